Background: an optimization exercise with open tools, aiming at small area. Do not read the settings as production practice.
RTL that was checked went through simulation tests only; none was proved equivalent to the original.
Runs are listed by start time; runs that overlapped did not see each other's results, and the first one shown may already differ from the original design.
The series may have gaps, and a smaller design here may also do less where the tests do not look.
The RTL of run 1 was laid out without a check of its function.

<file path="design/flow/config.mk">
export PLATFORM = sky130hd
export DESIGN_NAME = mf_alu
export DESIGN_NICKNAME = mf_alu
export VERILOG_FILES = /design/flow/design.v
export SDC_FILE = /design/flow/constraint.sdc
export NUM_CORES = 4
export LEC_CHECK = 0
export CAP_MARGIN = 20
export CORE_MARGIN = 2
export CORE_UTILIZATION = 45
export SLEW_MARGIN = 20
</file>
<file path="design/flow/constraint.sdc">
create_clock -name core_clock -period 70.0 [get_ports {clk}]
set_input_delay 14.0000 -clock core_clock [delete_from_list [all_inputs] [get_ports {clk}]]
set_output_delay 14.0000 -clock core_clock [all_outputs]
set_load 0.01 [all_outputs]
</file>
<file path="design/flow/design.v">
`timescale 1ns/1ps
module mf_alu #(parameter WIDTH = 16) (
    input clk,     
    input rst_n,   
    input signed [WIDTH-1:0] a1, a2, b1, b2,
    input op, is_complex, use_cop,
    output logic signed [WIDTH-1:0] out1, out2
);
    wire signed [WIDTH-1:0] res1_add, res2_add;  
    wire signed [WIDTH-1:0] res1_cop, res2_cop;  
    arithm #(WIDTH) ar1(clk, rst_n, a1, a2, b1, b2, op, res1_add, res2_add);
    coproc #(WIDTH) cop(clk, rst_n, a1, a2, b1, b2, op, is_complex, res1_cop, res2_cop);
    assign out1 = use_cop ? res1_cop : res1_add;
    assign out2 = use_cop ? res2_cop : res2_add;
endmodule
module arithm #(parameter WIDTH = 16) (
    input clk,     
    input rst_n,   
    input signed [WIDTH-1:0] a1, a2, b1, b2,
    input addsub,
    output logic signed [WIDTH-1:0] out1, out2
);
    reg signed [WIDTH-1:0] res1, res2; 
    assign res1 = addsub ? (a1-a2) : (a1+a2);
    assign res2 = addsub ? (b1-b2) : (b1+b2);
    always_ff @(posedge clk or negedge rst_n) begin
        if(~rst_n) begin
            {out2, out1} <= '0;
        end else begin
            out1 <= res1;
            out2 <= res2;
        end
    end
endmodule
module coproc #(parameter WIDTH = 16) (
    input clk,     
    input rst_n,   
    input signed [WIDTH-1:0] a1, a2, b1, b2,
    input muldiv, is_complex,
    output logic signed [WIDTH-1:0] out1, out2
);
    reg signed [WIDTH-1:0] res1, res2; 
    function automatic signed [WIDTH-1:0] sdiv(input signed [WIDTH-1:0] n, input signed [WIDTH-1:0] d);
        if (d == 0)
            sdiv = -1;
        else if (d == -1)
            sdiv = -n;
        else
            sdiv = n / d;
    endfunction
    always_comb begin 
        case (is_complex)
            0:  case (muldiv)
                    0:  begin   
                            res1 = a1*a2;
                            res2 = b1*b2;
                        end
                    1:  begin
                            res1 = sdiv(a1, a2);
                            res2 = sdiv(b1, b2);
                        end
                endcase
            1:  case (muldiv)
                    0:  begin
                            res1 = (a1*a2) - (b1*b2);  
                            res2 = (a1*b2) + (b1*a2);
                        end
                    1:  begin
                            res1 = sdiv((a1*a2) + (b1*b2), (a2*a2)+(b2*b2));
                            res2 = sdiv((a2*b1) - (b2*a1), (a2*a2)+(b2*b2));
                        end
                endcase
        endcase
    end
    always_ff @(posedge clk or negedge rst_n) begin
        if(~rst_n) begin
            {out2, out1} <= '0;
        end else begin
            out1 <= res1;
            out2 <= res2;
        end
    end
endmodule
</file>
<file path="design/flow/run.sh">
#!/bin/bash
# synth_recipe.tcl (not shown) runs the flow's synth.tcl, then flattens the netlist and writes it again
# the make line also repeats each setting of config.mk as NAME=value (left out here)
make -C /OpenROAD-flow-scripts/flow DESIGN_CONFIG=/design/flow/config.mk WORK_HOME=/design/flow/orfs CLKGATE_MAP_FILE= SYNTH_SCRIPT=/design/flow/synth_recipe.tcl finish
</file>
==> results of run 1 <==
-- stage by stage --
step,setup slack [ns],instances,instance area (sq um),hold slack [ns],util [%]
after floorplan,13.27,7904,60000,13.70,-
after global placement,6.75,9601,63200,14.17,47.9
after detailed placement,6.54,9601,63200,14.17,47.9
after CTS,6.67,9617,63500,13.78,48.1
after global routing,2.63,9617,63500,13.83,48.1
final,6.06,9618,63500,13.75,48.1
-- routing by layer --
metal / routed length, um / vias to the layer above / global-route usage [%]
li1: - / 26800 / -
met3: 14100 / 308 / 2.77
met1: 92400 / 27400 / 41.3
met2: 93200 / 1968 / 49.5
met5: 7 / - / 0
met4: 6100 / 2 / 7.80
-- placed cells by master (no fill, tap or decap), drive strengths merged, types with 105 or more instances in the layout --
master  instances
inv          1008
ha           1004
nand2         660
nor2          601
fa            482
xnor2         455
a21oi         376
and2          357
o21ai         351
nor3          318
o21a          273
mux2          173
buf           171
xor2          155
a21o          133
nand3         105
-- sequential cells by signal (all words and copies together) (netlist names) --
signal    flops
ar1.out1     16
ar1.out2     16
cop.out1     16
cop.out2     16
-- critical path, delay by kind of cell --
kind / cells / cell delay (ns)
multiplexers: 3 / 1.21
AO/OA/AOI/OAI: 117 / 26.78
buffers and inverters: 14 / 3.46
AND/OR/NAND/NOR: 31 / 8.03
XOR/XNOR: 7 / 1.80
adder cells (fa/ha/maj): 24 / 8.77
-- cells by family after synthesis --
family,after synthesis,share of synthesized area [%]
multiplexers,212,3.91
AO/OA/AOI/OAI,1667,18.3
buffers and inverters,1335,8.41
XOR/XNOR,615,9.09
adder cells (fa/ha/maj),1488,37.1
flip-flops,64,2.67
AND/OR/NAND/NOR,2523,20.5
-- worst min path at each step --
stage,from,cells after the start,end
after detailed placement,rst_n,1,ar1.out1[8]$_DFF_PN0_
after floorplan,rst_n,0,ar1.out1[0]$_DFF_PN0_
after global placement,rst_n,1,cop.out1[8]$_DFF_PN0_
final,rst_n,1,ar1.out1[8]$_DFF_PN0_
after CTS,rst_n,1,cop.out1[6]$_DFF_PN0_
after global routing,rst_n,1,cop.out1[9]$_DFF_PN0_
-- cell type report --
| class | count | area, sq um |
|---|---|---|
| tap | 1755 | 2200 |
| timing repair buffer | 254 | 2070 |
| clock inverter | 5 | 31.3 |
| fill | 13200 | 68500 |
| clock buffer | 11 | 253 |
| multi-input combinational | 6505 | 53500 |
| sequential | 64 | 1600 |
| inverter | 1023 | 3840 |
| antenna | 1 | 2.50 |
==> results_dict.tcl, run 1 <==
set metrics [dict create \
    nets 9412 \
    holdBufCountCts 0 \
    drive_gt1_share_pct 6.17 \
    antenna_found_initial 9 \
    slew_violations 0 \
    yosys-top-cells-area "ha_1 21%, fa_1 16%, xnor2_1 6.6%" \
    post_cts_buffers 0 \
    critPathLaunchType "primary input" \
    hp-class "primary input to asynchronous set/reset pin" \
    rsz0062_at_grt "no" \
    yosysSeqAreaShare_pct 2.67 \
    cts_buffers 9 \
    slew_headroom_pct 27.3 \
    root_buffer "clkbuf_16" \
    dieArea_sq_um 136000 \
    wl_um 206000 \
    cpMaxStageDelayCell "clkdlybuf4s50_1" \
    initialDrtViolationCount 4659 \
    antenna_left 0 \
    cpPeakStageDelay_ns 1.17 \
    syn_nets 9459 \
    drc 0 \
    clock_sink_count 64 \
    dp_hpwl_um 164000 \
    cp-endpoint "cop.out1[4]$_DFF_PN0_" \
    fp-row-count 133 \
    maxCapViolCount 0 \
    crit_top_cell "o21a_1" \
    synth_area_leader_cell "ha_1" \
    tritoncts "built" \
    first_global_vias 55300 \
    vias 56500 \
    boundaryPins 101 \
    drt_pass1_iterations 9 \
    die_w_um 369 \
    netlist-cell-type-count 106 \
    critical_path.max_fanout 23 \
    startpoint "b2[12]" \
    areaGrowthSynthToFinish_pct 5.88 \
    setup_viol 0 \
    grt_max_degree 65 \
    setup_tns_ns 0 \
    synth.most_common_cell "inv_1" \
    syn_avg_cell_area_sq_um 7.59 \
    netlist_instances 7904 \
    synth-seq-cells 64 \
    synth_edf_count 0 \
    finalHoldViolCount 0 \
    ctsResizeCount 0 \
    fin_crit_sh_pct 91.3 \
    cp.required_ns 70.22 \
    endpoint_kind "register" \
    synthArstFlopShare_pct 100 \
    clock.fmax_mhz 15.6 \
    initial_utilization_pct 45.5 \
    cts_max_path_buffers 2 \
    grt_use_total_pct 29.8 \
    wl_per_cell_um 21.4 \
    grt_pass1_wl_um 320000 \
    gp_congestion 0.944 \
    clkSlewWorstSetupHoldPaths_ns 0.06 \
    core_sq_um 132000 \
    yosysWarnings 4 \
    grt.overflow.total 0 \
    worstPathArrival_ns 64.16 \
    die_y_um 369 \
    finalCriticalPeriod_ns 63.94 \
    vias_per_cell 5.87 \
    synthTopCellsByCount "1007 x inv_1, 1004 x ha_1, 660 x nand2_1" \
    syn-cell-area_sq_um 60000 \
    cts_max_level 3 \
    outcome "no timing/DRC/antenna violations" \
    synth_top_area_share_pct 20.9 \
    worst_pin_slew_ns 1.08 \
    ys.flop_type "dfrtp_1" \
    port_buffers 100 \
    path_class "primary input to register" \
]
Power of run 1 is not shown: default switching activity piles up to over one toggle a cycle in this logic, so the estimate is an artifact.
==> run 2: too many edits to list; what changed since run 1 <==
design/flow/design.v: 83 -> 2591 lines; modules unchanged: 0
  mf_alu: edited, 14 -> 2590 lines, shown in part
  removed: arithm, coproc
==> module mf_alu, changes in run 2, first 47 of 2591 lines <==
@@ -7,8 +7,2584 @@
 );
-    wire signed [WIDTH-1:0] res1_add, res2_add;  
-    wire signed [WIDTH-1:0] res1_cop, res2_cop;  
-    arithm #(WIDTH) ar1(clk, rst_n, a1, a2, b1, b2, op, res1_add, res2_add);
-    coproc #(WIDTH) cop(clk, rst_n, a1, a2, b1, b2, op, is_complex, res1_cop, res2_cop);
-    assign out1 = use_cop ? res1_cop : res1_add;
-    assign out2 = use_cop ? res2_cop : res2_add;
+  wire cx = is_complex;
+  wire rd = op & ~is_complex;
+  wire n1 = a2[0] ^ op;
+  wire n2 = a2[1] ^ op;
+  wire n3 = a2[2] ^ op;
+  wire n4 = a2[3] ^ op;
+  wire n5 = a2[4] ^ op;
+  wire n6 = a2[5] ^ op;
+  wire n7 = a2[6] ^ op;
+  wire n8 = a2[7] ^ op;
+  wire n9 = a2[8] ^ op;
+  wire n10 = a2[9] ^ op;
+  wire n11 = a2[10] ^ op;
+  wire n12 = a2[11] ^ op;
+  wire n13 = a2[12] ^ op;
+  wire n14 = a2[13] ^ op;
+  wire n15 = a2[14] ^ op;
+  wire n16 = a2[15] ^ op;
+  wire s17 = a1[0] ^ n1 ^ op;
+  wire c18 = (a1[0] & n1) | (a1[0] & op) | (n1 & op);
+  wire s19 = a1[1] ^ n2 ^ c18;
+  wire c20 = (a1[1] & n2) | (a1[1] & c18) | (n2 & c18);
+  wire s21 = a1[2] ^ n3 ^ c20;
+  wire c22 = (a1[2] & n3) | (a1[2] & c20) | (n3 & c20);
+  wire s23 = a1[3] ^ n4 ^ c22;
+  wire c24 = (a1[3] & n4) | (a1[3] & c22) | (n4 & c22);
+  wire s25 = a1[4] ^ n5 ^ c24;
+  wire c26 = (a1[4] & n5) | (a1[4] & c24) | (n5 & c24);
+  wire s27 = a1[5] ^ n6 ^ c26;
+  wire c28 = (a1[5] & n6) | (a1[5] & c26) | (n6 & c26);
+  wire s29 = a1[6] ^ n7 ^ c28;
+  wire c30 = (a1[6] & n7) | (a1[6] & c28) | (n7 & c28);
+  wire s31 = a1[7] ^ n8 ^ c30;
+  wire c32 = (a1[7] & n8) | (a1[7] & c30) | (n8 & c30);
+  wire s33 = a1[8] ^ n9 ^ c32;
+  wire c34 = (a1[8] & n9) | (a1[8] & c32) | (n9 & c32);
+  wire s35 = a1[9] ^ n10 ^ c34;
+  wire c36 = (a1[9] & n10) | (a1[9] & c34) | (n10 & c34);
+  wire s37 = a1[10] ^ n11 ^ c36;
--- a/design/flow/config.mk
+++ b/design/flow/config.mk
@@ -7,2 +7,3 @@
 export LEC_CHECK = 0
+export ABC_AREA = 1
 export CAP_MARGIN = 20
==> results_dict.tcl, run 2 <==
set metrics [dict create \
    outcome "no timing/DRC/antenna violations" \
    synth_top_area_share_pct 26.3 \
    post_cts_buffers 0 \
    areaGrowthSynthToFinish_pct 5.42 \
    syn_avg_cell_area_sq_um 7.31 \
    grt_use_total_pct 27.5 \
    synthArstFlopShare_pct 100 \
    wl_um 105000 \
    path_buf_inv 34 \
    synth_edf_count 0 \
    hold_slack_ns 13.84 \
    antenna_left 0 \
    setup_tns_ns 0 \
    grt_pass1_wl_um 167000 \
    grt_max_degree 70 \
    synth_top_family_by_area "adder cells" \
    synth-simple-area-share_pct 29.1 \
    synth_compound_area_share_pct 3.54 \
    drc 0 \
    grt.overflow.total 0 \
    ctsResizeCount 0 \
    vias 29300 \
    ys.flop_type "dfrtp_1" \
    yosysWarnings 1 \
    gp_congestion 0.917 \
    dp_hpwl_um 86400 \
    synth_mux_area_share_pct 1.08 \
    synth-seq-cells 64 \
    maxCapViolCount 0 \
    final_cell_count_no_fill 5695 \
    synth_xor_area_share_pct 11.0 \
    dieArea_sq_um 78300 \
    initial_utilization_pct 45.3 \
    clock.fmax_mhz 17.5 \
    die_w_um 280 \
    nets 5506 \
    wl_per_cell_um 18.5 \
    layout_setup_ws_ns 12.75 \
    clock_sink_count 64 \
    cts_max_level 3 \
    first_global_vias 29200 \
    core_sq_um 75600 \
    boundaryPins 101 \
    antenna_found_initial 2 \
    holdBufCountCts 0 \
    drt_pass1_iterations 6 \
    placed_cells 5677 \
    synth_fa_ha_area_share_pct 36.5 \
    drive_gt1_share_pct 12.6 \
    slew_headroom_pct 36.8 \
    critical_path.max_fanout 25 \
    cts_max_path_buffers 2 \
    finalCriticalPeriod_ns 57.25 \
    fp-row-count 101 \
    netlist_instances 4681 \
    endpoint_kind "register" \
    synth_area_leader_cell "fa_1" \
    worstPathArrival_ns 57.49 \
    path_class "primary input to register" \
    clkSlewWorstSetupHoldPaths_ns 0.06 \
    syn_nets 5477 \
    final_common_cell "inv_1" \
    die_y_um 280 \
    syn-cell-area_sq_um 34200 \
    tritoncts "built" \
    worst_pin_slew_ns 0.948 \
    crit_top_cell "nand2_2" \
    setup_viol 0 \
    synthTopCellsByCount "929 x inv_1, 732 x nand2_1, 450 x fa_1" \
    cp.required_ns 70.24 \
    startpoint "b2[0]" \
    rsz0062_at_grt "no" \
    cpMaxStageDelayCell "fa_1" \
    cpPeakStageDelay_ns 0.56 \
    yosysSeqAreaShare_pct 4.68 \
    port_buffers 100 \
    slew_violations 0 \
    yosys-top-cells-area "fa_1 26%, inv_1 10%, ha_1 10%" \
    vias_per_cell 5.15 \
    layout_common_cells "929 x inv_1, 732 x nand2_1, 450 x fa_1, 448 x nor2_1, 403 x nand3_1" \
    critPathLaunchType "primary input" \
    cp_num_cells 306 \
    pre_cts_slack_ns 12.41 \
    fillers 7680 \
    hp-class "primary input to asynchronous set/reset pin" \
    cp-endpoint "res2_cop[14]$_DFF_PN0_" \
    netlist-cell-type-count 61 \
    initialDrtViolationCount 2147 \
    fin_crit_sh_pct 81.8 \
    root_buffer "clkbuf_16" \
    finalHoldViolCount 0 \
    cts_buffers 9 \
    synth.most_common_cell "inv_1" \
    critPathTopFamily "simple AND/OR/NAND/NOR gates" \
]
[run 2: changes by cell type after synthesis, sizes merged, moves of 262 or more]
cell	change
o21ai	-270
nand2	+426
nor3	-284
o21a	-262
and2	-357
ha	-727
nand3	+325
a21oi	-300
[run 2: kinds of logic after synthesis]
| kind of cell | count (synthesis) |
|---|---|
| AOI/OAI and AO/OA | 207 |
| xor gates and xnor gates | 427 |
| adders and majority gates | 727 |
| buffers and inverters | 1121 |
| DFF | 64 |
| muxes | 33 |
| and+or+nand+nor | 2102 |
[run 2: how the worst min path moves through the flow]
stage               start                endpoint  slack [ns]  cells past startpoint
CTS                 rst_n  res2_cop[10]$_DFF_PN0_       13.88                      2
floorplan           rst_n   res1_add[0]$_DFF_PN0_       13.70                      0
detailed placement  rst_n  res2_cop[10]$_DFF_PN0_       14.25                      2
global placement    rst_n  res2_cop[10]$_DFF_PN0_       14.25                      2
finish              rst_n  res2_cop[10]$_DFF_PN0_       13.84                      2
global route        rst_n  res2_add[10]$_DFF_PN0_       13.91                      2
[run 2: routing by layer]
layer	vias up	GRT usage (%)	routed length, um	part of all wire, %
li1	14100	-	-	-
met1	14000	37.1	45100	43
met2	1009	46.4	49400	47
met3	176	3.01	7350	7.0
met4	0	7.93	3370	3.2
met5	-	0	0	0
[run 2: cell type report]
cell class / instances / area, sq um / share of cell area [%]
inverter: 974 / 3680 / 10.2
sequential: 64 / 1600 / 4.44
antenna: 2 / 5.00 / 0.0139
clock buffer: 9 / 225 / 0.624
multi-input combinational: 3496 / 27800 / 77.1
tap: 978 / 1220 / 3.39
timing repair buffer: 165 / 1470 / 4.08
clock inverter: 7 / 71.3 / 0.198
[run 2: through the flow]
stage	util, %	cell area [sq um]
floorplan	-	34200
global placement	47.3	35800
detailed placement	47.3	35800
CTS	47.7	36100
global route	47.7	36100
finish	47.7	36100
Power of run 2 is left out for the same reason.
==> run 3: changes to the inputs <==
==> design/flow/flow/run.sh (new file) <==
#!/bin/bash
# Standard synthesis, then a netlist clean-up, then the standard layout.
#  1. the standard synthesis (standard.sh) up to 1_2_yosys.v
#  2. fa_flip.py: complement full-adder cells where that removes inverters
#  3. reabc.ys: re-map the logic between adders and flip-flops for area with ABC
#     (adders, flip-flops and tie cells are kept as they are)
#  4. the rest of the standard layout from the new netlist
set -euo pipefail
here=$(pwd)
res=$here/orfs/results/$FLOW_PLATFORM/mf_alu/base
lib=$FLOW_HOME/platforms/$FLOW_PLATFORM/lib/sky130_fd_sc_hd__tt_025C_1v80.lib

bash standard.sh $res/1_2_yosys.v > synth_standard.log 2>&1
cp $res/1_2_yosys.v $here/netlist_standard.v

python3 flow/fa_flip.py $here/netlist_standard.v $here/netlist_flip.v > fa_flip.log 2>&1

sed -e "s#@LIB@#$lib#g" -e "s#@IN@#$here/netlist_flip.v#g" -e "s#@OUT@#$here/netlist_reabc.v#g" \
    -e "s#@ABC@#$here/flow/area.abc#g" flow/reabc.ys > reabc_run.ys
yosys -s reabc_run.ys > yosys_reabc.log 2>&1
python3 flow/check_netlist.py $here/netlist_standard.v $here/netlist_reabc.v > check_netlist.log 2>&1

cp $here/netlist_reabc.v $res/1_2_yosys.v
touch $res/1_2_yosys.v
bash standard.sh finish > layout_standard.log 2>&1
==> design/flow/flow/area.abc (new file) <==
strash; dch; map -a; strash; dch; map -a; topo; stime -c
==> design/flow/flow/check_netlist.py (new file) <==
#!/usr/bin/env python3
"""Check the re-mapped netlist: same flip-flops (names, cell types), only platform cells,
no don't-use cells, no assign statements."""
import re
import sys

def cells(f):
    t = open(f).read()
    assert not re.search(r"^\s*assign\b", t, re.M), "assign in " + f
    return re.findall(r"^\s*(sky130_fd_sc_hd__\w+)\s+(\S+)\s*\(", t, re.M)

a = cells(sys.argv[1])
b = cells(sys.argv[2])
fa = sorted((n, c) for c, n in a if "__df" in c)
fb = sorted((n, c) for c, n in b if "__df" in c)
assert fa == fb, "flip-flops differ"
for c, n in b:
    assert "lpflow" not in c and "probe" not in c, c
print("ok: %d cells before, %d after, %d flip-flops" % (len(a), len(b), len(fb)))
==> design/flow/flow/fa_flip.py (new file) <==
#!/usr/bin/env python3
"""Remove inverters around full-adder cells in a mapped Yosys netlist.

A full adder is self-dual: FA(~a, ~b, ~c) = (~cout, ~sum). Yosys's extract_fa
often leaves a cell with inverted inputs and outputs. This pass collapses all
inverters, chooses for each fa cell whether to complement it, and re-inserts
one inverter per net that still needs the complement.

usage: fa_flip.py in.v out.v
"""
import re
import sys

INV = re.compile(r"sky130_fd_sc_hd__(inv|clkinv)_\d+$")
FA = re.compile(r"sky130_fd_sc_hd__fa_\d+$")
OUTPINS = {"X", "Y", "SUM", "COUT", "Q", "Q_N", "HI", "LO"}

src = open(sys.argv[1]).read()
m = re.search(r"^module\s+(\w+)\s*\((.*?)\);(.*?)^endmodule", src, re.S | re.M)
head_end = m.start(3)
body = m.group(3)

cell_re = re.compile(r"^\s*(sky130_fd_sc_hd__\w+)\s+(\S+)\s*\((.*?)\);\s*$", re.S | re.M)
cells = []
decls = []
pos = 0
for cm in cell_re.finditer(body):
    decls.append(body[pos:cm.start()])
    pos = cm.end()
    pins = [(p, n.strip()) for p, n in re.findall(r"\.(\w+)\(([^()]*)\)", cm.group(3))]
    cells.append([cm.group(1), cm.group(2), pins])
tail = body[pos:]
decl_text = "".join(decls)
assert "assign" not in decl_text and "assign" not in tail, "assign statements not supported"

ports = set()
for d in re.findall(r"^\s*(?:input|output)\s+(?:\[(\d+):(\d+)\]\s+)?(\w+);", decl_text, re.M):
    if d[0]:
        for i in range(int(d[1]), int(d[0]) + 1):
            ports.add(f"{d[2]}[{i}]")
    else:
        ports.add(d[2])
outports = set()
for d in re.findall(r"^\s*output\s+(?:\[(\d+):(\d+)\]\s+)?(\w+);", decl_text, re.M):
    if d[0]:
        for i in range(int(d[1]), int(d[0]) + 1):
            outports.add(f"{d[2]}[{i}]")
    else:
        outports.add(d[2])

# inverters that can be collapsed: output not a port
invmap = {}  # out net -> in net
for typ, name, pins in cells:
    if INV.match(typ):
        pd = dict(pins)
        if pd["Y"] not in outports:
            invmap[pd["Y"]] = pd["A"]


def root(n):
    p = 0
    while n in invmap:
        n = invmap[n]
        p ^= 1
    return n, p


driver = {}
for ci, (typ, name, pins) in enumerate(cells):
    for p, n in pins:
        if p in OUTPINS:
            driver[n] = ci

keep = [ci for ci, (typ, name, pins) in enumerate(cells)
        if not (INV.match(typ) and dict(pins)["Y"] in invmap)]
isfa = {ci: bool(FA.match(cells[ci][0])) for ci in keep}
flip = {ci: 0 for ci in keep}

# load list: (cell, pinidx, root, pol)
loads = {}
cellins = {ci: [] for ci in keep}
for ci in keep:
    typ, name, pins = cells[ci]
    for k, (p, n) in enumerate(pins):
        if p in OUTPINS:
            continue
        r, pol = root(n)
        loads.setdefault(r, []).append((ci, k, pol))
        cellins[ci].append(r)
# output ports driven through collapsed inverters are kept (not in invmap)


def drvflip(r):
    ci = driver.get(r)
    if ci is None or ci not in flip:
        return 0
    return flip[ci]


def cost(r):
    fd = drvflip(r)
    for ci, k, pol in loads.get(r, []):
        if pol ^ flip[ci] ^ fd:
            return 1
    return 0


def touched(ci):
    rs = set(cellins[ci])
    for p, n in cells[ci][2]:
        if p in OUTPINS:
            rs.add(n)
    return rs


base = sum(cost(r) for r in loads)
changed = True
it = 0
while changed and it < 50:
    changed = False
    it += 1
    for ci in keep:
        if not isfa[ci]:
            continue
        rs = touched(ci)
        before = sum(cost(r) for r in rs)
        flip[ci] ^= 1
        after = sum(cost(r) for r in rs)
        if after < before:
            changed = True
        else:
            flip[ci] ^= 1
final = sum(cost(r) for r in loads)
ninv = sum(1 for typ, name, pins in cells if INV.match(typ))
print(f"fa_flip: inverters before {ninv}, collapsed-net need {base}, after flipping {final}, "
      f"flipped {sum(flip.values())} fa cells", file=sys.stderr)

# rewrite
def esc(n):
    return n + " " if n.startswith("\\") else n


newnets = []
out = []
negname = {}
for r in loads:
    if cost(r):
        nn = "_faflip_n%d_" % len(negname)
        negname[r] = nn
        newnets.append(nn)
for ci in keep:
    typ, name, pins = cells[ci]
    newpins = []
    for p, n in pins:
        if p in OUTPINS:
            newpins.append((p, n))
        else:
            r, pol = root(n)
            need = pol ^ flip[ci] ^ drvflip(r)
            newpins.append((p, negname[r] if need else r))
    out.append(f"  {typ} {name} (\n" + ",\n".join(f"    .{p}({esc(n)})" for p, n in newpins) + "\n  );\n")
for i, (r, nn) in enumerate(negname.items()):
    out.append(f"  sky130_fd_sc_hd__inv_1 _faflip_inv{i}_ (\n    .A({esc(r)}),\n    .Y({nn})\n  );\n")
newdecl = "".join(f"  wire {n};\n" for n in newnets)
res = src[:head_end] + decl_text + newdecl + "".join(out) + tail + src[m.end(3):]
open(sys.argv[2], "w").write(res)
==> design/flow/flow/reabc.ys (new file) <==
read_liberty -ignore_miss_func @LIB@
read_verilog @IN@
hierarchy -top mf_alu
# keep multi-output, sequential and tie cells as they are
blackbox =sky130_fd_sc_hd__fa_* =sky130_fd_sc_hd__ha_* =sky130_fd_sc_hd__df* =sky130_fd_sc_hd__conb_*
flatten -wb
opt_clean
delete t:$scopeinfo
techmap
opt -purge
abc -liberty @LIB@ -script @ABC@ -dont_use sky130_fd_sc_hd__probe_p_8 -dont_use sky130_fd_sc_hd__probec_p_8 -dont_use sky130_fd_sc_hd__lpflow_*
opt_clean -purge
hilomap -singleton -hicell sky130_fd_sc_hd__conb_1 HI -locell sky130_fd_sc_hd__conb_1 LO
insbuf -buf sky130_fd_sc_hd__buf_4 A X
splitnets
opt_clean -purge
stat -liberty @LIB@
read_liberty -lib -overwrite -ignore_miss_func @LIB@
check -assert
write_verilog -noattr -noexpr -nohex -nodec @OUT@
==> design/flow/standard.sh (new file) <==
#!/bin/bash
# synth_recipe.tcl (not shown) runs the flow's synth.tcl, then flattens the netlist and writes it again
# the make line also repeats each setting of config.mk as NAME=value (left out here)
make -C /OpenROAD-flow-scripts/flow DESIGN_CONFIG=/design/flow/config.mk WORK_HOME=/design/flow/orfs CLKGATE_MAP_FILE= SYNTH_SCRIPT=/design/flow/synth_recipe.tcl "${@:-finish}"
removed: design/flow/run.sh
==> results_dict.tcl, run 3 <==
set metrics [dict create \
    outcome "no timing/DRC/antenna violations" \
    die_w_um 258 \
    grt_use_total_pct 29.2 \
    grt_max_degree 65 \
    fp-row-count 93 \
    hp-class "primary input to asynchronous set/reset pin" \
    syn-cell-area_sq_um 29100 \
    nets 4761 \
    worst_pin_slew_ns 0.994 \
    cts_max_level 3 \
    worstPathArrival_ns 64.46 \
    critPathLaunchType "primary input" \
    netlist_instances 3777 \
    finalHoldViolCount 0 \
    cp.required_ns 70.22 \
    die_y_um 258 \
    drive_gt1_share_pct 5.79 \
    drc 0 \
    wl_um 95400 \
    vias_per_cell 5.33 \
    holdBufCountCts 0 \
    finalCriticalPeriod_ns 64.23 \
    clkSlewWorstSetupHoldPaths_ns 0.06 \
    root_buffer "clkbuf_16" \
    first_global_vias 25200 \
    fillers 6422 \
    slew_violations 0 \
    layout_common_cells "607 x nor2_1, 576 x clkinv_1, 570 x nand2_1, 449 x fa_1, 277 x ha_1" \
    vias 25700 \
    syn_avg_cell_area_sq_um 7.70 \
    antenna_found_initial 0 \
    initial_utilization_pct 45.3 \
    fin_crit_sh_pct 91.8 \
    areaGrowthSynthToFinish_pct 11.4 \
    top_layer "met4" \
    maxCapViolCount 0 \
    syn_nets 4573 \
    cts_max_path_buffers 2 \
    antennaDiodeCount 0 \
    antenna_left 0 \
    cpPeakStageDelay_ns 0.57 \
    path_class "primary input to register" \
    grt_pass1_wl_um 150000 \
    setup_viol 0 \
    core_sq_um 64200 \
    tritoncts "built" \
    met1_length_um 42100 \
    initialDrtViolationCount 1931 \
    met3WireLength_um 6380 \
    final_common_cell "nor2_1" \
    endpoint_kind "register" \
    cts_buffers 9 \
    critical_path.max_fanout 20 \
    placed_cells 4784 \
    yosysWarnings 1 \
    dp_hpwl_um 78000 \
    grt.overflow.total 0 \
    cpMaxStageDelayCell "fa_1" \
    port_buffers 100 \
    wl_per_cell_um 19.8 \
    boundaryPins 101 \
    slew_headroom_pct 33.7 \
    pre_cts_slack_ns 1.95 \
    wl_met2_um 43200 \
    placed_cell_area_sq_um 31600 \
    layout_setup_ws_ns 5.77 \
    clock_sink_count 64 \
    dieArea_sq_um 66700 \
    gp_congestion 0.993 \
    clock.fmax_mhz 15.6 \
    hold_slack_ns 13.74 \
    crit_top_cell "clkinv_1" \
    final_cell_count_no_fill 4825 \
    drt_pass1_iterations 5 \
    finish.instance_area_sq_um 32400 \
]
==> run 3: cell types whose count changed in the layout (fill, tap and decap cells not counted), moves of 21 or more <==
| cell | delta |
|---|---|
| nor2_1 | +159 |
| nand2_1 | -162 |
| o21ai_0 | +101 |
| inv_1 | -929 |
| nand2_2 | -341 |
| a21oi_2 | +21 |
| nand3_2 | -27 |
| nand3_1 | -300 |
| a21oi_1 | +177 |
| xnor2_1 | +49 |
| nand4_1 | -27 |
| clkinv_1 | +551 |
==> run 3: critical path, delay by kind of cell <==
kind | cells | cell delay, ns
AND/OR/NAND/NOR | 55 | 6.73
XOR/XNOR | 17 | 3.16
buffers and inverters | 80 | 9.75
AO/OA/AOI/OAI | 100 | 17.38
adder cells (fa/ha/maj) | 35 | 13.36
==> run 3: path summary, 6_finish.rpt <==
kind                       startpoint                      to  slack [ns]  depth (start not counted)
min                             rst_n   res2_add[8]$_DFF_PN0_       13.74                          1
min in group core_clock         a1[0]   res1_add[0]$_DFF_PN0_       14.13                          3
max                             b2[0]  res2_cop[15]$_DFF_PN0_        5.77                        287
max in group asynchronous       rst_n   res1_cop[0]$_DFF_PN0_       55.64                          1
==> run 3: per-stage QoR <==
stage	util [%]	setup TNS [ns]
final	50.5	0
after CTS	49.7	0
after floorplan	-	0
after global placement	49.2	0
after global routing	50.5	-0.00776
after detailed placement	49.2	0
==> run 3: routing by layer <==
metal / vias up / track usage [%]
li1: 12300 / -
met1: 12400 / 41.0
met2: 894 / 47.0
met3: 155 / 3.72
met4: 0 / 9.62
met5: - / 0
==> run 3: repair_timing <==
item                                    in CTS  in global routing
gates resized for setup                      0                 77
endpoints found under the setup margin       0                 32
setup buffers                                0                 24
==> run 3: layout make-up <==
class / instances / area [sq um] / share of cell area (%)
clock buffers: 9 / 225 / 0.695
clock inverters: 7 / 125 / 0.386
inverters: 589 / 2240 / 6.90
multi-input cells: 3124 / 25600 / 78.9
flip-flops and latches: 64 / 1600 / 4.94
well taps: 855 / 1070 / 3.30
repair buffers: 176 / 1570 / 4.84
repair inverters: 1 / 5.00 / 0.0154
Power of run 3 is left out for the same reason.
==> run 4: changes to the inputs <==
--- a/design/flow/design.v
+++ b/design/flow/design.v
@@ -1892,3 +1892,3 @@
   wire b1866 = ~d1_nm[14] & d1_dm[0];
-  wire b1867 = (~r1865 & d1_dm[1]) | (~(r1865 ^ d1_dm[1]) & b1866);
+  wire b1867 = (r1865 ^ d1_dm[1]) ? d1_dm[1] : b1866;
   wire q1868 = ~b1867 & z1860;
@@ -1897,4 +1897,4 @@
   wire b1871 = ~d1_nm[13] & d1_dm[0];
-  wire b1872 = (~r1869 & d1_dm[1]) | (~(r1869 ^ d1_dm[1]) & b1871);
-  wire b1873 = (~r1870 & d1_dm[2]) | (~(r1870 ^ d1_dm[2]) & b1872);
+  wire b1872 = (r1869 ^ d1_dm[1]) ? d1_dm[1] : b1871;
+  wire b1873 = (r1870 ^ d1_dm[2]) ? d1_dm[2] : b1872;
   wire q1874 = ~b1873 & z1859;
@@ -1904,5 +1904,5 @@
   wire b1878 = ~d1_nm[12] & d1_dm[0];
-  wire b1879 = (~r1875 & d1_dm[1]) | (~(r1875 ^ d1_dm[1]) & b1878);
-  wire b1880 = (~r1876 & d1_dm[2]) | (~(r1876 ^ d1_dm[2]) & b1879);
-  wire b1881 = (~r1877 & d1_dm[3]) | (~(r1877 ^ d1_dm[3]) & b1880);
+  wire b1879 = (r1875 ^ d1_dm[1]) ? d1_dm[1] : b1878;
+  wire b1880 = (r1876 ^ d1_dm[2]) ? d1_dm[2] : b1879;
+  wire b1881 = (r1877 ^ d1_dm[3]) ? d1_dm[3] : b1880;
   wire q1882 = ~b1881 & z1858;
@@ -1913,6 +1913,6 @@
   wire b1887 = ~d1_nm[11] & d1_dm[0];
-  wire b1888 = (~r1883 & d1_dm[1]) | (~(r1883 ^ d1_dm[1]) & b1887);
-  wire b1889 = (~r1884 & d1_dm[2]) | (~(r1884 ^ d1_dm[2]) & b1888);
-  wire b1890 = (~r1885 & d1_dm[3]) | (~(r1885 ^ d1_dm[3]) & b1889);
-  wire b1891 = (~r1886 & d1_dm[4]) | (~(r1886 ^ d1_dm[4]) & b1890);
+  wire b1888 = (r1883 ^ d1_dm[1]) ? d1_dm[1] : b1887;
+  wire b1889 = (r1884 ^ d1_dm[2]) ? d1_dm[2] : b1888;
+  wire b1890 = (r1885 ^ d1_dm[3]) ? d1_dm[3] : b1889;
+  wire b1891 = (r1886 ^ d1_dm[4]) ? d1_dm[4] : b1890;
   wire q1892 = ~b1891 & z1857;
@@ -1924,7 +1924,7 @@
   wire b1898 = ~d1_nm[10] & d1_dm[0];
-  wire b1899 = (~r1893 & d1_dm[1]) | (~(r1893 ^ d1_dm[1]) & b1898);
-  wire b1900 = (~r1894 & d1_dm[2]) | (~(r1894 ^ d1_dm[2]) & b1899);
-  wire b1901 = (~r1895 & d1_dm[3]) | (~(r1895 ^ d1_dm[3]) & b1900);
-  wire b1902 = (~r1896 & d1_dm[4]) | (~(r1896 ^ d1_dm[4]) & b1901);
-  wire b1903 = (~r1897 & d1_dm[5]) | (~(r1897 ^ d1_dm[5]) & b1902);
+  wire b1899 = (r1893 ^ d1_dm[1]) ? d1_dm[1] : b1898;
+  wire b1900 = (r1894 ^ d1_dm[2]) ? d1_dm[2] : b1899;
+  wire b1901 = (r1895 ^ d1_dm[3]) ? d1_dm[3] : b1900;
+  wire b1902 = (r1896 ^ d1_dm[4]) ? d1_dm[4] : b1901;
+  wire b1903 = (r1897 ^ d1_dm[5]) ? d1_dm[5] : b1902;
   wire q1904 = ~b1903 & z1856;
@@ -1937,8 +1937,8 @@
   wire b1911 = ~d1_nm[9] & d1_dm[0];
-  wire b1912 = (~r1905 & d1_dm[1]) | (~(r1905 ^ d1_dm[1]) & b1911);
-  wire b1913 = (~r1906 & d1_dm[2]) | (~(r1906 ^ d1_dm[2]) & b1912);
-  wire b1914 = (~r1907 & d1_dm[3]) | (~(r1907 ^ d1_dm[3]) & b1913);
-  wire b1915 = (~r1908 & d1_dm[4]) | (~(r1908 ^ d1_dm[4]) & b1914);
-  wire b1916 = (~r1909 & d1_dm[5]) | (~(r1909 ^ d1_dm[5]) & b1915);
-  wire b1917 = (~r1910 & d1_dm[6]) | (~(r1910 ^ d1_dm[6]) & b1916);
+  wire b1912 = (r1905 ^ d1_dm[1]) ? d1_dm[1] : b1911;
+  wire b1913 = (r1906 ^ d1_dm[2]) ? d1_dm[2] : b1912;
+  wire b1914 = (r1907 ^ d1_dm[3]) ? d1_dm[3] : b1913;
+  wire b1915 = (r1908 ^ d1_dm[4]) ? d1_dm[4] : b1914;
+  wire b1916 = (r1909 ^ d1_dm[5]) ? d1_dm[5] : b1915;
+  wire b1917 = (r1910 ^ d1_dm[6]) ? d1_dm[6] : b1916;
   wire q1918 = ~b1917 & z1855;
@@ -1952,9 +1952,9 @@
   wire b1926 = ~d1_nm[8] & d1_dm[0];
-  wire b1927 = (~r1919 & d1_dm[1]) | (~(r1919 ^ d1_dm[1]) & b1926);
-  wire b1928 = (~r1920 & d1_dm[2]) | (~(r1920 ^ d1_dm[2]) & b1927);
-  wire b1929 = (~r1921 & d1_dm[3]) | (~(r1921 ^ d1_dm[3]) & b1928);
-  wire b1930 = (~r1922 & d1_dm[4]) | (~(r1922 ^ d1_dm[4]) & b1929);
-  wire b1931 = (~r1923 & d1_dm[5]) | (~(r1923 ^ d1_dm[5]) & b1930);
-  wire b1932 = (~r1924 & d1_dm[6]) | (~(r1924 ^ d1_dm[6]) & b1931);
-  wire b1933 = (~r1925 & d1_dm[7]) | (~(r1925 ^ d1_dm[7]) & b1932);
+  wire b1927 = (r1919 ^ d1_dm[1]) ? d1_dm[1] : b1926;
+  wire b1928 = (r1920 ^ d1_dm[2]) ? d1_dm[2] : b1927;
+  wire b1929 = (r1921 ^ d1_dm[3]) ? d1_dm[3] : b1928;
+  wire b1930 = (r1922 ^ d1_dm[4]) ? d1_dm[4] : b1929;
+  wire b1931 = (r1923 ^ d1_dm[5]) ? d1_dm[5] : b1930;
+  wire b1932 = (r1924 ^ d1_dm[6]) ? d1_dm[6] : b1931;
+  wire b1933 = (r1925 ^ d1_dm[7]) ? d1_dm[7] : b1932;
   wire q1934 = ~b1933 & z1854;
@@ -1969,10 +1969,10 @@
   wire b1943 = ~d1_nm[7] & d1_dm[0];
-  wire b1944 = (~r1935 & d1_dm[1]) | (~(r1935 ^ d1_dm[1]) & b1943);
-  wire b1945 = (~r1936 & d1_dm[2]) | (~(r1936 ^ d1_dm[2]) & b1944);
-  wire b1946 = (~r1937 & d1_dm[3]) | (~(r1937 ^ d1_dm[3]) & b1945);
-  wire b1947 = (~r1938 & d1_dm[4]) | (~(r1938 ^ d1_dm[4]) & b1946);
-  wire b1948 = (~r1939 & d1_dm[5]) | (~(r1939 ^ d1_dm[5]) & b1947);
-  wire b1949 = (~r1940 & d1_dm[6]) | (~(r1940 ^ d1_dm[6]) & b1948);
-  wire b1950 = (~r1941 & d1_dm[7]) | (~(r1941 ^ d1_dm[7]) & b1949);
-  wire b1951 = (~r1942 & d1_dm[8]) | (~(r1942 ^ d1_dm[8]) & b1950);
+  wire b1944 = (r1935 ^ d1_dm[1]) ? d1_dm[1] : b1943;
+  wire b1945 = (r1936 ^ d1_dm[2]) ? d1_dm[2] : b1944;
+  wire b1946 = (r1937 ^ d1_dm[3]) ? d1_dm[3] : b1945;
+  wire b1947 = (r1938 ^ d1_dm[4]) ? d1_dm[4] : b1946;
+  wire b1948 = (r1939 ^ d1_dm[5]) ? d1_dm[5] : b1947;
+  wire b1949 = (r1940 ^ d1_dm[6]) ? d1_dm[6] : b1948;
+  wire b1950 = (r1941 ^ d1_dm[7]) ? d1_dm[7] : b1949;
+  wire b1951 = (r1942 ^ d1_dm[8]) ? d1_dm[8] : b1950;
   wire q1952 = ~b1951 & z1853;
@@ -1988,11 +1988,11 @@
   wire b1962 = ~d1_nm[6] & d1_dm[0];
-  wire b1963 = (~r1953 & d1_dm[1]) | (~(r1953 ^ d1_dm[1]) & b1962);
-  wire b1964 = (~r1954 & d1_dm[2]) | (~(r1954 ^ d1_dm[2]) & b1963);
-  wire b1965 = (~r1955 & d1_dm[3]) | (~(r1955 ^ d1_dm[3]) & b1964);
-  wire b1966 = (~r1956 & d1_dm[4]) | (~(r1956 ^ d1_dm[4]) & b1965);
-  wire b1967 = (~r1957 & d1_dm[5]) | (~(r1957 ^ d1_dm[5]) & b1966);
-  wire b1968 = (~r1958 & d1_dm[6]) | (~(r1958 ^ d1_dm[6]) & b1967);
-  wire b1969 = (~r1959 & d1_dm[7]) | (~(r1959 ^ d1_dm[7]) & b1968);
-  wire b1970 = (~r1960 & d1_dm[8]) | (~(r1960 ^ d1_dm[8]) & b1969);
-  wire b1971 = (~r1961 & d1_dm[9]) | (~(r1961 ^ d1_dm[9]) & b1970);
+  wire b1963 = (r1953 ^ d1_dm[1]) ? d1_dm[1] : b1962;
+  wire b1964 = (r1954 ^ d1_dm[2]) ? d1_dm[2] : b1963;
+  wire b1965 = (r1955 ^ d1_dm[3]) ? d1_dm[3] : b1964;
+  wire b1966 = (r1956 ^ d1_dm[4]) ? d1_dm[4] : b1965;
+  wire b1967 = (r1957 ^ d1_dm[5]) ? d1_dm[5] : b1966;
+  wire b1968 = (r1958 ^ d1_dm[6]) ? d1_dm[6] : b1967;
+  wire b1969 = (r1959 ^ d1_dm[7]) ? d1_dm[7] : b1968;
+  wire b1970 = (r1960 ^ d1_dm[8]) ? d1_dm[8] : b1969;
+  wire b1971 = (r1961 ^ d1_dm[9]) ? d1_dm[9] : b1970;
   wire q1972 = ~b1971 & z1852;
@@ -2009,12 +2009,12 @@
   wire b1983 = ~d1_nm[5] & d1_dm[0];
-  wire b1984 = (~r1973 & d1_dm[1]) | (~(r1973 ^ d1_dm[1]) & b1983);
-  wire b1985 = (~r1974 & d1_dm[2]) | (~(r1974 ^ d1_dm[2]) & b1984);
-  wire b1986 = (~r1975 & d1_dm[3]) | (~(r1975 ^ d1_dm[3]) & b1985);
-  wire b1987 = (~r1976 & d1_dm[4]) | (~(r1976 ^ d1_dm[4]) & b1986);
-  wire b1988 = (~r1977 & d1_dm[5]) | (~(r1977 ^ d1_dm[5]) & b1987);
-  wire b1989 = (~r1978 & d1_dm[6]) | (~(r1978 ^ d1_dm[6]) & b1988);
-  wire b1990 = (~r1979 & d1_dm[7]) | (~(r1979 ^ d1_dm[7]) & b1989);
-  wire b1991 = (~r1980 & d1_dm[8]) | (~(r1980 ^ d1_dm[8]) & b1990);
-  wire b1992 = (~r1981 & d1_dm[9]) | (~(r1981 ^ d1_dm[9]) & b1991);
-  wire b1993 = (~r1982 & d1_dm[10]) | (~(r1982 ^ d1_dm[10]) & b1992);
+  wire b1984 = (r1973 ^ d1_dm[1]) ? d1_dm[1] : b1983;
+  wire b1985 = (r1974 ^ d1_dm[2]) ? d1_dm[2] : b1984;
+  wire b1986 = (r1975 ^ d1_dm[3]) ? d1_dm[3] : b1985;
+  wire b1987 = (r1976 ^ d1_dm[4]) ? d1_dm[4] : b1986;
+  wire b1988 = (r1977 ^ d1_dm[5]) ? d1_dm[5] : b1987;
+  wire b1989 = (r1978 ^ d1_dm[6]) ? d1_dm[6] : b1988;
+  wire b1990 = (r1979 ^ d1_dm[7]) ? d1_dm[7] : b1989;
+  wire b1991 = (r1980 ^ d1_dm[8]) ? d1_dm[8] : b1990;
+  wire b1992 = (r1981 ^ d1_dm[9]) ? d1_dm[9] : b1991;
+  wire b1993 = (r1982 ^ d1_dm[10]) ? d1_dm[10] : b1992;
   wire q1994 = ~b1993 & z1851;
@@ -2032,13 +2032,13 @@
   wire b2006 = ~d1_nm[4] & d1_dm[0];
-  wire b2007 = (~r1995 & d1_dm[1]) | (~(r1995 ^ d1_dm[1]) & b2006);
-  wire b2008 = (~r1996 & d1_dm[2]) | (~(r1996 ^ d1_dm[2]) & b2007);
-  wire b2009 = (~r1997 & d1_dm[3]) | (~(r1997 ^ d1_dm[3]) & b2008);
-  wire b2010 = (~r1998 & d1_dm[4]) | (~(r1998 ^ d1_dm[4]) & b2009);
-  wire b2011 = (~r1999 & d1_dm[5]) | (~(r1999 ^ d1_dm[5]) & b2010);
-  wire b2012 = (~r2000 & d1_dm[6]) | (~(r2000 ^ d1_dm[6]) & b2011);
-  wire b2013 = (~r2001 & d1_dm[7]) | (~(r2001 ^ d1_dm[7]) & b2012);
-  wire b2014 = (~r2002 & d1_dm[8]) | (~(r2002 ^ d1_dm[8]) & b2013);
-  wire b2015 = (~r2003 & d1_dm[9]) | (~(r2003 ^ d1_dm[9]) & b2014);
-  wire b2016 = (~r2004 & d1_dm[10]) | (~(r2004 ^ d1_dm[10]) & b2015);
-  wire b2017 = (~r2005 & d1_dm[11]) | (~(r2005 ^ d1_dm[11]) & b2016);
+  wire b2007 = (r1995 ^ d1_dm[1]) ? d1_dm[1] : b2006;
+  wire b2008 = (r1996 ^ d1_dm[2]) ? d1_dm[2] : b2007;
+  wire b2009 = (r1997 ^ d1_dm[3]) ? d1_dm[3] : b2008;
+  wire b2010 = (r1998 ^ d1_dm[4]) ? d1_dm[4] : b2009;
+  wire b2011 = (r1999 ^ d1_dm[5]) ? d1_dm[5] : b2010;
+  wire b2012 = (r2000 ^ d1_dm[6]) ? d1_dm[6] : b2011;
+  wire b2013 = (r2001 ^ d1_dm[7]) ? d1_dm[7] : b2012;
+  wire b2014 = (r2002 ^ d1_dm[8]) ? d1_dm[8] : b2013;
+  wire b2015 = (r2003 ^ d1_dm[9]) ? d1_dm[9] : b2014;
+  wire b2016 = (r2004 ^ d1_dm[10]) ? d1_dm[10] : b2015;
+  wire b2017 = (r2005 ^ d1_dm[11]) ? d1_dm[11] : b2016;
   wire q2018 = ~b2017 & z1850;
@@ -2057,14 +2057,14 @@
   wire b2031 = ~d1_nm[3] & d1_dm[0];
-  wire b2032 = (~r2019 & d1_dm[1]) | (~(r2019 ^ d1_dm[1]) & b2031);
-  wire b2033 = (~r2020 & d1_dm[2]) | (~(r2020 ^ d1_dm[2]) & b2032);
-  wire b2034 = (~r2021 & d1_dm[3]) | (~(r2021 ^ d1_dm[3]) & b2033);
-  wire b2035 = (~r2022 & d1_dm[4]) | (~(r2022 ^ d1_dm[4]) & b2034);
-  wire b2036 = (~r2023 & d1_dm[5]) | (~(r2023 ^ d1_dm[5]) & b2035);
-  wire b2037 = (~r2024 & d1_dm[6]) | (~(r2024 ^ d1_dm[6]) & b2036);
-  wire b2038 = (~r2025 & d1_dm[7]) | (~(r2025 ^ d1_dm[7]) & b2037);
-  wire b2039 = (~r2026 & d1_dm[8]) | (~(r2026 ^ d1_dm[8]) & b2038);
-  wire b2040 = (~r2027 & d1_dm[9]) | (~(r2027 ^ d1_dm[9]) & b2039);
-  wire b2041 = (~r2028 & d1_dm[10]) | (~(r2028 ^ d1_dm[10]) & b2040);
-  wire b2042 = (~r2029 & d1_dm[11]) | (~(r2029 ^ d1_dm[11]) & b2041);
-  wire b2043 = (~r2030 & d1_dm[12]) | (~(r2030 ^ d1_dm[12]) & b2042);
+  wire b2032 = (r2019 ^ d1_dm[1]) ? d1_dm[1] : b2031;
+  wire b2033 = (r2020 ^ d1_dm[2]) ? d1_dm[2] : b2032;
+  wire b2034 = (r2021 ^ d1_dm[3]) ? d1_dm[3] : b2033;
+  wire b2035 = (r2022 ^ d1_dm[4]) ? d1_dm[4] : b2034;
+  wire b2036 = (r2023 ^ d1_dm[5]) ? d1_dm[5] : b2035;
+  wire b2037 = (r2024 ^ d1_dm[6]) ? d1_dm[6] : b2036;
+  wire b2038 = (r2025 ^ d1_dm[7]) ? d1_dm[7] : b2037;
+  wire b2039 = (r2026 ^ d1_dm[8]) ? d1_dm[8] : b2038;
+  wire b2040 = (r2027 ^ d1_dm[9]) ? d1_dm[9] : b2039;
+  wire b2041 = (r2028 ^ d1_dm[10]) ? d1_dm[10] : b2040;
+  wire b2042 = (r2029 ^ d1_dm[11]) ? d1_dm[11] : b2041;
+  wire b2043 = (r2030 ^ d1_dm[12]) ? d1_dm[12] : b2042;
   wire q2044 = ~b2043 & z1849;
@@ -2084,15 +2084,15 @@
   wire b2058 = ~d1_nm[2] & d1_dm[0];
-  wire b2059 = (~r2045 & d1_dm[1]) | (~(r2045 ^ d1_dm[1]) & b2058);
-  wire b2060 = (~r2046 & d1_dm[2]) | (~(r2046 ^ d1_dm[2]) & b2059);
-  wire b2061 = (~r2047 & d1_dm[3]) | (~(r2047 ^ d1_dm[3]) & b2060);
-  wire b2062 = (~r2048 & d1_dm[4]) | (~(r2048 ^ d1_dm[4]) & b2061);
-  wire b2063 = (~r2049 & d1_dm[5]) | (~(r2049 ^ d1_dm[5]) & b2062);
-  wire b2064 = (~r2050 & d1_dm[6]) | (~(r2050 ^ d1_dm[6]) & b2063);
-  wire b2065 = (~r2051 & d1_dm[7]) | (~(r2051 ^ d1_dm[7]) & b2064);
-  wire b2066 = (~r2052 & d1_dm[8]) | (~(r2052 ^ d1_dm[8]) & b2065);
-  wire b2067 = (~r2053 & d1_dm[9]) | (~(r2053 ^ d1_dm[9]) & b2066);
-  wire b2068 = (~r2054 & d1_dm[10]) | (~(r2054 ^ d1_dm[10]) & b2067);
-  wire b2069 = (~r2055 & d1_dm[11]) | (~(r2055 ^ d1_dm[11]) & b2068);
-  wire b2070 = (~r2056 & d1_dm[12]) | (~(r2056 ^ d1_dm[12]) & b2069);
-  wire b2071 = (~r2057 & d1_dm[13]) | (~(r2057 ^ d1_dm[13]) & b2070);
+  wire b2059 = (r2045 ^ d1_dm[1]) ? d1_dm[1] : b2058;
+  wire b2060 = (r2046 ^ d1_dm[2]) ? d1_dm[2] : b2059;
+  wire b2061 = (r2047 ^ d1_dm[3]) ? d1_dm[3] : b2060;
+  wire b2062 = (r2048 ^ d1_dm[4]) ? d1_dm[4] : b2061;
+  wire b2063 = (r2049 ^ d1_dm[5]) ? d1_dm[5] : b2062;
+  wire b2064 = (r2050 ^ d1_dm[6]) ? d1_dm[6] : b2063;
+  wire b2065 = (r2051 ^ d1_dm[7]) ? d1_dm[7] : b2064;
+  wire b2066 = (r2052 ^ d1_dm[8]) ? d1_dm[8] : b2065;
+  wire b2067 = (r2053 ^ d1_dm[9]) ? d1_dm[9] : b2066;
+  wire b2068 = (r2054 ^ d1_dm[10]) ? d1_dm[10] : b2067;
+  wire b2069 = (r2055 ^ d1_dm[11]) ? d1_dm[11] : b2068;
+  wire b2070 = (r2056 ^ d1_dm[12]) ? d1_dm[12] : b2069;
+  wire b2071 = (r2057 ^ d1_dm[13]) ? d1_dm[13] : b2070;
   wire q2072 = ~b2071 & z1848;
@@ -2113,16 +2113,16 @@
   wire b2087 = ~d1_nm[1] & d1_dm[0];
-  wire b2088 = (~r2073 & d1_dm[1]) | (~(r2073 ^ d1_dm[1]) & b2087);
-  wire b2089 = (~r2074 & d1_dm[2]) | (~(r2074 ^ d1_dm[2]) & b2088);
-  wire b2090 = (~r2075 & d1_dm[3]) | (~(r2075 ^ d1_dm[3]) & b2089);
-  wire b2091 = (~r2076 & d1_dm[4]) | (~(r2076 ^ d1_dm[4]) & b2090);
-  wire b2092 = (~r2077 & d1_dm[5]) | (~(r2077 ^ d1_dm[5]) & b2091);
-  wire b2093 = (~r2078 & d1_dm[6]) | (~(r2078 ^ d1_dm[6]) & b2092);
-  wire b2094 = (~r2079 & d1_dm[7]) | (~(r2079 ^ d1_dm[7]) & b2093);
-  wire b2095 = (~r2080 & d1_dm[8]) | (~(r2080 ^ d1_dm[8]) & b2094);
-  wire b2096 = (~r2081 & d1_dm[9]) | (~(r2081 ^ d1_dm[9]) & b2095);
-  wire b2097 = (~r2082 & d1_dm[10]) | (~(r2082 ^ d1_dm[10]) & b2096);
-  wire b2098 = (~r2083 & d1_dm[11]) | (~(r2083 ^ d1_dm[11]) & b2097);
-  wire b2099 = (~r2084 & d1_dm[12]) | (~(r2084 ^ d1_dm[12]) & b2098);
-  wire b2100 = (~r2085 & d1_dm[13]) | (~(r2085 ^ d1_dm[13]) & b2099);
-  wire b2101 = (~r2086 & d1_dm[14]) | (~(r2086 ^ d1_dm[14]) & b2100);
+  wire b2088 = (r2073 ^ d1_dm[1]) ? d1_dm[1] : b2087;
+  wire b2089 = (r2074 ^ d1_dm[2]) ? d1_dm[2] : b2088;
+  wire b2090 = (r2075 ^ d1_dm[3]) ? d1_dm[3] : b2089;
+  wire b2091 = (r2076 ^ d1_dm[4]) ? d1_dm[4] : b2090;
+  wire b2092 = (r2077 ^ d1_dm[5]) ? d1_dm[5] : b2091;
+  wire b2093 = (r2078 ^ d1_dm[6]) ? d1_dm[6] : b2092;
+  wire b2094 = (r2079 ^ d1_dm[7]) ? d1_dm[7] : b2093;
+  wire b2095 = (r2080 ^ d1_dm[8]) ? d1_dm[8] : b2094;
+  wire b2096 = (r2081 ^ d1_dm[9]) ? d1_dm[9] : b2095;
+  wire b2097 = (r2082 ^ d1_dm[10]) ? d1_dm[10] : b2096;
+  wire b2098 = (r2083 ^ d1_dm[11]) ? d1_dm[11] : b2097;
+  wire b2099 = (r2084 ^ d1_dm[12]) ? d1_dm[12] : b2098;
+  wire b2100 = (r2085 ^ d1_dm[13]) ? d1_dm[13] : b2099;
+  wire b2101 = (r2086 ^ d1_dm[14]) ? d1_dm[14] : b2100;
   wire q2102 = ~b2101 & z1847;
@@ -2144,17 +2144,17 @@
   wire b2118 = ~d1_nm[0] & d1_dm[0];
-  wire b2119 = (~r2103 & d1_dm[1]) | (~(r2103 ^ d1_dm[1]) & b2118);
-  wire b2120 = (~r2104 & d1_dm[2]) | (~(r2104 ^ d1_dm[2]) & b2119);
-  wire b2121 = (~r2105 & d1_dm[3]) | (~(r2105 ^ d1_dm[3]) & b2120);
-  wire b2122 = (~r2106 & d1_dm[4]) | (~(r2106 ^ d1_dm[4]) & b2121);
-  wire b2123 = (~r2107 & d1_dm[5]) | (~(r2107 ^ d1_dm[5]) & b2122);
-  wire b2124 = (~r2108 & d1_dm[6]) | (~(r2108 ^ d1_dm[6]) & b2123);
-  wire b2125 = (~r2109 & d1_dm[7]) | (~(r2109 ^ d1_dm[7]) & b2124);
-  wire b2126 = (~r2110 & d1_dm[8]) | (~(r2110 ^ d1_dm[8]) & b2125);
-  wire b2127 = (~r2111 & d1_dm[9]) | (~(r2111 ^ d1_dm[9]) & b2126);
-  wire b2128 = (~r2112 & d1_dm[10]) | (~(r2112 ^ d1_dm[10]) & b2127);
-  wire b2129 = (~r2113 & d1_dm[11]) | (~(r2113 ^ d1_dm[11]) & b2128);
-  wire b2130 = (~r2114 & d1_dm[12]) | (~(r2114 ^ d1_dm[12]) & b2129);
-  wire b2131 = (~r2115 & d1_dm[13]) | (~(r2115 ^ d1_dm[13]) & b2130);
-  wire b2132 = (~r2116 & d1_dm[14]) | (~(r2116 ^ d1_dm[14]) & b2131);
-  wire b2133 = (~r2117 & d1_dm[15]) | (~(r2117 ^ d1_dm[15]) & b2132);
+  wire b2119 = (r2103 ^ d1_dm[1]) ? d1_dm[1] : b2118;
+  wire b2120 = (r2104 ^ d1_dm[2]) ? d1_dm[2] : b2119;
+  wire b2121 = (r2105 ^ d1_dm[3]) ? d1_dm[3] : b2120;
+  wire b2122 = (r2106 ^ d1_dm[4]) ? d1_dm[4] : b2121;
+  wire b2123 = (r2107 ^ d1_dm[5]) ? d1_dm[5] : b2122;
+  wire b2124 = (r2108 ^ d1_dm[6]) ? d1_dm[6] : b2123;
+  wire b2125 = (r2109 ^ d1_dm[7]) ? d1_dm[7] : b2124;
+  wire b2126 = (r2110 ^ d1_dm[8]) ? d1_dm[8] : b2125;
+  wire b2127 = (r2111 ^ d1_dm[9]) ? d1_dm[9] : b2126;
+  wire b2128 = (r2112 ^ d1_dm[10]) ? d1_dm[10] : b2127;
+  wire b2129 = (r2113 ^ d1_dm[11]) ? d1_dm[11] : b2128;
+  wire b2130 = (r2114 ^ d1_dm[12]) ? d1_dm[12] : b2129;
+  wire b2131 = (r2115 ^ d1_dm[13]) ? d1_dm[13] : b2130;
+  wire b2132 = (r2116 ^ d1_dm[14]) ? d1_dm[14] : b2131;
+  wire b2133 = (r2117 ^ d1_dm[15]) ? d1_dm[15] : b2132;
   wire q2134 = ~b2133;
@@ -2272,3 +2272,3 @@
   wire b2242 = ~d2_nm[14] & d2_dm[0];
-  wire b2243 = (~r2241 & d2_dm[1]) | (~(r2241 ^ d2_dm[1]) & b2242);
+  wire b2243 = (r2241 ^ d2_dm[1]) ? d2_dm[1] : b2242;
   wire q2244 = ~b2243 & z2236;
@@ -2277,4 +2277,4 @@
   wire b2247 = ~d2_nm[13] & d2_dm[0];
-  wire b2248 = (~r2245 & d2_dm[1]) | (~(r2245 ^ d2_dm[1]) & b2247);
-  wire b2249 = (~r2246 & d2_dm[2]) | (~(r2246 ^ d2_dm[2]) & b2248);
+  wire b2248 = (r2245 ^ d2_dm[1]) ? d2_dm[1] : b2247;
+  wire b2249 = (r2246 ^ d2_dm[2]) ? d2_dm[2] : b2248;
   wire q2250 = ~b2249 & z2235;
@@ -2284,5 +2284,5 @@
   wire b2254 = ~d2_nm[12] & d2_dm[0];
-  wire b2255 = (~r2251 & d2_dm[1]) | (~(r2251 ^ d2_dm[1]) & b2254);
-  wire b2256 = (~r2252 & d2_dm[2]) | (~(r2252 ^ d2_dm[2]) & b2255);
-  wire b2257 = (~r2253 & d2_dm[3]) | (~(r2253 ^ d2_dm[3]) & b2256);
+  wire b2255 = (r2251 ^ d2_dm[1]) ? d2_dm[1] : b2254;
+  wire b2256 = (r2252 ^ d2_dm[2]) ? d2_dm[2] : b2255;
+  wire b2257 = (r2253 ^ d2_dm[3]) ? d2_dm[3] : b2256;
   wire q2258 = ~b2257 & z2234;
@@ -2293,6 +2293,6 @@
   wire b2263 = ~d2_nm[11] & d2_dm[0];
-  wire b2264 = (~r2259 & d2_dm[1]) | (~(r2259 ^ d2_dm[1]) & b2263);
-  wire b2265 = (~r2260 & d2_dm[2]) | (~(r2260 ^ d2_dm[2]) & b2264);
-  wire b2266 = (~r2261 & d2_dm[3]) | (~(r2261 ^ d2_dm[3]) & b2265);
-  wire b2267 = (~r2262 & d2_dm[4]) | (~(r2262 ^ d2_dm[4]) & b2266);
+  wire b2264 = (r2259 ^ d2_dm[1]) ? d2_dm[1] : b2263;
+  wire b2265 = (r2260 ^ d2_dm[2]) ? d2_dm[2] : b2264;
+  wire b2266 = (r2261 ^ d2_dm[3]) ? d2_dm[3] : b2265;
+  wire b2267 = (r2262 ^ d2_dm[4]) ? d2_dm[4] : b2266;
   wire q2268 = ~b2267 & z2233;
@@ -2304,7 +2304,7 @@
   wire b2274 = ~d2_nm[10] & d2_dm[0];
-  wire b2275 = (~r2269 & d2_dm[1]) | (~(r2269 ^ d2_dm[1]) & b2274);
-  wire b2276 = (~r2270 & d2_dm[2]) | (~(r2270 ^ d2_dm[2]) & b2275);
-  wire b2277 = (~r2271 & d2_dm[3]) | (~(r2271 ^ d2_dm[3]) & b2276);
-  wire b2278 = (~r2272 & d2_dm[4]) | (~(r2272 ^ d2_dm[4]) & b2277);
-  wire b2279 = (~r2273 & d2_dm[5]) | (~(r2273 ^ d2_dm[5]) & b2278);
+  wire b2275 = (r2269 ^ d2_dm[1]) ? d2_dm[1] : b2274;
+  wire b2276 = (r2270 ^ d2_dm[2]) ? d2_dm[2] : b2275;
+  wire b2277 = (r2271 ^ d2_dm[3]) ? d2_dm[3] : b2276;
+  wire b2278 = (r2272 ^ d2_dm[4]) ? d2_dm[4] : b2277;
+  wire b2279 = (r2273 ^ d2_dm[5]) ? d2_dm[5] : b2278;
   wire q2280 = ~b2279 & z2232;
@@ -2317,8 +2317,8 @@
   wire b2287 = ~d2_nm[9] & d2_dm[0];
-  wire b2288 = (~r2281 & d2_dm[1]) | (~(r2281 ^ d2_dm[1]) & b2287);
-  wire b2289 = (~r2282 & d2_dm[2]) | (~(r2282 ^ d2_dm[2]) & b2288);
-  wire b2290 = (~r2283 & d2_dm[3]) | (~(r2283 ^ d2_dm[3]) & b2289);
-  wire b2291 = (~r2284 & d2_dm[4]) | (~(r2284 ^ d2_dm[4]) & b2290);
-  wire b2292 = (~r2285 & d2_dm[5]) | (~(r2285 ^ d2_dm[5]) & b2291);
-  wire b2293 = (~r2286 & d2_dm[6]) | (~(r2286 ^ d2_dm[6]) & b2292);
+  wire b2288 = (r2281 ^ d2_dm[1]) ? d2_dm[1] : b2287;
+  wire b2289 = (r2282 ^ d2_dm[2]) ? d2_dm[2] : b2288;
+  wire b2290 = (r2283 ^ d2_dm[3]) ? d2_dm[3] : b2289;
+  wire b2291 = (r2284 ^ d2_dm[4]) ? d2_dm[4] : b2290;
+  wire b2292 = (r2285 ^ d2_dm[5]) ? d2_dm[5] : b2291;
+  wire b2293 = (r2286 ^ d2_dm[6]) ? d2_dm[6] : b2292;
   wire q2294 = ~b2293 & z2231;
@@ -2332,9 +2332,9 @@
   wire b2302 = ~d2_nm[8] & d2_dm[0];
-  wire b2303 = (~r2295 & d2_dm[1]) | (~(r2295 ^ d2_dm[1]) & b2302);
-  wire b2304 = (~r2296 & d2_dm[2]) | (~(r2296 ^ d2_dm[2]) & b2303);
-  wire b2305 = (~r2297 & d2_dm[3]) | (~(r2297 ^ d2_dm[3]) & b2304);
-  wire b2306 = (~r2298 & d2_dm[4]) | (~(r2298 ^ d2_dm[4]) & b2305);
-  wire b2307 = (~r2299 & d2_dm[5]) | (~(r2299 ^ d2_dm[5]) & b2306);
-  wire b2308 = (~r2300 & d2_dm[6]) | (~(r2300 ^ d2_dm[6]) & b2307);
-  wire b2309 = (~r2301 & d2_dm[7]) | (~(r2301 ^ d2_dm[7]) & b2308);
+  wire b2303 = (r2295 ^ d2_dm[1]) ? d2_dm[1] : b2302;
+  wire b2304 = (r2296 ^ d2_dm[2]) ? d2_dm[2] : b2303;
+  wire b2305 = (r2297 ^ d2_dm[3]) ? d2_dm[3] : b2304;
+  wire b2306 = (r2298 ^ d2_dm[4]) ? d2_dm[4] : b2305;
+  wire b2307 = (r2299 ^ d2_dm[5]) ? d2_dm[5] : b2306;
+  wire b2308 = (r2300 ^ d2_dm[6]) ? d2_dm[6] : b2307;
+  wire b2309 = (r2301 ^ d2_dm[7]) ? d2_dm[7] : b2308;
   wire q2310 = ~b2309 & z2230;
@@ -2349,10 +2349,10 @@
   wire b2319 = ~d2_nm[7] & d2_dm[0];
-  wire b2320 = (~r2311 & d2_dm[1]) | (~(r2311 ^ d2_dm[1]) & b2319);
-  wire b2321 = (~r2312 & d2_dm[2]) | (~(r2312 ^ d2_dm[2]) & b2320);
-  wire b2322 = (~r2313 & d2_dm[3]) | (~(r2313 ^ d2_dm[3]) & b2321);
-  wire b2323 = (~r2314 & d2_dm[4]) | (~(r2314 ^ d2_dm[4]) & b2322);
-  wire b2324 = (~r2315 & d2_dm[5]) | (~(r2315 ^ d2_dm[5]) & b2323);
-  wire b2325 = (~r2316 & d2_dm[6]) | (~(r2316 ^ d2_dm[6]) & b2324);
-  wire b2326 = (~r2317 & d2_dm[7]) | (~(r2317 ^ d2_dm[7]) & b2325);
-  wire b2327 = (~r2318 & d2_dm[8]) | (~(r2318 ^ d2_dm[8]) & b2326);
+  wire b2320 = (r2311 ^ d2_dm[1]) ? d2_dm[1] : b2319;
+  wire b2321 = (r2312 ^ d2_dm[2]) ? d2_dm[2] : b2320;
+  wire b2322 = (r2313 ^ d2_dm[3]) ? d2_dm[3] : b2321;
+  wire b2323 = (r2314 ^ d2_dm[4]) ? d2_dm[4] : b2322;
+  wire b2324 = (r2315 ^ d2_dm[5]) ? d2_dm[5] : b2323;
+  wire b2325 = (r2316 ^ d2_dm[6]) ? d2_dm[6] : b2324;
+  wire b2326 = (r2317 ^ d2_dm[7]) ? d2_dm[7] : b2325;
+  wire b2327 = (r2318 ^ d2_dm[8]) ? d2_dm[8] : b2326;
   wire q2328 = ~b2327 & z2229;
@@ -2368,11 +2368,11 @@
   wire b2338 = ~d2_nm[6] & d2_dm[0];
-  wire b2339 = (~r2329 & d2_dm[1]) | (~(r2329 ^ d2_dm[1]) & b2338);
-  wire b2340 = (~r2330 & d2_dm[2]) | (~(r2330 ^ d2_dm[2]) & b2339);
-  wire b2341 = (~r2331 & d2_dm[3]) | (~(r2331 ^ d2_dm[3]) & b2340);
-  wire b2342 = (~r2332 & d2_dm[4]) | (~(r2332 ^ d2_dm[4]) & b2341);
-  wire b2343 = (~r2333 & d2_dm[5]) | (~(r2333 ^ d2_dm[5]) & b2342);
-  wire b2344 = (~r2334 & d2_dm[6]) | (~(r2334 ^ d2_dm[6]) & b2343);
-  wire b2345 = (~r2335 & d2_dm[7]) | (~(r2335 ^ d2_dm[7]) & b2344);
-  wire b2346 = (~r2336 & d2_dm[8]) | (~(r2336 ^ d2_dm[8]) & b2345);
-  wire b2347 = (~r2337 & d2_dm[9]) | (~(r2337 ^ d2_dm[9]) & b2346);
+  wire b2339 = (r2329 ^ d2_dm[1]) ? d2_dm[1] : b2338;
+  wire b2340 = (r2330 ^ d2_dm[2]) ? d2_dm[2] : b2339;
+  wire b2341 = (r2331 ^ d2_dm[3]) ? d2_dm[3] : b2340;
+  wire b2342 = (r2332 ^ d2_dm[4]) ? d2_dm[4] : b2341;
+  wire b2343 = (r2333 ^ d2_dm[5]) ? d2_dm[5] : b2342;
+  wire b2344 = (r2334 ^ d2_dm[6]) ? d2_dm[6] : b2343;
+  wire b2345 = (r2335 ^ d2_dm[7]) ? d2_dm[7] : b2344;
+  wire b2346 = (r2336 ^ d2_dm[8]) ? d2_dm[8] : b2345;
+  wire b2347 = (r2337 ^ d2_dm[9]) ? d2_dm[9] : b2346;
   wire q2348 = ~b2347 & z2228;
@@ -2389,12 +2389,12 @@
   wire b2359 = ~d2_nm[5] & d2_dm[0];
-  wire b2360 = (~r2349 & d2_dm[1]) | (~(r2349 ^ d2_dm[1]) & b2359);
-  wire b2361 = (~r2350 & d2_dm[2]) | (~(r2350 ^ d2_dm[2]) & b2360);
-  wire b2362 = (~r2351 & d2_dm[3]) | (~(r2351 ^ d2_dm[3]) & b2361);
-  wire b2363 = (~r2352 & d2_dm[4]) | (~(r2352 ^ d2_dm[4]) & b2362);
-  wire b2364 = (~r2353 & d2_dm[5]) | (~(r2353 ^ d2_dm[5]) & b2363);
-  wire b2365 = (~r2354 & d2_dm[6]) | (~(r2354 ^ d2_dm[6]) & b2364);
-  wire b2366 = (~r2355 & d2_dm[7]) | (~(r2355 ^ d2_dm[7]) & b2365);
-  wire b2367 = (~r2356 & d2_dm[8]) | (~(r2356 ^ d2_dm[8]) & b2366);
-  wire b2368 = (~r2357 & d2_dm[9]) | (~(r2357 ^ d2_dm[9]) & b2367);
-  wire b2369 = (~r2358 & d2_dm[10]) | (~(r2358 ^ d2_dm[10]) & b2368);
+  wire b2360 = (r2349 ^ d2_dm[1]) ? d2_dm[1] : b2359;
+  wire b2361 = (r2350 ^ d2_dm[2]) ? d2_dm[2] : b2360;
+  wire b2362 = (r2351 ^ d2_dm[3]) ? d2_dm[3] : b2361;
+  wire b2363 = (r2352 ^ d2_dm[4]) ? d2_dm[4] : b2362;
+  wire b2364 = (r2353 ^ d2_dm[5]) ? d2_dm[5] : b2363;
+  wire b2365 = (r2354 ^ d2_dm[6]) ? d2_dm[6] : b2364;
+  wire b2366 = (r2355 ^ d2_dm[7]) ? d2_dm[7] : b2365;
+  wire b2367 = (r2356 ^ d2_dm[8]) ? d2_dm[8] : b2366;
+  wire b2368 = (r2357 ^ d2_dm[9]) ? d2_dm[9] : b2367;
+  wire b2369 = (r2358 ^ d2_dm[10]) ? d2_dm[10] : b2368;
   wire q2370 = ~b2369 & z2227;
@@ -2412,13 +2412,13 @@
   wire b2382 = ~d2_nm[4] & d2_dm[0];
-  wire b2383 = (~r2371 & d2_dm[1]) | (~(r2371 ^ d2_dm[1]) & b2382);
-  wire b2384 = (~r2372 & d2_dm[2]) | (~(r2372 ^ d2_dm[2]) & b2383);
-  wire b2385 = (~r2373 & d2_dm[3]) | (~(r2373 ^ d2_dm[3]) & b2384);
-  wire b2386 = (~r2374 & d2_dm[4]) | (~(r2374 ^ d2_dm[4]) & b2385);
-  wire b2387 = (~r2375 & d2_dm[5]) | (~(r2375 ^ d2_dm[5]) & b2386);
-  wire b2388 = (~r2376 & d2_dm[6]) | (~(r2376 ^ d2_dm[6]) & b2387);
-  wire b2389 = (~r2377 & d2_dm[7]) | (~(r2377 ^ d2_dm[7]) & b2388);
-  wire b2390 = (~r2378 & d2_dm[8]) | (~(r2378 ^ d2_dm[8]) & b2389);
-  wire b2391 = (~r2379 & d2_dm[9]) | (~(r2379 ^ d2_dm[9]) & b2390);
-  wire b2392 = (~r2380 & d2_dm[10]) | (~(r2380 ^ d2_dm[10]) & b2391);
-  wire b2393 = (~r2381 & d2_dm[11]) | (~(r2381 ^ d2_dm[11]) & b2392);
+  wire b2383 = (r2371 ^ d2_dm[1]) ? d2_dm[1] : b2382;
+  wire b2384 = (r2372 ^ d2_dm[2]) ? d2_dm[2] : b2383;
+  wire b2385 = (r2373 ^ d2_dm[3]) ? d2_dm[3] : b2384;
+  wire b2386 = (r2374 ^ d2_dm[4]) ? d2_dm[4] : b2385;
+  wire b2387 = (r2375 ^ d2_dm[5]) ? d2_dm[5] : b2386;
+  wire b2388 = (r2376 ^ d2_dm[6]) ? d2_dm[6] : b2387;
+  wire b2389 = (r2377 ^ d2_dm[7]) ? d2_dm[7] : b2388;
+  wire b2390 = (r2378 ^ d2_dm[8]) ? d2_dm[8] : b2389;
+  wire b2391 = (r2379 ^ d2_dm[9]) ? d2_dm[9] : b2390;
+  wire b2392 = (r2380 ^ d2_dm[10]) ? d2_dm[10] : b2391;
+  wire b2393 = (r2381 ^ d2_dm[11]) ? d2_dm[11] : b2392;
   wire q2394 = ~b2393 & z2226;
@@ -2437,14 +2437,14 @@
   wire b2407 = ~d2_nm[3] & d2_dm[0];
-  wire b2408 = (~r2395 & d2_dm[1]) | (~(r2395 ^ d2_dm[1]) & b2407);
-  wire b2409 = (~r2396 & d2_dm[2]) | (~(r2396 ^ d2_dm[2]) & b2408);
-  wire b2410 = (~r2397 & d2_dm[3]) | (~(r2397 ^ d2_dm[3]) & b2409);
-  wire b2411 = (~r2398 & d2_dm[4]) | (~(r2398 ^ d2_dm[4]) & b2410);
-  wire b2412 = (~r2399 & d2_dm[5]) | (~(r2399 ^ d2_dm[5]) & b2411);
-  wire b2413 = (~r2400 & d2_dm[6]) | (~(r2400 ^ d2_dm[6]) & b2412);
-  wire b2414 = (~r2401 & d2_dm[7]) | (~(r2401 ^ d2_dm[7]) & b2413);
-  wire b2415 = (~r2402 & d2_dm[8]) | (~(r2402 ^ d2_dm[8]) & b2414);
-  wire b2416 = (~r2403 & d2_dm[9]) | (~(r2403 ^ d2_dm[9]) & b2415);
-  wire b2417 = (~r2404 & d2_dm[10]) | (~(r2404 ^ d2_dm[10]) & b2416);
-  wire b2418 = (~r2405 & d2_dm[11]) | (~(r2405 ^ d2_dm[11]) & b2417);
-  wire b2419 = (~r2406 & d2_dm[12]) | (~(r2406 ^ d2_dm[12]) & b2418);
+  wire b2408 = (r2395 ^ d2_dm[1]) ? d2_dm[1] : b2407;
+  wire b2409 = (r2396 ^ d2_dm[2]) ? d2_dm[2] : b2408;
+  wire b2410 = (r2397 ^ d2_dm[3]) ? d2_dm[3] : b2409;
+  wire b2411 = (r2398 ^ d2_dm[4]) ? d2_dm[4] : b2410;
+  wire b2412 = (r2399 ^ d2_dm[5]) ? d2_dm[5] : b2411;
+  wire b2413 = (r2400 ^ d2_dm[6]) ? d2_dm[6] : b2412;
+  wire b2414 = (r2401 ^ d2_dm[7]) ? d2_dm[7] : b2413;
+  wire b2415 = (r2402 ^ d2_dm[8]) ? d2_dm[8] : b2414;
+  wire b2416 = (r2403 ^ d2_dm[9]) ? d2_dm[9] : b2415;
+  wire b2417 = (r2404 ^ d2_dm[10]) ? d2_dm[10] : b2416;
+  wire b2418 = (r2405 ^ d2_dm[11]) ? d2_dm[11] : b2417;
+  wire b2419 = (r2406 ^ d2_dm[12]) ? d2_dm[12] : b2418;
   wire q2420 = ~b2419 & z2225;
@@ -2464,15 +2464,15 @@
   wire b2434 = ~d2_nm[2] & d2_dm[0];
-  wire b2435 = (~r2421 & d2_dm[1]) | (~(r2421 ^ d2_dm[1]) & b2434);
-  wire b2436 = (~r2422 & d2_dm[2]) | (~(r2422 ^ d2_dm[2]) & b2435);
-  wire b2437 = (~r2423 & d2_dm[3]) | (~(r2423 ^ d2_dm[3]) & b2436);
-  wire b2438 = (~r2424 & d2_dm[4]) | (~(r2424 ^ d2_dm[4]) & b2437);
-  wire b2439 = (~r2425 & d2_dm[5]) | (~(r2425 ^ d2_dm[5]) & b2438);
-  wire b2440 = (~r2426 & d2_dm[6]) | (~(r2426 ^ d2_dm[6]) & b2439);
-  wire b2441 = (~r2427 & d2_dm[7]) | (~(r2427 ^ d2_dm[7]) & b2440);
-  wire b2442 = (~r2428 & d2_dm[8]) | (~(r2428 ^ d2_dm[8]) & b2441);
-  wire b2443 = (~r2429 & d2_dm[9]) | (~(r2429 ^ d2_dm[9]) & b2442);
-  wire b2444 = (~r2430 & d2_dm[10]) | (~(r2430 ^ d2_dm[10]) & b2443);
-  wire b2445 = (~r2431 & d2_dm[11]) | (~(r2431 ^ d2_dm[11]) & b2444);
-  wire b2446 = (~r2432 & d2_dm[12]) | (~(r2432 ^ d2_dm[12]) & b2445);
-  wire b2447 = (~r2433 & d2_dm[13]) | (~(r2433 ^ d2_dm[13]) & b2446);
+  wire b2435 = (r2421 ^ d2_dm[1]) ? d2_dm[1] : b2434;
+  wire b2436 = (r2422 ^ d2_dm[2]) ? d2_dm[2] : b2435;
+  wire b2437 = (r2423 ^ d2_dm[3]) ? d2_dm[3] : b2436;
+  wire b2438 = (r2424 ^ d2_dm[4]) ? d2_dm[4] : b2437;
+  wire b2439 = (r2425 ^ d2_dm[5]) ? d2_dm[5] : b2438;
+  wire b2440 = (r2426 ^ d2_dm[6]) ? d2_dm[6] : b2439;
+  wire b2441 = (r2427 ^ d2_dm[7]) ? d2_dm[7] : b2440;
+  wire b2442 = (r2428 ^ d2_dm[8]) ? d2_dm[8] : b2441;
+  wire b2443 = (r2429 ^ d2_dm[9]) ? d2_dm[9] : b2442;
+  wire b2444 = (r2430 ^ d2_dm[10]) ? d2_dm[10] : b2443;
+  wire b2445 = (r2431 ^ d2_dm[11]) ? d2_dm[11] : b2444;
+  wire b2446 = (r2432 ^ d2_dm[12]) ? d2_dm[12] : b2445;
+  wire b2447 = (r2433 ^ d2_dm[13]) ? d2_dm[13] : b2446;
   wire q2448 = ~b2447 & z2224;
@@ -2493,16 +2493,16 @@
   wire b2463 = ~d2_nm[1] & d2_dm[0];
-  wire b2464 = (~r2449 & d2_dm[1]) | (~(r2449 ^ d2_dm[1]) & b2463);
-  wire b2465 = (~r2450 & d2_dm[2]) | (~(r2450 ^ d2_dm[2]) & b2464);
-  wire b2466 = (~r2451 & d2_dm[3]) | (~(r2451 ^ d2_dm[3]) & b2465);
-  wire b2467 = (~r2452 & d2_dm[4]) | (~(r2452 ^ d2_dm[4]) & b2466);
-  wire b2468 = (~r2453 & d2_dm[5]) | (~(r2453 ^ d2_dm[5]) & b2467);
-  wire b2469 = (~r2454 & d2_dm[6]) | (~(r2454 ^ d2_dm[6]) & b2468);
-  wire b2470 = (~r2455 & d2_dm[7]) | (~(r2455 ^ d2_dm[7]) & b2469);
-  wire b2471 = (~r2456 & d2_dm[8]) | (~(r2456 ^ d2_dm[8]) & b2470);
-  wire b2472 = (~r2457 & d2_dm[9]) | (~(r2457 ^ d2_dm[9]) & b2471);
-  wire b2473 = (~r2458 & d2_dm[10]) | (~(r2458 ^ d2_dm[10]) & b2472);
-  wire b2474 = (~r2459 & d2_dm[11]) | (~(r2459 ^ d2_dm[11]) & b2473);
-  wire b2475 = (~r2460 & d2_dm[12]) | (~(r2460 ^ d2_dm[12]) & b2474);
-  wire b2476 = (~r2461 & d2_dm[13]) | (~(r2461 ^ d2_dm[13]) & b2475);
-  wire b2477 = (~r2462 & d2_dm[14]) | (~(r2462 ^ d2_dm[14]) & b2476);
+  wire b2464 = (r2449 ^ d2_dm[1]) ? d2_dm[1] : b2463;
+  wire b2465 = (r2450 ^ d2_dm[2]) ? d2_dm[2] : b2464;
+  wire b2466 = (r2451 ^ d2_dm[3]) ? d2_dm[3] : b2465;
+  wire b2467 = (r2452 ^ d2_dm[4]) ? d2_dm[4] : b2466;
+  wire b2468 = (r2453 ^ d2_dm[5]) ? d2_dm[5] : b2467;
+  wire b2469 = (r2454 ^ d2_dm[6]) ? d2_dm[6] : b2468;
+  wire b2470 = (r2455 ^ d2_dm[7]) ? d2_dm[7] : b2469;
+  wire b2471 = (r2456 ^ d2_dm[8]) ? d2_dm[8] : b2470;
+  wire b2472 = (r2457 ^ d2_dm[9]) ? d2_dm[9] : b2471;
+  wire b2473 = (r2458 ^ d2_dm[10]) ? d2_dm[10] : b2472;
+  wire b2474 = (r2459 ^ d2_dm[11]) ? d2_dm[11] : b2473;
+  wire b2475 = (r2460 ^ d2_dm[12]) ? d2_dm[12] : b2474;
+  wire b2476 = (r2461 ^ d2_dm[13]) ? d2_dm[13] : b2475;
+  wire b2477 = (r2462 ^ d2_dm[14]) ? d2_dm[14] : b2476;
   wire q2478 = ~b2477 & z2223;
@@ -2524,17 +2524,17 @@
   wire b2494 = ~d2_nm[0] & d2_dm[0];
-  wire b2495 = (~r2479 & d2_dm[1]) | (~(r2479 ^ d2_dm[1]) & b2494);
-  wire b2496 = (~r2480 & d2_dm[2]) | (~(r2480 ^ d2_dm[2]) & b2495);
-  wire b2497 = (~r2481 & d2_dm[3]) | (~(r2481 ^ d2_dm[3]) & b2496);
-  wire b2498 = (~r2482 & d2_dm[4]) | (~(r2482 ^ d2_dm[4]) & b2497);
-  wire b2499 = (~r2483 & d2_dm[5]) | (~(r2483 ^ d2_dm[5]) & b2498);
-  wire b2500 = (~r2484 & d2_dm[6]) | (~(r2484 ^ d2_dm[6]) & b2499);
-  wire b2501 = (~r2485 & d2_dm[7]) | (~(r2485 ^ d2_dm[7]) & b2500);
-  wire b2502 = (~r2486 & d2_dm[8]) | (~(r2486 ^ d2_dm[8]) & b2501);
-  wire b2503 = (~r2487 & d2_dm[9]) | (~(r2487 ^ d2_dm[9]) & b2502);
-  wire b2504 = (~r2488 & d2_dm[10]) | (~(r2488 ^ d2_dm[10]) & b2503);
-  wire b2505 = (~r2489 & d2_dm[11]) | (~(r2489 ^ d2_dm[11]) & b2504);
-  wire b2506 = (~r2490 & d2_dm[12]) | (~(r2490 ^ d2_dm[12]) & b2505);
-  wire b2507 = (~r2491 & d2_dm[13]) | (~(r2491 ^ d2_dm[13]) & b2506);
-  wire b2508 = (~r2492 & d2_dm[14]) | (~(r2492 ^ d2_dm[14]) & b2507);
-  wire b2509 = (~r2493 & d2_dm[15]) | (~(r2493 ^ d2_dm[15]) & b2508);
+  wire b2495 = (r2479 ^ d2_dm[1]) ? d2_dm[1] : b2494;
+  wire b2496 = (r2480 ^ d2_dm[2]) ? d2_dm[2] : b2495;
+  wire b2497 = (r2481 ^ d2_dm[3]) ? d2_dm[3] : b2496;
+  wire b2498 = (r2482 ^ d2_dm[4]) ? d2_dm[4] : b2497;
+  wire b2499 = (r2483 ^ d2_dm[5]) ? d2_dm[5] : b2498;
+  wire b2500 = (r2484 ^ d2_dm[6]) ? d2_dm[6] : b2499;
+  wire b2501 = (r2485 ^ d2_dm[7]) ? d2_dm[7] : b2500;
+  wire b2502 = (r2486 ^ d2_dm[8]) ? d2_dm[8] : b2501;
+  wire b2503 = (r2487 ^ d2_dm[9]) ? d2_dm[9] : b2502;
+  wire b2504 = (r2488 ^ d2_dm[10]) ? d2_dm[10] : b2503;
+  wire b2505 = (r2489 ^ d2_dm[11]) ? d2_dm[11] : b2504;
+  wire b2506 = (r2490 ^ d2_dm[12]) ? d2_dm[12] : b2505;
+  wire b2507 = (r2491 ^ d2_dm[13]) ? d2_dm[13] : b2506;
+  wire b2508 = (r2492 ^ d2_dm[14]) ? d2_dm[14] : b2507;
+  wire b2509 = (r2493 ^ d2_dm[15]) ? d2_dm[15] : b2508;
   wire q2510 = ~b2509;
--- a/design/flow/flow/run.sh
+++ b/design/flow/flow/run.sh
@@ -24,2 +24,2 @@
 touch $res/1_2_yosys.v
-bash standard.sh finish > layout_standard.log 2>&1
+bash standard.sh "BUFFER_PORTS_ARGS=-buffer_cell sky130_fd_sc_hd__buf_1" finish > layout_standard.log 2>&1
==> design/flow/flow/area.abc (replaced) <==
strash; dch; map -a; strash; dch; map -a; strash; dch; map -a; topo; stime -c
==> results_dict.tcl, run 4 <==
set metrics [dict create \
    finalHoldViolCount 0 \
    syn_nets 4361 \
    antennaDiodeCount 0 \
    cts_max_path_buffers 2 \
    first_global_vias 24900 \
    die_w_um 250 \
    dieArea_sq_um 62500 \
    syn_avg_cell_area_sq_um 7.21 \
    maxCapViolCount 0 \
    path_buf_inv 48 \
    gp_congestion 0.987 \
    drive_gt1_share_pct 4.26 \
    drt_pass1_iterations 6 \
    wl_per_cell_um 19.9 \
    startpoint "b2[0]" \
    placed_cell_area_sq_um 29100 \
    clock_sink_count 64 \
    cts_max_level 3 \
    grt_use_total_pct 30.7 \
    grt_max_degree 65 \
    clkSlewWorstSetupHoldPaths_ns 0.06 \
    vias 25600 \
    grt.overflow.total 0 \
    syn-cell-area_sq_um 27200 \
    root_buffer "clkbuf_16" \
    final_common_cell "nor2_1" \
    die_y_um 250 \
    path_class "primary input to register" \
    cp.required_ns 70.20 \
    areaGrowthSynthToFinish_pct 8.62 \
    critPathLaunchType "primary input" \
    hp-class "primary input to asynchronous set/reset pin" \
    finalCriticalPeriod_ns 63.88 \
    dp_hpwl_um 77700 \
    worstPathArrival_ns 64.08 \
    critPathTopFamily "compound AO/OA/AOI/OAI gates" \
    vias_per_cell 5.40 \
    layout_setup_ws_ns 6.12 \
    fin_crit_sh_pct 91.3 \
    fp-row-count 90 \
    antenna_found_initial 2 \
    finish.instance_area_sq_um 29600 \
    netlist_instances 3777 \
    endpoint_kind "register" \
    wl_um 94600 \
    core_sq_um 60100 \
    tritoncts "built" \
    cts_buffers 9 \
    drc 0 \
    initialDrtViolationCount 2172 \
    critical_path.max_fanout 21 \
    clock.fmax_mhz 15.7 \
    layout_common_cells "765 x nor2_1, 650 x nand2_1, 616 x clkinv_1, 450 x fa_1, 337 x xor2_1" \
    grt_pass1_wl_um 148000 \
    crit_top_cell "o21ai_0" \
    setup_viol 0 \
    slew_headroom_pct 34.1 \
    yosysWarnings 1 \
    cpMaxStageDelayCell "fa_1" \
    worst_pin_slew_ns 0.988 \
    initial_utilization_pct 45.3 \
    nets 4545 \
    boundaryPins 101 \
    slew_violations 0 \
    cpPeakStageDelay_ns 0.59 \
    post-route-util_pct 49.2 \
    pre_cts_slack_ns 3.60 \
    outcome "no timing/DRC/antenna violations" \
    antenna_left 0 \
    port_buffers 100 \
]
-- run 4: per-stage QoR --
stage | setup TNS, ns | hold WS (ns) | instances
2_1_floorplan | 0 | 13.70 | 3777
3_3_place_gp | 0 | 14.25 | 4726
3_5_place_dp | 0 | 14.25 | 4726
4_1_cts | 0 | 13.89 | 4742
5_1_grt | -0.00227 | 13.95 | 4748
6_report | 0 | 13.85 | 4748
-- run 4: final cells by class --
type / count / area, sq um
sequential: 64 / 1600
inverter: 623 / 2350
timing repair buffer: 173 / 942
clock inverter: 7 / 120
fill: 6210 / 30500
multi-input combinational: 3090 / 23400
tap: 782 / 978
clock buffer: 9 / 225
-- run 4: worst paths after layout --
kind,to,slack [ns],depth (start not counted)
max,res2_cop[13]$_DFF_PN0_,6.12,326
min,res1_cop[8]$_DFF_PN0_,13.85,2
max in group asynchronous,res2_cop[14]$_DFF_PN0_,55.57,2
min in group core_clock,res1_add[0]$_DFF_PN0_,14.11,3
-- run 4: metal layers --
metal | vias to the layer above | routed length, um | track usage, %
li1 | 12100 | - | -
met1 | 12400 | 41000 | 43.2
met2 | 1026 | 43100 | 49.8
met3 | 187 | 6930 | 3.14
met4 | 2 | 3500 | 9.55
met5 | - | 13 | 0
-- run 4: repair_timing --
action,CTS,global route
hold buffers,0,0
gates resized for setup,0,32
setup buffers,0,6
endpoints found under the setup margin,0,19
Power of run 4 is left out for the same reason.
==> run 5: changes to the inputs <==
==> design/flow/flow/area.abc (replaced) <==
strash; dch; amap; strash; dch; amap; topo; stime -c
==> results_dict.tcl, run 5 <==
set metrics [dict create \
    outcome "no timing/DRC/antenna violations" \
    drive_gt1_share_pct 6.31 \
    cts_max_path_buffers 2 \
    grt-busiest-layer "met2" \
    drt_pass1_iterations 5 \
    yosysWarnings 1 \
    critPathTopFamily "compound AO/OA/AOI/OAI gates" \
    layout_common_cells "1021 x nor2_1, 462 x clkinv_1, 450 x fa_1, 346 x nand2_1, 341 x a21oi_1" \
    clkSlewWorstSetupHoldPaths_ns 0.06 \
    setup_tns_ns 0 \
    dp_hpwl_um 78900 \
    cpMaxStageDelayCell "o21ai_0" \
    first_global_vias 26000 \
    root_buffer "clkbuf_16" \
    finalHoldViolCount 0 \
    die_y_um 246 \
    initialDrtViolationCount 2174 \
    vias_per_cell 5.77 \
    worstPathArrival_ns 64.55 \
    gp_congestion 0.983 \
    dieArea_sq_um 60600 \
    antenna_left 0 \
    slew_headroom_pct 27.3 \
    use_met2_pct 54.4 \
    boundaryPins 101 \
    crit_top_cell "a21oi_1" \
    hp-class "primary input to asynchronous set/reset pin" \
    critPathLaunchType "primary input" \
    cts_max_level 3 \
    fp-row-count 88 \
    final_common_cell "nor2_1" \
    core_sq_um 57800 \
    cpPeakStageDelay_ns 0.64 \
    use_met1_pct 43.0 \
    setup_viol 0 \
    path_class "primary input to register" \
    initial_utilization_pct 45.6 \
    maxCapViolCount 0 \
    wl_per_cell_um 20.8 \
    tritoncts "built" \
    slew_violations 0 \
    final_cell_count_no_fill 4776 \
    worst_pin_slew_ns 1.09 \
    path_buf_inv 33 \
    hold_slack_ns 13.81 \
    cts_buffers 9 \
    placed_cells 4728 \
    critical_path.max_fanout 37 \
    port_buffers 100 \
    grt_pass1_wl_um 153000 \
    grt.overflow.total 0 \
    holdBufCountCts 0 \
    cp.required_ns 70.20 \
    clock_sink_count 64 \
    syn-cell-area_sq_um 26400 \
    wl_um 99100 \
    endpoint_kind "register" \
    syn_nets 4355 \
    grtUsageMet3_pct 3.99 \
    grt_max_degree 65 \
    syn_avg_cell_area_sq_um 7.00 \
    antenna_found_initial 7 \
    netlist_instances 3771 \
    vias 27500 \
    grt_use_total_pct 33.1 \
    finalCriticalPeriod_ns 64.35 \
    die_w_um 246 \
    areaGrowthSynthToFinish_pct 11.7 \
    clock.fmax_mhz 15.5 \
    drc 0 \
    fin_crit_sh_pct 91.9 \
    nets 4588 \
]
[run 5: per-stage QoR]
| stage | worst slack, ns | instance area, sq um | utilization, % |
|---|---|---|---|
| 2_1_floorplan | 3.49 | 26400 | - |
| 3_3_place_gp | 0.972 | 28400 | 49.2 |
| 3_5_place_dp | -0.305 | 28500 | 49.2 |
| 4_1_cts | 0.385 | 28800 | 49.8 |
| 5_1_grt | -0.317 | 29500 | 51.0 |
| 6_report | 5.65 | 29500 | 51.0 |
[run 5: worst max path at each step]
stage	to	depth (start not counted)	from
floorplan	res2_cop[14]$_DFF_PN0_	325	is_complex
global placement	res1_cop[13]$_DFF_PN0_	291	b2[0]
detailed placement	res2_cop[14]$_DFF_PN0_	330	b2[0]
CTS	res2_cop[14]$_DFF_PN0_	330	b2[0]
global route	res2_cop[14]$_DFF_PN0_	339	op
finish	res1_cop[13]$_DFF_PN0_	296	is_complex
[run 5: cell type report]
cell class	count	area [sq um]
Clock inverter	5	81.3
Inverter	477	1810
Multi-Input combinational cell	3230	23500
Timing Repair Buffer	222	1320
Antenna cell	2	5.00
Clock buffer	11	233
Sequential cell	64	1600
Fill cell	5909	28300
Tap cell	765	957
[run 5: what timing repair did]
item                       4_1_cts  5_1_grt
setup endpoints to repair        1       32
pin swaps                        0       17
setup buffers                    0       30
gates resized for setup          1      166
[run 5: layer usage]
| layer | part of all wire, % | wire [um] |
|---|---|---|
| met1 | 41 | 40700 |
| met3 | 7.0 | 6890 |
| met5 | 0.037 | 37 |
| met4 | 6.0 | 5990 |
| met2 | 46 | 45500 |
Power of run 5 is left out for the same reason.
==> run 6: changes to the inputs <==
==> design/flow/flow/area.abc (replaced) <==
strash; dch; map -a; strash; dch; map -a; strash; dch; map -a; topo; stime -c
--- a/design/flow/config.mk
+++ b/design/flow/config.mk
@@ -11,2 +11,4 @@
 export CORE_UTILIZATION = 45
+export CTS_CLUSTER_DIAMETER = 300
+export CTS_CLUSTER_SIZE = 64
 export SLEW_MARGIN = 20
==> results_dict.tcl, run 6 <==
set metrics [dict create \
    post-route-util_pct 49.2 \
    cts_max_path_buffers 2 \
    clock.fmax_mhz 15.7 \
    areaGrowthSynthToFinish_pct 8.62 \
    maxCapViolCount 0 \
    cts_buffers 9 \
    core_sq_um 60100 \
    boundaryPins 101 \
    setup_tns_ns 0 \
    worstPathArrival_ns 64.08 \
    die_w_um 250 \
    endpoint_kind "register" \
    outcome "no timing/DRC/antenna violations" \
    antenna_found_initial 2 \
    clkSlewWorstSetupHoldPaths_ns 0.06 \
    cpMaxStageDelayCell "fa_1" \
    finalHoldViolCount 0 \
    yosysWarnings 1 \
    antennaDiodeCount 0 \
    antenna_left 0 \
    placed_cells 4726 \
    dp_hpwl_um 77700 \
    path_class "primary input to register" \
    nets 4545 \
    cp.required_ns 70.20 \
    syn-cell-area_sq_um 27200 \
    port_buffers 100 \
    register_area_sq_um 1600 \
    finalCriticalPeriod_ns 63.88 \
    first_global_vias 24900 \
    layout_common_cells "765 x nor2_1, 650 x nand2_1, 616 x clkinv_1, 450 x fa_1, 337 x xor2_1" \
    hold_slack_ns 13.85 \
    crit_top_cell "o21ai_0" \
    hp-class "primary input to asynchronous set/reset pin" \
    cts_max_level 3 \
    wl_per_cell_um 19.9 \
    fp-row-count 90 \
    initial_utilization_pct 45.3 \
    netlist_instances 3777 \
    dieArea_sq_um 62500 \
    drc 0 \
    grt_pass1_wl_um 148000 \
    wl_um 94600 \
    drive_gt1_share_pct 4.26 \
    final_common_cell "nor2_1" \
    tritoncts "built" \
    root_buffer "clkbuf_16" \
    fin_crit_sh_pct 91.3 \
    fillers 6210 \
    vias_per_cell 5.40 \
    syn_nets 4361 \
    slew_violations 0 \
    critical_path.max_fanout 21 \
    vias 25600 \
    initialDrtViolationCount 2172 \
    clock_sink_count 64 \
    slew_headroom_pct 34.1 \
    multi_input_area_sq_um 23400 \
    gp_congestion 0.987 \
    die_y_um 250 \
    grt_max_degree 65 \
    grt_use_total_pct 30.7 \
    final_cell_count_no_fill 4748 \
    cpPeakStageDelay_ns 0.59 \
    setup_viol 0 \
    grt.overflow.total 0 \
    critPathLaunchType "primary input" \
    drt_pass1_iterations 6 \
    syn_avg_cell_area_sq_um 7.21 \
    worst_pin_slew_ns 0.988 \
]
-- run 6: changes by cell type in the layout (fill, tap and decap cells not counted), moves of 47 or more --
cell	change
o22ai_1	-78
xor2_1	+330
clkinv_1	+154
nand2_1	+304
o21ai_0	-69
buf_4	-47
a211oi_1	-66
o221ai_1	-67
or2_0	-59
nor2_1	-256
a21oi_1	-163
xnor2_1	+136
-- run 6: final timing paths --
path                       start                endpoint  slack, ns  depth (start not counted)
hold / removal             rst_n   res1_cop[8]$_DFF_PN0_      13.85                          2
setup / recovery           b2[0]  res2_cop[13]$_DFF_PN0_       6.12                        326
min in group core_clock    a1[0]   res1_add[0]$_DFF_PN0_      14.11                          3
max in group asynchronous  rst_n  res2_cop[14]$_DFF_PN0_      55.57                          2
-- run 6: layer usage --
metal / global-route usage, % / vias up / wire [um]
met5: 0 / - / 13
met4: 9.55 / 2 / 3500
met3: 3.14 / 187 / 6930
met2: 49.8 / 1026 / 43100
met1: 43.2 / 12400 / 41000
li1: - / 12100 / -
-- run 6: repair_timing --
item / CTS / global route
hold buffers: 0 / 0
endpoints found under the setup margin: 0 / 19
gates resized for setup: 0 / 32
buffers inserted: 0 / 6
-- run 6: cell type report --
type / count / area share [%]
sequential: 64 / 5.41
tap: 782 / 3.31
clock inverter: 7 / 0.406
multi-input combinational: 3090 / 79.0
inverter: 623 / 7.95
clock buffer: 9 / 0.761
timing repair buffer: 173 / 3.18
-- run 6: worst max-delay path, delay by kind of cell --
kind	cells	cell delay, ns
compound gates	119	16.51
xor+xnor	20	3.78
fa+ha+maj	26	11.12
buf+inv	48	5.33
simple gates	113	13.31
-- run 6: stage by stage --
step	cell area [sq um]	setup slack, ns
floorplan	27200	9.99
global placement	29100	4.01
detailed placement	29100	3.60
CTS	29500	3.79
global route	29600	-0.00227
finish	29600	6.12
Power of run 6 is left out for the same reason.
==> run 7: changes to the inputs <==
==> design/flow/flow/area.abc (replaced) <==
strash; dch; amap; strash; dch; amap; topo; stime -c
--- a/design/flow/config.mk
+++ b/design/flow/config.mk
@@ -10,5 +10,4 @@
 export CORE_MARGIN = 2
-export CORE_UTILIZATION = 45
-export CTS_CLUSTER_DIAMETER = 300
-export CTS_CLUSTER_SIZE = 64
+export CORE_UTILIZATION = 65
+export PLACE_DENSITY = 0.75
 export SLEW_MARGIN = 20
==> results_dict.tcl, run 7 <==
set metrics [dict create \
    clkSlewWorstSetupHoldPaths_ns 0.07 \
    register_area_sq_um 1600 \
    slew_headroom_pct 18.6 \
    fillers 3323 \
    syn-cell-area_sq_um 26400 \
    yosysWarnings 1 \
    nets 4575 \
    cpMaxStageDelayCell "fa_1" \
    critPathLaunchType "primary input" \
    clock.fmax_mhz 15.2 \
    cpPeakStageDelay_ns 0.70 \
    cts_max_level 3 \
    layout_common_cells "1019 x nor2_1, 459 x clkinv_1, 450 x fa_1, 346 x nand2_1, 341 x a21oi_1" \
    setup_viol 0 \
    wl_um 99200 \
    critPathTopFamily "compound AO/OA/AOI/OAI gates" \
    drive_gt1_share_pct 6.01 \
    path_class "primary input to register" \
    wl_per_cell_um 21.9 \
    syn_avg_cell_area_sq_um 7.00 \
    first_global_vias 28300 \
    holdBufCountCts 0 \
    final_common_cell "nor2_1" \
    cts_buffers 9 \
    layout_setup_ws_ns 4.03 \
    die_w_um 205 \
    netlist_instances 3771 \
    worstPathArrival_ns 66.20 \
    grt_max_degree 72 \
    path_buf_inv 42 \
    hp-class "primary input to asynchronous set/reset pin" \
    dieArea_sq_um 42200 \
    outcome "no timing/DRC/antenna violations" \
    port_buffers 100 \
    antenna_left 0 \
    core_sq_um 39900 \
    vias 29700 \
    slew_violations 0 \
    die_y_um 205 \
    boundaryPins 101 \
    gp_congestion 1.08 \
    syn_nets 4355 \
    finalHoldViolCount 0 \
    dp_hpwl_um 76600 \
    endpoint_kind "register" \
    vias_per_cell 6.57 \
    root_buffer "clkbuf_16" \
    finalCriticalPeriod_ns 65.97 \
    drc 0 \
    fin_crit_sh_pct 94.2 \
    multi_input_area_sq_um 23500 \
    tritoncts "built" \
    fp-row-count 73 \
    grt.overflow.total 0 \
    drt_pass1_iterations 8 \
    grt_use_total_pct 47.1 \
    pre_cts_slack_ns -1.76 \
    crit_top_cell "o21ai_0" \
    initial_utilization_pct 66.1 \
    clock_sink_count 64 \
    cts_max_path_buffers 2 \
    antenna_found_initial 0 \
    cp.required_ns 70.22 \
    critical_path.max_fanout 15 \
    initialDrtViolationCount 3838 \
    grt_pass1_wl_um 152000 \
    worst_pin_slew_ns 1.22 \
    antennaDiodeCount 0 \
    areaGrowthSynthToFinish_pct 10.4 \
    maxCapViolCount 0 \
]
run 7: worst max path at each step:
stage          depth (start not counted)                     end        from
6_report                             330  res2_cop[14]$_DFF_PN0_       a2[1]
5_1_grt                              334  res2_cop[14]$_DFF_PN0_       a2[1]
4_1_cts                              329  res2_cop[14]$_DFF_PN0_       b2[0]
3_5_place_dp                         329  res2_cop[14]$_DFF_PN0_       b2[0]
3_3_place_gp                         328  res2_cop[14]$_DFF_PN0_       b2[0]
2_1_floorplan                        325  res2_cop[14]$_DFF_PN0_  is_complex
run 7: metal layers:
metal | wire (um) | vias to the layer above | GRT usage, %
met2 | 42300 | 2220 | 71.6
li1 | - | 13300 | -
met5 | 0 | - | 0
met1 | 34700 | 13600 | 58.7
met3 | 13800 | 592 | 13.1
met4 | 8390 | 0 | 31.3
run 7: layout make-up:
type / instances / area share (%)
inverters: 477 / 6.34
clock inverters: 7 / 0.429
flip-flops and latches: 64 / 5.50
clock buffers: 9 / 0.773
well taps: 525 / 2.25
repair buffers: 206 / 4.15
multi-input cells: 3231 / 80.5
repair inverters: 2 / 0.0344
run 7: stage by stage:
step / utilization [%] / instances / hold WS, ns / area, sq um / setup TNS (ns)
global route: 73.0 / 4521 / 13.90 / 29100 / -1.42
finish: 73.0 / 4521 / 13.82 / 29100 / 0
floorplan: - / 3771 / 13.70 / 26400 / 0
detailed placement: 70.0 / 4463 / 14.22 / 27900 / -8.99
global placement: 70.0 / 4463 / 14.20 / 27900 / 0
CTS: 71.0 / 4479 / 13.86 / 28300 / 0
run 7: what timing repair did:
item                                    in CTS  in global routing
pin swaps                                    0                 17
gates cloned                                 0                  3
gates resized for setup                      7                162
buffers inserted                             0                 37
endpoints found under the setup margin       8                 32
Power of run 7 is left out for the same reason.
==> run 8: changes to the inputs <==
--- a/design/flow/config.mk
+++ b/design/flow/config.mk
@@ -10,4 +10,4 @@
 export CORE_MARGIN = 2
-export CORE_UTILIZATION = 65
-export PLACE_DENSITY = 0.75
+export CORE_UTILIZATION = 45
+export CTS_BUF_LIST = sky130_fd_sc_hd__clkbuf_8
 export SLEW_MARGIN = 20
==> results_dict.tcl, run 8 <==
set metrics [dict create \
    boundaryPins 101 \
    grt.overflow.total 0 \
    cp.required_ns 70.23 \
    vias_per_cell 5.79 \
    maxCapViolCount 0 \
    antenna_left 0 \
    register_area_sq_um 1600 \
    placed_cell_area_sq_um 28500 \
    initialDrtViolationCount 2389 \
    wl_um 99000 \
    path_class "primary input to register" \
    syn_nets 4355 \
    dp_hpwl_um 78900 \
    cpMaxStageDelayCell "o21ai_0" \
    dieArea_sq_um 60600 \
    layout_common_cells "1021 x nor2_1, 462 x clkinv_1, 450 x fa_1, 346 x nand2_1, 341 x a21oi_1" \
    grt_max_degree 65 \
    initial_utilization_pct 45.6 \
    endpoint_kind "register" \
    core_sq_um 57800 \
    multi_input_area_sq_um 23500 \
    cts_max_path_buffers 2 \
    fillers 5924 \
    yosysWarnings 1 \
    port_buffers 100 \
    die_y_um 246 \
    fp-row-count 88 \
    syn-cell-area_sq_um 26400 \
    finish.instance_area_sq_um 29400 \
    first_global_vias 26000 \
    root_buffer "clkbuf_8" \
    finalHoldViolCount 0 \
    wl_per_cell_um 20.7 \
    hp-class "primary input to asynchronous set/reset pin" \
    final_common_cell "nor2_1" \
    clock.fmax_mhz 15.5 \
    vias 27700 \
    clkSlewWorstSetupHoldPaths_ns 0.09 \
    pre_cts_slack_ns -0.305 \
    drc 0 \
    grt_pass1_wl_um 153000 \
    setup_viol 0 \
    clock_sink_count 64 \
    post-route-util_pct 50.8 \
    nets 4588 \
    drive_gt1_share_pct 6.31 \
    syn_avg_cell_area_sq_um 7.00 \
    gp_congestion 0.983 \
    critPathLaunchType "primary input" \
    crit_top_cell "a21oi_1" \
    drt_pass1_iterations 8 \
    critical_path.max_fanout 37 \
    netlist_instances 3771 \
    worst_pin_slew_ns 1.10 \
    fin_crit_sh_pct 91.9 \
    grt_use_total_pct 33.0 \
    antenna_found_initial 7 \
    tritoncts "built" \
    slew_headroom_pct 26.7 \
    cts_buffers 9 \
    outcome "no timing/DRC/antenna violations" \
    die_w_um 246 \
    areaGrowthSynthToFinish_pct 11.3 \
    cts_max_level 3 \
    layout_setup_ws_ns 5.69 \
    finalCriticalPeriod_ns 64.31 \
    worstPathArrival_ns 64.54 \
    cpPeakStageDelay_ns 0.59 \
    slew_violations 0 \
]
[run 8: final timing paths]
path	to	depth (start not counted)	startpoint	slack, ns
min in group core_clock	res2_add[0]$_DFF_PN0_	4	op	14.14
worst min-delay path	res2_add[11]$_DFF_PN0_	2	rst_n	13.75
max in group asynchronous	res1_add[8]$_DFF_PN0_	2	rst_n	55.55
worst max-delay path	res1_cop[13]$_DFF_PN0_	296	is_complex	5.69
[run 8: worst max-delay path, delay by kind of cell]
kind / cells / cell delay, ns
AOI/OAI and AO/OA: 163 / 26.74
and+or+nand+nor: 79 / 9.42
adders and majority gates: 21 / 9.11
buffers and inverters: 33 / 5.04
[run 8: stage by stage]
step	hold slack (ns)	setup TNS, ns	instances
2_1_floorplan	13.70	0	3771
5_1_grt	13.86	-1.09	4775
4_1_cts	13.81	0	4744
3_3_place_gp	14.23	0	4727
3_5_place_dp	14.23	-0.538	4728
6_report	13.75	0	4777
[run 8: final cells by class]
cell class | instances | area share, %
Sequential cell | 64 | 5.45
Clock buffer | 9 | 0.422
Multi-Input combinational cell | 3230 | 79.9
Timing Repair Buffer | 222 | 4.48
Inverter | 477 | 6.16
Tap cell | 765 | 3.26
Antenna cell | 3 | 0.0256
Clock inverter | 7 | 0.302
[run 8: timing repair]
item / CTS / global route
setup endpoints to repair: 1 / 32
resized for setup: 1 / 166
hold endpoints to repair: 0 / 0
setup buffers: 0 / 30
pin swaps: 0 / 17
hold buffers: 0 / 0
cloned: 0 / 0
[run 8: routing by layer]
layer  routed length (um)  vias to the layer above  global-route usage [%]
met3                 6580                      276                    3.40
li1                     -                    13300                       -
met5                   46                        -                       0
met4                 6230                        8                    17.6
met1                41000                    12900                    43.3
met2                45100                     1118                    53.8
Power of run 8 is left out for the same reason.
==> run 9: changes to the inputs <==
--- a/design/flow/flow/run.sh
+++ b/design/flow/flow/run.sh
@@ -6,3 +6,4 @@
 #     (adders, flip-flops and tie cells are kept as they are)
-#  4. the rest of the standard layout from the new netlist
+#  4. the rest of the standard layout from the new netlist, with the smallest
+#     buffer (buf_1) on each input and output port
 set -euo pipefail
--- a/design/flow/flow/fa_flip.py
+++ b/design/flow/flow/fa_flip.py
@@ -6,3 +6,4 @@
 inverters, chooses for each fa cell whether to complement it, and re-inserts
-one inverter per net that still needs the complement.
+one inverter per net that still needs the complement. ABC re-maps the logic
+around the adders afterwards (reabc.ys).
 
@@ -76,3 +77,5 @@
 isfa = {ci: bool(FA.match(cells[ci][0])) for ci in keep}
-flip = {ci: 0 for ci in keep}
+# start from every full adder complemented (partial products then come from NAND gates),
+# then improve greedily
+flip = {ci: (1 if isfa[ci] else 0) for ci in keep}
 
==> results_dict.tcl, run 9 <==
set metrics [dict create \
    yosysWarnings 1 \
    dp_hpwl_um 78900 \
    cpMaxStageDelayCell "fa_1" \
    syn-cell-area_sq_um 25900 \
    netlist_instances 3686 \
    final_common_cell "nor2_1" \
    dieArea_sq_um 59600 \
    startpoint "op" \
    worst_pin_slew_ns 1.13 \
    grtUsageMet3_pct 4.70 \
    maxCapViolCount 0 \
    drt_pass1_iterations 6 \
    grt_use_total_pct 32.8 \
    hp-class "primary input to asynchronous set/reset pin" \
    finalHoldViolCount 0 \
    gp_congestion 1.01 \
    drive_gt1_share_pct 5.06 \
    first_global_vias 25200 \
    port_buffers 100 \
    clock_sink_count 64 \
    critPathLaunchType "primary input" \
    grt_max_degree 75 \
    clkSlewWorstSetupHoldPaths_ns 0.09 \
    path_class "primary input to register" \
    grt-busiest-layer "met2" \
    fp-row-count 88 \
    cts_max_path_buffers 2 \
    vias_per_cell 5.83 \
    grt.overflow.total 0 \
    use_met2_pct 51.8 \
    core_sq_um 57400 \
    slew_violations 0 \
    initialDrtViolationCount 2390 \
    boundaryPins 101 \
    worstPathArrival_ns 63.96 \
    critical_path.max_fanout 17 \
    cts_max_level 3 \
    antenna_found_initial 8 \
    drc 0 \
    cp.required_ns 70.20 \
    tritoncts "built" \
    initial_utilization_pct 45.2 \
    layout_common_cells "1060 x nor2_1, 450 x fa_1, 396 x clkinv_1, 360 x a21oi_1, 339 x nand2_1" \
    finalCriticalPeriod_ns 63.77 \
    die_y_um 244 \
    outcome "no timing/DRC/antenna violations" \
    post-route-util_pct 50.0 \
    cts_buffers 9 \
    nets 4493 \
    wl_um 97500 \
    syn_nets 4270 \
    root_buffer "clkbuf_8" \
    grt_pass1_wl_um 151000 \
    endpoint_kind "register" \
    crit_top_cell "a21oi_1" \
    syn_avg_cell_area_sq_um 7.04 \
    clock.fmax_mhz 15.7 \
    setup_viol 0 \
    areaGrowthSynthToFinish_pct 10.5 \
    vias 27300 \
    cpPeakStageDelay_ns 0.57 \
    fillers 5795 \
    slew_headroom_pct 24.2 \
    fin_crit_sh_pct 91.1 \
    antenna_left 0 \
    wl_per_cell_um 20.8 \
    use_met1_pct 45.5 \
    die_w_um 244 \
]
[run 9: cell type report]
cell class | count | area [sq um] | share of cell area, %
well taps | 765 | 957 | 3.34
multi-input cells | 3216 | 23100 | 80.6
diodes | 5 | 12.5 | 0.0436
clock inverters | 6 | 67.6 | 0.236
repair buffers | 212 | 1250 | 4.37
flip-flops and latches | 64 | 1600 | 5.58
inverters | 406 | 1540 | 5.38
clock buffers | 10 | 138 | 0.480
[run 9: repair_timing]
item                                    in CTS  in global routing
resized for setup                            0                 89
setup buffers                                0                 16
endpoints found under the setup margin       0                 32
hold buffers                                 0                  0
[run 9: worst max-delay path by stage]
stage                                  end  depth (start not counted)
CTS                 res1_cop[14]$_DFF_PN0_                        285
finish              res2_cop[13]$_DFF_PN0_                        320
global placement    res1_cop[14]$_DFF_PN0_                        285
detailed placement  res1_cop[14]$_DFF_PN0_                        285
global route        res1_cop[14]$_DFF_PN0_                        285
floorplan           res2_cop[14]$_DFF_PN0_                        313
[run 9: critical path, delay by kind of cell]
kind	cells	cell delay (ns)
AOI/OAI and AO/OA	181	26.40
and+or+nand+nor	77	8.96
xor gates and xnor gates	1	0.21
buffers and inverters	40	5.20
adders and majority gates	21	9.08
[run 9: per-layer routing]
| metal | wire length, um | part of all wire [%] |
|---|---|---|
| met1 | 40600 | 42 |
| met4 | 4660 | 4.8 |
| met5 | 13 | 0.013 |
| met2 | 43500 | 45 |
| met3 | 8760 | 9.0 |
[run 9: stage by stage]
stage	cells	hold slack [ns]	worst slack, ns	area, sq um	setup TNS [ns]
after floorplan	3686	13.70	4.58	25900	0
after global placement	4646	14.21	1.24	28000	0
after detailed placement	4646	14.23	0.999	28000	0
after CTS	4662	13.85	1.19	28300	0
after global routing	4680	13.88	-0.0659	28700	-0.0677
final	4684	13.81	6.23	28700	0
Power of run 9 is left out for the same reason.
==> run 10: changes to the inputs <==
--- a/design/flow/config.mk
+++ b/design/flow/config.mk
@@ -12,2 +12,3 @@
 export CTS_BUF_LIST = sky130_fd_sc_hd__clkbuf_8
+export GPL_TIMING_DRIVEN = 0
 export SLEW_MARGIN = 20
==> results_dict.tcl, run 10 <==
set metrics [dict create \
    outcome "no timing/DRC/antenna violations" \
    endpoint_kind "register" \
    fin_crit_sh_pct 91.9 \
    pre_cts_slack_ns -3.91 \
    holdBufCountCts 0 \
    critical_path.max_fanout 18 \
    gp_congestion 0.959 \
    vias_per_cell 5.74 \
    syn-cell-area_sq_um 25900 \
    initial_utilization_pct 45.2 \
    placed_cells 4576 \
    fp-row-count 88 \
    grt_pass1_wl_um 142000 \
    clock_sink_count 64 \
    die_y_um 244 \
    yosysWarnings 1 \
    drc 0 \
    grt.overflow.total 0 \
    worst_pin_slew_ns 1.15 \
    critPathTopFamily "compound AO/OA/AOI/OAI gates" \
    hp-class "primary input to asynchronous set/reset pin" \
    port_buffers 100 \
    slew_violations 0 \
    final_cell_count_no_fill 4671 \
    wl_um 92800 \
    syn_nets 4270 \
    setup_viol 0 \
    syn_avg_cell_area_sq_um 7.04 \
    post-route-util_pct 51.0 \
    drt_pass1_iterations 8 \
    layout_common_cells "1058 x nor2_1, 448 x fa_1, 389 x clkinv_1, 342 x a21oi_1, 339 x nand2_1" \
    areaGrowthSynthToFinish_pct 12.7 \
    grt_use_total_pct 30.6 \
    die_w_um 244 \
    cts_buffers 9 \
    clock.fmax_mhz 15.5 \
    first_global_vias 24900 \
    layout_setup_ws_ns 5.66 \
    slew_headroom_pct 22.7 \
    path_class "primary input to register" \
    cpPeakStageDelay_ns 0.60 \
    path_buf_inv 37 \
    finalHoldViolCount 0 \
    critPathLaunchType "primary input" \
    root_buffer "clkbuf_8" \
    antenna_left 0 \
    netlist_instances 3686 \
    worstPathArrival_ns 64.55 \
    maxCapViolCount 0 \
    finalCriticalPeriod_ns 64.34 \
    clkSlewWorstSetupHoldPaths_ns 0.08 \
    cpMaxStageDelayCell "fa_1" \
    wl_per_cell_um 19.9 \
    antenna_found_initial 11 \
    grt_max_degree 91 \
    final_common_cell "nor2_1" \
    vias 26800 \
    core_sq_um 57400 \
    boundaryPins 101 \
    crit_top_cell "a21oi_1" \
    initialDrtViolationCount 2165 \
    tritoncts "built" \
    nets 4480 \
    cts_max_path_buffers 2 \
    dp_hpwl_um 75100 \
    cts_max_level 3 \
    cp.required_ns 70.21 \
    hold_slack_ns 13.50 \
    drive_gt1_share_pct 6.54 \
    dieArea_sq_um 59600 \
]
[run 10: how the worst max path moves through the flow]
stage               start                     end  slack, ns  cells after the start
2_1_floorplan          op  res2_cop[14]$_DFF_PN0_       4.58                    313
3_3_place_gp           op  res2_cop[15]$_DFF_PN0_     -13.45                    312
3_5_place_dp        b2[1]  res2_cop[15]$_DFF_PN0_      -3.91                    314
4_1_cts        is_complex  res2_cop[15]$_DFF_PN0_       0.03                    316
5_1_grt        is_complex  res2_cop[13]$_DFF_PN0_      -0.30                    320
6_report            a2[0]  res2_cop[15]$_DFF_PN0_       5.66                    317
[run 10: stage by stage]
stage          area [sq um]  TNS, ns
6_report              29300        0
5_1_grt               29200    -1.13
4_1_cts               28100        0
3_5_place_dp          27800   -65.97
3_3_place_gp          27300  -381.57
2_1_floorplan         25900        0
[run 10: timing repair]
item	CTS	global route
endpoints found under the setup margin	32	32
cloned	0	6
pin swaps	0	24
setup buffers	0	68
gates resized for setup	21	171
[run 10: layer usage]
| metal | GRT usage [%] | share of wire [%] | vias up |
|---|---|---|---|
| met4 | 11.0 | 4.5 | 6 |
| met1 | 42.4 | 42 | 12600 |
| li1 | - | - | 13100 |
| met2 | 48.4 | 45 | 958 |
| met3 | 5.07 | 8.2 | 182 |
| met5 | 0 | 0.040 | - |
[run 10: cell type report]
type / count / area, sq um
fill: 5773 / 28100
multi-input combinational: 3219 / 23600
sequential: 64 / 1600
inverter: 406 / 1600
timing repair buffer: 194 / 1290
tap: 765 / 957
clock buffer: 10 / 138
clock inverter: 5 / 81.3
timing repair inverter: 2 / 16.3
antenna: 6 / 15.0
Power of run 10 is left out for the same reason.
==> run 11: changes to the inputs <==
--- a/design/flow/config.mk
+++ b/design/flow/config.mk
@@ -8,3 +8,3 @@
 export ABC_AREA = 1
-export CAP_MARGIN = 20
+export CAP_MARGIN = 0
 export CORE_MARGIN = 2
@@ -12,3 +12,2 @@
 export CTS_BUF_LIST = sky130_fd_sc_hd__clkbuf_8
-export GPL_TIMING_DRIVEN = 0
-export SLEW_MARGIN = 20
+export SLEW_MARGIN = 0
==> results_dict.tcl, run 11 <==
set metrics [dict create \
    outcome "no timing/DRC/antenna violations" \
    crit_top_cell "a21oi_1" \
    finalCriticalPeriod_ns 63.79 \
    grt_use_total_pct 32.8 \
    fp-row-count 88 \
    core_sq_um 57400 \
    drc 0 \
    antenna_left 0 \
    vias_per_cell 5.83 \
    clock_sink_count 64 \
    pre_cts_slack_ns 0.999 \
    grt_pass1_wl_um 151000 \
    tritoncts "built" \
    initialDrtViolationCount 2368 \
    cts_max_level 3 \
    final_common_cell "nor2_1" \
    layout_setup_ws_ns 6.21 \
    cts_max_path_buffers 2 \
    maxCapViolCount 0 \
    slew_headroom_pct 25.4 \
    initial_utilization_pct 45.2 \
    cp.required_ns 70.20 \
    die_y_um 244 \
    syn_avg_cell_area_sq_um 7.04 \
    grt_max_degree 75 \
    dp_hpwl_um 78900 \
    drt_pass1_iterations 5 \
    layout_common_cells "1059 x nor2_1, 450 x fa_1, 396 x clkinv_1, 360 x a21oi_1, 339 x nand2_1" \
    port_buffers 100 \
    die_w_um 244 \
    drive_gt1_share_pct 5.01 \
    nets 4491 \
    critical_path.max_fanout 17 \
    hold_slack_ns 13.81 \
    critPathLaunchType "primary input" \
    netlist_instances 3686 \
    path_buf_inv 40 \
    cpPeakStageDelay_ns 0.57 \
    syn-cell-area_sq_um 25900 \
    boundaryPins 101 \
    finalHoldViolCount 0 \
    root_buffer "clkbuf_8" \
    cpMaxStageDelayCell "fa_1" \
    wl_per_cell_um 20.8 \
    dieArea_sq_um 59600 \
    endpoint_kind "register" \
    cts_buffers 9 \
    grt.overflow.total 0 \
    areaGrowthSynthToFinish_pct 10.4 \
    critPathTopFamily "compound AO/OA/AOI/OAI gates" \
    wl_um 97600 \
    fin_crit_sh_pct 91.1 \
    setup_tns_ns 0 \
    antenna_found_initial 8 \
    first_global_vias 25200 \
    setup_viol 0 \
    yosysWarnings 1 \
    path_class "primary input to register" \
    final_cell_count_no_fill 4682 \
    vias 27300 \
    gp_congestion 1.01 \
    clock.fmax_mhz 15.7 \
    hp-class "primary input to asynchronous set/reset pin" \
    worstPathArrival_ns 63.98 \
    placed_cells 4646 \
    slew_violations 0 \
    clkSlewWorstSetupHoldPaths_ns 0.08 \
    syn_nets 4270 \
    worst_pin_slew_ns 1.11 \
]
run 11: area by class of cell:
type,count,area [sq um]
fillers,5797,28700
multi-input cells,3216,23100
flip-flops and latches,64,1600
inverters,406,1540
repair buffers,210,1220
well taps,765,957
clock buffers,10,138
clock inverters,6,67.6
diodes,5,12.5
run 11: worst paths after layout:
check | start | end | slack [ns] | cells past startpoint
max in group asynchronous | rst_n | res1_add[2]$_DFF_PN0_ | 55.61 | 2
min | rst_n | res1_add[12]$_DFF_PN0_ | 13.81 | 2
min in group core_clock | a1[5] | res1_add[5]$_DFF_PN0_ | 14.16 | 2
max | op | res2_cop[13]$_DFF_PN0_ | 6.21 | 320
run 11: per-stage QoR:
step / cell area [sq um] / util (%)
2_1_floorplan: 25900 / -
3_3_place_gp: 28000 / 48.9
3_5_place_dp: 28000 / 48.9
4_1_cts: 28300 / 49.3
5_1_grt: 28600 / 49.9
6_report: 28600 / 49.9
run 11: timing repair:
action / CTS / global route
buffers inserted: 0 / 15
hold buffers: 0 / 0
resized for setup: 0 / 93
setup endpoints to repair: 0 / 32
run 11: layer usage:
| layer | vias to the layer above | track usage (%) | share of wire (%) |
|---|---|---|---|
| met5 | - | 0 | 0.013 |
| met4 | 2 | 13.0 | 4.7 |
| met3 | 214 | 4.70 | 8.8 |
| met2 | 1243 | 51.8 | 45 |
| met1 | 12700 | 45.5 | 42 |
| li1 | 13100 | - | - |
Power of run 11 is left out for the same reason.
==> run 12: changes to the inputs <==
--- a/design/flow/config.mk
+++ b/design/flow/config.mk
@@ -8,3 +8,3 @@
 export ABC_AREA = 1
-export CAP_MARGIN = 0
+export CAP_MARGIN = 10
 export CORE_MARGIN = 2
@@ -12,2 +12,2 @@
 export CTS_BUF_LIST = sky130_fd_sc_hd__clkbuf_8
-export SLEW_MARGIN = 0
+export SLEW_MARGIN = 10
==> results_dict.tcl, run 12 <==
set metrics [dict create \
    cts_max_level 3 \
    antenna_found_initial 8 \
    post-route-util_pct 49.9 \
    port_buffers 100 \
    nets 4491 \
    clock.fmax_mhz 15.7 \
    maxCapViolCount 0 \
    finalHoldViolCount 0 \
    drc 0 \
    root_buffer "clkbuf_8" \
    initial_utilization_pct 45.2 \
    final_common_cell "nor2_1" \
    vias 27300 \
    antenna_left 0 \
    crit_top_cell "a21oi_1" \
    finalCriticalPeriod_ns 63.79 \
    cp.required_ns 70.20 \
    tritoncts "built" \
    fin_crit_sh_pct 91.1 \
    grt_max_degree 75 \
    slew_headroom_pct 25.4 \
    outcome "no timing/DRC/antenna violations" \
    vias_per_cell 5.83 \
    holdBufCountCts 0 \
    clkSlewWorstSetupHoldPaths_ns 0.08 \
    cpPeakStageDelay_ns 0.57 \
    endpoint_kind "register" \
    grt.overflow.total 0 \
    syn_nets 4270 \
    path_class "primary input to register" \
    cts_max_path_buffers 2 \
    setup_viol 0 \
    drive_gt1_share_pct 5.01 \
    hold_slack_ns 13.81 \
    clock_sink_count 64 \
    first_global_vias 25200 \
    grt_use_total_pct 32.8 \
    critPathLaunchType "primary input" \
    areaGrowthSynthToFinish_pct 10.4 \
    core_sq_um 57400 \
    critical_path.max_fanout 17 \
    setup_tns_ns 0 \
    layout_common_cells "1059 x nor2_1, 450 x fa_1, 396 x clkinv_1, 360 x a21oi_1, 339 x nand2_1" \
    syn_avg_cell_area_sq_um 7.04 \
    gp_congestion 1.01 \
    drt_pass1_iterations 5 \
    worst_pin_slew_ns 1.11 \
    cts_buffers 9 \
    wl_per_cell_um 20.8 \
    die_w_um 244 \
    hp-class "primary input to asynchronous set/reset pin" \
    dp_hpwl_um 78900 \
    dieArea_sq_um 59600 \
    syn-cell-area_sq_um 25900 \
    boundaryPins 101 \
    initialDrtViolationCount 2368 \
    fp-row-count 88 \
    slew_violations 0 \
    cpMaxStageDelayCell "fa_1" \
    worstPathArrival_ns 63.98 \
    wl_um 97600 \
    netlist_instances 3686 \
    yosysWarnings 1 \
    die_y_um 244 \
    grt_pass1_wl_um 151000 \
]
## run 12: final cells by class
cell class / count / area (sq um)
multi-input combinational: 3216 / 23100
sequential: 64 / 1600
antenna: 5 / 12.5
inverter: 406 / 1540
timing repair buffer: 210 / 1220
fill: 5797 / 28700
tap: 765 / 957
clock buffer: 10 / 138
clock inverter: 6 / 67.6
## run 12: worst max-delay path: cells and delay by family
family	cells	cell delay [ns]
simple gates	77	8.89
buf+inv	40	5.20
fa+ha+maj	21	9.10
xor+xnor	1	0.20
compound gates	181	26.44
## run 12: per-layer routing
layer	share of wire [%]	global-route usage (%)	routed length, um
met1	42	45.5	40900
met4	4.7	13.0	4620
met5	0.013	0	13
met3	8.8	4.70	8610
met2	45	51.8	43500
## run 12: how the worst max path moves through the flow
| stage | cells after the start | slack (ns) | to | start |
|---|---|---|---|---|
| detailed placement | 285 | 1.0 | res1_cop[14]$_DFF_PN0_ | is_complex |
| global route | 290 | -0.06 | res1_cop[14]$_DFF_PN0_ | is_complex |
| finish | 320 | 6.21 | res2_cop[13]$_DFF_PN0_ | op |
| global placement | 285 | 1.24 | res1_cop[14]$_DFF_PN0_ | is_complex |
| CTS | 285 | 1.19 | res1_cop[14]$_DFF_PN0_ | is_complex |
| floorplan | 313 | 4.58 | res2_cop[14]$_DFF_PN0_ | op |
## run 12: per-stage QoR
step / area (sq um) / instances / setup slack (ns)
2_1_floorplan: 25900 / 3686 / 4.58
3_3_place_gp: 28000 / 4646 / 1.24
3_5_place_dp: 28000 / 4646 / 0.999
4_1_cts: 28300 / 4662 / 1.19
5_1_grt: 28600 / 4678 / -0.0632
6_report: 28600 / 4682 / 6.21
## run 12: timing repair
action,CTS,global route
resized for setup,0,93
setup buffers,0,15
setup endpoints to repair,0,32
Power of run 12 is left out for the same reason.
==> run 13: changes to the inputs <==
--- a/design/flow/design.v
+++ b/design/flow/design.v
@@ -2160,414 +2160,404 @@
   wire q2134 = ~b2133;
-  wire [15:0] d1_q = {q1864, q1868, q1874, q1882, q1892, q1904, q1918, q1934, q1952, q1972, q1994, q2018, q2044, q2072, q2102, q2134};
   wire g2135 = (re[15] ^ dv1[15]) & ~z1862;
-  wire m2136 = d1_q[1] ^ (g2135 & d1_q[0]);
-  wire o2137 = d1_q[0] | d1_q[1];
-  wire m2138 = d1_q[2] ^ (g2135 & o2137);
-  wire o2139 = o2137 | d1_q[2];
-  wire m2140 = d1_q[3] ^ (g2135 & o2139);
-  wire o2141 = o2139 | d1_q[3];
-  wire m2142 = d1_q[4] ^ (g2135 & o2141);
-  wire o2143 = o2141 | d1_q[4];
-  wire m2144 = d1_q[5] ^ (g2135 & o2143);
-  wire o2145 = o2143 | d1_q[5];
-  wire m2146 = d1_q[6] ^ (g2135 & o2145);
-  wire o2147 = o2145 | d1_q[6];
-  wire m2148 = d1_q[7] ^ (g2135 & o2147);
-  wire o2149 = o2147 | d1_q[7];
-  wire m2150 = d1_q[8] ^ (g2135 & o2149);
-  wire o2151 = o2149 | d1_q[8];
-  wire m2152 = d1_q[9] ^ (g2135 & o2151);
-  wire o2153 = o2151 | d1_q[9];
-  wire m2154 = d1_q[10] ^ (g2135 & o2153);
-  wire o2155 = o2153 | d1_q[10];
-  wire m2156 = d1_q[11] ^ (g2135 & o2155);
-  wire o2157 = o2155 | d1_q[11];
-  wire m2158 = d1_q[12] ^ (g2135 & o2157);
-  wire o2159 = o2157 | d1_q[12];
-  wire m2160 = d1_q[13] ^ (g2135 & o2159);
-  wire o2161 = o2159 | d1_q[13];
-  wire m2162 = d1_q[14] ^ (g2135 & o2161);
-  wire o2163 = o2161 | d1_q[14];
-  wire m2164 = d1_q[15] ^ (g2135 & o2163);
-  wire [15:0] d1_res = {m2164, m2162, m2160, m2158, m2156, m2154, m2152, m2150, m2148, m2146, m2144, m2142, m2140, m2138, m2136, d1_q[0]};
-  wire m2165 = im[1] ^ (im[15] & im[0]);
-  wire o2166 = im[0] | im[1];
-  wire m2167 = im[2] ^ (im[15] & o2166);
-  wire o2168 = o2166 | im[2];
-  wire m2169 = im[3] ^ (im[15] & o2168);
-  wire o2170 = o2168 | im[3];
-  wire m2171 = im[4] ^ (im[15] & o2170);
-  wire o2172 = o2170 | im[4];
-  wire m2173 = im[5] ^ (im[15] & o2172);
-  wire o2174 = o2172 | im[5];
-  wire m2175 = im[6] ^ (im[15] & o2174);
-  wire o2176 = o2174 | im[6];
-  wire m2177 = im[7] ^ (im[15] & o2176);
-  wire o2178 = o2176 | im[7];
-  wire m2179 = im[8] ^ (im[15] & o2178);
-  wire o2180 = o2178 | im[8];
-  wire m2181 = im[9] ^ (im[15] & o2180);
-  wire o2182 = o2180 | im[9];
-  wire m2183 = im[10] ^ (im[15] & o2182);
-  wire o2184 = o2182 | im[10];
-  wire m2185 = im[11] ^ (im[15] & o2184);
-  wire o2186 = o2184 | im[11];
-  wire m2187 = im[12] ^ (im[15] & o2186);
-  wire o2188 = o2186 | im[12];
-  wire m2189 = im[13] ^ (im[15] & o2188);
-  wire o2190 = o2188 | im[13];
-  wire m2191 = im[14] ^ (im[15] & o2190);
-  wire o2192 = o2190 | im[14];
-  wire m2193 = im[15] ^ (im[15] & o2192);
-  wire [15:0] d2_nm = {m2193, m2191, m2189, m2187, m2185, m2183, m2181, m2179, m2177, m2175, m2173, m2171, m2169, m2167, m2165, im[0]};
-  wire m2194 = dv2[1] ^ (dv2[15] & dv2[0]);
-  wire o2195 = dv2[0] | dv2[1];
-  wire m2196 = dv2[2] ^ (dv2[15] & o2195);
-  wire o2197 = o2195 | dv2[2];
-  wire m2198 = dv2[3] ^ (dv2[15] & o2197);
-  wire o2199 = o2197 | dv2[3];
-  wire m2200 = dv2[4] ^ (dv2[15] & o2199);
-  wire o2201 = o2199 | dv2[4];
-  wire m2202 = dv2[5] ^ (dv2[15] & o2201);
-  wire o2203 = o2201 | dv2[5];
-  wire m2204 = dv2[6] ^ (dv2[15] & o2203);
-  wire o2205 = o2203 | dv2[6];
-  wire m2206 = dv2[7] ^ (dv2[15] & o2205);
-  wire o2207 = o2205 | dv2[7];
-  wire m2208 = dv2[8] ^ (dv2[15] & o2207);
-  wire o2209 = o2207 | dv2[8];
-  wire m2210 = dv2[9] ^ (dv2[15] & o2209);
-  wire o2211 = o2209 | dv2[9];
-  wire m2212 = dv2[10] ^ (dv2[15] & o2211);
-  wire o2213 = o2211 | dv2[10];
-  wire m2214 = dv2[11] ^ (dv2[15] & o2213);
-  wire o2215 = o2213 | dv2[11];
-  wire m2216 = dv2[12] ^ (dv2[15] & o2215);
-  wire o2217 = o2215 | dv2[12];
-  wire m2218 = dv2[13] ^ (dv2[15] & o2217);
-  wire o2219 = o2217 | dv2[13];
-  wire m2220 = dv2[14] ^ (dv2[15] & o2219);
-  wire o2221 = o2219 | dv2[14];
-  wire m2222 = dv2[15] ^ (dv2[15] & o2221);
-  wire [15:0] d2_dm = {m2222, m2220, m2218, m2216, m2214, m2212, m2210, m2208, m2206, m2204, m2202, m2200, m2198, m2196, m2194, dv2[0]};
-  wire z2223 = 1'b1 & ~d2_dm[15];
-  wire z2224 = z2223 & ~d2_dm[14];
-  wire z2225 = z2224 & ~d2_dm[13];
-  wire z2226 = z2225 & ~d2_dm[12];
-  wire z2227 = z2226 & ~d2_dm[11];
-  wire z2228 = z2227 & ~d2_dm[10];
-  wire z2229 = z2228 & ~d2_dm[9];
-  wire z2230 = z2229 & ~d2_dm[8];
-  wire z2231 = z2230 & ~d2_dm[7];
-  wire z2232 = z2231 & ~d2_dm[6];
-  wire z2233 = z2232 & ~d2_dm[5];
-  wire z2234 = z2233 & ~d2_dm[4];
-  wire z2235 = z2234 & ~d2_dm[3];
-  wire z2236 = z2235 & ~d2_dm[2];
-  wire z2237 = z2236 & ~d2_dm[1];
-  wire z2238 = z2237 & ~d2_dm[0];
-  wire b2239 = ~d2_nm[15] & d2_dm[0];
-  wire q2240 = ~b2239 & z2237;
-  wire r2241 = d2_nm[15] ^ (q2240 & (d2_dm[0] ^ 1'b0));
-  wire b2242 = ~d2_nm[14] & d2_dm[0];
-  wire b2243 = (r2241 ^ d2_dm[1]) ? d2_dm[1] : b2242;
-  wire q2244 = ~b2243 & z2236;
-  wire r2245 = d2_nm[14] ^ (q2244 & (d2_dm[0] ^ 1'b0));
-  wire r2246 = r2241 ^ (q2244 & (d2_dm[1] ^ b2242));
-  wire b2247 = ~d2_nm[13] & d2_dm[0];
-  wire b2248 = (r2245 ^ d2_dm[1]) ? d2_dm[1] : b2247;
-  wire b2249 = (r2246 ^ d2_dm[2]) ? d2_dm[2] : b2248;
-  wire q2250 = ~b2249 & z2235;
-  wire r2251 = d2_nm[13] ^ (q2250 & (d2_dm[0] ^ 1'b0));
-  wire r2252 = r2245 ^ (q2250 & (d2_dm[1] ^ b2247));
-  wire r2253 = r2246 ^ (q2250 & (d2_dm[2] ^ b2248));
-  wire b2254 = ~d2_nm[12] & d2_dm[0];
-  wire b2255 = (r2251 ^ d2_dm[1]) ? d2_dm[1] : b2254;
-  wire b2256 = (r2252 ^ d2_dm[2]) ? d2_dm[2] : b2255;
-  wire b2257 = (r2253 ^ d2_dm[3]) ? d2_dm[3] : b2256;
-  wire q2258 = ~b2257 & z2234;
-  wire r2259 = d2_nm[12] ^ (q2258 & (d2_dm[0] ^ 1'b0));
-  wire r2260 = r2251 ^ (q2258 & (d2_dm[1] ^ b2254));
-  wire r2261 = r2252 ^ (q2258 & (d2_dm[2] ^ b2255));
-  wire r2262 = r2253 ^ (q2258 & (d2_dm[3] ^ b2256));
-  wire b2263 = ~d2_nm[11] & d2_dm[0];
-  wire b2264 = (r2259 ^ d2_dm[1]) ? d2_dm[1] : b2263;
-  wire b2265 = (r2260 ^ d2_dm[2]) ? d2_dm[2] : b2264;
-  wire b2266 = (r2261 ^ d2_dm[3]) ? d2_dm[3] : b2265;
-  wire b2267 = (r2262 ^ d2_dm[4]) ? d2_dm[4] : b2266;
-  wire q2268 = ~b2267 & z2233;
-  wire r2269 = d2_nm[11] ^ (q2268 & (d2_dm[0] ^ 1'b0));
-  wire r2270 = r2259 ^ (q2268 & (d2_dm[1] ^ b2263));
-  wire r2271 = r2260 ^ (q2268 & (d2_dm[2] ^ b2264));
-  wire r2272 = r2261 ^ (q2268 & (d2_dm[3] ^ b2265));
-  wire r2273 = r2262 ^ (q2268 & (d2_dm[4] ^ b2266));
-  wire b2274 = ~d2_nm[10] & d2_dm[0];
-  wire b2275 = (r2269 ^ d2_dm[1]) ? d2_dm[1] : b2274;
-  wire b2276 = (r2270 ^ d2_dm[2]) ? d2_dm[2] : b2275;
-  wire b2277 = (r2271 ^ d2_dm[3]) ? d2_dm[3] : b2276;
-  wire b2278 = (r2272 ^ d2_dm[4]) ? d2_dm[4] : b2277;
-  wire b2279 = (r2273 ^ d2_dm[5]) ? d2_dm[5] : b2278;
-  wire q2280 = ~b2279 & z2232;
-  wire r2281 = d2_nm[10] ^ (q2280 & (d2_dm[0] ^ 1'b0));
-  wire r2282 = r2269 ^ (q2280 & (d2_dm[1] ^ b2274));
-  wire r2283 = r2270 ^ (q2280 & (d2_dm[2] ^ b2275));
-  wire r2284 = r2271 ^ (q2280 & (d2_dm[3] ^ b2276));
-  wire r2285 = r2272 ^ (q2280 & (d2_dm[4] ^ b2277));
-  wire r2286 = r2273 ^ (q2280 & (d2_dm[5] ^ b2278));
-  wire b2287 = ~d2_nm[9] & d2_dm[0];
-  wire b2288 = (r2281 ^ d2_dm[1]) ? d2_dm[1] : b2287;
-  wire b2289 = (r2282 ^ d2_dm[2]) ? d2_dm[2] : b2288;
-  wire b2290 = (r2283 ^ d2_dm[3]) ? d2_dm[3] : b2289;
-  wire b2291 = (r2284 ^ d2_dm[4]) ? d2_dm[4] : b2290;
-  wire b2292 = (r2285 ^ d2_dm[5]) ? d2_dm[5] : b2291;
-  wire b2293 = (r2286 ^ d2_dm[6]) ? d2_dm[6] : b2292;
-  wire q2294 = ~b2293 & z2231;
-  wire r2295 = d2_nm[9] ^ (q2294 & (d2_dm[0] ^ 1'b0));
-  wire r2296 = r2281 ^ (q2294 & (d2_dm[1] ^ b2287));
-  wire r2297 = r2282 ^ (q2294 & (d2_dm[2] ^ b2288));
-  wire r2298 = r2283 ^ (q2294 & (d2_dm[3] ^ b2289));
-  wire r2299 = r2284 ^ (q2294 & (d2_dm[4] ^ b2290));
-  wire r2300 = r2285 ^ (q2294 & (d2_dm[5] ^ b2291));
-  wire r2301 = r2286 ^ (q2294 & (d2_dm[6] ^ b2292));
-  wire b2302 = ~d2_nm[8] & d2_dm[0];
-  wire b2303 = (r2295 ^ d2_dm[1]) ? d2_dm[1] : b2302;
-  wire b2304 = (r2296 ^ d2_dm[2]) ? d2_dm[2] : b2303;
-  wire b2305 = (r2297 ^ d2_dm[3]) ? d2_dm[3] : b2304;
-  wire b2306 = (r2298 ^ d2_dm[4]) ? d2_dm[4] : b2305;
-  wire b2307 = (r2299 ^ d2_dm[5]) ? d2_dm[5] : b2306;
-  wire b2308 = (r2300 ^ d2_dm[6]) ? d2_dm[6] : b2307;
-  wire b2309 = (r2301 ^ d2_dm[7]) ? d2_dm[7] : b2308;
-  wire q2310 = ~b2309 & z2230;
-  wire r2311 = d2_nm[8] ^ (q2310 & (d2_dm[0] ^ 1'b0));
-  wire r2312 = r2295 ^ (q2310 & (d2_dm[1] ^ b2302));
-  wire r2313 = r2296 ^ (q2310 & (d2_dm[2] ^ b2303));
-  wire r2314 = r2297 ^ (q2310 & (d2_dm[3] ^ b2304));
-  wire r2315 = r2298 ^ (q2310 & (d2_dm[4] ^ b2305));
-  wire r2316 = r2299 ^ (q2310 & (d2_dm[5] ^ b2306));
-  wire r2317 = r2300 ^ (q2310 & (d2_dm[6] ^ b2307));
-  wire r2318 = r2301 ^ (q2310 & (d2_dm[7] ^ b2308));
-  wire b2319 = ~d2_nm[7] & d2_dm[0];
-  wire b2320 = (r2311 ^ d2_dm[1]) ? d2_dm[1] : b2319;
-  wire b2321 = (r2312 ^ d2_dm[2]) ? d2_dm[2] : b2320;
-  wire b2322 = (r2313 ^ d2_dm[3]) ? d2_dm[3] : b2321;
-  wire b2323 = (r2314 ^ d2_dm[4]) ? d2_dm[4] : b2322;
-  wire b2324 = (r2315 ^ d2_dm[5]) ? d2_dm[5] : b2323;
-  wire b2325 = (r2316 ^ d2_dm[6]) ? d2_dm[6] : b2324;
-  wire b2326 = (r2317 ^ d2_dm[7]) ? d2_dm[7] : b2325;
-  wire b2327 = (r2318 ^ d2_dm[8]) ? d2_dm[8] : b2326;
-  wire q2328 = ~b2327 & z2229;
-  wire r2329 = d2_nm[7] ^ (q2328 & (d2_dm[0] ^ 1'b0));
-  wire r2330 = r2311 ^ (q2328 & (d2_dm[1] ^ b2319));
-  wire r2331 = r2312 ^ (q2328 & (d2_dm[2] ^ b2320));
-  wire r2332 = r2313 ^ (q2328 & (d2_dm[3] ^ b2321));
-  wire r2333 = r2314 ^ (q2328 & (d2_dm[4] ^ b2322));
-  wire r2334 = r2315 ^ (q2328 & (d2_dm[5] ^ b2323));
-  wire r2335 = r2316 ^ (q2328 & (d2_dm[6] ^ b2324));
-  wire r2336 = r2317 ^ (q2328 & (d2_dm[7] ^ b2325));
-  wire r2337 = r2318 ^ (q2328 & (d2_dm[8] ^ b2326));
-  wire b2338 = ~d2_nm[6] & d2_dm[0];
-  wire b2339 = (r2329 ^ d2_dm[1]) ? d2_dm[1] : b2338;
-  wire b2340 = (r2330 ^ d2_dm[2]) ? d2_dm[2] : b2339;
-  wire b2341 = (r2331 ^ d2_dm[3]) ? d2_dm[3] : b2340;
-  wire b2342 = (r2332 ^ d2_dm[4]) ? d2_dm[4] : b2341;
-  wire b2343 = (r2333 ^ d2_dm[5]) ? d2_dm[5] : b2342;
-  wire b2344 = (r2334 ^ d2_dm[6]) ? d2_dm[6] : b2343;
-  wire b2345 = (r2335 ^ d2_dm[7]) ? d2_dm[7] : b2344;
-  wire b2346 = (r2336 ^ d2_dm[8]) ? d2_dm[8] : b2345;
-  wire b2347 = (r2337 ^ d2_dm[9]) ? d2_dm[9] : b2346;
-  wire q2348 = ~b2347 & z2228;
-  wire r2349 = d2_nm[6] ^ (q2348 & (d2_dm[0] ^ 1'b0));
-  wire r2350 = r2329 ^ (q2348 & (d2_dm[1] ^ b2338));
-  wire r2351 = r2330 ^ (q2348 & (d2_dm[2] ^ b2339));
-  wire r2352 = r2331 ^ (q2348 & (d2_dm[3] ^ b2340));
-  wire r2353 = r2332 ^ (q2348 & (d2_dm[4] ^ b2341));
-  wire r2354 = r2333 ^ (q2348 & (d2_dm[5] ^ b2342));
-  wire r2355 = r2334 ^ (q2348 & (d2_dm[6] ^ b2343));
-  wire r2356 = r2335 ^ (q2348 & (d2_dm[7] ^ b2344));
-  wire r2357 = r2336 ^ (q2348 & (d2_dm[8] ^ b2345));
-  wire r2358 = r2337 ^ (q2348 & (d2_dm[9] ^ b2346));
-  wire b2359 = ~d2_nm[5] & d2_dm[0];
-  wire b2360 = (r2349 ^ d2_dm[1]) ? d2_dm[1] : b2359;
-  wire b2361 = (r2350 ^ d2_dm[2]) ? d2_dm[2] : b2360;
-  wire b2362 = (r2351 ^ d2_dm[3]) ? d2_dm[3] : b2361;
-  wire b2363 = (r2352 ^ d2_dm[4]) ? d2_dm[4] : b2362;
-  wire b2364 = (r2353 ^ d2_dm[5]) ? d2_dm[5] : b2363;
-  wire b2365 = (r2354 ^ d2_dm[6]) ? d2_dm[6] : b2364;
-  wire b2366 = (r2355 ^ d2_dm[7]) ? d2_dm[7] : b2365;
-  wire b2367 = (r2356 ^ d2_dm[8]) ? d2_dm[8] : b2366;
-  wire b2368 = (r2357 ^ d2_dm[9]) ? d2_dm[9] : b2367;
-  wire b2369 = (r2358 ^ d2_dm[10]) ? d2_dm[10] : b2368;
-  wire q2370 = ~b2369 & z2227;
-  wire r2371 = d2_nm[5] ^ (q2370 & (d2_dm[0] ^ 1'b0));
-  wire r2372 = r2349 ^ (q2370 & (d2_dm[1] ^ b2359));
-  wire r2373 = r2350 ^ (q2370 & (d2_dm[2] ^ b2360));
-  wire r2374 = r2351 ^ (q2370 & (d2_dm[3] ^ b2361));
-  wire r2375 = r2352 ^ (q2370 & (d2_dm[4] ^ b2362));
-  wire r2376 = r2353 ^ (q2370 & (d2_dm[5] ^ b2363));
-  wire r2377 = r2354 ^ (q2370 & (d2_dm[6] ^ b2364));
-  wire r2378 = r2355 ^ (q2370 & (d2_dm[7] ^ b2365));
-  wire r2379 = r2356 ^ (q2370 & (d2_dm[8] ^ b2366));
-  wire r2380 = r2357 ^ (q2370 & (d2_dm[9] ^ b2367));
-  wire r2381 = r2358 ^ (q2370 & (d2_dm[10] ^ b2368));
-  wire b2382 = ~d2_nm[4] & d2_dm[0];
-  wire b2383 = (r2371 ^ d2_dm[1]) ? d2_dm[1] : b2382;
-  wire b2384 = (r2372 ^ d2_dm[2]) ? d2_dm[2] : b2383;
-  wire b2385 = (r2373 ^ d2_dm[3]) ? d2_dm[3] : b2384;
-  wire b2386 = (r2374 ^ d2_dm[4]) ? d2_dm[4] : b2385;
-  wire b2387 = (r2375 ^ d2_dm[5]) ? d2_dm[5] : b2386;
-  wire b2388 = (r2376 ^ d2_dm[6]) ? d2_dm[6] : b2387;
-  wire b2389 = (r2377 ^ d2_dm[7]) ? d2_dm[7] : b2388;
-  wire b2390 = (r2378 ^ d2_dm[8]) ? d2_dm[8] : b2389;
-  wire b2391 = (r2379 ^ d2_dm[9]) ? d2_dm[9] : b2390;
-  wire b2392 = (r2380 ^ d2_dm[10]) ? d2_dm[10] : b2391;
-  wire b2393 = (r2381 ^ d2_dm[11]) ? d2_dm[11] : b2392;
-  wire q2394 = ~b2393 & z2226;
-  wire r2395 = d2_nm[4] ^ (q2394 & (d2_dm[0] ^ 1'b0));
-  wire r2396 = r2371 ^ (q2394 & (d2_dm[1] ^ b2382));
-  wire r2397 = r2372 ^ (q2394 & (d2_dm[2] ^ b2383));
-  wire r2398 = r2373 ^ (q2394 & (d2_dm[3] ^ b2384));
-  wire r2399 = r2374 ^ (q2394 & (d2_dm[4] ^ b2385));
-  wire r2400 = r2375 ^ (q2394 & (d2_dm[5] ^ b2386));
-  wire r2401 = r2376 ^ (q2394 & (d2_dm[6] ^ b2387));
-  wire r2402 = r2377 ^ (q2394 & (d2_dm[7] ^ b2388));
-  wire r2403 = r2378 ^ (q2394 & (d2_dm[8] ^ b2389));
-  wire r2404 = r2379 ^ (q2394 & (d2_dm[9] ^ b2390));
-  wire r2405 = r2380 ^ (q2394 & (d2_dm[10] ^ b2391));
-  wire r2406 = r2381 ^ (q2394 & (d2_dm[11] ^ b2392));
-  wire b2407 = ~d2_nm[3] & d2_dm[0];
-  wire b2408 = (r2395 ^ d2_dm[1]) ? d2_dm[1] : b2407;
-  wire b2409 = (r2396 ^ d2_dm[2]) ? d2_dm[2] : b2408;
-  wire b2410 = (r2397 ^ d2_dm[3]) ? d2_dm[3] : b2409;
-  wire b2411 = (r2398 ^ d2_dm[4]) ? d2_dm[4] : b2410;
-  wire b2412 = (r2399 ^ d2_dm[5]) ? d2_dm[5] : b2411;
-  wire b2413 = (r2400 ^ d2_dm[6]) ? d2_dm[6] : b2412;
-  wire b2414 = (r2401 ^ d2_dm[7]) ? d2_dm[7] : b2413;
-  wire b2415 = (r2402 ^ d2_dm[8]) ? d2_dm[8] : b2414;
-  wire b2416 = (r2403 ^ d2_dm[9]) ? d2_dm[9] : b2415;
-  wire b2417 = (r2404 ^ d2_dm[10]) ? d2_dm[10] : b2416;
-  wire b2418 = (r2405 ^ d2_dm[11]) ? d2_dm[11] : b2417;
-  wire b2419 = (r2406 ^ d2_dm[12]) ? d2_dm[12] : b2418;
-  wire q2420 = ~b2419 & z2225;
-  wire r2421 = d2_nm[3] ^ (q2420 & (d2_dm[0] ^ 1'b0));
-  wire r2422 = r2395 ^ (q2420 & (d2_dm[1] ^ b2407));
-  wire r2423 = r2396 ^ (q2420 & (d2_dm[2] ^ b2408));
-  wire r2424 = r2397 ^ (q2420 & (d2_dm[3] ^ b2409));
-  wire r2425 = r2398 ^ (q2420 & (d2_dm[4] ^ b2410));
-  wire r2426 = r2399 ^ (q2420 & (d2_dm[5] ^ b2411));
-  wire r2427 = r2400 ^ (q2420 & (d2_dm[6] ^ b2412));
-  wire r2428 = r2401 ^ (q2420 & (d2_dm[7] ^ b2413));
-  wire r2429 = r2402 ^ (q2420 & (d2_dm[8] ^ b2414));
-  wire r2430 = r2403 ^ (q2420 & (d2_dm[9] ^ b2415));
-  wire r2431 = r2404 ^ (q2420 & (d2_dm[10] ^ b2416));
-  wire r2432 = r2405 ^ (q2420 & (d2_dm[11] ^ b2417));
-  wire r2433 = r2406 ^ (q2420 & (d2_dm[12] ^ b2418));
-  wire b2434 = ~d2_nm[2] & d2_dm[0];
-  wire b2435 = (r2421 ^ d2_dm[1]) ? d2_dm[1] : b2434;
-  wire b2436 = (r2422 ^ d2_dm[2]) ? d2_dm[2] : b2435;
-  wire b2437 = (r2423 ^ d2_dm[3]) ? d2_dm[3] : b2436;
-  wire b2438 = (r2424 ^ d2_dm[4]) ? d2_dm[4] : b2437;
-  wire b2439 = (r2425 ^ d2_dm[5]) ? d2_dm[5] : b2438;
-  wire b2440 = (r2426 ^ d2_dm[6]) ? d2_dm[6] : b2439;
-  wire b2441 = (r2427 ^ d2_dm[7]) ? d2_dm[7] : b2440;
-  wire b2442 = (r2428 ^ d2_dm[8]) ? d2_dm[8] : b2441;
-  wire b2443 = (r2429 ^ d2_dm[9]) ? d2_dm[9] : b2442;
-  wire b2444 = (r2430 ^ d2_dm[10]) ? d2_dm[10] : b2443;
-  wire b2445 = (r2431 ^ d2_dm[11]) ? d2_dm[11] : b2444;
-  wire b2446 = (r2432 ^ d2_dm[12]) ? d2_dm[12] : b2445;
-  wire b2447 = (r2433 ^ d2_dm[13]) ? d2_dm[13] : b2446;
-  wire q2448 = ~b2447 & z2224;
-  wire r2449 = d2_nm[2] ^ (q2448 & (d2_dm[0] ^ 1'b0));
-  wire r2450 = r2421 ^ (q2448 & (d2_dm[1] ^ b2434));
-  wire r2451 = r2422 ^ (q2448 & (d2_dm[2] ^ b2435));
-  wire r2452 = r2423 ^ (q2448 & (d2_dm[3] ^ b2436));
-  wire r2453 = r2424 ^ (q2448 & (d2_dm[4] ^ b2437));
-  wire r2454 = r2425 ^ (q2448 & (d2_dm[5] ^ b2438));
-  wire r2455 = r2426 ^ (q2448 & (d2_dm[6] ^ b2439));
-  wire r2456 = r2427 ^ (q2448 & (d2_dm[7] ^ b2440));
-  wire r2457 = r2428 ^ (q2448 & (d2_dm[8] ^ b2441));
-  wire r2458 = r2429 ^ (q2448 & (d2_dm[9] ^ b2442));
-  wire r2459 = r2430 ^ (q2448 & (d2_dm[10] ^ b2443));
-  wire r2460 = r2431 ^ (q2448 & (d2_dm[11] ^ b2444));
-  wire r2461 = r2432 ^ (q2448 & (d2_dm[12] ^ b2445));
-  wire r2462 = r2433 ^ (q2448 & (d2_dm[13] ^ b2446));
-  wire b2463 = ~d2_nm[1] & d2_dm[0];
-  wire b2464 = (r2449 ^ d2_dm[1]) ? d2_dm[1] : b2463;
-  wire b2465 = (r2450 ^ d2_dm[2]) ? d2_dm[2] : b2464;
-  wire b2466 = (r2451 ^ d2_dm[3]) ? d2_dm[3] : b2465;
-  wire b2467 = (r2452 ^ d2_dm[4]) ? d2_dm[4] : b2466;
-  wire b2468 = (r2453 ^ d2_dm[5]) ? d2_dm[5] : b2467;
-  wire b2469 = (r2454 ^ d2_dm[6]) ? d2_dm[6] : b2468;
-  wire b2470 = (r2455 ^ d2_dm[7]) ? d2_dm[7] : b2469;
-  wire b2471 = (r2456 ^ d2_dm[8]) ? d2_dm[8] : b2470;
-  wire b2472 = (r2457 ^ d2_dm[9]) ? d2_dm[9] : b2471;
-  wire b2473 = (r2458 ^ d2_dm[10]) ? d2_dm[10] : b2472;
-  wire b2474 = (r2459 ^ d2_dm[11]) ? d2_dm[11] : b2473;
-  wire b2475 = (r2460 ^ d2_dm[12]) ? d2_dm[12] : b2474;
-  wire b2476 = (r2461 ^ d2_dm[13]) ? d2_dm[13] : b2475;
-  wire b2477 = (r2462 ^ d2_dm[14]) ? d2_dm[14] : b2476;
-  wire q2478 = ~b2477 & z2223;
-  wire r2479 = d2_nm[1] ^ (q2478 & (d2_dm[0] ^ 1'b0));
-  wire r2480 = r2449 ^ (q2478 & (d2_dm[1] ^ b2463));
-  wire r2481 = r2450 ^ (q2478 & (d2_dm[2] ^ b2464));
-  wire r2482 = r2451 ^ (q2478 & (d2_dm[3] ^ b2465));
-  wire r2483 = r2452 ^ (q2478 & (d2_dm[4] ^ b2466));
-  wire r2484 = r2453 ^ (q2478 & (d2_dm[5] ^ b2467));
-  wire r2485 = r2454 ^ (q2478 & (d2_dm[6] ^ b2468));
-  wire r2486 = r2455 ^ (q2478 & (d2_dm[7] ^ b2469));
-  wire r2487 = r2456 ^ (q2478 & (d2_dm[8] ^ b2470));
-  wire r2488 = r2457 ^ (q2478 & (d2_dm[9] ^ b2471));
-  wire r2489 = r2458 ^ (q2478 & (d2_dm[10] ^ b2472));
-  wire r2490 = r2459 ^ (q2478 & (d2_dm[11] ^ b2473));
-  wire r2491 = r2460 ^ (q2478 & (d2_dm[12] ^ b2474));
-  wire r2492 = r2461 ^ (q2478 & (d2_dm[13] ^ b2475));
-  wire r2493 = r2462 ^ (q2478 & (d2_dm[14] ^ b2476));
-  wire b2494 = ~d2_nm[0] & d2_dm[0];
-  wire b2495 = (r2479 ^ d2_dm[1]) ? d2_dm[1] : b2494;
-  wire b2496 = (r2480 ^ d2_dm[2]) ? d2_dm[2] : b2495;
-  wire b2497 = (r2481 ^ d2_dm[3]) ? d2_dm[3] : b2496;
-  wire b2498 = (r2482 ^ d2_dm[4]) ? d2_dm[4] : b2497;
-  wire b2499 = (r2483 ^ d2_dm[5]) ? d2_dm[5] : b2498;
-  wire b2500 = (r2484 ^ d2_dm[6]) ? d2_dm[6] : b2499;
-  wire b2501 = (r2485 ^ d2_dm[7]) ? d2_dm[7] : b2500;
-  wire b2502 = (r2486 ^ d2_dm[8]) ? d2_dm[8] : b2501;
-  wire b2503 = (r2487 ^ d2_dm[9]) ? d2_dm[9] : b2502;
-  wire b2504 = (r2488 ^ d2_dm[10]) ? d2_dm[10] : b2503;
-  wire b2505 = (r2489 ^ d2_dm[11]) ? d2_dm[11] : b2504;
-  wire b2506 = (r2490 ^ d2_dm[12]) ? d2_dm[12] : b2505;
-  wire b2507 = (r2491 ^ d2_dm[13]) ? d2_dm[13] : b2506;
-  wire b2508 = (r2492 ^ d2_dm[14]) ? d2_dm[14] : b2507;
-  wire b2509 = (r2493 ^ d2_dm[15]) ? d2_dm[15] : b2508;
-  wire q2510 = ~b2509;
-  wire [15:0] d2_q = {q2240, q2244, q2250, q2258, q2268, q2280, q2294, q2310, q2328, q2348, q2370, q2394, q2420, q2448, q2478, q2510};
-  wire g2511 = (im[15] ^ dv2[15]) & ~z2238;
-  wire m2512 = d2_q[1] ^ (g2511 & d2_q[0]);
-  wire o2513 = d2_q[0] | d2_q[1];
-  wire m2514 = d2_q[2] ^ (g2511 & o2513);
-  wire o2515 = o2513 | d2_q[2];
-  wire m2516 = d2_q[3] ^ (g2511 & o2515);
-  wire o2517 = o2515 | d2_q[3];
-  wire m2518 = d2_q[4] ^ (g2511 & o2517);
-  wire o2519 = o2517 | d2_q[4];
-  wire m2520 = d2_q[5] ^ (g2511 & o2519);
-  wire o2521 = o2519 | d2_q[5];
-  wire m2522 = d2_q[6] ^ (g2511 & o2521);
-  wire o2523 = o2521 | d2_q[6];
-  wire m2524 = d2_q[7] ^ (g2511 & o2523);
-  wire o2525 = o2523 | d2_q[7];
-  wire m2526 = d2_q[8] ^ (g2511 & o2525);
-  wire o2527 = o2525 | d2_q[8];
-  wire m2528 = d2_q[9] ^ (g2511 & o2527);
-  wire o2529 = o2527 | d2_q[9];
-  wire m2530 = d2_q[10] ^ (g2511 & o2529);
-  wire o2531 = o2529 | d2_q[10];
-  wire m2532 = d2_q[11] ^ (g2511 & o2531);
-  wire o2533 = o2531 | d2_q[11];
-  wire m2534 = d2_q[12] ^ (g2511 & o2533);
-  wire o2535 = o2533 | d2_q[12];
-  wire m2536 = d2_q[13] ^ (g2511 & o2535);
-  wire o2537 = o2535 | d2_q[13];
-  wire m2538 = d2_q[14] ^ (g2511 & o2537);
-  wire o2539 = o2537 | d2_q[14];
-  wire m2540 = d2_q[15] ^ (g2511 & o2539);
-  wire [15:0] d2_res = {m2540, m2538, m2536, m2534, m2532, m2530, m2528, m2526, m2524, m2522, m2520, m2518, m2516, m2514, m2512, d2_q[0]};
+  wire m2136 = q2102 ^ (g2135 & (q2134));
+  wire m2137 = q2072 ^ (g2135 & (q2134 | q2102));
+  wire m2138 = q2044 ^ (g2135 & (q2134 | q2102 | q2072));
+  wire m2139 = q2018 ^ (g2135 & (q2134 | q2102 | q2072 | q2044));
+  wire m2140 = q1994 ^ (g2135 & (q2018 | q2134 | q2102 | q2072 | q2044));
+  wire o2141 = q2018 | q1994;
+  wire m2142 = q1972 ^ (g2135 & (o2141 | q2134 | q2102 | q2072 | q2044));
+  wire o2143 = o2141 | q1972;
+  wire m2144 = q1952 ^ (g2135 & (o2143 | q2134 | q2102 | q2072 | q2044));
+  wire o2145 = o2143 | q1952;
+  wire m2146 = q1934 ^ (g2135 & (o2145 | q2134 | q2102 | q2072 | q2044));
+  wire o2147 = o2145 | q1934;
+  wire m2148 = q1918 ^ (g2135 & (o2147 | q2134 | q2102 | q2072 | q2044));
+  wire o2149 = o2147 | q1918;
+  wire m2150 = q1904 ^ (g2135 & (o2149 | q2134 | q2102 | q2072 | q2044));
+  wire o2151 = o2149 | q1904;
+  wire m2152 = q1892 ^ (g2135 & (o2151 | q2134 | q2102 | q2072 | q2044));
+  wire o2153 = o2151 | q1892;
+  wire m2154 = q1882 ^ (g2135 & (o2153 | q2134 | q2102 | q2072 | q2044));
+  wire o2155 = o2153 | q1882;
+  wire m2156 = q1874 ^ (g2135 & (o2155 | q2134 | q2102 | q2072 | q2044));
+  wire o2157 = o2155 | q1874;
+  wire m2158 = q1868 ^ (g2135 & (o2157 | q2134 | q2102 | q2072 | q2044));
+  wire o2159 = o2157 | q1868;
+  wire m2160 = q1864 ^ (g2135 & (o2159 | q2134 | q2102 | q2072 | q2044));
+  wire [15:0] d1_res = {m2160, m2158, m2156, m2154, m2152, m2150, m2148, m2146, m2144, m2142, m2140, m2139, m2138, m2137, m2136, q2134};
+  wire m2161 = im[1] ^ (im[15] & im[0]);
+  wire o2162 = im[0] | im[1];
+  wire m2163 = im[2] ^ (im[15] & o2162);
+  wire o2164 = o2162 | im[2];
+  wire m2165 = im[3] ^ (im[15] & o2164);
+  wire o2166 = o2164 | im[3];
+  wire m2167 = im[4] ^ (im[15] & o2166);
+  wire o2168 = o2166 | im[4];
+  wire m2169 = im[5] ^ (im[15] & o2168);
+  wire o2170 = o2168 | im[5];
+  wire m2171 = im[6] ^ (im[15] & o2170);
+  wire o2172 = o2170 | im[6];
+  wire m2173 = im[7] ^ (im[15] & o2172);
+  wire o2174 = o2172 | im[7];
+  wire m2175 = im[8] ^ (im[15] & o2174);
+  wire o2176 = o2174 | im[8];
+  wire m2177 = im[9] ^ (im[15] & o2176);
+  wire o2178 = o2176 | im[9];
+  wire m2179 = im[10] ^ (im[15] & o2178);
+  wire o2180 = o2178 | im[10];
+  wire m2181 = im[11] ^ (im[15] & o2180);
+  wire o2182 = o2180 | im[11];
+  wire m2183 = im[12] ^ (im[15] & o2182);
+  wire o2184 = o2182 | im[12];
+  wire m2185 = im[13] ^ (im[15] & o2184);
+  wire o2186 = o2184 | im[13];
+  wire m2187 = im[14] ^ (im[15] & o2186);
+  wire o2188 = o2186 | im[14];
+  wire m2189 = im[15] ^ (im[15] & o2188);
+  wire [15:0] d2_nm = {m2189, m2187, m2185, m2183, m2181, m2179, m2177, m2175, m2173, m2171, m2169, m2167, m2165, m2163, m2161, im[0]};
+  wire m2190 = dv2[1] ^ (dv2[15] & dv2[0]);
+  wire o2191 = dv2[0] | dv2[1];
+  wire m2192 = dv2[2] ^ (dv2[15] & o2191);
+  wire o2193 = o2191 | dv2[2];
+  wire m2194 = dv2[3] ^ (dv2[15] & o2193);
+  wire o2195 = o2193 | dv2[3];
+  wire m2196 = dv2[4] ^ (dv2[15] & o2195);
+  wire o2197 = o2195 | dv2[4];
+  wire m2198 = dv2[5] ^ (dv2[15] & o2197);
+  wire o2199 = o2197 | dv2[5];
+  wire m2200 = dv2[6] ^ (dv2[15] & o2199);
+  wire o2201 = o2199 | dv2[6];
+  wire m2202 = dv2[7] ^ (dv2[15] & o2201);
+  wire o2203 = o2201 | dv2[7];
+  wire m2204 = dv2[8] ^ (dv2[15] & o2203);
+  wire o2205 = o2203 | dv2[8];
+  wire m2206 = dv2[9] ^ (dv2[15] & o2205);
+  wire o2207 = o2205 | dv2[9];
+  wire m2208 = dv2[10] ^ (dv2[15] & o2207);
+  wire o2209 = o2207 | dv2[10];
+  wire m2210 = dv2[11] ^ (dv2[15] & o2209);
+  wire o2211 = o2209 | dv2[11];
+  wire m2212 = dv2[12] ^ (dv2[15] & o2211);
+  wire o2213 = o2211 | dv2[12];
+  wire m2214 = dv2[13] ^ (dv2[15] & o2213);
+  wire o2215 = o2213 | dv2[13];
+  wire m2216 = dv2[14] ^ (dv2[15] & o2215);
+  wire o2217 = o2215 | dv2[14];
+  wire m2218 = dv2[15] ^ (dv2[15] & o2217);
+  wire [15:0] d2_dm = {m2218, m2216, m2214, m2212, m2210, m2208, m2206, m2204, m2202, m2200, m2198, m2196, m2194, m2192, m2190, dv2[0]};
+  wire z2219 = 1'b1 & ~d2_dm[15];
+  wire z2220 = z2219 & ~d2_dm[14];
+  wire z2221 = z2220 & ~d2_dm[13];
+  wire z2222 = z2221 & ~d2_dm[12];
+  wire z2223 = z2222 & ~d2_dm[11];
+  wire z2224 = z2223 & ~d2_dm[10];
+  wire z2225 = z2224 & ~d2_dm[9];
+  wire z2226 = z2225 & ~d2_dm[8];
+  wire z2227 = z2226 & ~d2_dm[7];
+  wire z2228 = z2227 & ~d2_dm[6];
+  wire z2229 = z2228 & ~d2_dm[5];
+  wire z2230 = z2229 & ~d2_dm[4];
+  wire z2231 = z2230 & ~d2_dm[3];
+  wire z2232 = z2231 & ~d2_dm[2];
+  wire z2233 = z2232 & ~d2_dm[1];
+  wire z2234 = z2233 & ~d2_dm[0];
+  wire b2235 = ~d2_nm[15] & d2_dm[0];
+  wire q2236 = ~b2235 & z2233;
+  wire r2237 = d2_nm[15] ^ (q2236 & (d2_dm[0] ^ 1'b0));
+  wire b2238 = ~d2_nm[14] & d2_dm[0];
+  wire b2239 = (r2237 ^ d2_dm[1]) ? d2_dm[1] : b2238;
+  wire q2240 = ~b2239 & z2232;
+  wire r2241 = d2_nm[14] ^ (q2240 & (d2_dm[0] ^ 1'b0));
+  wire r2242 = r2237 ^ (q2240 & (d2_dm[1] ^ b2238));
+  wire b2243 = ~d2_nm[13] & d2_dm[0];
+  wire b2244 = (r2241 ^ d2_dm[1]) ? d2_dm[1] : b2243;
+  wire b2245 = (r2242 ^ d2_dm[2]) ? d2_dm[2] : b2244;
+  wire q2246 = ~b2245 & z2231;
+  wire r2247 = d2_nm[13] ^ (q2246 & (d2_dm[0] ^ 1'b0));
+  wire r2248 = r2241 ^ (q2246 & (d2_dm[1] ^ b2243));
+  wire r2249 = r2242 ^ (q2246 & (d2_dm[2] ^ b2244));
+  wire b2250 = ~d2_nm[12] & d2_dm[0];
+  wire b2251 = (r2247 ^ d2_dm[1]) ? d2_dm[1] : b2250;
+  wire b2252 = (r2248 ^ d2_dm[2]) ? d2_dm[2] : b2251;
+  wire b2253 = (r2249 ^ d2_dm[3]) ? d2_dm[3] : b2252;
+  wire q2254 = ~b2253 & z2230;
+  wire r2255 = d2_nm[12] ^ (q2254 & (d2_dm[0] ^ 1'b0));
+  wire r2256 = r2247 ^ (q2254 & (d2_dm[1] ^ b2250));
+  wire r2257 = r2248 ^ (q2254 & (d2_dm[2] ^ b2251));
+  wire r2258 = r2249 ^ (q2254 & (d2_dm[3] ^ b2252));
+  wire b2259 = ~d2_nm[11] & d2_dm[0];
+  wire b2260 = (r2255 ^ d2_dm[1]) ? d2_dm[1] : b2259;
+  wire b2261 = (r2256 ^ d2_dm[2]) ? d2_dm[2] : b2260;
+  wire b2262 = (r2257 ^ d2_dm[3]) ? d2_dm[3] : b2261;
+  wire b2263 = (r2258 ^ d2_dm[4]) ? d2_dm[4] : b2262;
+  wire q2264 = ~b2263 & z2229;
+  wire r2265 = d2_nm[11] ^ (q2264 & (d2_dm[0] ^ 1'b0));
+  wire r2266 = r2255 ^ (q2264 & (d2_dm[1] ^ b2259));
+  wire r2267 = r2256 ^ (q2264 & (d2_dm[2] ^ b2260));
+  wire r2268 = r2257 ^ (q2264 & (d2_dm[3] ^ b2261));
+  wire r2269 = r2258 ^ (q2264 & (d2_dm[4] ^ b2262));
+  wire b2270 = ~d2_nm[10] & d2_dm[0];
+  wire b2271 = (r2265 ^ d2_dm[1]) ? d2_dm[1] : b2270;
+  wire b2272 = (r2266 ^ d2_dm[2]) ? d2_dm[2] : b2271;
+  wire b2273 = (r2267 ^ d2_dm[3]) ? d2_dm[3] : b2272;
+  wire b2274 = (r2268 ^ d2_dm[4]) ? d2_dm[4] : b2273;
+  wire b2275 = (r2269 ^ d2_dm[5]) ? d2_dm[5] : b2274;
+  wire q2276 = ~b2275 & z2228;
+  wire r2277 = d2_nm[10] ^ (q2276 & (d2_dm[0] ^ 1'b0));
+  wire r2278 = r2265 ^ (q2276 & (d2_dm[1] ^ b2270));
+  wire r2279 = r2266 ^ (q2276 & (d2_dm[2] ^ b2271));
+  wire r2280 = r2267 ^ (q2276 & (d2_dm[3] ^ b2272));
+  wire r2281 = r2268 ^ (q2276 & (d2_dm[4] ^ b2273));
+  wire r2282 = r2269 ^ (q2276 & (d2_dm[5] ^ b2274));
+  wire b2283 = ~d2_nm[9] & d2_dm[0];
+  wire b2284 = (r2277 ^ d2_dm[1]) ? d2_dm[1] : b2283;
+  wire b2285 = (r2278 ^ d2_dm[2]) ? d2_dm[2] : b2284;
+  wire b2286 = (r2279 ^ d2_dm[3]) ? d2_dm[3] : b2285;
+  wire b2287 = (r2280 ^ d2_dm[4]) ? d2_dm[4] : b2286;
+  wire b2288 = (r2281 ^ d2_dm[5]) ? d2_dm[5] : b2287;
+  wire b2289 = (r2282 ^ d2_dm[6]) ? d2_dm[6] : b2288;
+  wire q2290 = ~b2289 & z2227;
+  wire r2291 = d2_nm[9] ^ (q2290 & (d2_dm[0] ^ 1'b0));
+  wire r2292 = r2277 ^ (q2290 & (d2_dm[1] ^ b2283));
+  wire r2293 = r2278 ^ (q2290 & (d2_dm[2] ^ b2284));
+  wire r2294 = r2279 ^ (q2290 & (d2_dm[3] ^ b2285));
+  wire r2295 = r2280 ^ (q2290 & (d2_dm[4] ^ b2286));
+  wire r2296 = r2281 ^ (q2290 & (d2_dm[5] ^ b2287));
+  wire r2297 = r2282 ^ (q2290 & (d2_dm[6] ^ b2288));
+  wire b2298 = ~d2_nm[8] & d2_dm[0];
+  wire b2299 = (r2291 ^ d2_dm[1]) ? d2_dm[1] : b2298;
+  wire b2300 = (r2292 ^ d2_dm[2]) ? d2_dm[2] : b2299;
+  wire b2301 = (r2293 ^ d2_dm[3]) ? d2_dm[3] : b2300;
+  wire b2302 = (r2294 ^ d2_dm[4]) ? d2_dm[4] : b2301;
+  wire b2303 = (r2295 ^ d2_dm[5]) ? d2_dm[5] : b2302;
+  wire b2304 = (r2296 ^ d2_dm[6]) ? d2_dm[6] : b2303;
+  wire b2305 = (r2297 ^ d2_dm[7]) ? d2_dm[7] : b2304;
+  wire q2306 = ~b2305 & z2226;
+  wire r2307 = d2_nm[8] ^ (q2306 & (d2_dm[0] ^ 1'b0));
+  wire r2308 = r2291 ^ (q2306 & (d2_dm[1] ^ b2298));
+  wire r2309 = r2292 ^ (q2306 & (d2_dm[2] ^ b2299));
+  wire r2310 = r2293 ^ (q2306 & (d2_dm[3] ^ b2300));
+  wire r2311 = r2294 ^ (q2306 & (d2_dm[4] ^ b2301));
+  wire r2312 = r2295 ^ (q2306 & (d2_dm[5] ^ b2302));
+  wire r2313 = r2296 ^ (q2306 & (d2_dm[6] ^ b2303));
+  wire r2314 = r2297 ^ (q2306 & (d2_dm[7] ^ b2304));
+  wire b2315 = ~d2_nm[7] & d2_dm[0];
+  wire b2316 = (r2307 ^ d2_dm[1]) ? d2_dm[1] : b2315;
+  wire b2317 = (r2308 ^ d2_dm[2]) ? d2_dm[2] : b2316;
+  wire b2318 = (r2309 ^ d2_dm[3]) ? d2_dm[3] : b2317;
+  wire b2319 = (r2310 ^ d2_dm[4]) ? d2_dm[4] : b2318;
+  wire b2320 = (r2311 ^ d2_dm[5]) ? d2_dm[5] : b2319;
+  wire b2321 = (r2312 ^ d2_dm[6]) ? d2_dm[6] : b2320;
+  wire b2322 = (r2313 ^ d2_dm[7]) ? d2_dm[7] : b2321;
+  wire b2323 = (r2314 ^ d2_dm[8]) ? d2_dm[8] : b2322;
+  wire q2324 = ~b2323 & z2225;
+  wire r2325 = d2_nm[7] ^ (q2324 & (d2_dm[0] ^ 1'b0));
+  wire r2326 = r2307 ^ (q2324 & (d2_dm[1] ^ b2315));
+  wire r2327 = r2308 ^ (q2324 & (d2_dm[2] ^ b2316));
+  wire r2328 = r2309 ^ (q2324 & (d2_dm[3] ^ b2317));
+  wire r2329 = r2310 ^ (q2324 & (d2_dm[4] ^ b2318));
+  wire r2330 = r2311 ^ (q2324 & (d2_dm[5] ^ b2319));
+  wire r2331 = r2312 ^ (q2324 & (d2_dm[6] ^ b2320));
+  wire r2332 = r2313 ^ (q2324 & (d2_dm[7] ^ b2321));
+  wire r2333 = r2314 ^ (q2324 & (d2_dm[8] ^ b2322));
+  wire b2334 = ~d2_nm[6] & d2_dm[0];
+  wire b2335 = (r2325 ^ d2_dm[1]) ? d2_dm[1] : b2334;
+  wire b2336 = (r2326 ^ d2_dm[2]) ? d2_dm[2] : b2335;
+  wire b2337 = (r2327 ^ d2_dm[3]) ? d2_dm[3] : b2336;
+  wire b2338 = (r2328 ^ d2_dm[4]) ? d2_dm[4] : b2337;
+  wire b2339 = (r2329 ^ d2_dm[5]) ? d2_dm[5] : b2338;
+  wire b2340 = (r2330 ^ d2_dm[6]) ? d2_dm[6] : b2339;
+  wire b2341 = (r2331 ^ d2_dm[7]) ? d2_dm[7] : b2340;
+  wire b2342 = (r2332 ^ d2_dm[8]) ? d2_dm[8] : b2341;
+  wire b2343 = (r2333 ^ d2_dm[9]) ? d2_dm[9] : b2342;
+  wire q2344 = ~b2343 & z2224;
+  wire r2345 = d2_nm[6] ^ (q2344 & (d2_dm[0] ^ 1'b0));
+  wire r2346 = r2325 ^ (q2344 & (d2_dm[1] ^ b2334));
+  wire r2347 = r2326 ^ (q2344 & (d2_dm[2] ^ b2335));
+  wire r2348 = r2327 ^ (q2344 & (d2_dm[3] ^ b2336));
+  wire r2349 = r2328 ^ (q2344 & (d2_dm[4] ^ b2337));
+  wire r2350 = r2329 ^ (q2344 & (d2_dm[5] ^ b2338));
+  wire r2351 = r2330 ^ (q2344 & (d2_dm[6] ^ b2339));
+  wire r2352 = r2331 ^ (q2344 & (d2_dm[7] ^ b2340));
+  wire r2353 = r2332 ^ (q2344 & (d2_dm[8] ^ b2341));
+  wire r2354 = r2333 ^ (q2344 & (d2_dm[9] ^ b2342));
+  wire b2355 = ~d2_nm[5] & d2_dm[0];
+  wire b2356 = (r2345 ^ d2_dm[1]) ? d2_dm[1] : b2355;
+  wire b2357 = (r2346 ^ d2_dm[2]) ? d2_dm[2] : b2356;
+  wire b2358 = (r2347 ^ d2_dm[3]) ? d2_dm[3] : b2357;
+  wire b2359 = (r2348 ^ d2_dm[4]) ? d2_dm[4] : b2358;
+  wire b2360 = (r2349 ^ d2_dm[5]) ? d2_dm[5] : b2359;
+  wire b2361 = (r2350 ^ d2_dm[6]) ? d2_dm[6] : b2360;
+  wire b2362 = (r2351 ^ d2_dm[7]) ? d2_dm[7] : b2361;
+  wire b2363 = (r2352 ^ d2_dm[8]) ? d2_dm[8] : b2362;
+  wire b2364 = (r2353 ^ d2_dm[9]) ? d2_dm[9] : b2363;
+  wire b2365 = (r2354 ^ d2_dm[10]) ? d2_dm[10] : b2364;
+  wire q2366 = ~b2365 & z2223;
+  wire r2367 = d2_nm[5] ^ (q2366 & (d2_dm[0] ^ 1'b0));
+  wire r2368 = r2345 ^ (q2366 & (d2_dm[1] ^ b2355));
+  wire r2369 = r2346 ^ (q2366 & (d2_dm[2] ^ b2356));
+  wire r2370 = r2347 ^ (q2366 & (d2_dm[3] ^ b2357));
+  wire r2371 = r2348 ^ (q2366 & (d2_dm[4] ^ b2358));
+  wire r2372 = r2349 ^ (q2366 & (d2_dm[5] ^ b2359));
+  wire r2373 = r2350 ^ (q2366 & (d2_dm[6] ^ b2360));
+  wire r2374 = r2351 ^ (q2366 & (d2_dm[7] ^ b2361));
+  wire r2375 = r2352 ^ (q2366 & (d2_dm[8] ^ b2362));
+  wire r2376 = r2353 ^ (q2366 & (d2_dm[9] ^ b2363));
+  wire r2377 = r2354 ^ (q2366 & (d2_dm[10] ^ b2364));
+  wire b2378 = ~d2_nm[4] & d2_dm[0];
+  wire b2379 = (r2367 ^ d2_dm[1]) ? d2_dm[1] : b2378;
+  wire b2380 = (r2368 ^ d2_dm[2]) ? d2_dm[2] : b2379;
+  wire b2381 = (r2369 ^ d2_dm[3]) ? d2_dm[3] : b2380;
+  wire b2382 = (r2370 ^ d2_dm[4]) ? d2_dm[4] : b2381;
+  wire b2383 = (r2371 ^ d2_dm[5]) ? d2_dm[5] : b2382;
+  wire b2384 = (r2372 ^ d2_dm[6]) ? d2_dm[6] : b2383;
+  wire b2385 = (r2373 ^ d2_dm[7]) ? d2_dm[7] : b2384;
+  wire b2386 = (r2374 ^ d2_dm[8]) ? d2_dm[8] : b2385;
+  wire b2387 = (r2375 ^ d2_dm[9]) ? d2_dm[9] : b2386;
+  wire b2388 = (r2376 ^ d2_dm[10]) ? d2_dm[10] : b2387;
+  wire b2389 = (r2377 ^ d2_dm[11]) ? d2_dm[11] : b2388;
+  wire q2390 = ~b2389 & z2222;
+  wire r2391 = d2_nm[4] ^ (q2390 & (d2_dm[0] ^ 1'b0));
+  wire r2392 = r2367 ^ (q2390 & (d2_dm[1] ^ b2378));
+  wire r2393 = r2368 ^ (q2390 & (d2_dm[2] ^ b2379));
+  wire r2394 = r2369 ^ (q2390 & (d2_dm[3] ^ b2380));
+  wire r2395 = r2370 ^ (q2390 & (d2_dm[4] ^ b2381));
+  wire r2396 = r2371 ^ (q2390 & (d2_dm[5] ^ b2382));
+  wire r2397 = r2372 ^ (q2390 & (d2_dm[6] ^ b2383));
+  wire r2398 = r2373 ^ (q2390 & (d2_dm[7] ^ b2384));
+  wire r2399 = r2374 ^ (q2390 & (d2_dm[8] ^ b2385));
+  wire r2400 = r2375 ^ (q2390 & (d2_dm[9] ^ b2386));
+  wire r2401 = r2376 ^ (q2390 & (d2_dm[10] ^ b2387));
+  wire r2402 = r2377 ^ (q2390 & (d2_dm[11] ^ b2388));
+  wire b2403 = ~d2_nm[3] & d2_dm[0];
+  wire b2404 = (r2391 ^ d2_dm[1]) ? d2_dm[1] : b2403;
+  wire b2405 = (r2392 ^ d2_dm[2]) ? d2_dm[2] : b2404;
+  wire b2406 = (r2393 ^ d2_dm[3]) ? d2_dm[3] : b2405;
+  wire b2407 = (r2394 ^ d2_dm[4]) ? d2_dm[4] : b2406;
+  wire b2408 = (r2395 ^ d2_dm[5]) ? d2_dm[5] : b2407;
+  wire b2409 = (r2396 ^ d2_dm[6]) ? d2_dm[6] : b2408;
+  wire b2410 = (r2397 ^ d2_dm[7]) ? d2_dm[7] : b2409;
+  wire b2411 = (r2398 ^ d2_dm[8]) ? d2_dm[8] : b2410;
+  wire b2412 = (r2399 ^ d2_dm[9]) ? d2_dm[9] : b2411;
+  wire b2413 = (r2400 ^ d2_dm[10]) ? d2_dm[10] : b2412;
+  wire b2414 = (r2401 ^ d2_dm[11]) ? d2_dm[11] : b2413;
+  wire b2415 = (r2402 ^ d2_dm[12]) ? d2_dm[12] : b2414;
+  wire q2416 = ~b2415 & z2221;
+  wire r2417 = d2_nm[3] ^ (q2416 & (d2_dm[0] ^ 1'b0));
+  wire r2418 = r2391 ^ (q2416 & (d2_dm[1] ^ b2403));
+  wire r2419 = r2392 ^ (q2416 & (d2_dm[2] ^ b2404));
+  wire r2420 = r2393 ^ (q2416 & (d2_dm[3] ^ b2405));
+  wire r2421 = r2394 ^ (q2416 & (d2_dm[4] ^ b2406));
+  wire r2422 = r2395 ^ (q2416 & (d2_dm[5] ^ b2407));
+  wire r2423 = r2396 ^ (q2416 & (d2_dm[6] ^ b2408));
+  wire r2424 = r2397 ^ (q2416 & (d2_dm[7] ^ b2409));
+  wire r2425 = r2398 ^ (q2416 & (d2_dm[8] ^ b2410));
+  wire r2426 = r2399 ^ (q2416 & (d2_dm[9] ^ b2411));
+  wire r2427 = r2400 ^ (q2416 & (d2_dm[10] ^ b2412));
+  wire r2428 = r2401 ^ (q2416 & (d2_dm[11] ^ b2413));
+  wire r2429 = r2402 ^ (q2416 & (d2_dm[12] ^ b2414));
+  wire b2430 = ~d2_nm[2] & d2_dm[0];
+  wire b2431 = (r2417 ^ d2_dm[1]) ? d2_dm[1] : b2430;
+  wire b2432 = (r2418 ^ d2_dm[2]) ? d2_dm[2] : b2431;
+  wire b2433 = (r2419 ^ d2_dm[3]) ? d2_dm[3] : b2432;
+  wire b2434 = (r2420 ^ d2_dm[4]) ? d2_dm[4] : b2433;
+  wire b2435 = (r2421 ^ d2_dm[5]) ? d2_dm[5] : b2434;
+  wire b2436 = (r2422 ^ d2_dm[6]) ? d2_dm[6] : b2435;
+  wire b2437 = (r2423 ^ d2_dm[7]) ? d2_dm[7] : b2436;
+  wire b2438 = (r2424 ^ d2_dm[8]) ? d2_dm[8] : b2437;
+  wire b2439 = (r2425 ^ d2_dm[9]) ? d2_dm[9] : b2438;
+  wire b2440 = (r2426 ^ d2_dm[10]) ? d2_dm[10] : b2439;
+  wire b2441 = (r2427 ^ d2_dm[11]) ? d2_dm[11] : b2440;
+  wire b2442 = (r2428 ^ d2_dm[12]) ? d2_dm[12] : b2441;
+  wire b2443 = (r2429 ^ d2_dm[13]) ? d2_dm[13] : b2442;
+  wire q2444 = ~b2443 & z2220;
+  wire r2445 = d2_nm[2] ^ (q2444 & (d2_dm[0] ^ 1'b0));
+  wire r2446 = r2417 ^ (q2444 & (d2_dm[1] ^ b2430));
+  wire r2447 = r2418 ^ (q2444 & (d2_dm[2] ^ b2431));
+  wire r2448 = r2419 ^ (q2444 & (d2_dm[3] ^ b2432));
+  wire r2449 = r2420 ^ (q2444 & (d2_dm[4] ^ b2433));
+  wire r2450 = r2421 ^ (q2444 & (d2_dm[5] ^ b2434));
+  wire r2451 = r2422 ^ (q2444 & (d2_dm[6] ^ b2435));
+  wire r2452 = r2423 ^ (q2444 & (d2_dm[7] ^ b2436));
+  wire r2453 = r2424 ^ (q2444 & (d2_dm[8] ^ b2437));
+  wire r2454 = r2425 ^ (q2444 & (d2_dm[9] ^ b2438));
+  wire r2455 = r2426 ^ (q2444 & (d2_dm[10] ^ b2439));
+  wire r2456 = r2427 ^ (q2444 & (d2_dm[11] ^ b2440));
+  wire r2457 = r2428 ^ (q2444 & (d2_dm[12] ^ b2441));
+  wire r2458 = r2429 ^ (q2444 & (d2_dm[13] ^ b2442));
+  wire b2459 = ~d2_nm[1] & d2_dm[0];
+  wire b2460 = (r2445 ^ d2_dm[1]) ? d2_dm[1] : b2459;
+  wire b2461 = (r2446 ^ d2_dm[2]) ? d2_dm[2] : b2460;
+  wire b2462 = (r2447 ^ d2_dm[3]) ? d2_dm[3] : b2461;
+  wire b2463 = (r2448 ^ d2_dm[4]) ? d2_dm[4] : b2462;
+  wire b2464 = (r2449 ^ d2_dm[5]) ? d2_dm[5] : b2463;
+  wire b2465 = (r2450 ^ d2_dm[6]) ? d2_dm[6] : b2464;
+  wire b2466 = (r2451 ^ d2_dm[7]) ? d2_dm[7] : b2465;
+  wire b2467 = (r2452 ^ d2_dm[8]) ? d2_dm[8] : b2466;
+  wire b2468 = (r2453 ^ d2_dm[9]) ? d2_dm[9] : b2467;
+  wire b2469 = (r2454 ^ d2_dm[10]) ? d2_dm[10] : b2468;
+  wire b2470 = (r2455 ^ d2_dm[11]) ? d2_dm[11] : b2469;
+  wire b2471 = (r2456 ^ d2_dm[12]) ? d2_dm[12] : b2470;
+  wire b2472 = (r2457 ^ d2_dm[13]) ? d2_dm[13] : b2471;
+  wire b2473 = (r2458 ^ d2_dm[14]) ? d2_dm[14] : b2472;
+  wire q2474 = ~b2473 & z2219;
+  wire r2475 = d2_nm[1] ^ (q2474 & (d2_dm[0] ^ 1'b0));
+  wire r2476 = r2445 ^ (q2474 & (d2_dm[1] ^ b2459));
+  wire r2477 = r2446 ^ (q2474 & (d2_dm[2] ^ b2460));
+  wire r2478 = r2447 ^ (q2474 & (d2_dm[3] ^ b2461));
+  wire r2479 = r2448 ^ (q2474 & (d2_dm[4] ^ b2462));
+  wire r2480 = r2449 ^ (q2474 & (d2_dm[5] ^ b2463));
+  wire r2481 = r2450 ^ (q2474 & (d2_dm[6] ^ b2464));
+  wire r2482 = r2451 ^ (q2474 & (d2_dm[7] ^ b2465));
+  wire r2483 = r2452 ^ (q2474 & (d2_dm[8] ^ b2466));
+  wire r2484 = r2453 ^ (q2474 & (d2_dm[9] ^ b2467));
+  wire r2485 = r2454 ^ (q2474 & (d2_dm[10] ^ b2468));
+  wire r2486 = r2455 ^ (q2474 & (d2_dm[11] ^ b2469));
+  wire r2487 = r2456 ^ (q2474 & (d2_dm[12] ^ b2470));
+  wire r2488 = r2457 ^ (q2474 & (d2_dm[13] ^ b2471));
+  wire r2489 = r2458 ^ (q2474 & (d2_dm[14] ^ b2472));
+  wire b2490 = ~d2_nm[0] & d2_dm[0];
+  wire b2491 = (r2475 ^ d2_dm[1]) ? d2_dm[1] : b2490;
+  wire b2492 = (r2476 ^ d2_dm[2]) ? d2_dm[2] : b2491;
+  wire b2493 = (r2477 ^ d2_dm[3]) ? d2_dm[3] : b2492;
+  wire b2494 = (r2478 ^ d2_dm[4]) ? d2_dm[4] : b2493;
+  wire b2495 = (r2479 ^ d2_dm[5]) ? d2_dm[5] : b2494;
+  wire b2496 = (r2480 ^ d2_dm[6]) ? d2_dm[6] : b2495;
+  wire b2497 = (r2481 ^ d2_dm[7]) ? d2_dm[7] : b2496;
+  wire b2498 = (r2482 ^ d2_dm[8]) ? d2_dm[8] : b2497;
+  wire b2499 = (r2483 ^ d2_dm[9]) ? d2_dm[9] : b2498;
+  wire b2500 = (r2484 ^ d2_dm[10]) ? d2_dm[10] : b2499;
+  wire b2501 = (r2485 ^ d2_dm[11]) ? d2_dm[11] : b2500;
+  wire b2502 = (r2486 ^ d2_dm[12]) ? d2_dm[12] : b2501;
+  wire b2503 = (r2487 ^ d2_dm[13]) ? d2_dm[13] : b2502;
+  wire b2504 = (r2488 ^ d2_dm[14]) ? d2_dm[14] : b2503;
+  wire b2505 = (r2489 ^ d2_dm[15]) ? d2_dm[15] : b2504;
+  wire q2506 = ~b2505;
+  wire g2507 = (im[15] ^ dv2[15]) & ~z2234;
+  wire m2508 = q2474 ^ (g2507 & (q2506));
+  wire m2509 = q2444 ^ (g2507 & (q2506 | q2474));
+  wire m2510 = q2416 ^ (g2507 & (q2506 | q2474 | q2444));
+  wire m2511 = q2390 ^ (g2507 & (q2506 | q2474 | q2444 | q2416));
+  wire m2512 = q2366 ^ (g2507 & (q2390 | q2506 | q2474 | q2444 | q2416));
+  wire o2513 = q2390 | q2366;
+  wire m2514 = q2344 ^ (g2507 & (o2513 | q2506 | q2474 | q2444 | q2416));
+  wire o2515 = o2513 | q2344;
+  wire m2516 = q2324 ^ (g2507 & (o2515 | q2506 | q2474 | q2444 | q2416));
+  wire o2517 = o2515 | q2324;
+  wire m2518 = q2306 ^ (g2507 & (o2517 | q2506 | q2474 | q2444 | q2416));
+  wire o2519 = o2517 | q2306;
+  wire m2520 = q2290 ^ (g2507 & (o2519 | q2506 | q2474 | q2444 | q2416));
+  wire o2521 = o2519 | q2290;
+  wire m2522 = q2276 ^ (g2507 & (o2521 | q2506 | q2474 | q2444 | q2416));
+  wire o2523 = o2521 | q2276;
+  wire m2524 = q2264 ^ (g2507 & (o2523 | q2506 | q2474 | q2444 | q2416));
+  wire o2525 = o2523 | q2264;
+  wire m2526 = q2254 ^ (g2507 & (o2525 | q2506 | q2474 | q2444 | q2416));
+  wire o2527 = o2525 | q2254;
+  wire m2528 = q2246 ^ (g2507 & (o2527 | q2506 | q2474 | q2444 | q2416));
+  wire o2529 = o2527 | q2246;
+  wire m2530 = q2240 ^ (g2507 & (o2529 | q2506 | q2474 | q2444 | q2416));
+  wire o2531 = o2529 | q2240;
+  wire m2532 = q2236 ^ (g2507 & (o2531 | q2506 | q2474 | q2444 | q2416));
+  wire [15:0] d2_res = {m2532, m2530, m2528, m2526, m2524, m2522, m2520, m2518, m2516, m2514, m2512, m2511, m2510, m2509, m2508, q2506};
   wire [15:0] cop1 = op ? d1_res : re;
==> results_dict.tcl, run 13 <==
set metrics [dict create \
    areaGrowthSynthToFinish_pct 10.1 \
    cpPeakStageDelay_ns 0.60 \
    tritoncts "built" \
    finalHoldViolCount 0 \
    outcome "no timing/DRC/antenna violations" \
    slew_violations 0 \
    worst_pin_slew_ns 1.20 \
    dieArea_sq_um 59700 \
    netlist_instances 3680 \
    grt_pass1_wl_um 149000 \
    fp-row-count 88 \
    layout_common_cells "1091 x nor2_1, 450 x fa_1, 389 x a21oi_1, 361 x clkinv_1, 316 x nand2_1" \
    critical_path.max_fanout 18 \
    syn_nets 4264 \
    grt_use_total_pct 32.3 \
    endpoint_kind "register" \
    vias_per_cell 5.82 \
    drt_pass1_iterations 9 \
    gp_congestion 0.992 \
    core_sq_um 57400 \
    initial_utilization_pct 45.3 \
    critPathLaunchType "primary input" \
    cp-endpoint "res2_cop[10]$_DFF_PN0_" \
    drive_gt1_share_pct 4.34 \
    finalCriticalPeriod_ns 63.89 \
    slew_headroom_pct 19.7 \
    nets 4472 \
    antenna_left 0 \
    startpoint "b2[1]" \
    crit_top_cell "nor2_1" \
    setup_viol 0 \
    boundaryPins 101 \
    cts_buffers 9 \
    grt_max_degree 65 \
    syn_avg_cell_area_sq_um 7.07 \
    setup_tns_ns 0 \
    die_y_um 244 \
    holdBufCountCts 0 \
    clock_sink_count 64 \
    root_buffer "clkbuf_8" \
    cpMaxStageDelayCell "fa_1" \
    die_w_um 244 \
    syn-cell-area_sq_um 26000 \
    cts_max_path_buffers 2 \
    worstPathArrival_ns 64.10 \
    final_common_cell "nor2_1" \
    port_buffers 100 \
    hold_slack_ns 13.83 \
    cts_max_level 3 \
    grt.overflow.total 0 \
    wl_per_cell_um 20.7 \
    cp.required_ns 70.22 \
    path_class "primary input to register" \
    yosysWarnings 1 \
    antenna_found_initial 4 \
    clock.fmax_mhz 15.7 \
    drc 0 \
    wl_um 96600 \
    fin_crit_sh_pct 91.3 \
    clkSlewWorstSetupHoldPaths_ns 0.08 \
    maxCapViolCount 0 \
    placed_cells 4622 \
    dp_hpwl_um 78000 \
    initialDrtViolationCount 2621 \
    hp-class "primary input to asynchronous set/reset pin" \
    final_cell_count_no_fill 4659 \
    vias 27100 \
    first_global_vias 25200 \
]
## run 13: cell types whose count changed in the layout (fill, tap and decap cells not counted), moves of 8 or more
cell | previous run | this run
a21oi_1 | 360 | 389
a21oi_2 | 19 | 4
buf_4 | 109 | 92
clkinv_1 | 396 | 361
nand2_1 | 339 | 316
nor2_1 | 1059 | 1091
nor2b_1 | 17 | 25
o211ai_1 | 10 | 21
o21ai_0 | 304 | 278
or2_0 | 13 | 35
## run 13: how the worst min path moves through the flow
stage | from | endpoint | slack, ns | cells past startpoint
2_1_floorplan | rst_n | res1_add[0]$_DFF_PN0_ | 13.70 | 0
3_3_place_gp | rst_n | res1_cop[10]$_DFF_PN0_ | 14.24 | 2
3_5_place_dp | rst_n | res1_add[6]$_DFF_PN0_ | 14.24 | 2
4_1_cts | rst_n | res1_add[6]$_DFF_PN0_ | 13.86 | 2
5_1_grt | rst_n | res1_add[13]$_DFF_PN0_ | 13.89 | 2
6_report | rst_n | res1_cop[10]$_DFF_PN0_ | 13.83 | 2
## run 13: per-stage QoR
stage          worst slack (ns)  utilization (%)  cell area (sq um)
6_report                   6.11             49.9              28600
5_1_grt                 -0.0429             49.9              28600
3_3_place_gp               2.35             48.8              28000
3_5_place_dp               2.47             48.8              28000
2_1_floorplan              4.72                -              26000
4_1_cts                    2.60             49.2              28200
## run 13: what timing repair did
item | in CTS | in global routing
endpoints found under the setup margin | 0 | 32
buffers inserted | 0 | 16
gates resized for setup | 0 | 91
## run 13: final cells by class
cell class,instances,area [sq um]
Fill cell,5827,28700
Sequential cell,64,1600
Antenna cell,1,2.50
Inverter,375,1450
Timing Repair inverter,3,18.8
Clock buffer,9,124
Clock inverter,7,119
Timing Repair Buffer,194,1130
Tap cell,765,957
Multi-Input combinational cell,3241,23200
## run 13: routing by layer
| metal | vias to the layer above | routed length (um) | GRT usage [%] |
|---|---|---|---|
| met5 | - | 25 | 0 |
| met4 | 4 | 3620 | 10.6 |
| met3 | 172 | 9070 | 6.16 |
| met2 | 1106 | 42500 | 50.2 |
| met1 | 12800 | 41400 | 45.4 |
| li1 | 13100 | - | - |
## run 13: critical path, delay by kind of cell
kind	cells	cell delay (ns)
adders and majority gates	21	9.10
buffers and inverters	29	4.19
and+or+nand+nor	89	10.27
AOI/OAI and AO/OA	171	26.40
Power of run 13 is left out for the same reason.
==> run 14: changes to the inputs <==
==> design/flow/design.v: back to that of run 4 <==
==> design/flow/flow/area.abc (replaced) <==
strash; dch; amap -F 5 -A 5; strash; dch; amap -F 5 -A 5; topo; stime -c
==> results_dict.tcl, run 14 <==
set metrics [dict create \
    critPathTopFamily "compound AO/OA/AOI/OAI gates" \
    finalHoldViolCount 0 \
    cts_max_path_buffers 2 \
    yosysWarnings 1 \
    antenna_found_initial 1 \
    worstPathArrival_ns 63.89 \
    layout_common_cells "966 x nor2_1, 450 x fa_1, 415 x o21ai_0, 369 x a21oi_1, 355 x nand2_1" \
    finalCriticalPeriod_ns 63.68 \
    antenna_left 0 \
    dieArea_sq_um 59400 \
    cts_buffers 9 \
    areaGrowthSynthToFinish_pct 10.4 \
    gp_congestion 0.959 \
    outcome "no timing/DRC/antenna violations" \
    wl_per_cell_um 21.3 \
    dp_hpwl_um 79600 \
    syn-cell-area_sq_um 25900 \
    hp-class "primary input to asynchronous set/reset pin" \
    final_common_cell "nor2_1" \
    initial_utilization_pct 45.7 \
    boundaryPins 101 \
    clkSlewWorstSetupHoldPaths_ns 0.07 \
    antennaDiodeCount 0 \
    cpPeakStageDelay_ns 0.61 \
    grt.overflow.total 0 \
    path_buf_inv 21 \
    drt_pass1_iterations 6 \
    nets 4470 \
    first_global_vias 25900 \
    maxCapViolCount 0 \
    die_w_um 244 \
    cp.required_ns 70.21 \
    grt_max_degree 65 \
    path_class "primary input to register" \
    critical_path.max_fanout 40 \
    critPathLaunchType "primary input" \
    wl_um 99200 \
    port_buffers 100 \
    clock.fmax_mhz 15.7 \
    drc 0 \
    tritoncts "built" \
    netlist_instances 3667 \
    core_sq_um 56600 \
    cts_max_level 3 \
    setup_viol 0 \
    fp-row-count 87 \
    worst_pin_slew_ns 1.15 \
    crit_top_cell "o21ai_0" \
    grt_pass1_wl_um 153000 \
    post-route-util_pct 50.4 \
    fin_crit_sh_pct 91.0 \
    syn_avg_cell_area_sq_um 7.05 \
    grt_use_total_pct 33.3 \
    drive_gt1_share_pct 5.04 \
    endpoint_kind "register" \
    syn_nets 4251 \
    setup_tns_ns 0 \
    die_y_um 244 \
    vias 27400 \
    slew_headroom_pct 23.3 \
    clock_sink_count 64 \
    root_buffer "clkbuf_8" \
    slew_violations 0 \
    vias_per_cell 5.90 \
    initialDrtViolationCount 2723 \
    cpMaxStageDelayCell "fa_1" \
]
==> run 14: worst paths after layout <==
| kind | from | to | slack [ns] | cells after the start |
|---|---|---|---|---|
| hold / removal | rst_n | res2_cop[5]$_DFF_PN0_ | 13.85 | 2 |
| min in group core_clock | a1[0] | res1_add[0]$_DFF_PN0_ | 14.15 | 2 |
| max in group asynchronous | rst_n | res1_add[4]$_DFF_PN0_ | 55.61 | 2 |
| setup / recovery | is_complex | res1_cop[14]$_DFF_PN0_ | 6.32 | 299 |
==> run 14: timing repair <==
| item | 4_1_cts | 5_1_grt |
|---|---|---|
| buffers inserted | 0 | 21 |
| hold buffers | 0 | 0 |
| setup endpoints to repair | 0 | 32 |
| gates resized for setup | 0 | 104 |
==> run 14: layer usage <==
layer | vias to the layer above | share of wire, % | GRT usage [%]
li1 | 13100 | - | -
met1 | 12900 | 42 | 46.3
met2 | 1168 | 44 | 52.1
met3 | 245 | 9.1 | 5.58
met4 | 2 | 4.7 | 12.6
met5 | - | 0.0071 | 0
==> run 14: through the flow <==
step                worst slack, ns  hold WS (ns)  instance area [sq um]  std cells
CTS                            1.73         13.87                  28100       4626
global placement               1.99         14.24                  27900       4610
floorplan                      5.29         13.70                  25900       3667
global route                 -0.211         13.92                  28500       4647
finish                         6.32         13.85                  28500       4647
detailed placement             1.62         14.24                  27900       4610
==> run 14: cell type report <==
type	instances	area, sq um
clock buffer	9	124
clock inverter	7	96.3
fill	5747	28100
inverter	364	1380
multi-input combinational	3239	23200
sequential	64	1600
tap	756	946
timing repair buffer	208	1210
Power of run 14 is left out for the same reason.
==> run 15: changes to the inputs <==
==> design/flow/design.v: back to that of run 13 <==
==> results_dict.tcl, run 15 <==
set metrics [dict create \
    vias 27200 \
    wl_um 96100 \
    clock.fmax_mhz 15.7 \
    finalHoldViolCount 0 \
    grt.overflow.total 0 \
    antenna_found_initial 3 \
    areaGrowthSynthToFinish_pct 9.92 \
    finish.instance_area_sq_um 28500 \
    dp_hpwl_um 76600 \
    antennaDiodeCount 0 \
    hp-class "primary input to asynchronous set/reset pin" \
    boundaryPins 101 \
    cts_max_path_buffers 2 \
    gp_congestion 0.954 \
    worst_pin_slew_ns 1.18 \
    fp-row-count 87 \
    slew_violations 0 \
    critPathLaunchType "primary input" \
    die_y_um 244 \
    die_w_um 244 \
    initialDrtViolationCount 2570 \
    syn-cell-area_sq_um 25900 \
    wl_per_cell_um 20.7 \
    outcome "no timing/DRC/antenna violations" \
    finalCriticalPeriod_ns 63.78 \
    clock_sink_count 64 \
    final_cell_count_no_fill 4642 \
    crit_top_cell "o21ai_0" \
    hold_slack_ns 13.83 \
    setup_viol 0 \
    holdBufCountCts 0 \
    yosysWarnings 1 \
    cts_buffers 9 \
    worstPathArrival_ns 64.01 \
    cpPeakStageDelay_ns 0.59 \
    placed_cells 4603 \
    antenna_left 0 \
    grt_use_total_pct 32.3 \
    tritoncts "built" \
    drc 0 \
    syn_avg_cell_area_sq_um 7.07 \
    root_buffer "clkbuf_8" \
    maxCapViolCount 0 \
    final_common_cell "nor2_1" \
    dieArea_sq_um 59500 \
    core_sq_um 56600 \
    fin_crit_sh_pct 91.1 \
    syn_nets 4246 \
    slew_headroom_pct 20.8 \
    layout_common_cells "931 x nor2_1, 450 x fa_1, 446 x o21ai_0, 404 x nand2_1, 343 x clkinv_1" \
    placed_cell_area_sq_um 27900 \
    grt_max_degree 65 \
    clkSlewWorstSetupHoldPaths_ns 0.08 \
    initial_utilization_pct 45.7 \
    first_global_vias 25200 \
    vias_per_cell 5.87 \
    drt_pass1_iterations 8 \
    drive_gt1_share_pct 4.37 \
    cp.required_ns 70.23 \
    nets 4465 \
    critical_path.max_fanout 15 \
    endpoint_kind "register" \
    grt_pass1_wl_um 149000 \
    cts_max_level 3 \
    path_class "primary input to register" \
    cpMaxStageDelayCell "fa_1" \
    netlist_instances 3662 \
    port_buffers 100 \
]
==> run 15: metrics by stage <==
stage	util [%]	setup WS [ns]	TNS (ns)
finish	50.3	6.22	0
global placement	49.3	3.27	0
CTS	49.7	3.31	0
detailed placement	49.3	3.19	0
global route	50.3	-0.0924	-0.0924
floorplan	-	6.49	0
==> run 15: repair_timing <==
| item | CTS | global route |
|---|---|---|
| setup endpoints to repair | 0 | 32 |
| setup buffers | 0 | 22 |
| resized for setup | 0 | 68 |
==> run 15: path summary, 6_finish.rpt <==
kind / start / to / slack (ns) / cells after the start
max in group asynchronous: rst_n / res1_add[0]$_DFF_PN0_ / 55.62 / 2
hold / removal: rst_n / res2_add[11]$_DFF_PN0_ / 13.83 / 2
setup / recovery: b2[0] / res2_cop[15]$_DFF_PN0_ / 6.22 / 295
min in group core_clock: op / res1_cop[11]$_DFF_PN0_ / 14.07 / 3
==> run 15: final cells by class <==
class,count,area [sq um]
Sequential cell,64,1600
Timing Repair inverter,1,5.00
Timing Repair Buffer,207,1200
Clock buffer,10,138
Multi-Input combinational cell,3247,23200
Clock inverter,6,67.6
Inverter,351,1340
Tap cell,756,946
Fill cell,5799,28100
==> run 15: layer usage <==
layer | vias to the layer above | share of wire, % | GRT usage, % | routed length [um]
met1 | 12800 | 43 | 45.9 | 41200
met2 | 1215 | 44 | 50.6 | 42400
met5 | - | 0.014 | 0 | 13
met3 | 153 | 9.9 | 5.97 | 9530
li1 | 13100 | - | - | -
met4 | 2 | 3.1 | 8.82 | 3000
==> run 15: critical path, delay by kind of cell <==
family / cells / cell delay [ns]
compound gates: 173 / 26.95
xor+xnor: 2 / 0.29
fa+ha+maj: 22 / 9.44
buf+inv: 20 / 2.90
simple gates: 78 / 10.34
Power of run 15 is left out for the same reason.

port drivers added, routing unchanged:
The flow's constraints put no driver on any port. The routed layouts listed below were extracted and timed again, unchanged, in two steps.
Step 1 sets driving cells, clkbuf_16 on the clock port and buf_2 on the other inputs (assumed; they add their load-dependent delay and slew).
Step 2 adds t to the input delays and takes it off the output delays; t is the mean of the earliest and latest rising clock arrival at the registers after step 1. Input paths then give back, and output paths get back, about the clock's delay inside the block.
Slacks: ideal ports / drivers / drivers and shift; pairs: ideal ports / drivers.
run	shift t [ns]	setup slack, ns	worst register clock-pin slew, ns	cell pins on the clock port's net
run 1	0.421	6.057 / 6.086 / 5.665	0.07 / 0.07	1
run 2	0.388	12.749 / 12.768 / 12.381	0.06 / 0.06	1
run 3	0.408	5.769 / 5.796 / 5.388	0.07 / 0.07	1
run 4	0.393	6.117 / 6.143 / 5.750	0.06 / 0.06	1
run 5	0.403	5.645 / 5.674 / 5.271	0.06 / 0.06	1
run 6	0.393	6.117 / 6.143 / 5.750	0.06 / 0.06	1
run 7	0.384	4.027 / 4.046 / 3.662	0.07 / 0.07	1
run 8	0.433	5.689 / 5.691 / 5.258	0.09 / 0.09	1
run 9	0.395	6.232 / 6.194 / 5.799	0.09 / 0.09	1
run 10	0.379	5.656 / 5.644 / 5.266	0.08 / 0.08	1
run 11	0.396	6.214 / 6.174 / 5.779	0.08 / 0.08	1
run 12	0.396	6.214 / 6.174 / 5.779	0.08 / 0.08	1
run 13	0.404	6.111 / 6.129 / 5.725	0.08 / 0.08	1
run 14	0.395	6.317 / 6.336 / 5.941	0.08 / 0.08	1
run 15	0.388	6.224 / 6.236 / 5.848	0.08 / 0.08	1
After both steps every run listed still meets setup and hold.
